From an optimization exercise on the open Yosys and OpenROAD flow, aimed at small area; shortcuts taken in it are not production practice.
At most, simulation tests tie the RTL to the original design; equivalence was not proved.
Order is by start time. A run may have started before the one above it ended, and the first run may already hold edits.
The series may have gaps, and a smaller design here may also do less where the tests do not look.
The RTL of runs 5 and 7 was laid out without a check of its function.

==> design/flow/design.v <==
module SinCos (Clock, ClkEn, Reset, Theta, Sine, Cosine);
    input wire Clock;
    input wire ClkEn;
    input wire Reset;
    input wire [9:0] Theta;
    output reg [9:0] Sine;
    output reg [9:0] Cosine;
    reg [19:0] rom [0:1023];
    initial $readmemh("sincos.hex", rom);
    always @(posedge Clock)
      if (Reset)
        begin
          Sine   <= 10'd0;
          Cosine <= 10'd0;
        end
      else if (ClkEn)
        begin
          Sine   <= rom[Theta][9:0];
          Cosine <= rom[Theta][19:10];
        end
endmodule
module Multiplier (Clock, ClkEn, Aclr, DataA, DataB, Result);
    input wire Clock;
    input wire ClkEn;
    input wire Aclr;
    input wire [9:0] DataA;
    input wire [9:0] DataB;
    output reg [19:0] Result;
    reg signed [9:0] rega;
    reg signed [9:0] regb;
    always @(posedge Clock)
      if (Aclr)
        begin
          rega   <= 10'd0;
          regb   <= 10'd0;
          Result <= 20'd0;
        end
      else if (ClkEn)
        begin
          rega   <= DataA;
          regb   <= DataB;
          Result <= rega * regb;
        end
endmodule
module nco_sig 
(clk,
rst,
phase_inc_carr,
phase_accum,
sin_out,
cos_out
);
input clk; 
input rst;
input [63:0] phase_inc_carr;
output sin_out;
output cos_out;
output reg [63:0] phase_accum;
assign sin_out = (phase_accum[63] == 1'b1)? 1'b0 : 1'b1 ; 
assign cos_out = ((phase_accum[63] ^ phase_accum[62]) == 1'b1)? 1'b0 :  1'b1;
always@(posedge clk) begin
	if (rst)
		phase_accum <= 64'd0;
	else
		phase_accum <= phase_accum + phase_inc_carr;
end
endmodule
module CIC 
  (input wire               osc_clk,
   input wire               rst,
   input wire [7:0]		Gain,
   input wire signed [19:0]  d_in,
   output reg signed [19:0]  d_out,
   output reg 				 d_clk);
  parameter width = 60;
  parameter decimation_ratio = 256;
  reg signed [width-1:0] d_tmp, d_d_tmp;
  reg signed [width-1:0] d1;
  reg signed [width-1:0] d2;
  reg signed [width-1:0] d3;
  reg signed [width-1:0] d4;
  reg signed [width-1:0] d5;
  reg signed [width-1:0] d6, d_d6;
  reg signed [width-1:0] d7, d_d7;
  reg signed [width-1:0] d8, d_d8;
  reg signed [width-1:0] d9, d_d9;
  reg signed [width-1:0] d10;
  reg [15:0] count;
  reg v_comb;   
  reg d_clk_tmp;
  always @(posedge osc_clk)
    if (rst)
      begin
        d1 <= 0; d2 <= 0; d3 <= 0; d4 <= 0; d5 <= 0;
        count <= 16'b0;
        d_tmp <= 0;
        d_clk_tmp <= 1'b0;
        v_comb <= 1'b0;
      end
    else
    begin
      d1 <= d_in + d1;
      d2 <= d1 + d2;
      d3 <= d2 + d3;
      d4 <= d3 + d4;
      d5 <= d4 + d5;
      if (count == decimation_ratio - 1)
        begin
          count <= 16'b0;
          d_tmp <= d5;
          d_clk_tmp <= 1'b1;
          v_comb <= 1'b1;
        end else if (count == decimation_ratio >> 1)
          begin
            d_clk_tmp <= 1'b0;
            count <= count + 16'd1;
            v_comb <= 1'b0;
          end else
            begin
              count <= count + 16'd1;
              v_comb <= 1'b0;
            end
    end
  always @(posedge osc_clk)   
    if (rst)
      begin
        d_clk <= 1'b0;
        d_d_tmp <= 0;
        d6 <= 0; d_d6 <= 0; d7 <= 0; d_d7 <= 0; d8 <= 0; d_d8 <= 0;
        d9 <= 0; d_d9 <= 0; d10 <= 0;
        d_out <= 0;
      end
    else
    begin
      d_clk <= d_clk_tmp;
      if (v_comb)
        begin
          d_d_tmp <= d_tmp;
          d6 <= d_tmp - d_d_tmp;
          d_d6 <= d6;
          d7 <= d6 - d_d6;
          d_d7 <= d7;
          d8 <= d7 - d_d7;
          d_d8 <= d8;
          d9 <= d8 - d_d8;
          d_d9 <= d9;
          d10 <= d9 - d_d9;
          d_out <= d10 >>> (width - 12 - Gain); 
        end
    end		
endmodule
module fpgarx
  (
   input             clk,
   input             rst,
   input             cmd_valid,
   input      [7:0]  cmd_byte,
   input      [9:0]  RFIn,
   output     [19:0] i_out,
   output     [19:0] q_out,
   output            out_clk,
   output            sinGen
   );
wire osc_clk = clk;
reg o_Rx_DV;
reg[7:0] o_Rx_Byte;
wire  cosGen;
wire signed [19:0] MixerOutSin;
wire signed [19:0] MixerOutCos;
wire signed [19:0] CIC1_outSin;
wire CIC1_out_clkSin;
wire signed [19:0] CIC1_outCos;
wire CIC1_out_clkCos;
wire [63:0] phase_accum;
wire signed [9:0] LOSine;
wire signed [9:0] LOCosine;
reg signed [63:0] phase_inc_carrGen;
reg signed [63:0] phase_inc_carrGen1;
reg [7:0] CICGain;
SinCos SinCos1 (
.Clock (osc_clk),
.ClkEn (1'b 1),
.Reset (rst),
.Theta (phase_accum[63:54]),
.Sine (LOSine),
.Cosine (LOCosine)
);
nco_sig	 ncoGen (
.clk (osc_clk),
.rst (rst),
.phase_inc_carr ( phase_inc_carrGen1),
.phase_accum (phase_accum),
.sin_out (sinGen),
.cos_out (cosGen)
);
CIC  #(.width(60), .decimation_ratio(256)) CIC1Sin (
.osc_clk (osc_clk),
.rst (rst),
.Gain (CICGain),
.d_in (MixerOutSin),
.d_out (CIC1_outSin),
.d_clk (CIC1_out_clkSin)
);
CIC  #(.width(60), .decimation_ratio(256)) CIC1Cos (
.osc_clk (osc_clk),
.rst (rst),
.Gain (CICGain),
.d_in (MixerOutCos),
.d_out (CIC1_outCos),
.d_clk (CIC1_out_clkCos)
);
Multiplier MixerI  (
	.Clock (osc_clk),
    .ClkEn (1'b1),
    .Aclr (rst),
    .DataA (LOSine[9:0]),
    .DataB (RFIn[9:0]),
    .Result (MixerOutSin[19:0])
);
Multiplier MixerQ  (
	.Clock (osc_clk),
    .ClkEn (1'b1),
    .Aclr (rst),
    .DataA (LOCosine[9:0]),
    .DataB (RFIn[9:0]),
    .Result (MixerOutCos[19:0])
);
assign i_out   = CIC1_outSin;
assign q_out   = CIC1_outCos;
assign out_clk = CIC1_out_clkSin;
always @ (posedge osc_clk)
	if (rst)
	begin
	phase_inc_carrGen1 <= 64'd0;
	phase_inc_carrGen  <= 64'd0;
	o_Rx_DV   <= 1'b0;
	o_Rx_Byte <= 8'd0;
	CICGain   <= 8'd0;
	end
	else
	begin
	phase_inc_carrGen1 <= phase_inc_carrGen;
	o_Rx_DV <= cmd_valid;
    o_Rx_Byte <= cmd_byte;
	if (o_Rx_DV)
		begin
 case (o_Rx_Byte)
    7'd48  : CICGain <= 7'd0;  
    7'd49  : CICGain <= 7'd1;  
	7'd50  : CICGain <= 7'd2;  
	7'd51  : CICGain <= 7'd3;  
 endcase
   case (o_Rx_Byte)
    97  : phase_inc_carrGen <= 64'h 2c6a19e88f1cfe2;  
    98  : phase_inc_carrGen <= 64'h 1aa60f8b8911654;  
	102  : phase_inc_carrGen <= 64'h 1dc38c076704516d;  
	103  : phase_inc_carrGen <= 64'h 1d60d923295482c6;  
	110 :  phase_inc_carrGen <= phase_inc_carrGen - 64'h 71b375868d170 ;  
	109 :  phase_inc_carrGen <= phase_inc_carrGen + 64'h 71b375868d170 ;  
	111 :  phase_inc_carrGen <= phase_inc_carrGen - 64'h 1436a8cdf6f3  ;  
	112 :  phase_inc_carrGen <= phase_inc_carrGen + 64'h 1436a8cdf6f3 ;  
	113 :  phase_inc_carrGen <= phase_inc_carrGen - 64'h ca22980ba57e ;  
	104 :  phase_inc_carrGen <= phase_inc_carrGen + 64'h ca22980ba57e ;  
  endcase
  end
end
endmodule
==> design/flow/sincos.hex <==
40000
40002
40003
40005
40006
40008
40009
4000b
4000d
4000e
40010
3fc11
3fc13
3fc14
3fc16
3fc18
3fc19
3fc1b
3f81c
3f81e
3f81f
3f821
3f822
3f424
3f426
3f427
3f429
3f02a
3f02c
3f02d
3f02f
3ec30
3ec32
3ec33
3e835
3e837
3e838
3e43a
3e43b
3e43d
3e03e
3e040
3e041
3dc43
3dc44
3d846
3d847
3d449
3d44a
3d44c
3d04d
3d04f
3cc50
3cc52
3c853
3c855
3c456
3c458
3c059
3bc5b
3bc5c
3b85e
3b85f
3b461
3b462
3b063
3ac65
3ac66
3a868
3a469
3a46b
3a06c
39c6d
39c6f
39870
39472
39473
39075
38c76
38c77
38879
3847a
3807b
3807d
37c7e
37880
37481
37082
37084
36c85
36886
36488
36089
35c8a
35c8c
3588d
3548e
35090
34c91
34892
34493
34095
33c96
33c97
33898
3349a
3309b
32c9c
3289d
3249f
320a0
31ca1
318a2
314a4
310a5
30ca6
308a7
304a8
300aa
2fcab
2f8ac
2f4ad
2f0ae
2e8af
2e4b1
2e0b2
2dcb3
2d8b4
2d4b5
2d0b6
2ccb7
2c8b8
2c4b9
2bcba
2b8bc
2b4bd
2b0be
2acbf
2a8c0
2a0c1
29cc2
298c3
294c4
290c5
288c6
284c7
280c8
27cc9
274ca
270cb
26ccc
268cd
260ce
25ccf
258cf
254d0
24cd1
248d2
244d3
240d4
238d5
234d6
230d7
228d7
224d8
220d9
218da
214db
210dc
208dc
204dd
200de
1f8df
1f4e0
1ece0
1e8e1
1e4e2
1dce3
1d8e3
1d4e4
1cce5
1c8e5
1c0e6
1bce7
1b4e7
1b0e8
1ace9
1a4e9
1a0ea
198eb
194eb
18cec
188ed
184ed
17cee
178ee
170ef
16cef
164f0
160f1
158f1
154f2
14cf2
148f3
140f3
13cf4
134f4
130f5
128f5
124f5
11cf6
118f6
110f7
10cf7
104f8
100f8
0f8f8
0f4f9
0ecf9
0e8f9
0e0fa
0dcfa
0d4fa
0ccfb
0c8fb
0c0fb
0bcfc
0b4fc
0b0fc
0a8fc
0a4fd
09cfd
098fd
090fd
088fe
084fe
07cfe
078fe
070fe
06cff
064ff
060ff
058ff
050ff
04cff
044ff
04100
03900
03500
02d00
02500
02100
01900
01500
00d00
00900
00100
ff900
ff500
fed00
fe900
fe100
fdd00
fd500
fcd00
fc900
fc100
fbcff
fb4ff
fb0ff
fa8ff
fa0ff
f9cff
f94ff
f90fe
f88fe
f84fe
f7cfe
f78fe
f70fd
f68fd
f64fd
f5cfd
f58fc
f50fc
f4cfc
f44fc
f40fb
f38fb
f34fb
f2cfa
f24fa
f20fa
f18f9
f14f9
f0cf9
f08f8
f00f8
efcf8
ef4f7
ef0f7
ee8f6
ee4f6
edcf5
ed8f5
ed0f5
eccf4
ec4f4
ec0f3
eb8f3
eb4f2
eacf2
ea8f1
ea0f1
e9cf0
e94ef
e90ef
e88ee
e84ee
e7ced
e78ed
e74ec
e6ceb
e68eb
e60ea
e5ce9
e54e9
e50e8
e4ce7
e44e7
e40e6
e38e5
e34e5
e2ce4
e28e3
e24e3
e1ce2
e18e1
e14e0
e0ce0
e08df
e00de
dfcdd
df8dc
df0dc
decdb
de8da
de0d9
ddcd8
dd8d7
dd0d7
dccd6
dc8d5
dc0d4
dbcd3
db8d2
db4d1
dacd0
da8cf
da4cf
da0ce
d98cd
d94cc
d90cb
d8cca
d84c9
d80c8
d7cc7
d78c6
d70c5
d6cc4
d68c3
d64c2
d60c1
d58c0
d54bf
d50be
d4cbd
d48bc
d44ba
d3cb9
d38b8
d34b7
d30b6
d2cb5
d28b4
d24b3
d20b2
d1cb1
d18af
d10ae
d0cad
d08ac
d04ab
d00aa
cfca8
cf8a7
cf4a6
cf0a5
ceca4
ce8a2
ce4a1
ce0a0
cdc9f
cd89d
cd49c
cd09b
ccc9a
cc898
cc497
cc496
cc095
cbc93
cb892
cb491
cb090
cac8e
ca88d
ca48c
ca48a
ca089
c9c88
c9886
c9485
c9084
c9082
c8c81
c8880
c847e
c807d
c807b
c7c7a
c7879
c7477
c7476
c7075
c6c73
c6c72
c6870
c646f
c646d
c606c
c5c6b
c5c69
c5868
c5466
c5465
c5063
c4c62
c4c61
c485f
c485e
c445c
c445b
c4059
c3c58
c3c56
c3855
c3853
c3452
c3450
c304f
c304d
c2c4c
c2c4a
c2c49
c2847
c2846
c2444
c2443
c2041
c2040
c203e
c1c3d
c1c3b
c1c3a
c1838
c1837
c1835
c1433
c1432
c1430
c102f
c102d
c102c
c102a
c0c29
c0c27
c0c26
c0c24
c0822
c0821
c081f
c081e
c081c
c041b
c0419
c0418
c0416
c0414
c0413
c0411
c0010
c000e
c000d
c000b
c0009
c0008
c0006
c0005
c0003
c0002
c0000
c03fe
c03fd
c03fb
c03fa
c03f8
c03f7
c03f5
c03f3
c03f2
c03f0
c07ef
c07ed
c07ec
c07ea
c07e8
c07e7
c07e5
c0be4
c0be2
c0be1
c0bdf
c0bde
c0fdc
c0fda
c0fd9
c0fd7
c13d6
c13d4
c13d3
c13d1
c17d0
c17ce
c17cd
c1bcb
c1bc9
c1bc8
c1fc6
c1fc5
c1fc3
c23c2
c23c0
c23bf
c27bd
c27bc
c2bba
c2bb9
c2fb7
c2fb6
c2fb4
c33b3
c33b1
c37b0
c37ae
c3bad
c3bab
c3faa
c3fa8
c43a7
c47a5
c47a4
c4ba2
c4ba1
c4f9f
c4f9e
c539d
c579b
c579a
c5b98
c5f97
c5f95
c6394
c6793
c6791
c6b90
c6f8e
c6f8d
c738b
c778a
c7789
c7b87
c7f86
c8385
c8383
c8782
c8b80
c8f7f
c937e
c937c
c977b
c9b7a
c9f78
ca377
ca776
ca774
cab73
caf72
cb370
cb76f
cbb6e
cbf6d
cc36b
cc76a
cc769
ccb68
ccf66
cd365
cd764
cdb63
cdf61
ce360
ce75f
ceb5e
cef5c
cf35b
cf75a
cfb59
cff58
d0356
d0755
d0b54
d0f53
d1352
d1b51
d1f4f
d234e
d274d
d2b4c
d2f4b
d334a
d3749
d3b48
d3f47
d4746
d4b44
d4f43
d5342
d5741
d5b40
d633f
d673e
d6b3d
d6f3c
d733b
d7b3a
d7f39
d8338
d8737
d8f36
d9335
d9734
d9b33
da332
da731
dab31
daf30
db72f
dbb2e
dbf2d
dc32c
dcb2b
dcf2a
dd329
ddb29
ddf28
de327
deb26
def25
df324
dfb24
dff23
e0322
e0b21
e0f20
e1720
e1b1f
e1f1e
e271d
e2b1d
e2f1c
e371b
e3b1b
e431a
e4719
e4f19
e5318
e5717
e5f17
e6316
e6b15
e6f15
e7714
e7b13
e7f13
e8712
e8b12
e9311
e9711
e9f10
ea30f
eab0f
eaf0e
eb70e
ebb0d
ec30d
ec70c
ecf0c
ed30b
edb0b
edf0b
ee70a
eeb0a
ef309
ef709
eff08
f0308
f0b08
f0f07
f1707
f1b07
f2306
f2706
f2f06
f3705
f3b05
f4305
f4704
f4f04
f5304
f5b04
f5f03
f6703
f6b03
f7303
f7b02
f7f02
f8702
f8b02
f9302
f9701
f9f01
fa301
fab01
fb301
fb701
fbf01
fc300
fcb00
fcf00
fd700
fdf00
fe300
feb00
fef00
ff700
ffb00
00300
00b00
00f00
01700
01b00
02300
02700
02f00
03700
03b00
04300
04701
04f01
05301
05b01
06301
06701
06f01
07302
07b02
07f02
08702
08b02
09303
09b03
09f03
0a703
0ab04
0b304
0b704
0bf04
0c305
0cb05
0cf05
0d706
0df06
0e306
0eb07
0ef07
0f707
0fb08
10308
10708
10f09
11309
11b0a
11f0a
1270b
12b0b
1330b
1370c
13f0c
1430d
14b0d
14f0e
1570e
15b0f
1630f
16710
16f11
17311
17b12
17f12
18713
18b13
18f14
19715
19b15
1a316
1a717
1af17
1b318
1b719
1bf19
1c31a
1cb1b
1cf1b
1d71c
1db1d
1df1d
1e71e
1eb1f
1ef20
1f720
1fb21
20322
20723
20b24
21324
21725
21b26
22327
22728
22b29
23329
2372a
23b2b
2432c
2472d
24b2e
24f2f
25730
25b31
25f31
26332
26b33
26f34
27335
27736
27f37
28338
28739
28b3a
2933b
2973c
29b3d
29f3e
2a33f
2ab40
2af41
2b342
2b743
2bb44
2bf46
2c747
2cb48
2cf49
2d34a
2d74b
2db4c
2df4d
2e34e
2e74f
2eb51
2f352
2f753
2fb54
2ff55
30356
30758
30b59
30f5a
3135b
3175c
31b5e
31f5f
32360
32761
32b63
32f64
33365
33766
33b68
33f69
33f6a
3436b
3476d
34b6e
34f6f
35370
35772
35b73
35f74
35f76
36377
36778
36b7a
36f7b
3737c
3737e
3777f
37b80
37f82
38383
38385
38786
38b87
38f89
38f8a
3938b
3978d
3978e
39b90
39f91
39f93
3a394
3a795
3a797
3ab98
3af9a
3af9b
3b39d
3b79e
3b79f
3bba1
3bba2
3bfa4
3bfa5
3c3a7
3c7a8
3c7aa
3cbab
3cbad
3cfae
3cfb0
3d3b1
3d3b3
3d7b4
3d7b6
3d7b7
3dbb9
3dbba
3dfbc
3dfbd
3e3bf
3e3c0
3e3c2
3e7c3
3e7c5
3e7c6
3ebc8
3ebc9
3ebcb
3efcd
3efce
3efd0
3f3d1
3f3d3
3f3d4
3f3d6
3f7d7
3f7d9
3f7da
3f7dc
3fbde
3fbdf
3fbe1
3fbe2
3fbe4
3ffe5
3ffe7
3ffe8
3ffea
3ffec
3ffed
3ffef
403f0
403f2
403f3
403f5
403f7
403f8
403fa
403fb
403fd
403fe
==> design/flow/run.sh <==
#!/bin/bash
# synth_recipe.tcl (not shown) runs the flow's synth.tcl, then flattens the netlist and writes it again
# the make line also repeats each setting of config.mk as NAME=value (left out here)
make -C /OpenROAD-flow-scripts/flow DESIGN_CONFIG=/design/flow/config.mk WORK_HOME=/design/flow/orfs CLKGATE_MAP_FILE= SYNTH_SCRIPT=/design/flow/synth_recipe.tcl finish
==> design/flow/config.mk <==
export PLATFORM = sky130hd
export DESIGN_NAME = fpgarx
export DESIGN_NICKNAME = fpgarx
export VERILOG_FILES = /design/flow/design.v
export SDC_FILE = /design/flow/constraint.sdc
export NUM_CORES = 4
export LEC_CHECK = 0
export CAP_MARGIN = 20
export CORE_MARGIN = 2
export CORE_UTILIZATION = 40
export SLEW_MARGIN = 20
export SYNTH_MEMORY_MAX_BITS = 32768
==> design/flow/constraint.sdc <==
create_clock -name core_clock -period 10.0 [get_ports {clk}]
set_input_delay 2.0000 -clock core_clock [delete_from_list [all_inputs] [get_ports {clk}]]
set_output_delay 2.0000 -clock core_clock [all_outputs]
set_load 0.01 [all_outputs]
==> flow_summary.ini, run 1 <==
[cts]
root_buffer = clkbuf_16
cts-buffers-inserted = 267
worst_skew_pair.late_latency_ns = 0.93
cts_resized = 0
postCtsSetupBuffers = 0
clkTransAtPathRegs_ns = 0.07
cts_max_level = 5
cts_hold_buf = 0
cts_sinks = 2201
tritoncts = built
clockBufferDepth = 4

[synthesis]
synthCells = 19900
synthMostInstantiatedCell = nor2_1
synth_nets = 21600
syn-cell-area_sq_um = 159000
synthTopCellsByArea = dfxtp_1, ha_1, nor2_1, mux2i_1, a21oi_1
yosysSeqAreaShare_pct = 27.7
async_reset_ff_share_pct = 0
yosys.area.top_type = dfxtp_1
synth_flop_cell = dfxtp_1
synth_cell_type_count = 108
synth_edf_count = 0
yosysWarnings = 5
synth_commonest_cells = nor2_1, dfxtp_1, a21oi_1
yosysTopAreaCellShare_pct = 27.7
syn_avg_cell_area_sq_um = 8.01
synth_seq_cells = 2201

[sta]
worst_pin_slew_ns = 1.11
clock.fmax_mhz = 170
finalSetupViolCount = 0
min_period_ns = 5.90
hold_viol = 0
slew_violations = 0
finalClockSkew_ns = 0.0569
slew_headroom_pct = 26.0
fin_tns_setup_ns = 0
rsz0062_at_grt = false
post-route-period-util_pct = 59.0

[placed_design]
dp_hpwl_microns = 303000
gp_congestion = 0.894
io_buffers = 62

[setup_path]
reg2reg_from = MixerI.regb[2]
ff2ff_path_depth = 21
cp.required_ns = 10.76
worstPathMaxFanout = 20
timing.rr.end = MixerQ.Result[19]
path_depth = 21
worst_setup_path_end_kind = register
cp_data_arrival_time_ns = 6.65
path_cells = nand2_1, fa_1, inv_1, fa_1, inv_1, fa_1, inv_1, fa_1, inv_1, fa_1, inv_1, ha_1, a21oi_1, o21bai_1, a21oi_1, o211ai_1, a41o_1, a21o_1, a21oi_1, xnor2_1, nor2_1
reg2reg_setup_slack_ns = 4.10
path_class = register to register
max_stage_delay_ns = 0.89
critical_path.top_delay_family = adder cells
critPathBufInv = 5
crit_path_start_kind = register
critPathSlowestCell = dfxtp_1

[floorplanning]
io_pins = 63
rows = 231
floorplan.initialDensity_pct = 40.2
core_area_sq_um = 396000
die_w_microns = 635
dieArea_sq_um = 403000
die_y_microns = 635

[route]
dr_total_vias = 135000
ant_nets = 0
via_per_inst = 5.46
drt_first_pass_iters = 7
drc = 0
routed_wl_microns = 408000
avgRoutedWirePerCell_microns = 16.4
drt_iter0_drc = 9242

[job]
drv_cap = 0

[cells_and_area]
syn_to_final_growth_pct = 8.64
nets = 21100
layout-drive-gt1-share_pct = 3.87
layout_top_registers = ncoGen.phase_accum x64, phase_inc_carrGen1 x64, phase_inc_carrGen x64

[grt]
grt_usage_pct = 19.6
overflow = 0
antenna_found_initial = 4
first_global_vias = 129000
grt_pass1_wl_microns = 669000
grt_max_degree = 182

[hold_path]
holdPathEnd = CIC1Cos.d_tmp[56]
hold_path.class = register to register
min_delay_path_depth = 2
hp-start = CIC1Cos.d5[56]

[outcome]
outcome = finished clean
-- through the flow --
stage          utilization [%]  cell area (sq um)  setup slack, ns  hold slack (ns)  instances
3_5_place_dp              41.3             164000             4.13            0.454      24300
5_1_grt                   43.6             173000             3.73            0.469      24800
2_1_floorplan                -             159000             2.92            0.414      19900
6_report                  43.6             173000             4.10            0.449      24800
3_3_place_gp              41.3             164000             4.06            0.448      24300
4_1_cts                   43.6             173000             4.11            0.460      24800
-- metal layers --
metal	GRT usage, %	routed length (microns)	vias to the layer above
met2	32.7	184000	2503
li1	-	-	69100
met1	27.0	199000	63200
met3	2.03	15700	592
met4	4.66	9590	0
met5	0	0	-
-- final cells by class --
class | instances | area, sq um
fillers | 39800 | 223000
multi-input cells | 15500 | 107000
flip-flops and latches | 2201 | 44100
clock buffers | 355 | 7600
well taps | 5242 | 6560
inverters | 1241 | 4660
clock inverters | 126 | 1580
repair buffers | 155 | 1460
diodes | 5 | 12.5
-- worst max path at each step --
stage	from	endpoint
after floorplan	o_Rx_Byte[5]	phase_inc_carrGen[61]
after global placement	MixerI.regb[1]	MixerI.Result[19]
after detailed placement	MixerI.regb[1]	MixerQ.Result[19]
after CTS	MixerI.regb[1]	MixerQ.Result[19]
after global routing	MixerI.regb[2]	MixerI.Result[19]
final	MixerI.regb[2]	MixerQ.Result[19]
-- kinds of logic after synthesis --
kind of cell,share of synthesized area (%)
AOI/OAI and AO/OA,22.4
xor gates and xnor gates,6.95
adders and majority gates,14.7
buffers and inverters,5.17
DFF,27.7
muxes,6.18
and+or+nand+nor,16.9
-- worst reg2reg max path: stages (launching register included) --
cell and delay, ns:
dfxtp_1 0.89, nand2_1 0.19, fa_1 0.55, inv_1 0.05, fa_1 0.49, inv_1 0.05, fa_1 0.52, inv_1 0.05
fa_1 0.47, inv_1 0.05, fa_1 0.47, inv_1 0.04, ha_1 0.28, a21oi_1 0.20, o21bai_1 0.11, a21oi_1 0.30
o211ai_1 0.20, a41o_1 0.29, a21o_1 0.18, a21oi_1 0.17, xnor2_1 0.13, nor2_1 0.05
-- cells in the final DEF (no fill, tap or decap), types with 50 or more instances in the layout --
cell type,count
o211ai_1,96
and3_1,131
nand2b_1,184
and2_1,144
ha_1,1540
a211oi_1,214
o21ai_1,59
nor3_1,255
a31oi_1,173
xnor2_1,700
fa_1,205
nand3_1,309
mux2i_1,857
o21ai_0,1030
a221oi_1,77
clkinv_2,51
clkdlybuf4s50_1,61
or2_2,50
buf_4,83
clkbuf_16,273
or3_1,70
xor2_1,562
a21o_1,953
nor2b_1,348
inv_1,1235
nand4_1,260
o21bai_1,278
o21a_1,167
o31ai_1,102
nand2_1,1600
a21oi_1,1712
o22ai_1,51
dfxtp_1,2193
nor2_1,2442
Power of run 1 is not shown: the default activity estimate is doubtful for this run.
==> run 2: changes to the inputs <==
==> design/flow/design.v (replaced) <==
module SinCos (Theta, SinSign, SinMag, CosSign, CosMag);
    input  wire [9:0] Theta;
    output wire       SinSign;
    output wire [8:0] SinMag;
    output wire       CosSign;
    output wire [8:0] CosMag;
    localparam [255:0] TS0 = 256'h003f83c38e3399b36db694ad56aaaa955a94b4b4924db366ccccccce663319cc;
    localparam [255:0] TS1 = 256'h003ffc03f03c1e3c71c718ce673333266cd926d92496da4b6969696b4b5a5296;
    localparam [255:0] TS2 = 256'h003ffffc003fe03f81f81f0f87c3c3c78f1e38e1c718e38c718e718c739c6318;
    localparam [255:0] TS3 = 256'h003fffffffc0003ffe001ff007fc03f80fe03f01f81f03f07e0f81f07c1f83e0;
    localparam [255:0] TS4 = 256'h003fffffffffffc000001ffff80003fff0003ffe001ffc007ff001ff801ffc00;
    localparam [255:0] TS5 = 256'h003fffffffffffffffffe000000003ffffffc000001fffff800001ffffe00000;
    localparam [255:0] TS6 = 256'h003ffffffffffffffffffffffffffc0000000000001ffffffffffe0000000000;
    localparam [255:0] TS7 = 256'h003fffffffffffffffffffffffffffffffffffffffe000000000000000000000;
    localparam [255:0] TS8 = 256'hffc0000000000000000000000000000000000000000000000000000000000000;
    localparam [255:0] TC0 = 256'h673198cce6666666cd9b64925a5a52b552aaaad56a52db6d9b3398e38783f800;
    localparam [255:0] TC1 = 256'hd294b5a5ad2d2d2da4b6d24936c9366cc99999cce631c71c78f0781f807ff800;
    localparam [255:0] TC2 = 256'h318c739c631ce31c638e31c70e38f1e3c78787c3e1f03f03f80ff8007ffff800;
    localparam [255:0] TC3 = 256'h0f83f07c1f03e0fc1f81f03f01f80fe03f807fc01ff000fff80007fffffff800;
    localparam [255:0] TC4 = 256'h007ff003ff001ffc007ff000fff8001fff80003ffff0000007fffffffffff800;
    localparam [255:0] TC5 = 256'h00000fffff000003fffff0000007ffffff800000000ffffffffffffffffff800;
    localparam [255:0] TC6 = 256'h0000000000fffffffffff00000000000007ffffffffffffffffffffffffff800;
    localparam [255:0] TC7 = 256'h000000000000000000000ffffffffffffffffffffffffffffffffffffffff800;
    localparam [255:0] TC8 = 256'h00000000000000000000000000000000000000000000000000000000000007ff;
    wire [7:0] i = Theta[7:0];
    wire [8:0] s = {TS8[i], TS7[i], TS6[i], TS5[i], TS4[i], TS3[i], TS2[i], TS1[i], TS0[i]};
    wire [8:0] c = {TC8[i], TC7[i], TC6[i], TC5[i], TC4[i], TC3[i], TC2[i], TC1[i], TC0[i]};
    assign SinMag  = Theta[8] ? c : s;
    assign CosMag  = Theta[8] ? s : c;
    assign SinSign = Theta[9];
    assign CosSign = Theta[9] ^ Theta[8];
endmodule
module Multiplier
  (input  wire              clk,
   input  wire              rst,
   input  wire              clr,       
   input  wire              s_in,      
   input  wire [8:0]        m_in,      
   input  wire signed [9:0] b,         
   output reg  [18:0]       qx,
   output reg               sg);
  reg       sa;
  reg [8:0] ma;
  wire signed [9:0]  mm = {1'b0, ma};
  wire signed [18:0] q = b * mm;
  always @(posedge clk)
    if (rst) begin
      sa <= 1'b0; ma <= 9'd0; qx <= 19'd0; sg <= 1'b0;
    end else begin
      sa <= s_in & ~clr;
      ma <= clr ? 9'd0 : m_in;
      qx <= q ^ {19{sa}};
      sg <= sa;
    end
endmodule
module rca #(parameter W = 8)
  (input  wire [W-1:0] a,
   input  wire [W-1:0] b,
   input  wire         ci,
   output wire [W-1:0] s,
   output wire         co);
  wire [W:0] c;
  assign c[0] = ci;
  genvar i;
  generate for (i = 0; i < W; i = i + 1) begin : g
    assign s[i]   = a[i] ^ b[i] ^ c[i];
    assign c[i+1] = (a[i] & b[i]) | (a[i] & c[i]) | (b[i] & c[i]);
  end endgenerate
  assign co = c[W];
endmodule
module nco_sig
  (input  wire       clk,
   input  wire       rst,
   input  wire [3:0] opP,      
   input  wire [3:0] opA,      
   output wire [9:0] addr,     
   output wire       sin_out);
  reg [3:0] opB, opC;                
  reg [12:0] I0;  reg [18:0] I1;  reg [17:0] I2;  reg [13:0] I3;
  reg [12:0] P0;  reg [18:0] P1;  reg [17:0] P2;  reg [13:0] P3;
  reg ic0, ic1, ic2, pc0, pc1, pc2;
  wire [63:0] yP, yA, yB, yC;
  wire        lP, lA, lB, lC;
  nco_cmd cP (.op(opP), .y(yP), .ld(lP));
  nco_cmd cA (.op(opA), .y(yA), .ld(lA));
  nco_cmd cB (.op(opB), .y(yB), .ld(lB));
  nco_cmd cC (.op(opC), .y(yC), .ld(lC));
  wire [12:0] i0n;  wire [18:0] i1n;  wire [17:0] i2n;  wire [13:0] i3n;
  wire i0c, i1c, i2c, i3c;
  rca #(13) ai0 (.a(lP ? 13'd0 : I0), .b(yP[12:0]),  .ci(1'b0), .s(i0n), .co(i0c));
  rca #(19) ai1 (.a(lA ? 19'd0 : I1), .b(yA[31:13]), .ci(ic0),  .s(i1n), .co(i1c));
  rca #(18) ai2 (.a(lB ? 18'd0 : I2), .b(yB[49:32]), .ci(ic1),  .s(i2n), .co(i2c));
  rca #(14) ai3 (.a(lC ? 14'd0 : I3), .b(yC[63:50]), .ci(ic2),  .s(i3n), .co(i3c));
  wire [12:0] p0n;  wire [18:0] p1n;  wire [17:0] p2n;  wire [13:0] p3n;
  wire p0c, p1c, p2c, p3c;
  rca #(13) ap0 (.a(P0), .b(I0), .ci(1'b0), .s(p0n), .co(p0c));
  rca #(19) ap1 (.a(P1), .b(I1), .ci(pc0),  .s(p1n), .co(p1c));
  rca #(18) ap2 (.a(P2), .b(I2), .ci(pc1),  .s(p2n), .co(p2c));
  rca #(14) ap3 (.a(P3), .b(I3), .ci(pc2),  .s(p3n), .co(p3c));
  always @(posedge clk)
    if (rst) begin
      opB <= 4'd0; opC <= 4'd0;
      I0 <= 13'd0; I1 <= 19'd0; I2 <= 18'd0; I3 <= 14'd0;
      P0 <= 13'd0; P1 <= 19'd0; P2 <= 18'd0; P3 <= 14'd0;
      ic0 <= 1'b0; ic1 <= 1'b0; ic2 <= 1'b0;
      pc0 <= 1'b0; pc1 <= 1'b0; pc2 <= 1'b0;
    end else begin
      opB <= opA; opC <= opB;
      I0 <= i0n; I1 <= i1n; I2 <= i2n; I3 <= i3n;
      ic0 <= i0c; ic1 <= i1c; ic2 <= i2c;
      P0 <= p0n; P1 <= p1n; P2 <= p2n; P3 <= p3n;
      pc0 <= p0c; pc1 <= p1c; pc2 <= p2c;
    end
  assign addr    = P3[13:4];
  assign sin_out = ~p3n[13];
endmodule
module nco_cmd (input wire [3:0] op, output wire [63:0] y, output wire ld);
  localparam [63:0] PA = 64'h02c6a19e88f1cfe2;    
  localparam [63:0] PB = 64'h01aa60f8b8911654;    
  localparam [63:0] PF = 64'h1dc38c076704516d;    
  localparam [63:0] PG = 64'h1d60d923295482c6;    
  localparam [63:0] K1 = 64'h00071b375868d170;    
  localparam [63:0] K2 = 64'h00001436a8cdf6f3;    
  localparam [63:0] K3 = 64'h0000ca22980ba57e;    
  localparam [63:0] N1 = 64'h0 - K1;
  localparam [63:0] N2 = 64'h0 - K2;
  localparam [63:0] N3 = 64'h0 - K3;
  assign y = ({64{op == 4'd1}}  & PA) | ({64{op == 4'd2}} & PB) |
             ({64{op == 4'd3}}  & PF) | ({64{op == 4'd4}} & PG) |
             ({64{op == 4'd5}}  & K1) | ({64{op == 4'd6}} & N1) |
             ({64{op == 4'd7}}  & K2) | ({64{op == 4'd8}} & N2) |
             ({64{op == 4'd9}}  & K3) | ({64{op == 4'd10}} & N3);
  assign ld = (op == 4'd1) | (op == 4'd2) | (op == 4'd3) | (op == 4'd4);
endmodule
module CIC
  (input  wire        clk,
   input  wire        rst,
   input  wire        rst1,      
   input  wire        rst2,      
   input  wire        ld0,       
   input  wire        ld1,       
   input  wire        ld2,       
   input  wire        pass,      
   input  wire        pfirst,    
   input  wire        fsh,       
   input  wire        zval,      
   input  wire        vcomb,     
   input  wire        oval,      
   input  wire [1:0]  gain,
   input  wire [18:0] qx,
   input  wire        sg,
   output wire [19:0] d_out);
  localparam W = 59;
  reg  [W-1:0] I1, I2, I3, I4, I5;
  reg  [5:1]   ca1, ca2;           
  reg          e1, e2;             
  wire [W-1:0] din = {{19{e2}}, {20{e1}}, qx[18], qx};
  wire [W-1:0] n1, n2, n3, n4, n5;
  wire [5:1]   c0, c1;
  wire [W-1:0] a5 = I5 & ~{{19{ld2}}, {20{ld1}}, {20{ld0}}};
  rca #(20) s10 (.a(I1[19:0]),  .b(din[19:0]),  .ci(sg),     .s(n1[19:0]),  .co(c0[1]));
  rca #(20) s11 (.a(I1[39:20]), .b(din[39:20]), .ci(ca1[1]), .s(n1[39:20]), .co(c1[1]));
  rca #(19) s12 (.a(I1[58:40]), .b(din[58:40]), .ci(ca2[1]), .s(n1[58:40]), .co());
  rca #(20) s20 (.a(I2[19:0]),  .b(I1[19:0]),   .ci(1'b0),   .s(n2[19:0]),  .co(c0[2]));
  rca #(20) s21 (.a(I2[39:20]), .b(I1[39:20]),  .ci(ca1[2]), .s(n2[39:20]), .co(c1[2]));
  rca #(19) s22 (.a(I2[58:40]), .b(I1[58:40]),  .ci(ca2[2]), .s(n2[58:40]), .co());
  rca #(20) s30 (.a(I3[19:0]),  .b(I2[19:0]),   .ci(1'b0),   .s(n3[19:0]),  .co(c0[3]));
  rca #(20) s31 (.a(I3[39:20]), .b(I2[39:20]),  .ci(ca1[3]), .s(n3[39:20]), .co(c1[3]));
  rca #(19) s32 (.a(I3[58:40]), .b(I2[58:40]),  .ci(ca2[3]), .s(n3[58:40]), .co());
  rca #(20) s40 (.a(I4[19:0]),  .b(I3[19:0]),   .ci(1'b0),   .s(n4[19:0]),  .co(c0[4]));
  rca #(20) s41 (.a(I4[39:20]), .b(I3[39:20]),  .ci(ca1[4]), .s(n4[39:20]), .co(c1[4]));
  rca #(19) s42 (.a(I4[58:40]), .b(I3[58:40]),  .ci(ca2[4]), .s(n4[58:40]), .co());
  rca #(20) s50 (.a(a5[19:0]),  .b(I4[19:0]),   .ci(1'b0),   .s(n5[19:0]),  .co(c0[5]));
  rca #(20) s51 (.a(a5[39:20]), .b(I4[39:20]),  .ci(ca1[5]), .s(n5[39:20]), .co(c1[5]));
  rca #(19) s52 (.a(a5[58:40]), .b(I4[58:40]),  .ci(ca2[5]), .s(n5[58:40]), .co());
  always @(posedge clk) begin
    e1 <= qx[18]; e2 <= e1;
    ca1 <= c0; ca2 <= c1;
    if (rst) begin
      I1[19:0] <= 20'd0; I2[19:0] <= 20'd0; I3[19:0] <= 20'd0; I4[19:0] <= 20'd0; I5[19:0] <= 20'd0;
    end else begin
      I1[19:0] <= n1[19:0]; I2[19:0] <= n2[19:0]; I3[19:0] <= n3[19:0]; I4[19:0] <= n4[19:0]; I5[19:0] <= n5[19:0];
    end
    if (rst1) begin
      I1[39:20] <= 20'd0; I2[39:20] <= 20'd0; I3[39:20] <= 20'd0; I4[39:20] <= 20'd0; I5[39:20] <= 20'd0;
    end else begin
      I1[39:20] <= n1[39:20]; I2[39:20] <= n2[39:20]; I3[39:20] <= n3[39:20]; I4[39:20] <= n4[39:20]; I5[39:20] <= n5[39:20];
    end
    if (rst2) begin
      I1[58:40] <= 19'd0; I2[58:40] <= 19'd0; I3[58:40] <= 19'd0; I4[58:40] <= 19'd0; I5[58:40] <= 19'd0;
    end else begin
      I1[58:40] <= n1[58:40]; I2[58:40] <= n2[58:40]; I3[58:40] <= n3[58:40]; I4[58:40] <= n4[58:40]; I5[58:40] <= n5[58:40];
    end
  end
  reg [56:0] C;
  integer p;
  always @(posedge clk)
    for (p = 0; p < 57; p = p + 1)
      if (ld0 && p < 20)
        C[p] <= I5[p];
      else if (ld1 && p >= 19 && p < 39)
        C[p] <= I5[p + 1];
      else if (ld2 && p >= 38)
        C[p] <= I5[p + 2];
      else
        C[p] <= (p == 56) ? 1'b0 : C[p + 1];
  reg [63:0] R1, R2, R3, R4;
  reg        b1, b2, b3, b4;       
  wire d1 = C[0];
  wire z1 = R1[0] & zval, z2 = R2[0] & zval, z3 = R3[0] & zval, z4 = R4[0] & zval;
  wire k1 = pfirst | b1, k2 = pfirst | b2, k3 = pfirst | b3, k4 = pfirst | b4;
  wire d2 = d1 ^ ~z1 ^ k1;
  wire d3 = d2 ^ ~z2 ^ k2;
  wire d4 = d3 ^ ~z3 ^ k3;
  wire d5 = d4 ^ ~z4 ^ k4;
  always @(posedge clk) begin
    b1 <= (d1 & ~z1) | (d1 & k1) | (~z1 & k1);
    b2 <= (d2 & ~z2) | (d2 & k2) | (~z2 & k2);
    b3 <= (d3 & ~z3) | (d3 & k3) | (~z3 & k3);
    b4 <= (d4 & ~z4) | (d4 & k4) | (~z4 & k4);
    R1 <= {pass ? d1 : R1[0], R1[63:1]};
    R2 <= {pass ? d2 : R2[0], R2[63:1]};
    R3 <= {pass ? d3 : R3[0], R3[63:1]};
    R4 <= {pass ? d4 : R4[0], R4[63:1]};
  end
  reg [69:0] F;
  always @(posedge clk)
    if (fsh) F <= {d5, F[69:1]};
  reg [13:0] O;
  wire [15:0] Fx = {F[13], F[13], F[13:0]};    
  wire [12:0] sel = (gain == 2'd0) ? Fx[15:3] :
                    (gain == 2'd1) ? Fx[14:2] :
                    (gain == 2'd2) ? Fx[13:1] : Fx[12:0];
  always @(posedge clk)
    if (rst)
      O <= 14'd0;
    else if (vcomb)
      O <= oval ? {F[13], sel} : 14'd0;
  assign d_out = {{6{O[13]}}, O};
endmodule
module fpgarx
  (
   input             clk,
   input             rst,
   input             cmd_valid,
   input      [7:0]  cmd_byte,
   input      [9:0]  RFIn,
   output     [19:0] i_out,
   output     [19:0] q_out,
   output            out_clk,
   output            sinGen
   );
wire [3:0] opP = ~cmd_valid          ? 4'd0 :
                 (cmd_byte == 8'd97)  ? 4'd1 :
                 (cmd_byte == 8'd98)  ? 4'd2 :
                 (cmd_byte == 8'd102) ? 4'd3 :
                 (cmd_byte == 8'd103) ? 4'd4 :
                 (cmd_byte == 8'd109) ? 4'd5 :
                 (cmd_byte == 8'd110) ? 4'd6 :
                 (cmd_byte == 8'd112) ? 4'd7 :
                 (cmd_byte == 8'd111) ? 4'd8 :
                 (cmd_byte == 8'd104) ? 4'd9 :
                 (cmd_byte == 8'd113) ? 4'd10 : 4'd0;
wire       gsP  = cmd_valid & (cmd_byte[7:2] == 6'b001100);    
reg  [3:0] opA;
reg        gsA;
reg  [1:0] gA;
reg  [1:0] CICGain;
reg        rst1, rst2;
always @(posedge clk) begin
  rst1 <= rst;
  rst2 <= rst1;
  if (rst) begin
    opA <= 4'd0; gsA <= 1'b0; gA <= 2'd0; CICGain <= 2'd0;
  end else begin
    opA <= opP; gsA <= gsP; gA <= cmd_byte[1:0];
    if (gsA) CICGain <= gA;
  end
end
wire [9:0] addr;
nco_sig ncoGen (.clk(clk), .rst(rst), .opP(opP), .opA(opA), .addr(addr), .sin_out(sinGen));
wire       sinS, cosS;
wire [8:0] sinM, cosM;
SinCos SinCos1 (.Theta(addr), .SinSign(sinS), .SinMag(sinM), .CosSign(cosS), .CosMag(cosM));
reg signed [9:0] regb;
always @(posedge clk)
  if (rst) regb <= 10'd0; else regb <= RFIn;
wire [18:0] qxI, qxQ;
wire        sgI, sgQ;
Multiplier MixerI (.clk(clk), .rst(rst), .clr(rst1), .s_in(sinS), .m_in(sinM), .b(regb), .qx(qxI), .sg(sgI));
Multiplier MixerQ (.clk(clk), .rst(rst), .clr(rst1), .s_in(cosS), .m_in(cosM), .b(regb), .qx(qxQ), .sg(sgQ));
reg [7:0] count;
reg       run;           
reg [4:0] val;           
reg       d_clk_tmp, d_clk;
wire ld0    = (count == 8'd255);
wire ld1    = (count == 8'd0);
wire ld2    = (count == 8'd1);
wire pass   = run & (count <= 8'd58);
wire fsh    = run & (count >= 8'd45) & (count <= 8'd58);
wire pend   = run & (count == 8'd58);
wire vcomb  = run & ld1;
always @(posedge clk)
  if (rst) begin
    count <= 8'd0; run <= 1'b0; val <= 5'd0; d_clk_tmp <= 1'b0; d_clk <= 1'b0;
  end else begin
    count <= count + 8'd1;
    d_clk <= d_clk_tmp;
    if (ld0) begin
      run <= 1'b1;
      d_clk_tmp <= 1'b1;
    end else if (count == 8'd128)
      d_clk_tmp <= 1'b0;
    if (pend) val <= {1'b1, val[4:1]};
  end
CIC CIC1Sin (.clk(clk), .rst(rst), .rst1(rst1), .rst2(rst2), .ld0(ld0), .ld1(ld1), .ld2(ld2),
             .pass(pass), .pfirst(ld1), .fsh(fsh), .zval(val[4]), .vcomb(vcomb), .oval(val[0]),
             .gain(CICGain), .qx(qxI), .sg(sgI), .d_out(i_out));
CIC CIC1Cos (.clk(clk), .rst(rst), .rst1(rst1), .rst2(rst2), .ld0(ld0), .ld1(ld1), .ld2(ld2),
             .pass(pass), .pfirst(ld1), .fsh(fsh), .zval(val[4]), .vcomb(vcomb), .oval(val[0]),
             .gain(CICGain), .qx(qxQ), .sg(sgQ), .d_out(q_out));
assign out_clk = d_clk;
endmodule
--- a/design/flow/config.mk
+++ b/design/flow/config.mk
@@ -9,3 +9,3 @@
 export CORE_MARGIN = 2
-export CORE_UTILIZATION = 40
+export CORE_UTILIZATION = 70
 export SLEW_MARGIN = 20
removed: design/flow/sincos.hex
==> run 2 against run 1 <==
Effect of this change:
- largest cell class is now sequential cells
- fmax is 39% lower
- cell area is 55% lower
- setup slack worse by 3.8 ns
- critical endpoint is now CIC1Sin.I5[19]
- area after synthesis is 55% lower
- still clean on timing, DRC and antenna
- synthesized cell count is 71% lower
- routed wire length is 70% lower
==> flow_summary.ini, run 2 <==
[outcome]
outcome = finished clean

[synthesis]
async_reset_ff_share_pct = 0
synthCells = 5687
syn_avg_cell_area_sq_um = 12.5
synthTopCellsByArea = dfxtp_1, fa_1, nor2b_1, edfxtp_1, ha_1
synth_seq_cells = 1655
yosys.area.top_type = dfxtp_1
synthMostInstantiatedCell = dfxtp_1
synth_commonest_cells = dfxtp_1, fa_1, nor2b_1
yosysTopAreaCellShare_pct = 42.8
synth_nets = 6676
yosysWarnings = 4
synth_flop_cell = dfxtp_1
syn-cell-area_sq_um = 70900
synth_edf_count = 140
synth_cell_type_count = 104
yosysSeqAreaShare_pct = 48.7

[setup_path]
ff2ff_path_depth = 27
critPathSlowestCell = fa_1
worstPathMaxFanout = 5
reg2reg_setup_slack_ns = 0.34
cp.required_ns = 10.68
crit_path_start_kind = register
path_class = register to register
worst_setup_path_end_kind = register
reg2reg_from = count[1]
crit_top_cell = fa_1
timing.rr.end = CIC1Sin.I5[19]
cp_data_arrival_time_ns = 10.34
max_stage_delay_ns = 0.43

[route]
routed_wl_microns = 124000
avgRoutedWirePerCell_microns = 17.2
dr_total_vias = 38500
drc = 0
drt_iter0_drc = 2426
ant_nets = 0
drt_first_pass_iters = 5
via_per_inst = 5.36

[cts]
clkTransAtPathRegs_ns = 0.07
cts_hold_buf = 0
cts_sinks = 1655
cts-buffers-inserted = 159
clockBufferDepth = 3
tritoncts = built
cts_max_level = 4
worst_skew_pair.late_latency_ns = 0.80
root_buffer = clkbuf_16

[cells_and_area]
mostFrequentLayoutCells = dfxtp_1, fa_1, nor2b_1
layout_top_registers = CIC1Cos.F x70, CIC1Sin.F x70
nets = 6681
layout-drive-gt1-share_pct = 8.77
nFillCells = 5978
syn_to_final_growth_pct = 10.3
layout_commonest_cell = dfxtp_1

[job]
drv_cap = 0

[grt]
overflow = 0
grt_pass1_wl_microns = 215000
gr-usage-met1_pct = 34.2
grt_usage_pct = 25.7
busiest_layer = met2
use_met3_pct = 4.03
antenna_found_initial = 0
grtUsageMet2_pct = 43.7
grt_max_degree = 218
first_global_vias = 41800

[placed_design]
pre_cts_slack_ns = 0.0888
gp_congestion = 0.892
io_buffers = 62
dp_hpwl_microns = 75600

[hold_path]
hp-start = CIC1Cos.R2[60]
holdPathEnd = CIC1Cos.R2[59]
min_delay_path_depth = 0
hold_path.class = register to register

[floorplanning]
die_y_microns = 322
rows = 116
die_w_microns = 322
floorplan.initialDensity_pct = 70.7
dieArea_sq_um = 104000
core_area_sq_um = 100000
io_pins = 63

[sta]
finalSetupViolCount = 0
clock.fmax_mhz = 104
worst_pin_slew_ns = 1.06
hold_viol = 0
slew_headroom_pct = 29.2
finalClockSkew_ns = 0.0723
min_period_ns = 9.66
post-route-period-util_pct = 96.6
slew_violations = 0
fin_ws_ns = 0.343
-- run 2: cell families after synthesis --
group,after synthesis,synth area share (%)
simple gates,1727,13.1
flops,1655,48.7
fa+ha+maj,968,26.2
buf+inv,639,3.72
compound gates,439,4.13
mux,140,2.70
xor+xnor,119,1.47
-- run 2: area by class of cell --
| cell class | count | area (sq um) | area share (%) |
|---|---|---|---|
| flip-flops and latches | 1655 | 34500 | 44.2 |
| multi-input cells | 3394 | 33900 | 43.3 |
| clock buffers | 227 | 4640 | 5.93 |
| well taps | 1357 | 1700 | 2.17 |
| inverters | 369 | 1390 | 1.77 |
| clock inverters | 69 | 1070 | 1.37 |
| repair buffers | 113 | 1030 | 1.31 |
| diodes | 1 | 2.50 | 0.00320 |
-- run 2: worst max path at each step --
stage                           from        endpoint  cells past startpoint
final                       count[1]  CIC1Sin.I5[19]                     27
after global routing        count[3]  CIC1Sin.I5[39]                     26
after CTS                   count[0]  CIC1Cos.I5[39]                     26
after detailed placement    count[4]  CIC1Cos.I5[39]                     25
after global placement      count[4]  CIC1Cos.I5[39]                     25
after floorplan           CIC1Cos.e1  CIC1Cos.I1[39]                     24
-- run 2: stage by stage --
stage,setup TNS (ns),area (sq um),util (%),hold slack [ns],std cells
global route,-0.0917,78200,78.0,0.308,7184
floorplan,0,70900,-,0.310,5687
CTS,0,78100,77.9,0.316,7177
finish,0,78200,78.0,0.317,7185
global placement,0,72400,72.2,0.309,6881
detailed placement,0,72400,72.2,0.312,6881
-- run 2: timing repair --
action / 4_1_cts / 5_1_grt
cloned: 0 / 1
buffers inserted: 0 / 6
pin swaps: 0 / 3
resized for setup: 1 / 29
endpoints found under the setup margin: 1 / 14
-- run 2: routing by layer --
metal  wire length [microns]  up-vias
li1                        -    18100
met1                   52800    19300
met2                   62500      856
met3                    5090      255
met4                    3420        0
met5                       0        -
-- run 2: worst max-delay path, delay by kind of cell, from the launching register on --
kind                     cells  cell delay [ns]
adder cells (fa/ha/maj)     21             8.32
AND/OR/NAND/NOR              4             0.64
flip-flops                   1             0.35
buffers and inverters        2             0.23
Power of run 2 is not shown: the default activity estimate is doubtful for this run.
==> run 3: changes to the inputs <==
--- a/design/flow/config.mk
+++ b/design/flow/config.mk
@@ -10,2 +10,3 @@
 export CORE_UTILIZATION = 70
+export CTS_BUF_LIST = sky130_fd_sc_hd__clkbuf_8
 export SLEW_MARGIN = 20
==> run 3 against run 2 <==
Effect of this change:
- non-clock buffer count did not move
- die area did not move
- hold slack got worse by 0.023 ns
- critical endpoint is now CIC1Cos.I5[19]
- highest routed layer unchanged
==> flow_summary.ini, run 3 <==
[sta]
finalClockSkew_ns = 0.0577
finalSetupViolCount = 0
post-route-period-util_pct = 96.4
worst_pin_slew_ns = 1.06
slew_violations = 0
hold_viol = 0
fin_ws_ns = 0.356
min_period_ns = 9.64
clock.fmax_mhz = 104
slew_headroom_pct = 29.3

[synthesis]
async_reset_ff_share_pct = 0
synth_top_family_by_area = adder cells
synth_flop_cell = dfxtp_1
synth_compound_area_share_pct = 4.13
synth.mux.area_fraction_pct = 2.70
synth_cell_type_count = 104
yosysWarnings = 4
synth_commonest_cells = dfxtp_1, fa_1, nor2b_1
syn_avg_cell_area_sq_um = 12.5
synthTopCellsByArea = dfxtp_1, fa_1, nor2b_1, edfxtp_1, ha_1
synthCells = 5687
synth_xor_area_share_pct = 1.47
syn-cell-area_sq_um = 70900
synthAdderAreaFrac_pct = 26.2
synth_edf_count = 140
yosysSeqAreaShare_pct = 48.7
synth_seq_cells = 1655
synth-simple-area-share_pct = 13.1
yosys.area.top_type = dfxtp_1
synthMostInstantiatedCell = dfxtp_1
synth_nets = 6676
yosysTopAreaCellShare_pct = 42.8

[cts]
clkTransAtPathRegs_ns = 0.07
clockBufferDepth = 3
root_buffer = clkbuf_8
tritoncts = built
worst_skew_pair.late_latency_ns = 0.92
cts_max_level = 4
cts_sinks = 1655
cts-buffers-inserted = 240

[cells_and_area]
layout_commonest_cell = dfxtp_1
layout-drive-gt1-share_pct = 9.64
nets = 6762
layout_top_registers = CIC1Cos.F x70, CIC1Sin.F x70
syn_to_final_growth_pct = 9.28
multiInputGateArea_sq_um = 33900
nFillCells = 6177
register_area_sq_um = 34500
mostFrequentLayoutCells = dfxtp_1, fa_1, nor2b_1

[placed_design]
gp_congestion = 0.892
dp_hpwl_microns = 75600
io_buffers = 62
pre_cts_slack_ns = 0.0888

[hold_path]
hold_path.class = register to register
min_delay_path_depth = 0

[setup_path]
worst_setup_path_end_kind = register
cp.required_ns = 10.83
ff2ff_path_depth = 27
max_stage_delay_ns = 0.45
path_class = register to register
worstPathMaxFanout = 6
crit_path_start_kind = register
cp_data_arrival_time_ns = 10.47
crit_top_cell = fa_1
critPathSlowestCell = fa_1

[grt]
grt_usage_pct = 24.3
first_global_vias = 41600
antenna_found_initial = 1
grt_pass1_wl_microns = 206000
grt_max_degree = 218
overflow = 0

[route]
avgRoutedWirePerCell_microns = 15.9
drt_first_pass_iters = 8
ant_nets = 0
via_per_inst = 5.28
drc = 0
drt_iter0_drc = 2346
dr_total_vias = 38600
routed_wl_microns = 117000

[floorplanning]
dieArea_sq_um = 104000
rows = 116
core_area_sq_um = 100000
floorplan.initialDensity_pct = 70.7
io_pins = 63
die_w_microns = 322
die_y_microns = 322

[job]
drv_cap = 0

[outcome]
outcome = finished clean
run 3: changes by cell type in the layout (fill, tap and decap cells not counted), moves of 2 or more:
cell,change
inv_12,+3
clkinv_2,-6
inv_6,-2
clkinv_1,+21
clkbuf_8,+259
clkinv_4,-5
clkbuf_1,-32
inv_1,+83
clkinv_8,+2
clkbuf_16,-164
clkinv_16,-6
clkinvlp_4,-8
bufinv_16,-7
run 3: logic make-up (layout without fill, tap and decap cells):
logic type      Yosys count  in the layout
simple gates           1727           1728
mux                     140            140
fa+ha+maj               968            968
xor+xnor                119            119
compound gates          439            439
other cells               0              2
flops                  1655           1655
buf+inv                 639            916
run 3: stage by stage:
stage | hold slack [ns] | cell area (sq um) | util, % | cells | TNS, ns
floorplan | 0.310 | 70900 | - | 5687 | 0
global placement | 0.309 | 72400 | 72.2 | 6881 | 0
detailed placement | 0.312 | 72400 | 72.2 | 6881 | 0
CTS | 0.287 | 77400 | 77.2 | 7315 | 0
global route | 0.283 | 77500 | 77.3 | 7324 | -0.0800
finish | 0.294 | 77500 | 77.3 | 7324 | 0
run 3: final cells by class:
class                           count  area share (%)
Sequential cell                  1655            44.6
Multi-Input combinational cell   3394            43.7
Clock buffer                      289            5.13
Tap cell                         1357            2.19
Inverter                          369            1.79
Clock inverter                    145            1.32
Timing Repair Buffer              113            1.31
Antenna cell                        2         0.00646
run 3: worst max-delay path, delay by kind of cell, from the launching register on:
kind / cells / cell delay [ns]
flops: 1 / 0.33
fa+ha+maj: 21 / 8.34
buf+inv: 2 / 0.22
simple gates: 4 / 0.65
run 3: what timing repair did:
| action | in CTS | in global routing |
|---|---|---|
| endpoints found under the setup margin | 1 | 12 |
| resized for setup | 3 | 26 |
| hold buffers | 0 | 0 |
| cloned | 0 | 1 |
| pin swaps | 0 | 3 |
| endpoints found under the hold margin | 0 | 0 |
| buffers inserted | 0 | 6 |
run 3: per-layer routing:
metal  global-route usage (%)  vias to the layer above  wire, microns
li1                         -                    18300              -
met1                     32.9                    19300          51300
met2                     40.4                      806          57400
met3                     3.62                      229           4630
met4                     8.58                        0           3140
met5                        0                        -              0
run 3: path summary, 6_finish.rpt:
check                   endpoint            from  slack [ns]
setup / recovery  CIC1Cos.I5[19]        count[1]        0.36
hold / removal    CIC1Cos.R4[13]  CIC1Cos.R4[14]        0.29
setup reg to reg  CIC1Cos.I5[19]        count[1]        0.36
hold reg to reg   CIC1Cos.R4[13]  CIC1Cos.R4[14]        0.29
Power of run 3 is not shown: the default activity estimate is doubtful for this run.
==> run 4: changes to the inputs <==
--- a/design/flow/design.v
+++ b/design/flow/design.v
@@ -6,25 +6,29 @@
     output wire [8:0] CosMag;
-    localparam [255:0] TS0 = 256'h003f83c38e3399b36db694ad56aaaa955a94b4b4924db366ccccccce663319cc;
-    localparam [255:0] TS1 = 256'h003ffc03f03c1e3c71c718ce673333266cd926d92496da4b6969696b4b5a5296;
-    localparam [255:0] TS2 = 256'h003ffffc003fe03f81f81f0f87c3c3c78f1e38e1c718e38c718e718c739c6318;
-    localparam [255:0] TS3 = 256'h003fffffffc0003ffe001ff007fc03f80fe03f01f81f03f07e0f81f07c1f83e0;
-    localparam [255:0] TS4 = 256'h003fffffffffffc000001ffff80003fff0003ffe001ffc007ff001ff801ffc00;
-    localparam [255:0] TS5 = 256'h003fffffffffffffffffe000000003ffffffc000001fffff800001ffffe00000;
-    localparam [255:0] TS6 = 256'h003ffffffffffffffffffffffffffc0000000000001ffffffffffe0000000000;
-    localparam [255:0] TS7 = 256'h003fffffffffffffffffffffffffffffffffffffffe000000000000000000000;
-    localparam [255:0] TS8 = 256'hffc0000000000000000000000000000000000000000000000000000000000000;
-    localparam [255:0] TC0 = 256'h673198cce6666666cd9b64925a5a52b552aaaad56a52db6d9b3398e38783f800;
-    localparam [255:0] TC1 = 256'hd294b5a5ad2d2d2da4b6d24936c9366cc99999cce631c71c78f0781f807ff800;
-    localparam [255:0] TC2 = 256'h318c739c631ce31c638e31c70e38f1e3c78787c3e1f03f03f80ff8007ffff800;
-    localparam [255:0] TC3 = 256'h0f83f07c1f03e0fc1f81f03f01f80fe03f807fc01ff000fff80007fffffff800;
-    localparam [255:0] TC4 = 256'h007ff003ff001ffc007ff000fff8001fff80003ffff0000007fffffffffff800;
-    localparam [255:0] TC5 = 256'h00000fffff000003fffff0000007ffffff800000000ffffffffffffffffff800;
-    localparam [255:0] TC6 = 256'h0000000000fffffffffff00000000000007ffffffffffffffffffffffffff800;
-    localparam [255:0] TC7 = 256'h000000000000000000000ffffffffffffffffffffffffffffffffffffffff800;
-    localparam [255:0] TC8 = 256'h00000000000000000000000000000000000000000000000000000000000007ff;
+    localparam [127:0] TA0 = 128'h5a94b4b4924db366ccccccce663319cc;
+    localparam [127:0] TA1 = 128'h6cd926d92496da4b6969696b4b5a5296;
+    localparam [127:0] TA2 = 128'h8f1e38e1c718e38c718e718c739c6318;
+    localparam [127:0] TA3 = 128'h0fe03f01f81f03f07e0f81f07c1f83e0;
+    localparam [127:0] TA4 = 128'hf0003ffe001ffc007ff001ff801ffc00;
+    localparam [127:0] TA5 = 128'hffffc000001fffff800001ffffe00000;
+    localparam [127:0] TA6 = 128'h00000000001ffffffffffe0000000000;
+    localparam [127:0] TA7 = 128'hffffffffffe000000000000000000000;
+    localparam [127:0] TA8 = 128'h00000000000000000000000000000000;
+    localparam [127:0] TB0 = 128'h52aaaad56a52db6d9b3398e38783f800;
+    localparam [127:0] TB1 = 128'hc99999cce631c71c78f0781f807ff800;
+    localparam [127:0] TB2 = 128'hc78787c3e1f03f03f80ff8007ffff800;
+    localparam [127:0] TB3 = 128'h3f807fc01ff000fff80007fffffff800;
+    localparam [127:0] TB4 = 128'hff80003ffff0000007fffffffffff800;
+    localparam [127:0] TB5 = 128'hff800000000ffffffffffffffffff800;
+    localparam [127:0] TB6 = 128'h007ffffffffffffffffffffffffff800;
+    localparam [127:0] TB7 = 128'hfffffffffffffffffffffffffffff800;
+    localparam [127:0] TB8 = 128'h000000000000000000000000000007ff;
     wire [7:0] i = Theta[7:0];
-    wire [8:0] s = {TS8[i], TS7[i], TS6[i], TS5[i], TS4[i], TS3[i], TS2[i], TS1[i], TS0[i]};
-    wire [8:0] c = {TC8[i], TC7[i], TC6[i], TC5[i], TC4[i], TC3[i], TC2[i], TC1[i], TC0[i]};
-    assign SinMag  = Theta[8] ? c : s;
-    assign CosMag  = Theta[8] ? s : c;
+    wire [7:0] u = i[7] ? 8'd0 - i : i;
+    wire       h = u[7];                      
+    wire [6:0] k = u[6:0];
+    wire [8:0] a = h ? 9'd181 : {TA8[k], TA7[k], TA6[k], TA5[k], TA4[k], TA3[k], TA2[k], TA1[k], TA0[k]};
+    wire [8:0] b = h ? 9'd181 : {TB8[k], TB7[k], TB6[k], TB5[k], TB4[k], TB3[k], TB2[k], TB1[k], TB0[k]};
+    wire       sw = Theta[8] ^ i[7];
+    assign SinMag  = sw ? b : a;
+    assign CosMag  = sw ? a : b;
     assign SinSign = Theta[9];
@@ -33,14 +37,233 @@
 module Multiplier
-  (input  wire              clk,
-   input  wire              rst,
-   input  wire              clr,       
-   input  wire              s_in,      
-   input  wire [8:0]        m_in,      
-   input  wire signed [9:0] b,         
-   output reg  [18:0]       qx,
-   output reg               sg);
+  (input  wire        clk,
+   input  wire        rst,
+   input  wire        clr,       
+   input  wire        s_in,      
+   input  wire [8:0]  m_in,      
+   input  wire [9:0]  b,         
+   output reg  [18:0] qx,
+   output reg         sg);
   reg       sa;
   reg [8:0] ma;
-  wire signed [9:0]  mm = {1'b0, ma};
-  wire signed [18:0] q = b * mm;
+  wire t1 = (b[0] & ma[0]);
+  wire t2 = (b[1] & ma[0]);
+  wire t3 = (b[0] & ma[1]);
+  wire t4 = (b[2] & ma[0]);
+  wire t5 = (b[1] & ma[1]);
+  wire t6 = (b[0] & ma[2]);
+  wire t7 = (b[3] & ma[0]);
+  wire t8 = (b[2] & ma[1]);
+  wire t9 = (b[1] & ma[2]);
+  wire t10 = (b[0] & ma[3]);
+  wire t11 = (b[4] & ma[0]);
+  wire t12 = (b[3] & ma[1]);
+  wire t13 = (b[2] & ma[2]);
+  wire t14 = (b[1] & ma[3]);
+  wire t15 = (b[0] & ma[4]);
+  wire t16 = (b[5] & ma[0]);
+  wire t17 = (b[4] & ma[1]);
+  wire t18 = (b[3] & ma[2]);
+  wire t19 = (b[2] & ma[3]);
+  wire t20 = (b[1] & ma[4]);
+  wire t21 = (b[0] & ma[5]);
+  wire t22 = (b[6] & ma[0]);
+  wire t23 = (b[5] & ma[1]);
+  wire t24 = (b[4] & ma[2]);
+  wire t25 = (b[3] & ma[3]);
+  wire t26 = (b[2] & ma[4]);
+  wire t27 = (b[1] & ma[5]);
+  wire t28 = (b[0] & ma[6]);
+  wire t29 = (b[7] & ma[0]);
+  wire t30 = (b[6] & ma[1]);
+  wire t31 = (b[5] & ma[2]);
+  wire t32 = (b[4] & ma[3]);
+  wire t33 = (b[3] & ma[4]);
+  wire t34 = (b[2] & ma[5]);
+  wire t35 = (b[1] & ma[6]);
+  wire t36 = (b[0] & ma[7]);
+  wire t37 = (b[8] & ma[0]);
+  wire t38 = (b[7] & ma[1]);
+  wire t39 = (b[6] & ma[2]);
+  wire t40 = (b[5] & ma[3]);
+  wire t41 = (b[4] & ma[4]);
+  wire t42 = (b[3] & ma[5]);
+  wire t43 = (b[2] & ma[6]);
+  wire t44 = (b[1] & ma[7]);
+  wire t45 = (b[0] & ma[8]);
+  wire t46 = (b[9] & ma[0]);
+  wire t47 = (b[8] & ma[1]);
+  wire t48 = (b[7] & ma[2]);
+  wire t49 = (b[6] & ma[3]);
+  wire t50 = (b[5] & ma[4]);
+  wire t51 = (b[4] & ma[5]);
+  wire t52 = (b[3] & ma[6]);
+  wire t53 = (b[2] & ma[7]);
+  wire t54 = (b[1] & ma[8]);
+  wire t55 = ~(b[9] & ma[0]);
+  wire t56 = ~(b[9] & ma[1]);
+  wire t57 = (b[8] & ma[2]);
+  wire t58 = (b[7] & ma[3]);
+  wire t59 = (b[6] & ma[4]);
+  wire t60 = (b[5] & ma[5]);
+  wire t61 = (b[4] & ma[6]);
+  wire t62 = (b[3] & ma[7]);
+  wire t63 = (b[2] & ma[8]);
+  wire t64 = ~(b[9] & ma[2]);
+  wire t65 = (b[8] & ma[3]);
+  wire t66 = (b[7] & ma[4]);
+  wire t67 = (b[6] & ma[5]);
+  wire t68 = (b[5] & ma[6]);
+  wire t69 = (b[4] & ma[7]);
+  wire t70 = (b[3] & ma[8]);
+  wire t71 = ~(b[9] & ma[3]);
+  wire t72 = (b[8] & ma[4]);
+  wire t73 = (b[7] & ma[5]);
+  wire t74 = (b[6] & ma[6]);
+  wire t75 = (b[5] & ma[7]);
+  wire t76 = (b[4] & ma[8]);
+  wire t77 = ~(b[9] & ma[4]);
+  wire t78 = (b[8] & ma[5]);
+  wire t79 = (b[7] & ma[6]);
+  wire t80 = (b[6] & ma[7]);
+  wire t81 = (b[5] & ma[8]);
+  wire t82 = ~(b[9] & ma[5]);
+  wire t83 = (b[8] & ma[6]);
+  wire t84 = (b[7] & ma[7]);
+  wire t85 = (b[6] & ma[8]);
+  wire t86 = ~(b[9] & ma[6]);
+  wire t87 = (b[8] & ma[7]);
+  wire t88 = (b[7] & ma[8]);
+  wire t89 = ~(b[9] & ma[7]);
+  wire t90 = (b[8] & ma[8]);
+  wire t91 = ~(b[9] & ma[8]);
+  wire t92 = t22 ^ t23;
+  wire t93 = t22 & t23;
+  wire t94 = t29 ^ t30 ^ t31;
+  wire t95 = (t29 & t30) | (t29 & t31) | (t30 & t31);
+  wire t96 = t32 ^ t33;
+  wire t97 = t32 & t33;
+  wire t98 = t37 ^ t38 ^ t39;
+  wire t99 = (t37 & t38) | (t37 & t39) | (t38 & t39);
+  wire t100 = t40 ^ t41 ^ t42;
+  wire t101 = (t40 & t41) | (t40 & t42) | (t41 & t42);
+  wire t102 = t43 ^ t44;
+  wire t103 = t43 & t44;
+  wire t104 = t46 ^ t47 ^ t48;
+  wire t105 = (t46 & t47) | (t46 & t48) | (t47 & t48);
+  wire t106 = t49 ^ t50 ^ t51;
+  wire t107 = (t49 & t50) | (t49 & t51) | (t50 & t51);
+  wire t108 = t52 ^ t53 ^ t54;
+  wire t109 = (t52 & t53) | (t52 & t54) | (t53 & t54);
+  wire t110 = t55 ^ t56 ^ t57;
+  wire t111 = (t55 & t56) | (t55 & t57) | (t56 & t57);
+  wire t112 = t58 ^ t59 ^ t60;
+  wire t113 = (t58 & t59) | (t58 & t60) | (t59 & t60);
+  wire t114 = t61 ^ t62 ^ t63;
+  wire t115 = (t61 & t62) | (t61 & t63) | (t62 & t63);
+  wire t116 = t64 ^ t65 ^ t66;
+  wire t117 = (t64 & t65) | (t64 & t66) | (t65 & t66);
+  wire t118 = t67 ^ t68 ^ t69;
+  wire t119 = (t67 & t68) | (t67 & t69) | (t68 & t69);
+  wire t120 = t71 ^ t72 ^ t73;
+  wire t121 = (t71 & t72) | (t71 & t73) | (t72 & t73);
+  wire t122 = t11 ^ t12;
+  wire t123 = t11 & t12;
+  wire t124 = t16 ^ t17 ^ t18;
+  wire t125 = (t16 & t17) | (t16 & t18) | (t17 & t18);
+  wire t126 = t19 ^ t20;
+  wire t127 = t19 & t20;
+  wire t128 = t92 ^ t24 ^ t25;
+  wire t129 = (t92 & t24) | (t92 & t25) | (t24 & t25);
+  wire t130 = t26 ^ t27 ^ t28;
+  wire t131 = (t26 & t27) | (t26 & t28) | (t27 & t28);
+  wire t132 = t93 ^ t94 ^ t96;
+  wire t133 = (t93 & t94) | (t93 & t96) | (t94 & t96);
+  wire t134 = t34 ^ t35 ^ t36;
+  wire t135 = (t34 & t35) | (t34 & t36) | (t35 & t36);
+  wire t136 = t95 ^ t97 ^ t98;
+  wire t137 = (t95 & t97) | (t95 & t98) | (t97 & t98);
+  wire t138 = t100 ^ t102 ^ t45;
+  wire t139 = (t100 & t102) | (t100 & t45) | (t102 & t45);
+  wire t140 = t99 ^ t101 ^ t103;
+  wire t141 = (t99 & t101) | (t99 & t103) | (t101 & t103);
+  wire t142 = t104 ^ t106 ^ t108;
+  wire t143 = (t104 & t106) | (t104 & t108) | (t106 & t108);
+  wire t144 = t105 ^ t107 ^ t109;
+  wire t145 = (t105 & t107) | (t105 & t109) | (t107 & t109);
+  wire t146 = t110 ^ t112 ^ t114;
+  wire t147 = (t110 & t112) | (t110 & t114) | (t112 & t114);
+  wire t148 = t111 ^ t113 ^ t115;
+  wire t149 = (t111 & t113) | (t111 & t115) | (t113 & t115);
+  wire t150 = t116 ^ t118 ^ t70;
+  wire t151 = (t116 & t118) | (t116 & t70) | (t118 & t70);
+  wire t152 = t117 ^ t119 ^ t120;
+  wire t153 = (t117 & t119) | (t117 & t120) | (t119 & t120);
+  wire t154 = t74 ^ t75 ^ t76;
+  wire t155 = (t74 & t75) | (t74 & t76) | (t75 & t76);
+  wire t156 = t121 ^ t77 ^ t78;
+  wire t157 = (t121 & t77) | (t121 & t78) | (t77 & t78);
+  wire t158 = t79 ^ t80 ^ t81;
+  wire t159 = (t79 & t80) | (t79 & t81) | (t80 & t81);
+  wire t160 = t82 ^ t83 ^ t84;
+  wire t161 = (t82 & t83) | (t82 & t84) | (t83 & t84);
+  wire t162 = t7 ^ t8;
+  wire t163 = t7 & t8;
+  wire t164 = t122 ^ t13 ^ t14;
+  wire t165 = (t122 & t13) | (t122 & t14) | (t13 & t14);
+  wire t166 = t123 ^ t124 ^ t126;
+  wire t167 = (t123 & t124) | (t123 & t126) | (t124 & t126);
+  wire t168 = t125 ^ t127 ^ t128;
+  wire t169 = (t125 & t127) | (t125 & t128) | (t127 & t128);
+  wire t170 = t129 ^ t131 ^ t132;
+  wire t171 = (t129 & t131) | (t129 & t132) | (t131 & t132);
+  wire t172 = t133 ^ t135 ^ t136;
+  wire t173 = (t133 & t135) | (t133 & t136) | (t135 & t136);
+  wire t174 = t137 ^ t139 ^ t140;
+  wire t175 = (t137 & t139) | (t137 & t140) | (t139 & t140);
+  wire t176 = t141 ^ t143 ^ t144;
+  wire t177 = (t141 & t143) | (t141 & t144) | (t143 & t144);
+  wire t178 = t145 ^ t147 ^ t148;
+  wire t179 = (t145 & t147) | (t145 & t148) | (t147 & t148);
+  wire t180 = t149 ^ t151 ^ t152;
+  wire t181 = (t149 & t151) | (t149 & t152) | (t151 & t152);
+  wire t182 = t153 ^ t155 ^ t156;
+  wire t183 = (t153 & t155) | (t153 & t156) | (t155 & t156);
+  wire t184 = t157 ^ t159 ^ t160;
+  wire t185 = (t157 & t159) | (t157 & t160) | (t159 & t160);
+  wire t186 = t161 ^ t86 ^ t87;
+  wire t187 = (t161 & t86) | (t161 & t87) | (t86 & t87);
+  wire t188 = t4 ^ t5;
+  wire t189 = t4 & t5;
+  wire t190 = t162 ^ t9 ^ t10;
+  wire t191 = (t162 & t9) | (t162 & t10) | (t9 & t10);
+  wire t192 = t163 ^ t164 ^ t15;
+  wire t193 = (t163 & t164) | (t163 & t15) | (t164 & t15);
+  wire t194 = t165 ^ t166 ^ t21;
+  wire t195 = (t165 & t166) | (t165 & t21) | (t166 & t21);
+  wire t196 = t167 ^ t168 ^ t130;
+  wire t197 = (t167 & t168) | (t167 & t130) | (t168 & t130);
+  wire t198 = t169 ^ t170 ^ t134;
+  wire t199 = (t169 & t170) | (t169 & t134) | (t170 & t134);
+  wire t200 = t171 ^ t172 ^ t138;
+  wire t201 = (t171 & t172) | (t171 & t138) | (t172 & t138);
+  wire t202 = t173 ^ t174 ^ t142;
+  wire t203 = (t173 & t174) | (t173 & t142) | (t174 & t142);
+  wire t204 = t175 ^ t176 ^ t146;
+  wire t205 = (t175 & t176) | (t175 & t146) | (t176 & t146);
+  wire t206 = t177 ^ t178 ^ t150;
+  wire t207 = (t177 & t178) | (t177 & t150) | (t178 & t150);
+  wire t208 = t179 ^ t180 ^ t154;
+  wire t209 = (t179 & t180) | (t179 & t154) | (t180 & t154);
+  wire t210 = t181 ^ t182 ^ t158;
+  wire t211 = (t181 & t182) | (t181 & t158) | (t182 & t158);
+  wire t212 = t183 ^ t184 ^ t85;
+  wire t213 = (t183 & t184) | (t183 & t85) | (t184 & t85);
+  wire t214 = t185 ^ t186 ^ t88;
+  wire t215 = (t185 & t186) | (t185 & t88) | (t186 & t88);
+  wire t216 = t187 ^ t89 ^ t90;
+  wire t217 = (t187 & t89) | (t187 & t90) | (t89 & t90);
+  wire [18:0] ra = {1'b1, t217, t215, t213, t211, t209, t207, t205, t203, t201, t199, t197, t195, t193, t191, t189, t188, t2, t1};
+  wire [18:0] rb = {1'b0, t91, t216, t214, t212, t210, t208, t206, t204, t202, t200, t198, t196, t194, t192, t190, t6, t3, 1'b0};
+  wire [18:0] q;
+  rca #(19) fin (.a(ra), .b(rb), .ci(1'b0), .s(q), .co());
   always @(posedge clk)
@@ -51,3 +274,3 @@
       ma <= clr ? 9'd0 : m_in;
-      qx <= q ^ {19{sa}};
+      qx <= q;
       sg <= sa;
@@ -156,3 +379,4 @@
   reg          e1, e2;             
-  wire [W-1:0] din = {{19{e2}}, {20{e1}}, qx[18], qx};
+  wire [18:0]  qs  = qx ^ {19{sg}};    
+  wire [W-1:0] din = {{19{e2}}, {20{e1}}, qs[18], qs};
   wire [W-1:0] n1, n2, n3, n4, n5;
@@ -176,3 +400,3 @@
   always @(posedge clk) begin
-    e1 <= qx[18]; e2 <= e1;
+    e1 <= qs[18]; e2 <= e1;
     ca1 <= c0; ca2 <= c1;
--- a/design/flow/config.mk
+++ b/design/flow/config.mk
@@ -9,3 +9,3 @@
 export CORE_MARGIN = 2
-export CORE_UTILIZATION = 70
+export CORE_UTILIZATION = 75
 export CTS_BUF_LIST = sky130_fd_sc_hd__clkbuf_8
==> run 4 against run 3 <==
Effect of this change:
- still clean on timing, DRC and antenna
- sequential share of layout area is 2.0 points higher
- routed wire length is 8.0% lower
- area after synthesis is 5.3% lower
- critical endpoint is now CIC1Sin.I1[39]
- largest cell class unchanged
- highest routed layer unchanged
==> flow_summary.ini, run 4 <==
[outcome]
outcome = finished clean

[cts]
clkTransAtPathRegs_ns = 0.11
tritoncts = built
root_buffer = clkbuf_8
clockBufferDepth = 3
cts_hold_buf = 0
cts-buffers-inserted = 237
cts_max_level = 4
cts_sinks = 1655
worst_skew_pair.late_latency_ns = 0.91

[sta]
slew_headroom_pct = 24.0
worst_pin_slew_ns = 1.13
min_period_ns = 9.62
slew_violations = 0
clock.fmax_mhz = 104
fin_hold_ws_ns = 0.289
post-route-period-util_pct = 96.2
finalClockSkew_ns = 0.0524
rsz0062_at_grt = false
hold_viol = 0
finalSetupViolCount = 0

[floorplanning]
rows = 109
io_pins = 63
dieArea_sq_um = 91900
floorplan.initialDensity_pct = 75.9
die_w_microns = 303
die_y_microns = 303
core_area_sq_um = 88500

[synthesis]
synth_commonest_cells = dfxtp_1, fa_1, nor2b_1
synth_nets = 6055
yosysSeqAreaShare_pct = 51.4
synth_seq_cells = 1655
synth_edf_count = 140
yosysWarnings = 4
syn-cell-area_sq_um = 67100
synthTopCellsByArea = dfxtp_1, fa_1, edfxtp_1, nor2b_1, and2_1
async_reset_ff_share_pct = 0
yosys.area.top_type = dfxtp_1
synth_flop_cell = dfxtp_1
synthCells = 5137
synthMostInstantiatedCell = dfxtp_1
synth_cell_type_count = 78
syn_avg_cell_area_sq_um = 13.1
yosysTopAreaCellShare_pct = 45.2

[placed_design]
placed_cells = 6186
placement.cell_area_sq_um = 68700
io_buffers = 62
dp_hpwl_microns = 65900
gp_congestion = 0.873

[route]
drc = 0
avgRoutedWirePerCell_microns = 16.2
ant_nets = 0
dr_total_vias = 34800
via_per_inst = 5.25
drt_iter0_drc = 1907
drt_first_pass_iters = 5
routed_wl_microns = 107000

[setup_path]
timing.rr.end = CIC1Sin.I1[39]
reg2reg_setup_slack_ns = 0.38
worstPathMaxFanout = 2
reg2reg_from = CIC1Sin.e1
path_class = register to register
ff2ff_path_depth = 24
cp-startpoint = CIC1Sin.e1
crit_path_start_kind = register
cp.required_ns = 10.80
cp_data_arrival_time_ns = 10.43
worst_setup_path_end_kind = register
crit_end = CIC1Sin.I1[39]

[hold_path]
hp-start = CIC1Sin.R3[55]
hold_path.class = register to register

[grt]
overflow = 0
busiest_layer = met2
antenna_found_initial = 2
grt_max_degree = 210
grt_usage_pct = 25.2
gr-usage-met1_pct = 35.2
use_met3_pct = 3.87
grt_pass1_wl_microns = 187000
first_global_vias = 37700
grtUsageMet2_pct = 40.9

[cells_and_area]
layout-drive-gt1-share_pct = 11.5
finalNonFillerCells = 6633
syn_to_final_growth_pct = 10.5
multiInputGateArea_sq_um = 30500
nFillCells = 4587
nets = 6187
register_area_sq_um = 34500
layout_commonest_cell = dfxtp_1
layout_top_registers = CIC1Cos.F x70, CIC1Sin.F x70
final_cell_area_sq_um = 74200
mostFrequentLayoutCells = dfxtp_1, fa_1, nor2b_1

[job]
drv_cap = 0
==> run 4: cell count changes after synthesis, moves of 32 or more <==
| cell | previous run | this run |
|---|---|---|
| o21ai_0 | 73 | 41 |
| a21oi_1 | 137 | 102 |
| nand2_1 | 342 | 183 |
| mux2_2 | 84 | 126 |
| nor2b_1 | 695 | 634 |
| and2_1 | 194 | 258 |
| ha_1 | 110 | 51 |
==> run 4: logic make-up after synthesis <==
kind of cell | share of synthesized area (%)
compound gates | 2.63
xor+xnor | 1.11
fa+ha+maj | 26.2
buf+inv | 3.39
flops | 51.4
mux | 3.15
simple gates | 12.1
==> run 4: per-layer routing <==
| metal | part of all wire [%] | vias to the layer above | wire length, microns |
|---|---|---|---|
| li1 | - | 16400 | - |
| met1 | 44 | 17500 | 46700 |
| met2 | 50 | 677 | 53200 |
| met3 | 4.1 | 200 | 4370 |
| met4 | 2.6 | 0 | 2830 |
| met5 | 0 | - | 0 |
==> run 4: timing repair <==
action | 4_1_cts | 5_1_grt
buffers inserted | 7 | 2
endpoints found under the setup margin | 3 | 13
pin swaps | 1 | 2
gates resized for setup | 2 | 30
==> run 4: area by class of cell <==
type / instances / area share, %
inverter: 350 / 1.77
clock inverter: 125 / 1.43
antenna: 1 / 0.00337
tap: 1165 / 1.96
sequential: 1655 / 46.6
timing repair buffer: 117 / 1.41
multi-input combinational: 2908 / 41.1
clock buffer: 312 / 5.79
==> run 4: through the flow <==
step | setup TNS [ns] | setup WS [ns] | util (%)
3_3_place_gp | 0 | 0.0655 | 77.6
2_1_floorplan | -0.0678 | -0.0339 | -
4_1_cts | 0 | 0.0675 | 83.7
5_1_grt | 0 | 0.00921 | 83.8
6_report | 0 | 0.377 | 83.8
3_5_place_dp | -0.0215 | -0.0215 | 77.6
==> run 4: worst max-delay path, stage by stage (launching register included) <==
cell,delay [ns]
dfxtp_1,0.31
inv_1,0.17
fa_1,0.20
inv_1,0.05
fa_1,0.44
fa_1,0.46
fa_1,0.45
fa_1,0.45
fa_1,0.48
fa_1,0.47
fa_1,0.46
fa_1,0.46
fa_1,0.46
fa_1,0.46
fa_1,0.46
fa_1,0.46
fa_1,0.47
fa_1,0.46
fa_1,0.46
fa_1,0.46
fa_1,0.45
fa_1,0.43
inv_1,0.09
fa_1,0.39
nor2_1,0.09
==> run 4: worst min-delay path by stage <==
stage	cells past startpoint	endpoint	slack, ns
3_5_place_dp	0	CIC1Cos.R2[25]	0.31
6_report	0	CIC1Sin.R3[54]	0.29
2_1_floorplan	0	CIC1Cos.R1[0]	0.31
3_3_place_gp	0	CIC1Sin.R3[6]	0.31
5_1_grt	0	CIC1Sin.R3[58]	0.30
4_1_cts	0	CIC1Sin.R3[58]	0.29
Power of run 4 is not shown: the default activity estimate is doubtful for this run.
==> run 5: changes to the inputs <==
--- a/design/flow/design.v
+++ b/design/flow/design.v
@@ -304,14 +304,18 @@
   reg ic0, ic1, ic2, pc0, pc1, pc2;
-  wire [63:0] yP, yA, yB, yC;
+  wire [63:0] yP, yA, yB, yC, rP, rA, rB, rC;
   wire        lP, lA, lB, lC;
-  nco_cmd cP (.op(opP), .y(yP), .ld(lP));
-  nco_cmd cA (.op(opA), .y(yA), .ld(lA));
-  nco_cmd cB (.op(opB), .y(yB), .ld(lB));
-  nco_cmd cC (.op(opC), .y(yC), .ld(lC));
-  wire [12:0] i0n;  wire [18:0] i1n;  wire [17:0] i2n;  wire [13:0] i3n;
+  nco_cmd cP (.op(opP), .y(yP), .pr(rP), .ld(lP));
+  nco_cmd cA (.op(opA), .y(yA), .pr(rA), .ld(lA));
+  nco_cmd cB (.op(opB), .y(yB), .pr(rB), .ld(lB));
+  nco_cmd cC (.op(opC), .y(yC), .pr(rC), .ld(lC));
+  wire [12:0] i0s;  wire [18:0] i1s;  wire [17:0] i2s;  wire [13:0] i3s;
   wire i0c, i1c, i2c, i3c;
-  rca #(13) ai0 (.a(lP ? 13'd0 : I0), .b(yP[12:0]),  .ci(1'b0), .s(i0n), .co(i0c));
-  rca #(19) ai1 (.a(lA ? 19'd0 : I1), .b(yA[31:13]), .ci(ic0),  .s(i1n), .co(i1c));
-  rca #(18) ai2 (.a(lB ? 18'd0 : I2), .b(yB[49:32]), .ci(ic1),  .s(i2n), .co(i2c));
-  rca #(14) ai3 (.a(lC ? 14'd0 : I3), .b(yC[63:50]), .ci(ic2),  .s(i3n), .co(i3c));
+  rca #(13) ai0 (.a(I0), .b(yP[12:0]),  .ci(1'b0), .s(i0s), .co(i0c));
+  rca #(19) ai1 (.a(I1), .b(yA[31:13]), .ci(ic0),  .s(i1s), .co(i1c));
+  rca #(18) ai2 (.a(I2), .b(yB[49:32]), .ci(ic1),  .s(i2s), .co(i2c));
+  rca #(14) ai3 (.a(I3), .b(yC[63:50]), .ci(ic2),  .s(i3s), .co(i3c));
+  wire [12:0] i0n = lP ? rP[12:0]  : i0s;
+  wire [18:0] i1n = lA ? rA[31:13] : i1s;
+  wire [17:0] i2n = lB ? rB[49:32] : i2s;
+  wire [13:0] i3n = lC ? rC[63:50] : i3s;
   wire [12:0] p0n;  wire [18:0] p1n;  wire [17:0] p2n;  wire [13:0] p3n;
@@ -332,3 +336,3 @@
       I0 <= i0n; I1 <= i1n; I2 <= i2n; I3 <= i3n;
-      ic0 <= i0c; ic1 <= i1c; ic2 <= i2c;
+      ic0 <= i0c & ~lP; ic1 <= i1c & ~lA; ic2 <= i2c & ~lB;
       P0 <= p0n; P1 <= p1n; P2 <= p2n; P3 <= p3n;
@@ -339,3 +343,3 @@
 endmodule
-module nco_cmd (input wire [3:0] op, output wire [63:0] y, output wire ld);
+module nco_cmd (input wire [3:0] op, output wire [63:0] y, output wire [63:0] pr, output wire ld);
   localparam [63:0] PA = 64'h02c6a19e88f1cfe2;    
@@ -350,7 +354,7 @@
   localparam [63:0] N3 = 64'h0 - K3;
-  assign y = ({64{op == 4'd1}}  & PA) | ({64{op == 4'd2}} & PB) |
-             ({64{op == 4'd3}}  & PF) | ({64{op == 4'd4}} & PG) |
-             ({64{op == 4'd5}}  & K1) | ({64{op == 4'd6}} & N1) |
-             ({64{op == 4'd7}}  & K2) | ({64{op == 4'd8}} & N2) |
-             ({64{op == 4'd9}}  & K3) | ({64{op == 4'd10}} & N3);
+  assign pr = ({64{op == 4'd1}}  & PA) | ({64{op == 4'd2}} & PB) |
+              ({64{op == 4'd3}}  & PF) | ({64{op == 4'd4}} & PG);
+  assign y  = ({64{op == 4'd5}}  & K1) | ({64{op == 4'd6}} & N1) |
+              ({64{op == 4'd7}}  & K2) | ({64{op == 4'd8}} & N2) |
+              ({64{op == 4'd9}}  & K3) | ({64{op == 4'd10}} & N3);
   assign ld = (op == 4'd1) | (op == 4'd2) | (op == 4'd3) | (op == 4'd4);
@@ -368,2 +372,3 @@
    input  wire        fsh,       
+   input  wire [1:0]  slot,      
    input  wire        zval,      
@@ -449,7 +454,16 @@
   end
-  reg [69:0] F;
-  always @(posedge clk)
-    if (fsh) F <= {d5, F[69:1]};
+  reg [63:0] Q;
+  reg [13:0] S;
+  wire qr = (slot == 2'd0) ? Q[19] : (slot == 2'd1) ? Q[33] :
+            (slot == 2'd2) ? Q[47] : Q[61];
+  always @(posedge clk) begin
+    Q <= {Q[0], Q[63:62],
+          (fsh && slot == 2'd3) ? d5 : Q[61], Q[60:48],
+          (fsh && slot == 2'd2) ? d5 : Q[47], Q[46:34],
+          (fsh && slot == 2'd1) ? d5 : Q[33], Q[32:20],
+          (fsh && slot == 2'd0) ? d5 : Q[19], Q[18:1]};
+    if (fsh) S <= {qr, S[13:1]};
+  end
   reg [13:0] O;
-  wire [15:0] Fx = {F[13], F[13], F[13:0]};    
+  wire [15:0] Fx = {S[13], S[13], S[13:0]};    
   wire [12:0] sel = (gain == 2'd0) ? Fx[15:3] :
@@ -461,3 +475,3 @@
     else if (vcomb)
-      O <= oval ? {F[13], sel} : 14'd0;
+      O <= oval ? {S[13], sel} : 14'd0;
   assign d_out = {{6{O[13]}}, O};
@@ -519,2 +533,3 @@
 reg       d_clk_tmp, d_clk;
+reg [1:0] slot;          
 wire ld0    = (count == 8'd255);
@@ -528,3 +543,3 @@
   if (rst) begin
-    count <= 8'd0; run <= 1'b0; val <= 5'd0; d_clk_tmp <= 1'b0; d_clk <= 1'b0;
+    count <= 8'd0; run <= 1'b0; val <= 5'd0; d_clk_tmp <= 1'b0; d_clk <= 1'b0; slot <= 2'd0;
   end else begin
@@ -537,9 +552,12 @@
       d_clk_tmp <= 1'b0;
-    if (pend) val <= {1'b1, val[4:1]};
+    if (pend) begin
+      val <= {1'b1, val[4:1]};
+      slot <= slot + 2'd1;
+    end
   end
 CIC CIC1Sin (.clk(clk), .rst(rst), .rst1(rst1), .rst2(rst2), .ld0(ld0), .ld1(ld1), .ld2(ld2),
-             .pass(pass), .pfirst(ld1), .fsh(fsh), .zval(val[4]), .vcomb(vcomb), .oval(val[0]),
+             .pass(pass), .pfirst(ld1), .fsh(fsh), .slot(slot), .zval(val[4]), .vcomb(vcomb), .oval(val[0]),
              .gain(CICGain), .qx(qxI), .sg(sgI), .d_out(i_out));
 CIC CIC1Cos (.clk(clk), .rst(rst), .rst1(rst1), .rst2(rst2), .ld0(ld0), .ld1(ld1), .ld2(ld2),
-             .pass(pass), .pfirst(ld1), .fsh(fsh), .zval(val[4]), .vcomb(vcomb), .oval(val[0]),
+             .pass(pass), .pfirst(ld1), .fsh(fsh), .slot(slot), .zval(val[4]), .vcomb(vcomb), .oval(val[0]),
              .gain(CICGain), .qx(qxQ), .sg(sgQ), .d_out(q_out));
--- a/design/flow/config.mk
+++ b/design/flow/config.mk
@@ -10,3 +10,5 @@
 export CORE_UTILIZATION = 75
-export CTS_BUF_LIST = sky130_fd_sc_hd__clkbuf_8
+export CTS_BUF_LIST = sky130_fd_sc_hd__clkbuf_16
+export CTS_CLUSTER_DIAMETER = 100
+export CTS_CLUSTER_SIZE = 30
 export SLEW_MARGIN = 20
==> run 5 against run 4 <==
Effect of this change:
- still clean
- via count fell by 3.3%
- register-to-register slack improved by 0.04 ns
- fmax rose by 0.40%
- first-iteration DRC count rose by 15%
- area after synthesis fell by 0.33%
- flip-flop and latch count rose by 18
- critical path type unchanged
- critical endpoint is now CIC1Cos.I5[39]
- largest cell class unchanged
==> flow_summary.ini, run 5 <==
[outcome]
outcome = finished clean

[sta]
min_period_ns = 9.58
finalClockSkew_ns = 0.0399
finalSetupViolCount = 0
clock.fmax_mhz = 104
worst_pin_slew_ns = 1.12
post-route-period-util_pct = 95.8
slew_headroom_pct = 25.1
rsz0062_at_grt = false
hold_viol = 0
fin_tns_setup_ns = 0
slew_violations = 0

[setup_path]
critPathSlowestCell = fa_1
ff2ff_path_depth = 26
crit_top_cell = fa_1
max_stage_delay_ns = 0.45
reg2reg_from = count[2]
cp.required_ns = 10.59
timing.rr.end = CIC1Cos.I5[39]
crit_path_start_kind = register
path_class = register to register
reg2reg_setup_slack_ns = 0.42
worst_setup_path_end_kind = register
cp_data_arrival_time_ns = 10.17
worstPathMaxFanout = 5

[cells_and_area]
diodes = 0
nets = 6132
mostFrequentLayoutCells = dfxtp_1, fa_1, nor2b_1
syn_to_final_growth_pct = 5.47
layout_commonest_cell = dfxtp_1
layout-drive-gt1-share_pct = 6.64

[synthesis]
synthCells = 5251
synth_edf_count = 28
synth_cell_type_count = 84
synth_nets = 6173
synth_flop_cell = dfxtp_1
yosysSeqAreaShare_pct = 50.5
async_reset_ff_share_pct = 0
yosys.area.top_type = dfxtp_1
yosysTopAreaCellShare_pct = 49.2
synth_seq_cells = 1673
synthTopCellsByArea = dfxtp_1, fa_1, nor2b_1, and2_1, inv_1
synthMostInstantiatedCell = dfxtp_1
synth_commonest_cells = dfxtp_1, fa_1, nor2b_1
syn_avg_cell_area_sq_um = 12.7
yosysWarnings = 4
syn-cell-area_sq_um = 66900

[cts]
clkTransAtPathRegs_ns = 0.11
worst_skew_pair.late_latency_ns = 0.68
root_buffer = clkbuf_16
cts-buffers-inserted = 66
cts_sinks = 1673
cts_max_level = 3
tritoncts = built
cts_hold_buf = 0
clockBufferDepth = 3

[route]
ant_nets = 0
dr_total_vias = 33600
avgRoutedWirePerCell_microns = 17.1
drc = 0
drt_first_pass_iters = 5
routed_wl_microns = 109000
via_per_inst = 5.26
drt_iter0_drc = 2194

[job]
drv_cap = 0

[floorplanning]
rows = 109
io_pins = 63
core_area_sq_um = 88400
floorplan.initialDensity_pct = 75.7
dieArea_sq_um = 91600
die_w_microns = 303
die_y_microns = 303

[hold_path]
min_delay_path_depth = 0
hold_path.class = register to register
holdPathEnd = CIC1Sin.Q[22]
hp-start = CIC1Sin.Q[23]

[grt]
overflow = 0
grt_usage_pct = 25.2
grt_pass1_wl_microns = 185000
grt_max_degree = 247
antenna_found_initial = 5
first_global_vias = 35800

[placed_design]
dp_hpwl_microns = 72200
gp_congestion = 0.851
io_buffers = 62
## run 5: changes by cell type after synthesis, moves of 9 or more
cell	before	now
edfxtp_1	140	28
a21oi_1	102	131
inv_1	346	402
nand2_1	183	172
dfxtp_1	1515	1645
xnor2_1	64	55
nor3_1	29	41
o21ai_0	41	71
a211oi_1	9	22
## run 5: stage by stage
step / cells / setup WS, ns / util [%] / instance area (sq um) / hold slack (ns)
2_1_floorplan: 5251 / 0.0147 / - / 66900 / 0.310
6_report: 6390 / 0.415 / 79.9 / 70600 / 0.325
5_1_grt: 6390 / 0.000428 / 79.9 / 70600 / 0.325
4_1_cts: 6387 / 0.00887 / 79.7 / 70400 / 0.317
3_3_place_gp: 6303 / 0.164 / 77.5 / 68500 / 0.311
3_5_place_dp: 6303 / 0.0289 / 77.5 / 68500 / 0.312
## run 5: area by class of cell
| type | instances | area (sq um) |
|---|---|---|
| Clock buffer | 66 | 1650 |
| Clock inverter | 17 | 279 |
| Fill cell | 5113 | 17800 |
| Inverter | 405 | 1520 |
| Multi-Input combinational cell | 2946 | 30800 |
| Sequential cell | 1673 | 33800 |
| Tap cell | 1165 | 1460 |
| Timing Repair Buffer | 118 | 1110 |
## run 5: kinds of logic after synthesis
family	Yosys count	share of synthesized area (%)
DFF	1673	50.5
and+or+nand+nor	1450	11.9
adders and majority gates	901	26.3
buffers and inverters	632	3.75
AOI/OAI and AO/OA	338	3.17
muxes	173	3.19
xor gates and xnor gates	84	1.16
## run 5: repair_timing
action	CTS	global route
gates cloned	0	0
pin swaps	1	2
resized for setup	2	27
setup buffers	1	0
endpoints found under the setup margin	2	12
## run 5: critical path, delay by kind of cell, from the launching register on
kind	cells	cell delay (ns)
AND/OR/NAND/NOR	4	0.69
buffers and inverters	2	0.28
adder cells (fa/ha/maj)	20	8.19
flip-flops	1	0.34
## run 5: worst max-delay path by stage
| stage | startpoint | end | slack [ns] | depth (start not counted) |
|---|---|---|---|---|
| after global routing | CIC1Sin.I3[20] | CIC1Sin.I3[39] | 0.0004 | 24 |
| after floorplan | count[5] | CIC1Sin.I5[39] | 0.01 | 26 |
| after detailed placement | count[5] | CIC1Sin.I5[39] | 0.03 | 26 |
| after CTS | count[5] | CIC1Cos.I5[39] | 0.009 | 26 |
| final | count[2] | CIC1Cos.I5[39] | 0.42 | 26 |
| after global placement | count[5] | CIC1Sin.I5[39] | 0.16 | 26 |
## run 5: routing by layer
| layer | GRT usage, % | up-vias | share of wire, % |
|---|---|---|---|
| met5 | 0 | - | 0 |
| met4 | 6.90 | 0 | 2.5 |
| met3 | 3.02 | 148 | 3.3 |
| met2 | 41.5 | 589 | 49 |
| met1 | 36.2 | 16800 | 45 |
| li1 | - | 16100 | - |
Power of run 5 is not shown: the default activity estimate is doubtful for this run.
==> run 6: changes to the inputs <==
--- a/design/flow/design.v
+++ b/design/flow/design.v
@@ -269,10 +269,8 @@
   always @(posedge clk)
-    if (rst) begin
-      sa <= 1'b0; ma <= 9'd0; qx <= 19'd0; sg <= 1'b0;
-    end else begin
-      sa <= s_in & ~clr;
-      ma <= clr ? 9'd0 : m_in;
-      qx <= q;
-      sg <= sa;
-    end
+  begin
+    sa <= s_in & ~(rst | clr);
+    ma <= (rst | clr) ? 9'd0 : m_in;
+    qx <= q;           
+    sg <= sa;
+  end
 endmodule
@@ -366,2 +364,3 @@
    input  wire        rst2,      
+   input  wire        rst3,      
    input  wire        ld0,       
@@ -388,3 +387,3 @@
   wire [5:1]   c0, c1;
-  wire [W-1:0] a5 = I5 & ~{{19{ld2}}, {20{ld1}}, {20{ld0}}};
+  wire [W-1:0] a5 = I5 & ~{{19{ld2 | rst3}}, {20{ld1 | rst2}}, {20{ld0 | rst1}}};
   rca #(20) s10 (.a(I1[19:0]),  .b(din[19:0]),  .ci(sg),     .s(n1[19:0]),  .co(c0[1]));
@@ -405,18 +404,22 @@
   always @(posedge clk) begin
+    I5 <= n5;
     e1 <= qs[18]; e2 <= e1;
     ca1 <= c0; ca2 <= c1;
+    if (rst | rst1) I1[19:0] <= 20'd0; else I1[19:0] <= n1[19:0];
+    if (rst1 | rst2) I1[39:20] <= 20'd0; else I1[39:20] <= n1[39:20];
+    if (rst2 | rst3) I1[58:40] <= 19'd0; else I1[58:40] <= n1[58:40];
     if (rst) begin
-      I1[19:0] <= 20'd0; I2[19:0] <= 20'd0; I3[19:0] <= 20'd0; I4[19:0] <= 20'd0; I5[19:0] <= 20'd0;
+      I2[19:0] <= 20'd0; I3[19:0] <= 20'd0; I4[19:0] <= 20'd0;
     end else begin
-      I1[19:0] <= n1[19:0]; I2[19:0] <= n2[19:0]; I3[19:0] <= n3[19:0]; I4[19:0] <= n4[19:0]; I5[19:0] <= n5[19:0];
+      I2[19:0] <= n2[19:0]; I3[19:0] <= n3[19:0]; I4[19:0] <= n4[19:0];
     end
     if (rst1) begin
-      I1[39:20] <= 20'd0; I2[39:20] <= 20'd0; I3[39:20] <= 20'd0; I4[39:20] <= 20'd0; I5[39:20] <= 20'd0;
+      I2[39:20] <= 20'd0; I3[39:20] <= 20'd0; I4[39:20] <= 20'd0;
     end else begin
-      I1[39:20] <= n1[39:20]; I2[39:20] <= n2[39:20]; I3[39:20] <= n3[39:20]; I4[39:20] <= n4[39:20]; I5[39:20] <= n5[39:20];
+      I2[39:20] <= n2[39:20]; I3[39:20] <= n3[39:20]; I4[39:20] <= n4[39:20];
     end
     if (rst2) begin
-      I1[58:40] <= 19'd0; I2[58:40] <= 19'd0; I3[58:40] <= 19'd0; I4[58:40] <= 19'd0; I5[58:40] <= 19'd0;
+      I2[58:40] <= 19'd0; I3[58:40] <= 19'd0; I4[58:40] <= 19'd0;
     end else begin
-      I1[58:40] <= n1[58:40]; I2[58:40] <= n2[58:40]; I3[58:40] <= n3[58:40]; I4[58:40] <= n4[58:40]; I5[58:40] <= n5[58:40];
+      I2[58:40] <= n2[58:40]; I3[58:40] <= n3[58:40]; I4[58:40] <= n4[58:40];
     end
@@ -506,3 +509,3 @@
 reg  [1:0] CICGain;
-reg        rst1, rst2;
+reg        rst1, rst2, rst3;
 always @(posedge clk) begin
@@ -510,2 +513,3 @@
   rst2 <= rst1;
+  rst3 <= rst2;
   if (rst) begin
@@ -524,3 +528,3 @@
 always @(posedge clk)
-  if (rst) regb <= 10'd0; else regb <= RFIn;
+  regb <= RFIn;        
 wire [18:0] qxI, qxQ;
@@ -557,6 +561,6 @@
   end
-CIC CIC1Sin (.clk(clk), .rst(rst), .rst1(rst1), .rst2(rst2), .ld0(ld0), .ld1(ld1), .ld2(ld2),
+CIC CIC1Sin (.clk(clk), .rst(rst), .rst1(rst1), .rst2(rst2), .rst3(rst3), .ld0(ld0), .ld1(ld1), .ld2(ld2),
              .pass(pass), .pfirst(ld1), .fsh(fsh), .slot(slot), .zval(val[4]), .vcomb(vcomb), .oval(val[0]),
              .gain(CICGain), .qx(qxI), .sg(sgI), .d_out(i_out));
-CIC CIC1Cos (.clk(clk), .rst(rst), .rst1(rst1), .rst2(rst2), .ld0(ld0), .ld1(ld1), .ld2(ld2),
+CIC CIC1Cos (.clk(clk), .rst(rst), .rst1(rst1), .rst2(rst2), .rst3(rst3), .ld0(ld0), .ld1(ld1), .ld2(ld2),
              .pass(pass), .pfirst(ld1), .fsh(fsh), .slot(slot), .zval(val[4]), .vcomb(vcomb), .oval(val[0]),
--- a/design/flow/config.mk
+++ b/design/flow/config.mk
@@ -9,6 +9,6 @@
 export CORE_MARGIN = 2
-export CORE_UTILIZATION = 75
+export CORE_UTILIZATION = 80
 export CTS_BUF_LIST = sky130_fd_sc_hd__clkbuf_16
-export CTS_CLUSTER_DIAMETER = 100
-export CTS_CLUSTER_SIZE = 30
+export CTS_CLUSTER_DIAMETER = 80
+export CTS_CLUSTER_SIZE = 25
 export SLEW_MARGIN = 20
==> run 6 against run 5 <==
Effect of this change:
- critical path depth did not move
- flip-flop and latch count rose by 1
- clock skew rose by 0.021 ns
- non-clock buffer count did not move
- hold slack got worse by 0.022 ns
- register-to-register slack got worse by 0.12 ns
- still clean on timing, DRC and antenna
- synthesized cell count fell by 1.5%
- first-iteration DRC count rose by 9.9%
==> flow_summary.ini, run 6 <==
[route]
ant_nets = 0
drt_first_pass_iters = 8
routed_wl_microns = 128000
avgRoutedWirePerCell_microns = 20.4
drt_iter0_drc = 2411
drc = 0
dr_total_vias = 35300
via_per_inst = 5.64

[hold_path]
hp-start = CIC1Sin.R2[21]
hold_path.class = register to register
holdPathEnd = CIC1Sin.R2[20]
min_delay_path_depth = 0

[grt]
grt_usage_pct = 31.3
antenna_found_initial = 1
grt_pass1_wl_microns = 210000
grt_max_degree = 191
overflow = 0
first_global_vias = 39200

[synthesis]
yosysSeqAreaShare_pct = 51.1
synth_seq_cells = 1674
synthCells = 5171
yosysTopAreaCellShare_pct = 49.8
synthMostInstantiatedCell = dfxtp_1
syn-cell-area_sq_um = 66100
yosysWarnings = 4
synth_nets = 6092
yosys.area.top_type = dfxtp_1
synth_commonest_cells = dfxtp_1, fa_1, inv_1
synth_flop_cell = dfxtp_1
async_reset_ff_share_pct = 0
synth_cell_type_count = 82
synth_edf_count = 28
synthTopCellsByArea = dfxtp_1, fa_1, nor2b_1, and2_1, inv_1
syn_avg_cell_area_sq_um = 12.8

[floorplanning]
floorplan.initialDensity_pct = 80.7
core_area_sq_um = 82000
rows = 105
dieArea_sq_um = 85000
die_y_microns = 292
io_pins = 63
die_w_microns = 292

[sta]
hold_viol = 0
clock.fmax_mhz = 103
min_period_ns = 9.70
finalSetupViolCount = 0
slew_violations = 0
worst_pin_slew_ns = 1.06
slew_headroom_pct = 29.3
post-route-period-util_pct = 97.0
finalClockSkew_ns = 0.0605

[cts]
worst_skew_pair.late_latency_ns = 0.71
clockBufferDepth = 3
root_buffer = clkbuf_16
tritoncts = built
cts-buffers-inserted = 78
cts_sinks = 1674
cts_max_level = 3
cts_hold_buf = 0
clkTransAtPathRegs_ns = 0.10

[cells_and_area]
final_cell_area_sq_um = 70100
layout_commonest_cell = dfxtp_1
nets = 6080
nFillCells = 3800
layout-drive-gt1-share_pct = 6.45
mostFrequentLayoutCells = dfxtp_1, fa_1, inv_1
syn_to_final_growth_pct = 6.00
fin_util_pct = 85.5

[placed_design]
io_buffers = 62
placement.cell_area_sq_um = 67700
gp_congestion = 0.862
dp_hpwl_microns = 78000

[setup_path]
ff2ff_path_depth = 26
reg2reg_setup_slack_ns = 0.30
max_stage_delay_ns = 0.45
worstPathMaxFanout = 4
crit_top_cell = fa_1
cp_data_arrival_time_ns = 10.31
cp.required_ns = 10.61
critPathSlowestCell = fa_1
cp-startpoint = count[2]
worst_setup_path_end_kind = register
timing.rr.end = CIC1Sin.I5[39]
crit_path_start_kind = register
reg2reg_from = count[2]
path_class = register to register

[outcome]
outcome = finished clean

[job]
drv_cap = 0
-- run 6: cell types whose count changed in the layout (fill, tap and decap cells not counted), sizes merged, moves of 7 or more --
cell,previous run,this run
o22ai,11,18
o21ai,79,69
a21oi,131,102
nor2b,626,404
nor2,248,226
mux2i,24,32
and2,253,332
nand3,44,55
clkbuf,66,78
mux2,130,97
nand2,173,272
inv,415,438
-- run 6: per-stage QoR --
| stage | instances | worst slack, ns | hold WS [ns] | setup TNS, ns |
|---|---|---|---|---|
| floorplan | 5171 | 0.0314 | 0.310 | 0 |
| global placement | 6147 | 0.174 | 0.310 | 0 |
| detailed placement | 6147 | -0.0253 | 0.312 | -0.0385 |
| CTS | 6249 | 0.0273 | 0.306 | 0 |
| global route | 6253 | -0.00456 | 0.322 | -0.00456 |
| finish | 6254 | 0.299 | 0.303 | 0 |
-- run 6: layout make-up --
| class | instances | area, sq um | share of cell area, % |
|---|---|---|---|
| clock buffer | 78 | 1950 | 2.78 |
| sequential | 1674 | 33800 | 48.2 |
| multi-input combinational | 2863 | 30000 | 42.8 |
| tap | 1070 | 1340 | 1.91 |
| clock inverter | 24 | 297 | 0.423 |
| inverter | 424 | 1590 | 2.27 |
| timing repair buffer | 118 | 1090 | 1.56 |
| antenna | 3 | 7.51 | 0.0107 |
-- run 6: timing repair --
item                                    4_1_cts  5_1_grt
setup buffers                                 0        1
gates resized for setup                      13       29
pin swaps                                     0        2
endpoints found under the setup margin        6       13
-- run 6: worst max-delay path by stage --
stage / end / slack, ns / depth (start not counted)
floorplan: CIC1Cos.I5[39] / 0.03 / 28
global placement: CIC1Cos.I5[39] / 0.17 / 26
detailed placement: CIC1Cos.I5[19] / -0.03 / 29
CTS: CIC1Sin.I5[39] / 0.03 / 26
global route: CIC1Cos.I5[39] / -0.005 / 26
finish: CIC1Sin.I5[39] / 0.30 / 26
-- run 6: kinds of logic (layout without fill, tap and decap cells) --
| kind of cell | after synthesis | after routing | synth area share [%] |
|---|---|---|---|
| adders and majority gates | 900 | 900 | 26.6 |
| muxes | 147 | 147 | 2.75 |
| other | 0 | 3 | 0 |
| AOI/OAI and AO/OA | 326 | 326 | 3.20 |
| DFF | 1674 | 1674 | 51.1 |
| xor gates and xnor gates | 90 | 90 | 1.31 |
| buffers and inverters | 634 | 644 | 3.76 |
| and+or+nand+nor | 1400 | 1400 | 11.3 |
-- run 6: critical path: cells and delay by family (launching register included) --
family / cells / cell delay, ns
flip-flops: 1 / 0.36
buffers and inverters: 2 / 0.15
adder cells (fa/ha/maj): 20 / 8.28
AND/OR/NAND/NOR: 4 / 0.87
-- run 6: routing by layer --
layer	global-route usage (%)	routed length, microns	vias to the layer above
met3	3.74	5670	313
met5	0	0	-
met4	11.5	4940	0
met1	41.3	50900	17900
met2	54.3	66300	1073
li1	-	-	16000
Power of run 6 is not shown: the default activity estimate is doubtful for this run.
==> run 7: changes to the inputs <==
--- a/design/flow/design.v
+++ b/design/flow/design.v
@@ -314,6 +314,7 @@
   rca #(14) ai3 (.a(I3), .b(yC[63:50]), .ci(ic2),  .s(i3s), .co(i3c));
-  wire [12:0] i0n = lP ? rP[12:0]  : i0s;
-  wire [18:0] i1n = lA ? rA[31:13] : i1s;
-  wire [17:0] i2n = lB ? rB[49:32] : i2s;
-  wire [13:0] i3n = lC ? rC[63:50] : i3s;
+  wire [63:0] rz = {64{~rst}};
+  wire [12:0] i0n = (lP | rst) ? rP[12:0]  & rz[12:0]  : i0s;
+  wire [18:0] i1n = (lA | rst) ? rA[31:13] & rz[31:13] : i1s;
+  wire [17:0] i2n = (lB | rst) ? rB[49:32] & rz[49:32] : i2s;
+  wire [13:0] i3n = (lC | rst) ? rC[63:50] & rz[63:50] : i3s;
   wire [12:0] p0n;  wire [18:0] p1n;  wire [17:0] p2n;  wire [13:0] p3n;
@@ -324,6 +325,6 @@
   rca #(14) ap3 (.a(P3), .b(I3), .ci(pc2),  .s(p3n), .co(p3c));
-  always @(posedge clk)
+  always @(posedge clk) begin
+    I0 <= i0n; I1 <= i1n; I2 <= i2n; I3 <= i3n;
     if (rst) begin
       opB <= 4'd0; opC <= 4'd0;
-      I0 <= 13'd0; I1 <= 19'd0; I2 <= 18'd0; I3 <= 14'd0;
       P0 <= 13'd0; P1 <= 19'd0; P2 <= 18'd0; P3 <= 14'd0;
@@ -333,3 +334,2 @@
       opB <= opA; opC <= opB;
-      I0 <= i0n; I1 <= i1n; I2 <= i2n; I3 <= i3n;
       ic0 <= i0c & ~lP; ic1 <= i1c & ~lA; ic2 <= i2c & ~lB;
@@ -338,2 +338,3 @@
     end
+  end
   assign addr    = P3[13:4];
@@ -427,13 +428,7 @@
   reg [56:0] C;
-  integer p;
+  wire [56:0] cl = {{19{ld2}} & I5[58:40], 38'd0} |
+                   {18'd0, {20{ld1}} & I5[39:20], 19'd0} |
+                   {37'd0, {20{ld0}} & I5[19:0]};
   always @(posedge clk)
-    for (p = 0; p < 57; p = p + 1)
-      if (ld0 && p < 20)
-        C[p] <= I5[p];
-      else if (ld1 && p >= 19 && p < 39)
-        C[p] <= I5[p + 1];
-      else if (ld2 && p >= 38)
-        C[p] <= I5[p + 2];
-      else
-        C[p] <= (p == 56) ? 1'b0 : C[p + 1];
+    C <= {1'b0, C[56:1]} | cl;
   reg [63:0] R1, R2, R3, R4;
@@ -475,6 +470,6 @@
   always @(posedge clk)
-    if (rst)
+    if (rst | (vcomb & ~oval))
       O <= 14'd0;
     else if (vcomb)
-      O <= oval ? {S[13], sel} : 14'd0;
+      O <= {S[13], sel};
   assign d_out = {{6{O[13]}}, O};
--- a/design/flow/config.mk
+++ b/design/flow/config.mk
@@ -11,4 +11,4 @@
 export CTS_BUF_LIST = sky130_fd_sc_hd__clkbuf_16
-export CTS_CLUSTER_DIAMETER = 80
-export CTS_CLUSTER_SIZE = 25
+export CTS_CLUSTER_DIAMETER = 60
+export CTS_CLUSTER_SIZE = 20
 export SLEW_MARGIN = 20
==> run 7 against run 6 <==
Effect of this change:
- global-route usage increased by 1.5 points
- cell area increased by 0.58%
- flip-flop and latch count is the same
- final cell count fell by 0.29%
- non-clock buffer count increased by 3
- hold slack got worse by 0.022 ns
- fmax is 1.0% lower
- area after synthesis decreased by 0.88%
- die area fell by 0.87%
- via count rose by 2.6%
- clock skew rose by 0.0075 ns
- routed wire length up 11%
- critical path type unchanged
- highest routed layer is now met5
==> flow_summary.ini, run 7 <==
[sta]
clock.fmax_mhz = 102
slew_violations = 0
fin_ws_ns = 0.199
post-route-period-util_pct = 98.0
finalClockSkew_ns = 0.0680
hold_viol = 0
slew_headroom_pct = 23.6
min_period_ns = 9.80
worst_pin_slew_ns = 1.14
finalSetupViolCount = 0

[cts]
worst_skew_pair.late_latency_ns = 0.73
root_buffer = clkbuf_16
postCtsSetupBuffers = 0
cts_sinks = 1674
clockBufferDepth = 3
cts-buffers-inserted = 104
cts_max_level = 3
tritoncts = built
clkTransAtPathRegs_ns = 0.14

[route]
routed_wl_microns = 142000
drt_first_pass_iters = 6
dr_total_vias = 36200
ant_nets = 0
avgRoutedWirePerCell_microns = 22.7
drt_iter0_drc = 2832
via_per_inst = 5.80
drc = 0

[cells_and_area]
syn_to_final_growth_pct = 7.57
nets = 6045
layout-drive-gt1-share_pct = 5.99
mostFrequentLayoutCells = dfxtp_1, fa_1, inv_1
layout_commonest_cell = dfxtp_1
finalNonFillerCells = 6236

[setup_path]
max_stage_delay_ns = 0.60
worstPathMaxFanout = 11
reg2reg_setup_slack_ns = 0.20
critPathSlowestCell = dfxtp_1
ff2ff_path_depth = 25
path_class = register to register
crit_top_cell = fa_1
cp_data_arrival_time_ns = 10.42
reg2reg_from = opA[3]
worst_setup_path_end_kind = register
crit_path_start_kind = register
timing.rr.end = ncoGen.I1[18]
cp.required_ns = 10.62

[synthesis]
synthTopCellsByArea = dfxtp_1, fa_1, nor2b_1, and2_1, inv_1
async_reset_ff_share_pct = 0
synthMostInstantiatedCell = dfxtp_1
synth_flop_cell = dfxtp_1
syn_avg_cell_area_sq_um = 12.9
yosys.area.top_type = dfxtp_1
syn-cell-area_sq_um = 65600
synth_seq_cells = 1674
yosysWarnings = 4
synth_nets = 6018
synthCells = 5096
synth_edf_count = 28
yosysTopAreaCellShare_pct = 50.3
synth_cell_type_count = 78
yosysSeqAreaShare_pct = 51.5
synth_commonest_cells = dfxtp_1, fa_1, inv_1

[placed_design]
placed_cells = 6077
pre_cts_slack_ns = -0.0417
dp_hpwl_microns = 78000
gp_congestion = 0.883
io_buffers = 62

[hold_path]
hp-start = CIC1Cos.R3[21]
hold_path.class = register to register
min_delay_path_depth = 0
holdPathEnd = CIC1Cos.R3[20]

[floorplanning]
dieArea_sq_um = 84200
io_pins = 63
rows = 104
die_w_microns = 290
floorplan.initialDensity_pct = 81.1
die_y_microns = 290
core_area_sq_um = 80800

[grt]
first_global_vias = 39600
grt_usage_pct = 32.9
antenna_found_initial = 7
overflow = 0
grt_pass1_wl_microns = 217000
grt_max_degree = 152

[job]
drv_cap = 0

[outcome]
outcome = finished clean
[run 7: how the worst max path moves through the flow]
stage	start	endpoint	slack, ns
2_1_floorplan	count[4]	CIC1Cos.I5[39]	0.04
3_3_place_gp	count[1]	CIC1Cos.I5[39]	0.17
3_5_place_dp	cmd_byte[0]	ncoGen.I0[12]	-0.04
4_1_cts	count[0]	CIC1Cos.I5[19]	0.03
5_1_grt	count[1]	CIC1Cos.I5[39]	-0.08
6_report	opA[3]	ncoGen.I1[18]	0.20
[run 7: cells by family after synthesis]
kind of cell | share of synthesized area (%)
multiplexers | 1.39
XOR/XNOR | 1.19
AND/OR/NAND/NOR | 10.7
flip-flops | 51.5
buffers and inverters | 3.63
adder cells (fa/ha/maj) | 26.9
AO/OA/AOI/OAI | 4.63
[run 7: timing repair]
action	CTS	global route
setup endpoints to repair	1	16
pin swaps	0	0
hold buffers	0	0
gates resized for setup	2	32
[run 7: stage by stage]
| stage | instance area [sq um] | utilization [%] | setup TNS, ns | hold WS [ns] |
|---|---|---|---|---|
| 4_1_cts | 70400 | 87.1 | 0 | 0.295 |
| 3_5_place_dp | 67200 | 83.2 | -0.0417 | 0.312 |
| 6_report | 70500 | 87.3 | 0 | 0.280 |
| 2_1_floorplan | 65600 | - | 0 | 0.310 |
| 5_1_grt | 70500 | 87.3 | -0.225 | 0.289 |
| 3_3_place_gp | 67200 | 83.2 | 0 | 0.310 |
[run 7: area by class of cell]
cell class                      instances  area [sq um]
Inverter                              418          1570
Timing Repair Buffer                  121          1080
Fill cell                            3294         10300
Antenna cell                            4          10.0
Tap cell                             1060          1330
Multi-Input combinational cell       2804         29500
Clock inverter                         51           591
Clock buffer                          104          2600
Sequential cell                      1674         33800
[run 7: critical path, delay by kind of cell (launching register included)]
| kind | cells | cell delay [ns] |
|---|---|---|
| simple gates | 4 | 0.78 |
| fa+ha+maj | 19 | 8.18 |
| buf+inv | 1 | 0.06 |
| flops | 1 | 0.60 |
| compound gates | 1 | 0.08 |
[run 7: metal layers]
metal | global-route usage (%) | routed length, microns | vias up
met4 | 13.7 | 8560 | 10
met3 | 4.69 | 8190 | 557
met2 | 56.2 | 72300 | 1520
met5 | 0 | 65 | -
met1 | 42.7 | 52500 | 18200
li1 | - | - | 15900
Power of run 7 is not shown: the default activity estimate is doubtful for this run.
==> run 8: changes to the inputs <==
--- a/design/flow/design.v
+++ b/design/flow/design.v
@@ -533,5 +533,8 @@
 reg [1:0] slot;          
-wire ld0    = (count == 8'd255);
-wire ld1    = (count == 8'd0);
-wire ld2    = (count == 8'd1);
+reg  ld0, ld1, ld2;      
+always @(posedge clk) begin
+  ld0 <= ~rst & (count == 8'd254);
+  ld1 <= ~rst & ld0;
+  ld2 <= ~rst & ld1;
+end
 wire pass   = run & (count <= 8'd58);
--- a/design/flow/config.mk
+++ b/design/flow/config.mk
@@ -11,4 +11,4 @@
 export CTS_BUF_LIST = sky130_fd_sc_hd__clkbuf_16
-export CTS_CLUSTER_DIAMETER = 60
-export CTS_CLUSTER_SIZE = 20
+export CTS_CLUSTER_DIAMETER = 80
+export CTS_CLUSTER_SIZE = 25
 export SLEW_MARGIN = 20
==> run 8 against run 7 <==
Effect of this change:
- flip-flop and latch count increased by 3
- routed wire length decreased by 13%
- clock skew decreased by 0.019 ns
- first-iteration DRC count decreased by 13%
- setup slack improved by 0.16 ns
- cell area decreased by 1.5%
- die area increased by 0.20%
- critical path type unchanged
==> flow_summary.ini, run 8 <==
[cells_and_area]
nFillCells = 3906
nets = 5993
layout_commonest_cell = dfxtp_1
register_area_sq_um = 33900
layout-drive-gt1-share_pct = 4.53
mostFrequentLayoutCells = dfxtp_1, fa_1, inv_1
multiInputGateArea_sq_um = 29500
syn_to_final_growth_pct = 5.71

[grt]
antenna_found_initial = 6
first_global_vias = 38100
grt_max_degree = 87
grt_pass1_wl_microns = 207000
grt_usage_pct = 31.2
overflow = 0

[floorplanning]
rows = 105
floorplan.initialDensity_pct = 80.4
io_pins = 63
die_y_microns = 291
core_area_sq_um = 81700
dieArea_sq_um = 84400
die_w_microns = 291

[sta]
min_period_ns = 9.64
clock.fmax_mhz = 104
worst_pin_slew_ns = 1.14
post-route-period-util_pct = 96.4
fin_tns_setup_ns = 0
hold_viol = 0
slew_headroom_pct = 23.9
finalSetupViolCount = 0
rsz0062_at_grt = false
finalClockSkew_ns = 0.0486
slew_violations = 0

[synthesis]
synth_edf_count = 28
syn_avg_cell_area_sq_um = 12.9
yosysTopAreaCellShare_pct = 50.3
yosysWarnings = 4
synth_compound_area_share_pct = 4.41
synth_seq_cells = 1677
async_reset_ff_share_pct = 0
synthMostInstantiatedCell = dfxtp_1
syn-cell-area_sq_um = 65700
synth_top_family_by_area = adder cells
synth.mux.area_fraction_pct = 1.45
synth_commonest_cells = dfxtp_1, fa_1, nor2b_1
synth_cell_type_count = 83
synth_nets = 6014
synthTopCellsByArea = dfxtp_1, fa_1, nor2b_1, and2_1, inv_1
synth-simple-area-share_pct = 10.9
synth_xor_area_share_pct = 1.21
synthAdderAreaFrac_pct = 26.8
synthCells = 5092
yosys.area.top_type = dfxtp_1
yosysSeqAreaShare_pct = 51.5
synth_flop_cell = dfxtp_1

[outcome]
outcome = finished clean

[placed_design]
dp_hpwl_microns = 78300
gp_congestion = 0.886
io_buffers = 62

[cts]
clockBufferDepth = 3
cts_max_level = 3
worst_skew_pair.late_latency_ns = 0.68
root_buffer = clkbuf_16
cts_resized = 0
cts_hold_buf = 0
tritoncts = built
postCtsSetupBuffers = 0
cts-buffers-inserted = 79
clkTransAtPathRegs_ns = 0.10
cts_sinks = 1677

[setup_path]
reg2reg_setup_slack_ns = 0.36
cp_data_arrival_time_ns = 10.23
worstPathMaxFanout = 2
crit_path_start_kind = register
cp.required_ns = 10.59
path_class = register to register
ff2ff_path_depth = 24
reg2reg_from = CIC1Sin.I2[20]
cp-startpoint = CIC1Sin.I2[20]
crit_end = CIC1Sin.I3[39]
timing.rr.end = CIC1Sin.I3[39]
worst_setup_path_end_kind = register

[hold_path]
hold_path.class = register to register

[route]
dr_total_vias = 34300
avgRoutedWirePerCell_microns = 20.0
via_per_inst = 5.56
routed_wl_microns = 124000
drt_first_pass_iters = 6
drc = 0
ant_nets = 0
drt_iter0_drc = 2478

[job]
drv_cap = 0
## run 8: cells by family (layout without fill, tap and decap cells)
family | count (synthesis) | count (layout)
flip-flops | 1677 | 1677
AO/OA/AOI/OAI | 429 | 429
AND/OR/NAND/NOR | 1316 | 1316
adder cells (fa/ha/maj) | 901 | 901
other | 0 | 1
XOR/XNOR | 88 | 88
buffers and inverters | 616 | 618
multiplexers | 65 | 65
## run 8: worst min-delay path by stage
stage | slack, ns | to | cells after the start | start
global placement | 0.31 | CIC1Sin.R4[61] | 0 | CIC1Sin.R4[62]
CTS | 0.31 | CIC1Sin.R2[44] | 0 | CIC1Sin.R2[45]
finish | 0.31 | CIC1Sin.R2[44] | 0 | CIC1Sin.R2[45]
global route | 0.32 | CIC1Sin.R2[44] | 0 | CIC1Sin.R2[45]
floorplan | 0.31 | CIC1Cos.Q[0] | 0 | CIC1Cos.Q[1]
detailed placement | 0.31 | CIC1Cos.R4[19] | 0 | CIC1Cos.R4[20]
## run 8: routing by layer
layer	global-route usage, %	routed length (microns)	part of all wire [%]
met1	42.5	49900	40
met2	52.6	62600	51
met3	4.17	5990	4.9
met4	11.3	5050	4.1
met5	0	12	0.0097
## run 8: through the flow
stage / instance area (sq um) / setup slack, ns / hold slack [ns] / cells / utilization [%]
after detailed placement: 67100 / 0.162 / 0.312 / 6060 / 82.1
after floorplan: 65700 / 0.102 / 0.310 / 5092 / -
final: 69400 / 0.361 / 0.311 / 6165 / 85.0
after CTS: 69400 / 0.154 / 0.306 / 6164 / 84.9
after global placement: 67100 / 0.367 / 0.310 / 6060 / 82.1
after global routing: 69400 / 0.00281 / 0.321 / 6165 / 85.0
## run 8: layout make-up
cell class	count	area share, %
flip-flops and latches	1677	48.8
multi-input cells	2799	42.4
clock buffers	79	2.85
inverters	409	2.21
well taps	1070	1.93
repair buffers	105	1.37
clock inverters	25	0.434
diodes	1	0.00360
## run 8: critical path: stages (launching register included)
cell	delay [ns]
dfxtp_1	0.33
inv_1	0.13
fa_1	0.20
inv_1	0.08
fa_1	0.48
fa_1	0.49
fa_2	0.42
fa_1	0.45
fa_1	0.48
fa_1	0.47
fa_1	0.46
fa_1	0.46
fa_1	0.47
fa_2	0.41
fa_1	0.45
fa_1	0.46
fa_1	0.46
fa_1	0.46
fa_1	0.46
fa_2	0.41
fa_1	0.45
fa_1	0.42
inv_1	0.09
fa_1	0.40
nor2_1	0.12
Power of run 8 is not shown: the default activity estimate is doubtful for this run.
==> run 9: changes to the inputs <==
--- a/design/flow/design.v
+++ b/design/flow/design.v
@@ -272,3 +272,3 @@
     ma <= (rst | clr) ? 9'd0 : m_in;
-    qx <= q;           
+    qx <= q ^ {19{sa}};    
     sg <= sa;
@@ -294,7 +294,7 @@
    input  wire       rst,
-   input  wire [3:0] opP,      
-   input  wire [3:0] opA,      
+   input  wire [6:0] opP,      
+   input  wire [6:0] opA,      
    output wire [9:0] addr,     
    output wire       sin_out);
-  reg [3:0] opB, opC;                
+  reg [6:0] opB, opC;                
   reg [12:0] I0;  reg [18:0] I1;  reg [17:0] I2;  reg [13:0] I3;
@@ -310,3 +310,3 @@
   wire i0c, i1c, i2c, i3c;
-  rca #(13) ai0 (.a(I0), .b(yP[12:0]),  .ci(1'b0), .s(i0s), .co(i0c));
+  rca #(13) ai0 (.a(I0), .b(yP[12:0]),  .ci(opP[3]), .s(i0s), .co(i0c));    
   rca #(19) ai1 (.a(I1), .b(yA[31:13]), .ci(ic0),  .s(i1s), .co(i1c));
@@ -328,3 +328,3 @@
     if (rst) begin
-      opB <= 4'd0; opC <= 4'd0;
+      opB <= 7'd0; opC <= 7'd0;
       P0 <= 13'd0; P1 <= 19'd0; P2 <= 18'd0; P3 <= 14'd0;
@@ -342,3 +342,3 @@
 endmodule
-module nco_cmd (input wire [3:0] op, output wire [63:0] y, output wire [63:0] pr, output wire ld);
+module nco_cmd (input wire [6:0] op, output wire [63:0] y, output wire [63:0] pr, output wire ld);
   localparam [63:0] PA = 64'h02c6a19e88f1cfe2;    
@@ -350,11 +350,6 @@
   localparam [63:0] K3 = 64'h0000ca22980ba57e;    
-  localparam [63:0] N1 = 64'h0 - K1;
-  localparam [63:0] N2 = 64'h0 - K2;
-  localparam [63:0] N3 = 64'h0 - K3;
-  assign pr = ({64{op == 4'd1}}  & PA) | ({64{op == 4'd2}} & PB) |
-              ({64{op == 4'd3}}  & PF) | ({64{op == 4'd4}} & PG);
-  assign y  = ({64{op == 4'd5}}  & K1) | ({64{op == 4'd6}} & N1) |
-              ({64{op == 4'd7}}  & K2) | ({64{op == 4'd8}} & N2) |
-              ({64{op == 4'd9}}  & K3) | ({64{op == 4'd10}} & N3);
-  assign ld = (op == 4'd1) | (op == 4'd2) | (op == 4'd3) | (op == 4'd4);
+  assign ld = op[6];
+  assign pr = ({64{op[6] & (op[5:4] == 2'd0)}} & PA) | ({64{op[6] & (op[5:4] == 2'd1)}} & PB) |
+              ({64{op[6] & (op[5:4] == 2'd2)}} & PF) | ({64{op[6] & (op[5:4] == 2'd3)}} & PG);
+  assign y  = {64{op[3]}} ^ (({64{op[0]}} & K1) | ({64{op[1]}} & K2) | ({64{op[2]}} & K3));
 endmodule
@@ -369,2 +364,5 @@
    input  wire        ld2,       
+   input  wire        jc0,       
+   input  wire        jc1,       
+   input  wire        jc2,       
    input  wire        pass,      
@@ -384,3 +382,3 @@
   reg          e1, e2;             
-  wire [18:0]  qs  = qx ^ {19{sg}};    
+  wire [18:0]  qs  = qx;                
   wire [W-1:0] din = {{19{e2}}, {20{e1}}, qs[18], qs};
@@ -388,3 +386,3 @@
   wire [5:1]   c0, c1;
-  wire [W-1:0] a5 = I5 & ~{{19{ld2 | rst3}}, {20{ld1 | rst2}}, {20{ld0 | rst1}}};
+  wire [W-1:0] a5 = I5 & ~{{19{jc2}}, {20{jc1}}, {20{jc0}}};
   rca #(20) s10 (.a(I1[19:0]),  .b(din[19:0]),  .ci(sg),     .s(n1[19:0]),  .co(c0[1]));
@@ -488,15 +486,16 @@
    );
-wire [3:0] opP = ~cmd_valid          ? 4'd0 :
-                 (cmd_byte == 8'd97)  ? 4'd1 :
-                 (cmd_byte == 8'd98)  ? 4'd2 :
-                 (cmd_byte == 8'd102) ? 4'd3 :
-                 (cmd_byte == 8'd103) ? 4'd4 :
-                 (cmd_byte == 8'd109) ? 4'd5 :
-                 (cmd_byte == 8'd110) ? 4'd6 :
-                 (cmd_byte == 8'd112) ? 4'd7 :
-                 (cmd_byte == 8'd111) ? 4'd8 :
-                 (cmd_byte == 8'd104) ? 4'd9 :
-                 (cmd_byte == 8'd113) ? 4'd10 : 4'd0;
+wire [6:0] opP = ~cmd_valid          ? 7'b000_0_000 :
+                 (cmd_byte == 8'd97)  ? 7'b100_0_000 :    
+                 (cmd_byte == 8'd98)  ? 7'b101_0_000 :    
+                 (cmd_byte == 8'd102) ? 7'b110_0_000 :    
+                 (cmd_byte == 8'd103) ? 7'b111_0_000 :    
+                 (cmd_byte == 8'd109) ? 7'b000_0_001 :    
+                 (cmd_byte == 8'd110) ? 7'b000_1_001 :    
+                 (cmd_byte == 8'd112) ? 7'b000_0_010 :    
+                 (cmd_byte == 8'd111) ? 7'b000_1_010 :    
+                 (cmd_byte == 8'd104) ? 7'b000_0_100 :    
+                 (cmd_byte == 8'd113) ? 7'b000_1_100 :    
+                                        7'b000_0_000;
 wire       gsP  = cmd_valid & (cmd_byte[7:2] == 6'b001100);    
-reg  [3:0] opA;
+reg  [6:0] opA;
 reg        gsA;
@@ -510,3 +509,3 @@
   if (rst) begin
-    opA <= 4'd0; gsA <= 1'b0; gA <= 2'd0; CICGain <= 2'd0;
+    opA <= 7'd0; gsA <= 1'b0; gA <= 2'd0; CICGain <= 2'd0;
   end else begin
@@ -534,2 +533,3 @@
 reg  ld0, ld1, ld2;      
+reg  jc0, jc1, jc2;      
 always @(posedge clk) begin
@@ -538,2 +538,5 @@
   ld2 <= ~rst & ld1;
+  jc0 <= (~rst & (count == 8'd254)) | rst;
+  jc1 <= (~rst & ld0) | rst1;
+  jc2 <= (~rst & ld1) | rst2;
 end
@@ -559,6 +562,6 @@
   end
-CIC CIC1Sin (.clk(clk), .rst(rst), .rst1(rst1), .rst2(rst2), .rst3(rst3), .ld0(ld0), .ld1(ld1), .ld2(ld2),
+CIC CIC1Sin (.clk(clk), .rst(rst), .rst1(rst1), .rst2(rst2), .rst3(rst3), .ld0(ld0), .ld1(ld1), .ld2(ld2), .jc0(jc0), .jc1(jc1), .jc2(jc2),
              .pass(pass), .pfirst(ld1), .fsh(fsh), .slot(slot), .zval(val[4]), .vcomb(vcomb), .oval(val[0]),
              .gain(CICGain), .qx(qxI), .sg(sgI), .d_out(i_out));
-CIC CIC1Cos (.clk(clk), .rst(rst), .rst1(rst1), .rst2(rst2), .rst3(rst3), .ld0(ld0), .ld1(ld1), .ld2(ld2),
+CIC CIC1Cos (.clk(clk), .rst(rst), .rst1(rst1), .rst2(rst2), .rst3(rst3), .ld0(ld0), .ld1(ld1), .ld2(ld2), .jc0(jc0), .jc1(jc1), .jc2(jc2),
              .pass(pass), .pfirst(ld1), .fsh(fsh), .slot(slot), .zval(val[4]), .vcomb(vcomb), .oval(val[0]),
--- a/design/flow/config.mk
+++ b/design/flow/config.mk
@@ -11,4 +11,4 @@
 export CTS_BUF_LIST = sky130_fd_sc_hd__clkbuf_16
-export CTS_CLUSTER_DIAMETER = 80
-export CTS_CLUSTER_SIZE = 25
+export CTS_CLUSTER_DIAMETER = 50
+export CTS_CLUSTER_SIZE = 16
 export SLEW_MARGIN = 20
==> run 9 against run 8 <==
Effect of this change:
- still clean
- flip-flop and latch count rose by 10
- synthesized cell count fell by 3.3%
- count of clock-buffer cells in the layout rose by 65
- hold slack got worse by 0.024 ns
- routed wire length rose by 13%
- core utilization rose by 3.3 points
- register-to-register slack got worse by 0.05 ns
- clock skew rose by 0.020 ns
- fmax fell by 0.57%
==> flow_summary.ini, run 9 <==
[hold_path]
holdPathEnd = CIC1Sin.R4[28]
hold_path.class = register to register
hp-start = CIC1Sin.R4[29]
min_delay_path_depth = 0

[setup_path]
critPathSlowestCell = fa_1
worstPathMaxFanout = 2
path_cells = inv_1, fa_1, inv_1, fa_1, fa_1, fa_1, fa_1, fa_1, fa_1, fa_1, fa_1, fa_1, fa_1, fa_2, fa_1, fa_1, fa_1, fa_1, fa_1, fa_1, fa_1, inv_1, fa_1, nor2_2
worst_setup_path_end_kind = register
cp-startpoint = CIC1Sin.I3[20]
critPathBufInv = 3
critical_path.top_delay_family = adder cells
timing.rr.end = CIC1Sin.I3[39]
crit_path_start_kind = register
path_class = register to register
reg2reg_from = CIC1Sin.I3[20]
cp_data_arrival_time_ns = 10.38
reg2reg_setup_slack_ns = 0.31
crit_top_cell = fa_1
max_stage_delay_ns = 0.48
cp.required_ns = 10.69
ff2ff_path_depth = 24
path_depth = 24

[sta]
hold_viol = 0
slew_violations = 0
worst_pin_slew_ns = 1.20
slew_headroom_pct = 19.4
finalClockSkew_ns = 0.0686
min_period_ns = 9.69
clock.fmax_mhz = 103
post-route-period-util_pct = 96.9
finalSetupViolCount = 0

[synthesis]
synthTopCellsByArea = dfxtp_1, fa_1, nor2b_1, and2_1, inv_1
syn_avg_cell_area_sq_um = 13.3
synth_seq_cells = 1687
yosysTopAreaCellShare_pct = 50.8
async_reset_ff_share_pct = 0
syn-cell-area_sq_um = 65300
synth_edf_count = 28
yosysSeqAreaShare_pct = 52.1
synthMostInstantiatedCell = dfxtp_1
yosys.area.top_type = dfxtp_1
synth_cell_type_count = 88
synth_flop_cell = dfxtp_1
synth_nets = 5846
synth_commonest_cells = dfxtp_1, fa_1, nor2b_1
synthCells = 4923
yosysWarnings = 4

[route]
via_per_inst = 5.74
ant_nets = 0
drc = 0
avgRoutedWirePerCell_microns = 22.9
drt_first_pass_iters = 6
dr_total_vias = 35000
routed_wl_microns = 140000
drt_iter0_drc = 2530

[grt]
grt_usage_pct = 35.0
grt_pass1_wl_microns = 224000
overflow = 0
grt_max_degree = 99
first_global_vias = 40000
antenna_found_initial = 3

[cts]
worst_skew_pair.late_latency_ns = 0.78
cts-buffers-inserted = 143
tritoncts = built
cts_max_level = 4
cts_hold_buf = 0
clockBufferDepth = 3
root_buffer = clkbuf_16
postCtsSetupBuffers = 0
clkTransAtPathRegs_ns = 0.12
cts_sinks = 1687

[cells_and_area]
finalNonFillerCells = 6104
layout-drive-gt1-share_pct = 6.62
layout_commonest_cell = dfxtp_1
diodes = 0
fin_util_pct = 88.3
mostFrequentLayoutCells = dfxtp_1, fa_1, nor2b_1
nets = 5889
syn_to_final_growth_pct = 9.05

[placed_design]
dp_hpwl_microns = 74100
gp_congestion = 0.864
placed_cells = 5881
io_buffers = 62

[floorplanning]
die_y_microns = 290
floorplan.initialDensity_pct = 81.0
rows = 104
die_w_microns = 290
core_area_sq_um = 80700
io_pins = 63
dieArea_sq_um = 84000

[job]
drv_cap = 0

[outcome]
outcome = finished clean
[run 9: changes by cell type after synthesis, sizes merged, moves of 9 or more]
cell / before / now
dfxtp: 1649 / 1659
nor2b: 413 / 513
clkbuf: 155 / 146
o22ai: 24 / 7
o21ai: 72 / 37
nor2: 235 / 158
inv: 409 / 363
nor3: 41 / 50
xnor2: 60 / 42
nand2: 199 / 142
xor2: 28 / 57
and2: 334 / 266
[run 9: how the worst max path moves through the flow]
stage / endpoint / slack (ns)
detailed placement: CIC1Cos.I1[39] / 0.26
CTS: CIC1Cos.I1[39] / 0.12
global placement: CIC1Sin.I1[39] / 0.45
floorplan: CIC1Cos.I1[39] / 0.10
global route: CIC1Sin.I3[39] / -0.03
finish: CIC1Sin.I3[39] / 0.31
[run 9: metrics by stage]
| stage | TNS (ns) | setup WS [ns] | instance area, sq um | hold WS [ns] |
|---|---|---|---|---|
| 2_1_floorplan | 0 | 0.102 | 65300 | 0.310 |
| 3_3_place_gp | 0 | 0.454 | 66700 | 0.310 |
| 3_5_place_dp | 0 | 0.258 | 66700 | 0.312 |
| 4_1_cts | 0 | 0.117 | 71200 | 0.304 |
| 5_1_grt | -0.0286 | -0.0286 | 71200 | 0.294 |
| 6_report | 0 | 0.306 | 71200 | 0.288 |
[run 9: repair_timing]
item / in CTS / in global routing
setup endpoints to repair: 1 / 6
resized for setup: 1 / 14
pin swaps: 1 / 0
[run 9: cells by family (layout without fill, tap and decap cells)]
| group | count (synthesis) | in the layout | share of synthesized area [%] |
|---|---|---|---|
| AO/OA/AOI/OAI | 380 | 380 | 4.08 |
| XOR/XNOR | 99 | 99 | 1.34 |
| adder cells (fa/ha/maj) | 902 | 902 | 27.0 |
| buffers and inverters | 566 | 687 | 3.45 |
| flip-flops | 1687 | 1687 | 52.1 |
| multiplexers | 66 | 66 | 1.47 |
| AND/OR/NAND/NOR | 1223 | 1223 | 10.5 |
[run 9: layout make-up]
cell class	instances	area, sq um
Fill cell	3131	9440
Sequential cell	1687	34100
Tap cell	1060	1330
Multi-Input combinational cell	2670	29100
Timing Repair Buffer	98	893
Inverter	366	1370
Clock inverter	79	885
Clock buffer	144	3600
[run 9: routing by layer]
layer,up-vias,GRT usage [%],share of wire [%]
met5,-,0,0.0086
met4,2,15.6,4.7
met3,454,5.86,5.5
met2,1398,60.4,52
met1,17800,44.1,38
li1,15400,-,-
Power of run 9 is not shown: the default activity estimate is doubtful for this run.
==> run 10: changes to the inputs <==
--- a/design/flow/config.mk
+++ b/design/flow/config.mk
@@ -11,4 +11,4 @@
 export CTS_BUF_LIST = sky130_fd_sc_hd__clkbuf_16
-export CTS_CLUSTER_DIAMETER = 50
-export CTS_CLUSTER_SIZE = 16
+export CTS_CLUSTER_DIAMETER = 60
+export CTS_CLUSTER_SIZE = 24
 export SLEW_MARGIN = 20
==> run 10 against run 9 <==
Effect of this change:
- still clean on timing, DRC and antenna
- register-to-register slack barely moved
- final cell count fell by 1.3%
- routed wire length fell by 14%
- first-iteration DRC count fell by 14%
- critical endpoint is now CIC1Cos.I1[39]
- highest routed layer is now met4
==> flow_summary.ini, run 10 <==
[cts]
cts_hold_buf = 0
cts_sinks = 1687
tritoncts = built
worst_skew_pair.late_latency_ns = 0.70
clockBufferDepth = 3
clkTransAtPathRegs_ns = 0.10
root_buffer = clkbuf_16
cts-buffers-inserted = 94
cts_max_level = 3

[job]
drv_cap = 0

[setup_path]
crit_end = CIC1Cos.I1[39]
cp.required_ns = 10.60
reg2reg_setup_slack_ns = 0.29
worstPathMaxFanout = 2
path_class = register to register
cp-startpoint = CIC1Cos.e1
ff2ff_path_depth = 24
reg2reg_from = CIC1Cos.e1
cp_data_arrival_time_ns = 10.30
timing.rr.end = CIC1Cos.I1[39]
worst_setup_path_end_kind = register
crit_path_start_kind = register

[floorplanning]
floorplan.initialDensity_pct = 81.0
die_w_microns = 290
rows = 104
dieArea_sq_um = 84000
die_y_microns = 290
io_pins = 63
core_area_sq_um = 80700

[synthesis]
synth_seq_cells = 1687
synth_nets = 5846
synthMostInstantiatedCell = dfxtp_1
synth_cell_type_count = 88
synth_flop_cell = dfxtp_1
synth_edf_count = 28
yosysTopAreaCellShare_pct = 50.8
yosys.area.top_type = dfxtp_1
yosysWarnings = 4
async_reset_ff_share_pct = 0
syn-cell-area_sq_um = 65300
yosysSeqAreaShare_pct = 52.1
syn_avg_cell_area_sq_um = 13.3
synth_commonest_cells = dfxtp_1, fa_1, nor2b_1
synthTopCellsByArea = dfxtp_1, fa_1, nor2b_1, and2_1, inv_1
synthCells = 4923

[placed_design]
io_buffers = 62
dp_hpwl_microns = 74100
gp_congestion = 0.864
placement.cell_area_sq_um = 66700

[sta]
hold_viol = 0
post-route-period-util_pct = 97.1
min_period_ns = 9.71
slew_violations = 0
worst_pin_slew_ns = 1.12
clock.fmax_mhz = 103
finalClockSkew_ns = 0.0686
finalSetupViolCount = 0
slew_headroom_pct = 25.0

[grt]
antenna_found_initial = 1
overflow = 0
grt_usage_pct = 31.1
grt_pass1_wl_microns = 203000
grt_max_degree = 99
first_global_vias = 37300

[route]
dr_total_vias = 33400
drt_iter0_drc = 2170
ant_nets = 0
drt_first_pass_iters = 5
routed_wl_microns = 121000
drc = 0
via_per_inst = 5.54
avgRoutedWirePerCell_microns = 20.0

[cells_and_area]
mostFrequentLayoutCells = dfxtp_1, fa_1, nor2b_1
layout_commonest_cell = dfxtp_1
nets = 5840
layout-drive-gt1-share_pct = 5.30
register_area_sq_um = 34100
syn_to_final_growth_pct = 6.62
final_cell_area_sq_um = 69700
multiInputGateArea_sq_um = 29100
nFillCells = 3552

[outcome]
outcome = finished clean

[hold_path]
hold_path.class = register to register
==> run 10: cell counts after synthesis <==
Identical to the previous run, type by type.
==> run 10: area by class of cell <==
cell class                 count  area share [%]
antenna                        1         0.00359
clock buffer                  94            3.38
clock inverter                50           0.798
inverter                     366            1.97
multi-input combinational   2670            41.8
sequential                  1687            48.9
tap                         1060            1.90
timing repair buffer          98            1.29
==> run 10: worst max-delay path, stage by stage, from the launching register on <==
cell and delay [ns]:
dfxtp_1 0.33, inv_2 0.10, fa_1 0.18, inv_1 0.06, fa_1 0.45, fa_2 0.41
fa_1 0.46, fa_1 0.46, fa_1 0.46, fa_1 0.46, fa_1 0.47, fa_1 0.46
fa_1 0.47, fa_1 0.48, fa_1 0.47, fa_1 0.47, fa_1 0.46, fa_1 0.46
fa_1 0.46, fa_1 0.47, fa_2 0.41, fa_1 0.42, inv_1 0.10, fa_1 0.44
nor3_2 0.21
==> run 10: layer usage <==
layer | wire (microns) | GRT usage (%) | vias up | part of all wire (%)
met5 | 0 | 0 | - | 0
met4 | 4290 | 9.99 | 0 | 3.6
li1 | - | - | 15300 | -
met3 | 4690 | 4.14 | 291 | 3.9
met1 | 49400 | 41.8 | 17000 | 41
met2 | 62200 | 53.4 | 873 | 52
==> run 10: worst min path at each step <==
| stage | slack, ns | cells after the start | to | startpoint |
|---|---|---|---|---|
| after detailed placement | 0.31 | 0 | CIC1Cos.Q[29] | CIC1Cos.Q[30] |
| after global routing | 0.33 | 0 | CIC1Cos.R2[37] | CIC1Cos.R2[38] |
| final | 0.31 | 0 | CIC1Cos.Q[40] | CIC1Cos.Q[41] |
| after floorplan | 0.31 | 0 | CIC1Cos.Q[0] | CIC1Cos.Q[1] |
| after CTS | 0.33 | 0 | CIC1Cos.R2[37] | CIC1Cos.R2[38] |
| after global placement | 0.31 | 0 | CIC1Cos.R2[46] | CIC1Cos.R2[47] |
==> run 10: kinds of logic after synthesis <==
| group | count (synthesis) | synth area share [%] |
|---|---|---|
| muxes | 66 | 1.47 |
| and+or+nand+nor | 1223 | 10.5 |
| xor gates and xnor gates | 99 | 1.34 |
| AOI/OAI and AO/OA | 380 | 4.08 |
| adders and majority gates | 902 | 27.0 |
| DFF | 1687 | 52.1 |
| buffers and inverters | 566 | 3.45 |
==> run 10: what timing repair did <==
action                                  in CTS  in global routing
hold endpoints to repair                     0                  0
endpoints found under the setup margin       0                  6
gates resized for setup                      0                 10
buffers inserted                             0                  0
==> run 10: per-stage QoR <==
step | worst slack [ns] | TNS (ns) | util (%) | hold slack (ns) | std cells
6_report | 0.292 | 0 | 86.3 | 0.311 | 6026
3_5_place_dp | 0.258 | 0 | 82.7 | 0.312 | 5881
4_1_cts | 0.0321 | 0 | 86.3 | 0.326 | 6025
2_1_floorplan | 0.102 | 0 | - | 0.310 | 4923
3_3_place_gp | 0.454 | 0 | 82.7 | 0.310 | 5881
5_1_grt | -0.0272 | -0.0272 | 86.3 | 0.328 | 6025
Power of run 10 is not shown: the default activity estimate is doubtful for this run.
==> run 11: changes to the inputs <==
--- a/design/flow/config.mk
+++ b/design/flow/config.mk
@@ -9,6 +9,6 @@
 export CORE_MARGIN = 2
-export CORE_UTILIZATION = 80
+export CORE_UTILIZATION = 75
 export CTS_BUF_LIST = sky130_fd_sc_hd__clkbuf_16
-export CTS_CLUSTER_DIAMETER = 60
-export CTS_CLUSTER_SIZE = 24
+export CTS_CLUSTER_DIAMETER = 80
+export CTS_CLUSTER_SIZE = 25
 export SLEW_MARGIN = 20
==> run 11 against run 10 <==
Effect of this change:
- largest cell class unchanged
- area after synthesis stayed put
- flip-flop and latch count stayed put
- critical path depth stayed put
- die area is 6.6% higher
- cell area is 0.70% lower
- first-iteration DRC count is 19% lower
- still clean
- clock skew is 0.024 ns lower
- register-to-register slack better by 0.06 ns
- critical endpoint unchanged
- hold slack worse by 0.0049 ns
==> flow_summary.ini, run 11 <==
[setup_path]
path_class = register to register
crit_path_start_kind = register
ff2ff_path_depth = 24
worstPathMaxFanout = 2
cp_data_arrival_time_ns = 10.27
reg2reg_from = CIC1Cos.I1[20]
cp.required_ns = 10.62
timing.rr.end = CIC1Cos.I1[39]
reg2reg_setup_slack_ns = 0.35
worst_setup_path_end_kind = register

[synthesis]
synth_xor_area_share_pct = 1.34
synthCells = 4923
synthTopCellsByArea = dfxtp_1, fa_1, nor2b_1, and2_1, inv_1
yosysWarnings = 4
synth_commonest_cells = dfxtp_1, fa_1, nor2b_1
synth_seq_cells = 1687
synthMostInstantiatedCell = dfxtp_1
synth.mux.area_fraction_pct = 1.47
yosys.area.top_type = dfxtp_1
synth_flop_cell = dfxtp_1
syn-cell-area_sq_um = 65300
synth_top_family_by_area = adder cells
synth_compound_area_share_pct = 4.08
yosysSeqAreaShare_pct = 52.1
synthAdderAreaFrac_pct = 27.0
yosysTopAreaCellShare_pct = 50.8
syn_avg_cell_area_sq_um = 13.3
synth_cell_type_count = 88
synth_edf_count = 28
synth-simple-area-share_pct = 10.5
synth_nets = 5846
async_reset_ff_share_pct = 0

[floorplanning]
die_w_microns = 299
dieArea_sq_um = 89500
rows = 108
io_pins = 63
core_area_sq_um = 86500
floorplan.initialDensity_pct = 75.5
die_y_microns = 299

[outcome]
outcome = finished clean

[cts]
cts_resized = 0
clkTransAtPathRegs_ns = 0.10
cts-buffers-inserted = 80
cts_hold_buf = 0
clockBufferDepth = 3
worst_skew_pair.late_latency_ns = 0.69
tritoncts = built
postCtsSetupBuffers = 0
cts_max_level = 3
root_buffer = clkbuf_16
cts_sinks = 1687

[sta]
rsz0062_at_grt = false
fin_hold_ws_ns = 0.306
clock.fmax_mhz = 104
hold_viol = 0
worst_pin_slew_ns = 1.09
slew_violations = 0
slew_headroom_pct = 26.9
post-route-period-util_pct = 96.5
finalClockSkew_ns = 0.0441
fin_tns_setup_ns = 0
finalSetupViolCount = 0
min_period_ns = 9.65

[cells_and_area]
diodes = 0
layout-drive-gt1-share_pct = 4.47
nets = 5826
syn_to_final_growth_pct = 5.88
layout_commonest_cell = dfxtp_1
mostFrequentLayoutCells = dfxtp_1, fa_1, nor2b_1

[route]
avgRoutedWirePerCell_microns = 17.3
drc = 0
via_per_inst = 5.31
dr_total_vias = 32300
routed_wl_microns = 105000
drt_iter0_drc = 1762
ant_nets = 0
drt_first_pass_iters = 5

[hold_path]
holdPathEnd = CIC1Cos.Q[23]
hold_path.class = register to register
hp-start = CIC1Cos.Q[24]
min_delay_path_depth = 0

[grt]
first_global_vias = 35100
antenna_found_initial = 0
grt_pass1_wl_microns = 184000
grt_max_degree = 107
grt_usage_pct = 25.6
overflow = 0

[placed_design]
dp_hpwl_microns = 69100
io_buffers = 62
gp_congestion = 0.853

[job]
drv_cap = 0
[run 11: cell count changes in the layout (fill, tap and decap cells not counted), moves of 2 or more]
| cell | before | now |
|---|---|---|
| fa_2 | 6 | 1 |
| clkinv_2 | 3 | 0 |
| clkinv_4 | 3 | 1 |
| inv_6 | 6 | 1 |
| fa_1 | 842 | 847 |
| clkinv_8 | 7 | 3 |
| clkinvlp_4 | 3 | 1 |
| clkbuf_16 | 94 | 80 |
| inv_8 | 9 | 0 |
| clkinv_1 | 6 | 4 |
[run 11: area by class of cell]
type,instances,area (sq um)
Clock inverter,23,300
Fill cell,4816,17300
Inverter,366,1370
Timing Repair Buffer,98,897
Sequential cell,1687,34100
Tap cell,1155,1450
Multi-Input combinational cell,2670,29100
Clock buffer,80,2000
[run 11: metrics by stage]
stage	instance area, sq um	setup slack (ns)	cells	utilization (%)
floorplan	65300	0.102	4923	-
global placement	66800	0.476	5976	77.3
detailed placement	66800	0.274	5976	77.3
CTS	69100	0.0258	6079	79.9
global route	69200	0.00910	6079	80.0
finish	69200	0.351	6079	80.0
[run 11: worst max-delay path: stages, from the launching register on]
cell and delay, ns:
dfxtp_1 0.31, inv_1 0.11, fa_1 0.18, inv_1 0.05
fa_1 0.46, fa_1 0.48, fa_1 0.46, fa_1 0.47
fa_1 0.48, fa_1 0.46, fa_1 0.46, fa_1 0.46
fa_1 0.47, fa_1 0.46, fa_1 0.46, fa_1 0.46
fa_1 0.46, fa_1 0.46, fa_1 0.46, fa_1 0.46
fa_1 0.46, fa_1 0.44, inv_1 0.09, fa_1 0.38
nor3_1 0.13
[run 11: metal layers]
metal | part of all wire, % | vias to the layer above | GRT usage, %
li1 | - | 15200 | -
met1 | 45 | 16300 | 37.4
met2 | 49 | 612 | 42.0
met3 | 3.5 | 171 | 3.28
met4 | 2.1 | 0 | 5.79
met5 | 0 | - | 0
[run 11: worst max-delay path by stage]
stage / start / to / slack (ns) / depth (start not counted)
floorplan: CIC1Cos.e1 / CIC1Cos.I1[39] / 0.10 / 24
global placement: CIC1Sin.e1 / CIC1Sin.I1[39] / 0.48 / 24
detailed placement: CIC1Sin.e1 / CIC1Sin.I1[39] / 0.27 / 24
CTS: ncoGen.I3[0] / sinGen / 0.03 / 18
global route: CIC1Sin.e1 / CIC1Sin.I1[39] / 0.009 / 24
finish: CIC1Cos.I1[20] / CIC1Cos.I1[39] / 0.35 / 24
[run 11: cell families after synthesis]
kind of cell / count (synthesis)
buf+inv: 566
flops: 1687
compound gates: 380
fa+ha+maj: 902
simple gates: 1223
mux: 66
xor+xnor: 99
Power of run 11 is not shown: the default activity estimate is doubtful for this run.
==> run 12: changes to the inputs <==
--- a/design/flow/config.mk
+++ b/design/flow/config.mk
@@ -9,6 +9,6 @@
 export CORE_MARGIN = 2
-export CORE_UTILIZATION = 75
+export CORE_UTILIZATION = 70
 export CTS_BUF_LIST = sky130_fd_sc_hd__clkbuf_16
-export CTS_CLUSTER_DIAMETER = 80
-export CTS_CLUSTER_SIZE = 25
+export CTS_CLUSTER_DIAMETER = 100
+export CTS_CLUSTER_SIZE = 30
 export SLEW_MARGIN = 20
==> run 12 against run 11 <==
Effect of this change:
- flip-flop and latch count unchanged
- area after synthesis is the same
- still clean
- cell area decreased by 0.24%
- register-to-register slack gained 0.095 ns
- die area is 7.0% higher
- final cell count is 1.4% higher
- largest cell class unchanged
- clock skew shrank 0.015 ns
==> flow_summary.ini, run 12 <==
[sta]
min_period_ns = 9.55
rsz0062_at_grt = false
slew_violations = 0
hold_viol = 0
clock.fmax_mhz = 105
fin_tns_setup_ns = 0
fin_ws_ns = 0.446
finalClockSkew_ns = 0.0295
slew_headroom_pct = 25.4
worst_pin_slew_ns = 1.12
finalSetupViolCount = 0
post-route-period-util_pct = 95.5

[cts]
cts_hold_buf = 0
worst_skew_pair.late_latency_ns = 0.68
clkTransAtPathRegs_ns = 0.11
clockBufferDepth = 3
tritoncts = built
cts_max_level = 3
cts_sinks = 1687
root_buffer = clkbuf_16
cts-buffers-inserted = 68

[synthesis]
async_reset_ff_share_pct = 0
synthMostInstantiatedCell = dfxtp_1
synthCells = 4923
yosysTopAreaCellShare_pct = 50.8
synthTopCellsByArea = dfxtp_1, fa_1, nor2b_1, and2_1, inv_1
synth_nets = 5846
yosysWarnings = 4
yosys.area.top_type = dfxtp_1
yosysSeqAreaShare_pct = 52.1
synth_edf_count = 28
synth_cell_type_count = 88
syn-cell-area_sq_um = 65300
synth_commonest_cells = dfxtp_1, fa_1, nor2b_1
syn_avg_cell_area_sq_um = 13.3
synth_seq_cells = 1687
synth_flop_cell = dfxtp_1

[cells_and_area]
nFillCells = 6124
nets = 5815
multiInputGateArea_sq_um = 29100
layout-drive-gt1-share_pct = 4.28
layout_commonest_cell = dfxtp_1
mostFrequentLayoutCells = dfxtp_1, fa_1, nor2b_1
syn_to_final_growth_pct = 5.62
register_area_sq_um = 34100
diodes = 0

[setup_path]
worstPathMaxFanout = 2
critical_path.top_delay_family = adder cells
timing.rr.end = CIC1Sin.I1[39]
cp.required_ns = 10.59
reg2reg_setup_slack_ns = 0.45
crit_end = CIC1Sin.I1[39]
ff2ff_path_depth = 24
path_cells = inv_1, fa_1, inv_1, fa_1, fa_1, fa_1, fa_1, fa_1, fa_1, fa_1, fa_1, fa_1, fa_2, fa_1, fa_1, fa_1, fa_1, fa_1, fa_1, fa_1, fa_1, inv_1, fa_1, nor3_1
path_class = register to register
path_depth = 24
cp_data_arrival_time_ns = 10.14
critPathSlowestCell = fa_1
cp-startpoint = CIC1Sin.I1[20]
crit_path_start_kind = register
crit_top_cell = fa_1
critPathBufInv = 3
reg2reg_from = CIC1Sin.I1[20]
max_stage_delay_ns = 0.47
worst_setup_path_end_kind = register

[hold_path]
hp-start = CIC1Sin.R1[34]
hold_path.class = register to register

[job]
drv_cap = 0

[grt]
grt_pass1_wl_microns = 170000
first_global_vias = 33300
grt_max_degree = 87
grt_usage_pct = 22.0
overflow = 0
antenna_found_initial = 0

[floorplanning]
io_pins = 63
floorplan.initialDensity_pct = 70.3
die_w_microns = 309
dieArea_sq_um = 95800
core_area_sq_um = 92900
rows = 112
die_y_microns = 309

[route]
drc = 0
routed_wl_microns = 95600
avgRoutedWirePerCell_microns = 15.5
dr_total_vias = 31400
ant_nets = 0
drt_first_pass_iters = 5
drt_iter0_drc = 1815
via_per_inst = 5.09

[outcome]
outcome = finished clean

[placed_design]
io_buffers = 62
pre_cts_slack_ns = 0.280
gp_congestion = 0.854
dp_hpwl_microns = 65700
==> run 12: cell counts after synthesis <==
No cell type changed its count.
==> run 12: timing repair <==
item | 4_1_cts | 5_1_grt
endpoints found under the setup margin | 1 | 3
resized for setup | 1 | 5
buffers inserted | 0 | 0
==> run 12: cell families (layout without fill, tap and decap cells) <==
kind of cell	Yosys count	after routing	synth area share, %
and+or+nand+nor	1223	1223	10.5
buffers and inverters	566	553	3.45
adders and majority gates	902	902	27.0
DFF	1687	1687	52.1
muxes	66	66	1.47
xor gates and xnor gates	99	99	1.34
AOI/OAI and AO/OA	380	380	4.08
==> run 12: final cells by class <==
type | count | share of cell area, %
clock inverters | 19 | 0.386
flip-flops and latches | 1687 | 49.4
well taps | 1254 | 2.27
repair buffers | 99 | 1.31
multi-input cells | 2670 | 42.2
clock buffers | 69 | 2.50
inverters | 366 | 1.99
==> run 12: how the worst min path moves through the flow <==
stage,slack [ns],cells after the start,to
floorplan,0.31,0,CIC1Cos.Q[0]
global placement,0.31,0,CIC1Cos.R4[22]
detailed placement,0.31,0,CIC1Cos.R4[11]
CTS,0.33,0,CIC1Cos.R2[3]
global route,0.33,0,CIC1Cos.R4[62]
finish,0.32,0,CIC1Sin.R1[33]
==> run 12: layer usage <==
metal | routed length (microns) | track usage, %
met5 | 0 | 0
met4 | 1710 | 4.45
met3 | 3480 | 3.07
met2 | 44200 | 34.5
met1 | 46200 | 33.3
==> run 12: through the flow <==
stage | hold slack (ns) | area, sq um | util [%] | cells
after detailed placement | 0.312 | 67000 | 72.1 | 6076
after global placement | 0.310 | 67000 | 72.1 | 6076
final | 0.325 | 69000 | 74.3 | 6164
after floorplan | 0.310 | 65300 | - | 4923
after CTS | 0.330 | 69000 | 74.2 | 6164
after global routing | 0.331 | 69000 | 74.3 | 6164
Power of run 12 is not shown: the default activity estimate is doubtful for this run.
==> run 13: changes to the inputs <==
--- a/design/flow/config.mk
+++ b/design/flow/config.mk
@@ -9,3 +9,3 @@
 export CORE_MARGIN = 2
-export CORE_UTILIZATION = 70
+export CORE_UTILIZATION = 65
 export CTS_BUF_LIST = sky130_fd_sc_hd__clkbuf_16
==> run 13 against run 12 <==
Effect of this change:
- fmax is 0.35% lower
- routed wire length is 2.6% higher
- still clean
- flip-flop and latch count stayed put
- hold slack worse by 0.0050 ns
- area after synthesis stayed put
- register-to-register slack worse by 0.03 ns
==> flow_summary.ini, run 13 <==
[cts]
cts-buffers-inserted = 69
postCtsSetupBuffers = 0
cts_max_level = 3
cts_sinks = 1687
clockBufferDepth = 3
cts_hold_buf = 0
root_buffer = clkbuf_16
worst_skew_pair.late_latency_ns = 0.68
clkTransAtPathRegs_ns = 0.12
tritoncts = built
cts_resized = 0

[synthesis]
yosysWarnings = 4
synth_nets = 5846
synth_flop_cell = dfxtp_1
syn-cell-area_sq_um = 65300
syn_avg_cell_area_sq_um = 13.3
synthCells = 4923
synth_edf_count = 28
synthTopCellsByArea = dfxtp_1, fa_1, nor2b_1, and2_1, inv_1
synth_seq_cells = 1687
yosysSeqAreaShare_pct = 52.1
yosysTopAreaCellShare_pct = 50.8
synth_commonest_cells = dfxtp_1, fa_1, nor2b_1
synth_cell_type_count = 88
async_reset_ff_share_pct = 0
synthMostInstantiatedCell = dfxtp_1
yosys.area.top_type = dfxtp_1

[setup_path]
worst_setup_path_end_kind = register
cp_data_arrival_time_ns = 10.21
crit_path_start_kind = register
worstPathMaxFanout = 2
reg2reg_setup_slack_ns = 0.41
path_class = register to register
cp.required_ns = 10.62

[cells_and_area]
mostFrequentLayoutCells = dfxtp_1, fa_1, nor2b_1
fin_util_pct = 69.2
layout_commonest_cell = dfxtp_1
nets = 5816
syn_to_final_growth_pct = 5.84
layout-drive-gt1-share_pct = 4.36

[route]
drt_iter0_drc = 1608
ant_nets = 0
routed_wl_microns = 98100
avgRoutedWirePerCell_microns = 15.8
via_per_inst = 5.09
dr_total_vias = 31600
drt_first_pass_iters = 5
drc = 0

[grt]
gr-usage-met1_pct = 31.3
grt_max_degree = 82
overflow = 0
grt_pass1_wl_microns = 173000
grt_usage_pct = 20.6
use_met3_pct = 2.97
busiest_layer = met2
antenna_found_initial = 4
grtUsageMet2_pct = 32.0
first_global_vias = 33700

[floorplanning]
die_w_microns = 321
floorplan.initialDensity_pct = 65.4
core_area_sq_um = 99900
die_y_microns = 321
rows = 116
io_pins = 63
dieArea_sq_um = 103000

[sta]
post-route-period-util_pct = 95.9
finalSetupViolCount = 0
slew_headroom_pct = 29.6
worst_pin_slew_ns = 1.05
clock.fmax_mhz = 104
rsz0062_at_grt = false
hold_viol = 0
fin_tns_setup_ns = 0
slew_violations = 0
min_period_ns = 9.59
finalClockSkew_ns = 0.0488

[outcome]
outcome = finished clean

[placed_design]
dp_hpwl_microns = 67000
gp_congestion = 0.853
io_buffers = 62

[job]
drv_cap = 0

[hold_path]
hold_path.class = register to register
run 13: cell counts after synthesis:
No cell type changed its count.
run 13: metrics by stage:
step                hold slack, ns  std cells  cell area (sq um)  worst slack [ns]
floorplan                    0.310       4923              65300             0.102
global placement             0.310       6120              67000             0.387
detailed placement           0.312       6120              67000             0.285
CTS                          0.323       6210              69100           0.00773
global route                 0.323       6212              69100            0.0262
finish                       0.320       6212              69100             0.412
run 13: cell families after synthesis:
| family | share of synthesized area (%) |
|---|---|
| fa+ha+maj | 27.0 |
| simple gates | 10.5 |
| mux | 1.47 |
| xor+xnor | 1.34 |
| flops | 52.1 |
| compound gates | 4.08 |
| buf+inv | 3.45 |
run 13: layout make-up:
type	instances	area, sq um
flip-flops and latches	1687	34100
fillers	7147	30700
multi-input cells	2670	29100
clock buffers	70	1750
well taps	1298	1620
inverters	366	1370
repair buffers	99	905
clock inverters	20	329
diodes	2	5.00
run 13: worst max-delay path: stages, from the launching register on:
cell and delay, ns:
dfxtp_1 0.31, inv_1 0.10, fa_1 0.17, inv_1 0.05
fa_1 0.44, fa_1 0.46, fa_1 0.46, fa_1 0.46
fa_1 0.46, fa_1 0.46, fa_1 0.48, fa_1 0.49
fa_1 0.48, fa_1 0.46, fa_1 0.46, fa_1 0.47
fa_1 0.46, fa_1 0.47, fa_1 0.47, fa_1 0.47
fa_1 0.46, fa_1 0.42, inv_1 0.09, fa_1 0.39
nor2_1 0.08
run 13: metal layers:
metal / share of wire [%] / routed length (microns) / vias to the layer above
met5: 0 / 0 / -
met4: 1.8 / 1750 / 0
met3: 3.3 / 3250 / 112
met2: 46 / 44900 / 394
met1: 49 / 48200 / 15900
li1: - / - / 15200
run 13: worst paths after layout:
path | depth (start not counted) | end | start
max reg2reg | 24 | CIC1Cos.I4[39] | CIC1Cos.I3[20]
max | 24 | CIC1Cos.I4[39] | CIC1Cos.I3[20]
min reg2reg | 0 | CIC1Sin.R3[42] | CIC1Sin.R3[43]
min | 0 | CIC1Sin.R3[42] | CIC1Sin.R3[43]
Power of run 13 is not shown: the default activity estimate is doubtful for this run.
==> run 14: changes to the inputs <==
--- a/design/flow/design.v
+++ b/design/flow/design.v
@@ -42,3 +42,3 @@
    input  wire [8:0]  m_in,      
-   input  wire [9:0]  b,         
+   input  wire [9:0]  bn,        
    output reg  [18:0] qx,
@@ -46,94 +46,94 @@
   reg       sa;
-  reg [8:0] ma;
-  wire t1 = (b[0] & ma[0]);
-  wire t2 = (b[1] & ma[0]);
-  wire t3 = (b[0] & ma[1]);
-  wire t4 = (b[2] & ma[0]);
-  wire t5 = (b[1] & ma[1]);
-  wire t6 = (b[0] & ma[2]);
-  wire t7 = (b[3] & ma[0]);
-  wire t8 = (b[2] & ma[1]);
-  wire t9 = (b[1] & ma[2]);
-  wire t10 = (b[0] & ma[3]);
-  wire t11 = (b[4] & ma[0]);
-  wire t12 = (b[3] & ma[1]);
-  wire t13 = (b[2] & ma[2]);
-  wire t14 = (b[1] & ma[3]);
-  wire t15 = (b[0] & ma[4]);
-  wire t16 = (b[5] & ma[0]);
-  wire t17 = (b[4] & ma[1]);
-  wire t18 = (b[3] & ma[2]);
-  wire t19 = (b[2] & ma[3]);
-  wire t20 = (b[1] & ma[4]);
-  wire t21 = (b[0] & ma[5]);
-  wire t22 = (b[6] & ma[0]);
-  wire t23 = (b[5] & ma[1]);
-  wire t24 = (b[4] & ma[2]);
-  wire t25 = (b[3] & ma[3]);
-  wire t26 = (b[2] & ma[4]);
-  wire t27 = (b[1] & ma[5]);
-  wire t28 = (b[0] & ma[6]);
-  wire t29 = (b[7] & ma[0]);
-  wire t30 = (b[6] & ma[1]);
-  wire t31 = (b[5] & ma[2]);
-  wire t32 = (b[4] & ma[3]);
-  wire t33 = (b[3] & ma[4]);
-  wire t34 = (b[2] & ma[5]);
-  wire t35 = (b[1] & ma[6]);
-  wire t36 = (b[0] & ma[7]);
-  wire t37 = (b[8] & ma[0]);
-  wire t38 = (b[7] & ma[1]);
-  wire t39 = (b[6] & ma[2]);
-  wire t40 = (b[5] & ma[3]);
-  wire t41 = (b[4] & ma[4]);
-  wire t42 = (b[3] & ma[5]);
-  wire t43 = (b[2] & ma[6]);
-  wire t44 = (b[1] & ma[7]);
-  wire t45 = (b[0] & ma[8]);
-  wire t46 = (b[9] & ma[0]);
-  wire t47 = (b[8] & ma[1]);
-  wire t48 = (b[7] & ma[2]);
-  wire t49 = (b[6] & ma[3]);
-  wire t50 = (b[5] & ma[4]);
-  wire t51 = (b[4] & ma[5]);
-  wire t52 = (b[3] & ma[6]);
-  wire t53 = (b[2] & ma[7]);
-  wire t54 = (b[1] & ma[8]);
-  wire t55 = ~(b[9] & ma[0]);
-  wire t56 = ~(b[9] & ma[1]);
-  wire t57 = (b[8] & ma[2]);
-  wire t58 = (b[7] & ma[3]);
-  wire t59 = (b[6] & ma[4]);
-  wire t60 = (b[5] & ma[5]);
-  wire t61 = (b[4] & ma[6]);
-  wire t62 = (b[3] & ma[7]);
-  wire t63 = (b[2] & ma[8]);
-  wire t64 = ~(b[9] & ma[2]);
-  wire t65 = (b[8] & ma[3]);
-  wire t66 = (b[7] & ma[4]);
-  wire t67 = (b[6] & ma[5]);
-  wire t68 = (b[5] & ma[6]);
-  wire t69 = (b[4] & ma[7]);
-  wire t70 = (b[3] & ma[8]);
-  wire t71 = ~(b[9] & ma[3]);
-  wire t72 = (b[8] & ma[4]);
-  wire t73 = (b[7] & ma[5]);
-  wire t74 = (b[6] & ma[6]);
-  wire t75 = (b[5] & ma[7]);
-  wire t76 = (b[4] & ma[8]);
-  wire t77 = ~(b[9] & ma[4]);
-  wire t78 = (b[8] & ma[5]);
-  wire t79 = (b[7] & ma[6]);
-  wire t80 = (b[6] & ma[7]);
-  wire t81 = (b[5] & ma[8]);
-  wire t82 = ~(b[9] & ma[5]);
-  wire t83 = (b[8] & ma[6]);
-  wire t84 = (b[7] & ma[7]);
-  wire t85 = (b[6] & ma[8]);
-  wire t86 = ~(b[9] & ma[6]);
-  wire t87 = (b[8] & ma[7]);
-  wire t88 = (b[7] & ma[8]);
-  wire t89 = ~(b[9] & ma[7]);
-  wire t90 = (b[8] & ma[8]);
-  wire t91 = ~(b[9] & ma[8]);
+  reg [8:0] mn;        
+  wire t1 = ~(bn[0] | mn[0]);
+  wire t2 = ~(bn[1] | mn[0]);
+  wire t3 = ~(bn[0] | mn[1]);
+  wire t4 = ~(bn[2] | mn[0]);
+  wire t5 = ~(bn[1] | mn[1]);
+  wire t6 = ~(bn[0] | mn[2]);
+  wire t7 = ~(bn[3] | mn[0]);
+  wire t8 = ~(bn[2] | mn[1]);
+  wire t9 = ~(bn[1] | mn[2]);
+  wire t10 = ~(bn[0] | mn[3]);
+  wire t11 = ~(bn[4] | mn[0]);
+  wire t12 = ~(bn[3] | mn[1]);
+  wire t13 = ~(bn[2] | mn[2]);
+  wire t14 = ~(bn[1] | mn[3]);
+  wire t15 = ~(bn[0] | mn[4]);
+  wire t16 = ~(bn[5] | mn[0]);
+  wire t17 = ~(bn[4] | mn[1]);
+  wire t18 = ~(bn[3] | mn[2]);
+  wire t19 = ~(bn[2] | mn[3]);
+  wire t20 = ~(bn[1] | mn[4]);
+  wire t21 = ~(bn[0] | mn[5]);
+  wire t22 = ~(bn[6] | mn[0]);
+  wire t23 = ~(bn[5] | mn[1]);
+  wire t24 = ~(bn[4] | mn[2]);
+  wire t25 = ~(bn[3] | mn[3]);
+  wire t26 = ~(bn[2] | mn[4]);
+  wire t27 = ~(bn[1] | mn[5]);
+  wire t28 = ~(bn[0] | mn[6]);
+  wire t29 = ~(bn[7] | mn[0]);
+  wire t30 = ~(bn[6] | mn[1]);
+  wire t31 = ~(bn[5] | mn[2]);
+  wire t32 = ~(bn[4] | mn[3]);
+  wire t33 = ~(bn[3] | mn[4]);
+  wire t34 = ~(bn[2] | mn[5]);
+  wire t35 = ~(bn[1] | mn[6]);
+  wire t36 = ~(bn[0] | mn[7]);
+  wire t37 = ~(bn[8] | mn[0]);
+  wire t38 = ~(bn[7] | mn[1]);
+  wire t39 = ~(bn[6] | mn[2]);
+  wire t40 = ~(bn[5] | mn[3]);
+  wire t41 = ~(bn[4] | mn[4]);
+  wire t42 = ~(bn[3] | mn[5]);
+  wire t43 = ~(bn[2] | mn[6]);
+  wire t44 = ~(bn[1] | mn[7]);
+  wire t45 = ~(bn[0] | mn[8]);
+  wire t46 = ~(bn[9] | mn[0]);
+  wire t47 = ~(bn[8] | mn[1]);
+  wire t48 = ~(bn[7] | mn[2]);
+  wire t49 = ~(bn[6] | mn[3]);
+  wire t50 = ~(bn[5] | mn[4]);
+  wire t51 = ~(bn[4] | mn[5]);
+  wire t52 = ~(bn[3] | mn[6]);
+  wire t53 = ~(bn[2] | mn[7]);
+  wire t54 = ~(bn[1] | mn[8]);
+  wire t55 = (bn[9] | mn[0]);
+  wire t56 = (bn[9] | mn[1]);
+  wire t57 = ~(bn[8] | mn[2]);
+  wire t58 = ~(bn[7] | mn[3]);
+  wire t59 = ~(bn[6] | mn[4]);
+  wire t60 = ~(bn[5] | mn[5]);
+  wire t61 = ~(bn[4] | mn[6]);
+  wire t62 = ~(bn[3] | mn[7]);
+  wire t63 = ~(bn[2] | mn[8]);
+  wire t64 = (bn[9] | mn[2]);
+  wire t65 = ~(bn[8] | mn[3]);
+  wire t66 = ~(bn[7] | mn[4]);
+  wire t67 = ~(bn[6] | mn[5]);
+  wire t68 = ~(bn[5] | mn[6]);
+  wire t69 = ~(bn[4] | mn[7]);
+  wire t70 = ~(bn[3] | mn[8]);
+  wire t71 = (bn[9] | mn[3]);
+  wire t72 = ~(bn[8] | mn[4]);
+  wire t73 = ~(bn[7] | mn[5]);
+  wire t74 = ~(bn[6] | mn[6]);
+  wire t75 = ~(bn[5] | mn[7]);
+  wire t76 = ~(bn[4] | mn[8]);
+  wire t77 = (bn[9] | mn[4]);
+  wire t78 = ~(bn[8] | mn[5]);
+  wire t79 = ~(bn[7] | mn[6]);
+  wire t80 = ~(bn[6] | mn[7]);
+  wire t81 = ~(bn[5] | mn[8]);
+  wire t82 = (bn[9] | mn[5]);
+  wire t83 = ~(bn[8] | mn[6]);
+  wire t84 = ~(bn[7] | mn[7]);
+  wire t85 = ~(bn[6] | mn[8]);
+  wire t86 = (bn[9] | mn[6]);
+  wire t87 = ~(bn[8] | mn[7]);
+  wire t88 = ~(bn[7] | mn[8]);
+  wire t89 = (bn[9] | mn[7]);
+  wire t90 = ~(bn[8] | mn[8]);
+  wire t91 = (bn[9] | mn[8]);
   wire t92 = t22 ^ t23;
@@ -271,3 +271,3 @@
     sa <= s_in & ~(rst | clr);
-    ma <= (rst | clr) ? 9'd0 : m_in;
+    mn <= (rst | clr) ? 9'h1ff : ~m_in;
     qx <= q ^ {19{sa}};    
@@ -520,9 +520,9 @@
 SinCos SinCos1 (.Theta(addr), .SinSign(sinS), .SinMag(sinM), .CosSign(cosS), .CosMag(cosM));
-reg signed [9:0] regb;
+reg [9:0] regbn;       
 always @(posedge clk)
-  regb <= RFIn;        
+  regbn <= ~RFIn;      
 wire [18:0] qxI, qxQ;
 wire        sgI, sgQ;
-Multiplier MixerI (.clk(clk), .rst(rst), .clr(rst1), .s_in(sinS), .m_in(sinM), .b(regb), .qx(qxI), .sg(sgI));
-Multiplier MixerQ (.clk(clk), .rst(rst), .clr(rst1), .s_in(cosS), .m_in(cosM), .b(regb), .qx(qxQ), .sg(sgQ));
+Multiplier MixerI (.clk(clk), .rst(rst), .clr(rst1), .s_in(sinS), .m_in(sinM), .bn(regbn), .qx(qxI), .sg(sgI));
+Multiplier MixerQ (.clk(clk), .rst(rst), .clr(rst1), .s_in(cosS), .m_in(cosM), .bn(regbn), .qx(qxQ), .sg(sgQ));
 reg [7:0] count;
--- a/design/flow/config.mk
+++ b/design/flow/config.mk
@@ -9,3 +9,3 @@
 export CORE_MARGIN = 2
-export CORE_UTILIZATION = 65
+export CORE_UTILIZATION = 70
 export CTS_BUF_LIST = sky130_fd_sc_hd__clkbuf_16
==> run 14 against run 13 <==
Effect of this change:
- via count increased by 0.72%
- setup slack got worse by 0.017 ns
- first-iteration DRC count increased by 6.5%
- non-clock buffer count decreased by 1
- cell area decreased by 0.72%
- clock skew decreased by 0.024 ns
- routed wire length increased by 0.78%
- critical path depth decreased by 7
- largest cell class unchanged
- highest routed layer unchanged
==> flow_summary.ini, run 14 <==
[floorplanning]
floorplan.initialDensity_pct = 70.8
rows = 111
io_pins = 63
core_area_sq_um = 91900
die_y_microns = 309
dieArea_sq_um = 95500
die_w_microns = 309

[synthesis]
syn-cell-area_sq_um = 65100
async_reset_ff_share_pct = 0
synthCells = 4965
synth_nets = 5886
synthTopCellsByArea = dfxtp_1, fa_1, nor2b_1, inv_1, nor2_1
yosysTopAreaCellShare_pct = 51.0
yosysSeqAreaShare_pct = 52.3
syn_avg_cell_area_sq_um = 13.1
synth_cell_type_count = 89
synth_flop_cell = dfxtp_1
yosysWarnings = 4
synth_edf_count = 28
synth_commonest_cells = dfxtp_1, fa_1, nor2b_1
synth_seq_cells = 1687
synthMostInstantiatedCell = dfxtp_1
yosys.area.top_type = dfxtp_1

[sta]
fin_tns_setup_ns = 0
slew_headroom_pct = 27.1
finalSetupViolCount = 0
rsz0062_at_grt = false
post-route-period-util_pct = 96.1
finalClockSkew_ns = 0.0245
hold_viol = 0
worst_pin_slew_ns = 1.09
min_period_ns = 9.61
slew_violations = 0
clock.fmax_mhz = 104

[route]
drc = 0
drt_iter0_drc = 1712
routed_wl_microns = 98800
via_per_inst = 5.16
avgRoutedWirePerCell_microns = 16.0
drt_first_pass_iters = 5
dr_total_vias = 31800
ant_nets = 0

[setup_path]
max_stage_delay_ns = 0.57
cp_data_arrival_time_ns = 7.61
path_class = register to output pin
crit_path_start_kind = register
crit_top_cell = fa_1
cp.required_ns = 8.00
worstPathMaxFanout = 2
worst_setup_path_end_kind = output pin
critPathSlowestCell = clkdlybuf4s50_1
path_cells = inv_1, fa_1, inv_1, fa_1, fa_1, fa_1, fa_1, fa_1, fa_1, fa_1, fa_1, fa_1, fa_1, fa_2, fa_1, xnor2_2, clkdlybuf4s50_1

[cts]
cts-buffers-inserted = 68
cts_max_level = 3
root_buffer = clkbuf_16
worst_skew_pair.late_latency_ns = 0.68
cts_sinks = 1687
clkTransAtPathRegs_ns = 0.11
clockBufferDepth = 3
tritoncts = built

[cells_and_area]
syn_to_final_growth_pct = 5.41
nFillCells = 5937
nets = 5834
multiInputGateArea_sq_um = 28700
register_area_sq_um = 34100
layout_commonest_cell = dfxtp_1
mostFrequentLayoutCells = dfxtp_1, fa_1, nor2b_1
layout-drive-gt1-share_pct = 4.95

[job]
drv_cap = 0

[grt]
grt_usage_pct = 22.6
grt_max_degree = 118
first_global_vias = 34100
overflow = 0
grt_pass1_wl_microns = 174000
busiest_layer = met2
antenna_found_initial = 0
use_met3_pct = 2.99
grtUsageMet2_pct = 36.6
gr-usage-met1_pct = 32.7

[placed_design]
gp_congestion = 0.841
io_buffers = 62
dp_hpwl_microns = 67600

[hold_path]
hold_path.class = register to register

[outcome]
outcome = finished clean
-- run 14: cell count changes after synthesis, sizes merged, moves of 15 or more --
cell	before	now
clkbuf	146	161
nor3	50	34
or2	19	51
o21ai	37	62
and2	266	117
nor2	158	311
-- run 14: final cells by class --
class	instances	area share, %
Multi-Input combinational cell	2681	41.8
Clock inverter	20	0.423
Timing Repair Buffer	98	1.30
Inverter	377	2.06
Tap cell	1243	2.27
Antenna cell	1	0.00365
Clock buffer	68	2.48
Sequential cell	1687	49.6
-- run 14: path summary, 6_finish.rpt --
kind	startpoint	to	slack [ns]	cells past startpoint
worst max-delay path	ncoGen.I3[0]	sinGen	0.39	17
worst min-delay path	CIC1Cos.R4[57]	CIC1Cos.R4[56]	0.33	0
worst max register to register	CIC1Sin.I3[20]	CIC1Sin.I4[39]	0.47	24
worst min register to register	CIC1Cos.R4[57]	CIC1Cos.R4[56]	0.33	0
-- run 14: cells by family after synthesis --
logic type               share of synthesized area [%]
AO/OA/AOI/OAI                                     4.09
XOR/XNOR                                          1.43
adder cells (fa/ha/maj)                           27.1
buffers and inverters                             3.67
flip-flops                                        52.3
multiplexers                                      1.31
AND/OR/NAND/NOR                                   10.1
-- run 14: through the flow --
step	setup WS [ns]	cells	hold slack, ns	utilization, %	cell area, sq um
global route	0.0138	6174	0.333	74.7	68600
global placement	0.484	6086	0.310	72.5	66600
CTS	0.158	6174	0.321	74.6	68600
finish	0.395	6175	0.328	74.7	68600
floorplan	0.102	4965	0.310	-	65100
detailed placement	0.342	6086	0.312	72.5	66600
-- run 14: layer usage --
| metal | wire length [microns] | share of wire [%] | up-vias |
|---|---|---|---|
| met5 | 0 | 0 | - |
| met4 | 2330 | 2.4 | 0 |
| met3 | 3220 | 3.3 | 136 |
| met2 | 47600 | 48 | 452 |
| met1 | 45700 | 46 | 16000 |
| li1 | - | - | 15200 |
-- run 14: what timing repair did --
item	CTS	global route
gates resized for setup	0	6
setup buffers	0	0
hold buffers	0	0
setup endpoints to repair	0	3
-- run 14: critical path: cells and delay by family, from the launching register on --
kind       cells  cell delay, ns
buf+inv        3            0.69
fa+ha+maj     13            5.67
flops          1            0.34
xor+xnor       1            0.23
Power of run 14 is not shown: the default activity estimate is doubtful for this run.
==> run 15: changes to the inputs <==
--- a/design/flow/config.mk
+++ b/design/flow/config.mk
@@ -9,6 +9,6 @@
 export CORE_MARGIN = 2
-export CORE_UTILIZATION = 70
+export CORE_UTILIZATION = 75
 export CTS_BUF_LIST = sky130_fd_sc_hd__clkbuf_16
-export CTS_CLUSTER_DIAMETER = 100
-export CTS_CLUSTER_SIZE = 30
+export CTS_CLUSTER_DIAMETER = 80
+export CTS_CLUSTER_SIZE = 25
 export SLEW_MARGIN = 20
==> run 15 against run 14 <==
Effect of this change:
- non-clock buffer count is 1 higher
- critical path depth stayed put
- critical path type unchanged
- global-route usage up 3.5 points
- flip-flop and latch count stayed put
- first-iteration DRC count up 9.7%
- critical endpoint unchanged
- fmax decreased by 0.27%
- routed wire length up 7.8%
- count of clock-buffer cells in the layout increased by 13
- final cell count shrank 1.2%
- sequential share of layout area fell by 0.12 points
==> flow_summary.ini, run 15 <==
[setup_path]
reg2reg_from = CIC1Cos.I1[20]
ff2ff_path_depth = 24
timing.rr.end = CIC1Cos.I1[39]
cp-startpoint = ncoGen.I3[0]
reg2reg_setup_slack_ns = 0.48
worst_setup_path_end_kind = output pin
path_class = register to output pin
crit_path_start_kind = register
worstPathMaxFanout = 2
cp.required_ns = 8.00
cp_data_arrival_time_ns = 7.63

[sta]
clock.fmax_mhz = 104
fin_hold_ws_ns = 0.314
post-route-period-util_pct = 96.3
finalSetupViolCount = 0
rsz0062_at_grt = false
slew_violations = 0
min_period_ns = 9.63
hold_viol = 0
worst_pin_slew_ns = 1.07
finalClockSkew_ns = 0.0216
slew_headroom_pct = 28.6
fin_tns_setup_ns = 0

[grt]
grt_pass1_wl_microns = 186000
overflow = 0
grt_usage_pct = 26.1
first_global_vias = 35300
grt_max_degree = 84
antenna_found_initial = 2

[cells_and_area]
nFillCells = 4942
final_cell_area_sq_um = 68800
layout_commonest_cell = dfxtp_1
nets = 5846
layout-drive-gt1-share_pct = 5.14
diodes = 0
mostFrequentLayoutCells = dfxtp_1, fa_1, nor2b_1
syn_to_final_growth_pct = 5.68

[synthesis]
syn_avg_cell_area_sq_um = 13.1
synthCells = 4965
syn-cell-area_sq_um = 65100
synth_edf_count = 28
synth_seq_cells = 1687
async_reset_ff_share_pct = 0
synthTopCellsByArea = dfxtp_1, fa_1, nor2b_1, inv_1, nor2_1
synth_nets = 5886
synthMostInstantiatedCell = dfxtp_1
yosysSeqAreaShare_pct = 52.3
yosysWarnings = 4
yosys.area.top_type = dfxtp_1
synth_cell_type_count = 89
synth_commonest_cells = dfxtp_1, fa_1, nor2b_1
synth_flop_cell = dfxtp_1
yosysTopAreaCellShare_pct = 51.0

[placed_design]
dp_hpwl_microns = 70200
io_buffers = 62
placement.cell_area_sq_um = 66500
gp_congestion = 0.866

[cts]
clockBufferDepth = 3
cts_max_level = 3
cts-buffers-inserted = 79
worst_skew_pair.late_latency_ns = 0.69
clkTransAtPathRegs_ns = 0.10
root_buffer = clkbuf_16
cts_sinks = 1687
tritoncts = built
postCtsSetupBuffers = 0

[floorplanning]
dieArea_sq_um = 89200
rows = 108
die_w_microns = 299
die_y_microns = 299
io_pins = 63
floorplan.initialDensity_pct = 75.4
core_area_sq_um = 86300

[route]
routed_wl_microns = 107000
drt_first_pass_iters = 6
avgRoutedWirePerCell_microns = 17.5
dr_total_vias = 32400
ant_nets = 0
via_per_inst = 5.31
drt_iter0_drc = 1878
drc = 0

[hold_path]
hold_path.class = register to register
holdPathEnd = CIC1Cos.Q[25]
min_delay_path_depth = 0
hp-start = CIC1Cos.Q[26]

[outcome]
outcome = finished clean

[job]
drv_cap = 0
[run 15: critical path, cell delays in order (launching register included)]
cell and delay [ns]:
dfxtp_1 0.33, inv_1 0.06, fa_1 0.15, inv_1 0.05, fa_1 0.44, fa_1 0.46, fa_1 0.46, fa_1 0.46
fa_1 0.46, fa_1 0.46, fa_1 0.47, fa_1 0.47, fa_1 0.47, fa_1 0.46, fa_1 0.48, fa_1 0.49
xnor2_2 0.22, clkdlybuf4s50_1 0.57
[run 15: worst max-delay path by stage]
stage                endpoint  slack [ns]  cells after the start
2_1_floorplan  CIC1Cos.I1[39]        0.10                     24
3_3_place_gp   CIC1Sin.I4[39]        0.49                     24
3_5_place_dp   CIC1Cos.I1[39]        0.37                     24
4_1_cts                sinGen        0.21                     17
5_1_grt        CIC1Cos.I4[39]       0.004                     24
6_report               sinGen        0.37                     17
[run 15: cell families (layout without fill, tap and decap cells)]
logic type	Yosys count	in the layout	synth area share [%]
AND/OR/NAND/NOR	1229	1229	10.1
buffers and inverters	597	575	3.67
XOR/XNOR	101	101	1.43
AO/OA/AOI/OAI	392	392	4.09
adder cells (fa/ha/maj)	900	900	27.1
flip-flops	1687	1687	52.3
multiplexers	59	59	1.31
[run 15: layout make-up]
class	count	area (sq um)	area share [%]
Tap cell	1155	1450	2.10
Inverter	377	1420	2.06
Clock buffer	81	2030	2.95
Timing Repair Buffer	99	902	1.31
Sequential cell	1687	34100	49.5
Multi-Input combinational cell	2681	28700	41.7
Clock inverter	18	238	0.345
[run 15: routing by layer]
layer / vias to the layer above / track usage, % / wire, microns
met1: 16400 / 37.4 / 46900
met3: 154 / 2.89 / 3730
met2: 582 / 43.4 / 53400
li1: 15200 / - / -
met4: 0 / 6.64 / 2550
met5: - / 0 / 0
[run 15: timing repair]
item,in CTS,in global routing
hold buffers,0,0
gates resized for setup,0,3
endpoints found under the setup margin,0,3
[run 15: through the flow]
step,worst slack (ns),std cells,utilization (%)
after global placement,0.486,5999,77.0
after global routing,0.00408,6098,79.7
after detailed placement,0.366,5999,77.0
final,0.368,6098,79.7
after floorplan,0.102,4965,-
after CTS,0.209,6098,79.7
Power of run 15 is not shown: the default activity estimate is doubtful for this run.

[port drivers added, routing unchanged]
In the flow no input, the clock included, has a driving cell. The finished layouts below were timed again as built, in two steps.
Step 1, drivers: a clkbuf_16 drives clk and a buf_2 each remaining input, both assumed.
Step 2 also shifts input and output timing later by t, the mid clock arrival at the registers, as if the neighbouring blocks saw the same clock.
a / b / c = ideal / step 1 / step 2; a / b = the first two.
run	t (ns)	setup WS [ns]	worst setup path after step 2	worst register clock-pin slew, ns	worst slew at a driven data input, ns
run 1	1.023	4.105 / 4.105 / 4.105	register to register	0.07 / 0.07	0.18
run 2	0.837	0.343 / 0.343 / 0.343	register to register	0.08 / 0.08	0.06
run 3	0.959	0.356 / 0.356 / 0.356	register to register	0.08 / 0.08	0.07
run 4	0.956	0.377 / 0.359 / 0.062	input to register	0.11 / 0.11	0.05
run 5	0.732	0.415 / 0.415 / 0.275	input to register	0.12 / 0.12	0.08
run 6	0.750	0.299 / 0.299 / 0.222	input to register	0.12 / 0.12	0.05
run 7	0.788	0.199 / 0.199 / -0.324	input to register	0.14 / 0.14	0.05
run 8	0.739	0.361 / 0.361 / 0.036	input to register	0.12 / 0.12	0.07
run 9	0.832	0.306 / 0.303 / 0.104	input to register	0.12 / 0.12	0.04
run 10	0.743	0.292 / 0.292 / 0.292	register to register	0.10 / 0.10	0.04
run 11	0.735	0.351 / 0.351 / 0.351	register to register	0.10 / 0.10	0.04
run 12	0.727	0.446 / 0.446 / 0.446	register to register	0.11 / 0.11	0.04
run 13	0.728	0.412 / 0.412 / 0.412	register to register	0.12 / 0.12	0.07
run 14	0.738	0.395 / 0.326 / 0.467	register to register	0.11 / 0.11	0.07
run 15	0.746	0.368 / 0.305 / 0.480	register to register	0.11 / 0.11	0.07
Met with ideal ports but missed after step 2: setup timing in run 7. The setup slack of run 7, which loses most, moves by 0.000 ns with the drivers and by -0.523 ns with both steps.
